This design comes from an exercise in tuning for small area on the open sky130 flow, not from production work.
RTL that was checked went through simulation tests only; none was proved equivalent to the original.
The runs stand in the order in which they began. Some may have run side by side, so a run need not build on the results above it, and the first need not be the original design.
Not every run is shown, and edits may drop behaviour that the tests do not exercise.
For runs 3 to 5, only the layout was checked, not whether the RTL still works.
The clock cells of runs 8 to 17 come from the design's own scripts or RTL, not from TritonCTS.
The flow treats the clock pin as an ideal source. Dropping or thinning the clock tree relies on that and would not hold on a real chip.
Power is estimated from default activity; no workload was simulated.

==> design.v <==
module musec(input clk, input rb, output buzzer, output [7:0] segs, output [3:0] bits);
	parameter init = 0;
	parameter play = 1;
	reg state;
	reg [32:0] beat_cnt;
	reg [16:0] tone_cnt;
	reg [16:0] tone_value;
	reg buzz;
	reg [16:0] cur;
	reg silence, short, stop;
	reg [7:0] s;
	reg [3:0] b;
	reg [32:0] ctr;
	reg [1:0] st;
	assign buzzer = buzz;
	assign segs = s;
	assign bits = b;
	always @(posedge clk) begin
		ctr = ctr + 1;
		st = ctr[18:17];
		if (st == 2'b00) begin
			s = 8'b00000011;
			b = 4'b0111;
		end
		else if (st == 2'b01) begin
			s = 8'b11100011;
			b = 4'b1011;
		end
		else if (st == 2'b10) begin
			s = 8'b01100001;
			b = 4'b1101;
		end
		else if (st == 2'b11) begin
			s = 8'b01000011;
			b = 4'b1110;
		end
	end
	always @(posedge clk or posedge rb) begin
	if(rb) begin
		state = init;
		buzz=1;
		cur = 0;
		stop = 0;
		end
	else
		case(state)
			init : begin
				silence = 0;
				short = 0;
				beat_cnt = 0;
				tone_cnt = 0;
				buzz = 0;
				state = play;
				if(cur == 0) begin 
					tone_value = 8450;  
				end
				if(cur == 1) begin 
					tone_value = 7595; 
					short = 1;  
				end
				if(cur == 2) begin 
					silence = 1;  
				end
				if(cur == 3) begin 
					tone_value = 7595; 
					short = 1; 
				end
				if(cur == 4) begin 
					tone_value = 8450; 
				end
				if(cur == 5) begin 
					tone_value = 7595; 
					short = 1;  
				end
				if(cur == 6) begin 
					silence = 1;  
				end
				if(cur == 7) begin 
					tone_value = 7595; 
					short = 1; 
				end
				if(cur == 8) begin 
					tone_value = 8450;  
				end
				if(cur == 9) begin 
					tone_value = 7160; 
					short = 1;  
				end
				if(cur == 10) begin 
					silence = 1;  
				end
				if(cur == 11) begin 
					tone_value = 7160; 
					short = 1; 
				end
				if(cur == 12) begin 
					tone_value = 8450;  
				end
				if(cur == 13) begin 
					tone_value = 7160; 
					short = 1;  
				end
				if(cur == 14) begin 
					silence = 1;  
				end
				if(cur == 15) begin 
					tone_value = 7160; 
					short = 1; 
				end
				if(cur == 16) begin 
					tone_value = 8450;  
				end
				if(cur == 17) begin 
					tone_value = 6375; 
					short = 1;  
				end
				if(cur == 18) begin 
					silence = 1;  
				end
				if(cur == 19) begin 
					tone_value = 6375; 
					short = 1; 
				end
				if(cur == 20) begin 
					tone_value = 8450;  
				end
				if(cur == 21) begin 
					tone_value = 6375; 
					short = 1;  
				end
				if(cur == 22) begin 
					silence = 1;  
				end
				if(cur == 23) begin 
					tone_value = 6375; 
					short = 1; 
				end
				if(cur == 24) begin 
					tone_value = 5680; 
					short = 1;  
				end
				if(cur == 25) begin 
					silence = 1;  
				end
				if(cur == 26) begin 
					tone_value = 6375; 
					short = 1;  
				end
				if(cur == 27) begin 
					silence = 1;  
				end
				if(cur == 28) begin 
					tone_value = 7160; 
					short = 1;  
				end
				if(cur == 29) begin 
					silence = 1;  
				end
				if(cur == 30) begin 
					tone_value = 7595; 
					short = 1;  
				end
				if(cur == 31) begin 
					silence = 1; 
					if (!stop) begin 
						cur = 0; 
						stop = 1; 
					end
				end
				if(cur == 32) begin 
					tone_value = 8450;  
				end
				if(cur > 32) begin
					silence = 1;
				end
			end
			play : begin
				if (silence) begin
					beat_cnt = beat_cnt + 1;
					if(beat_cnt == 100000) begin 
						state = init; 
						if (cur <= 32) cur = cur + 1; 
					end
					buzz = 1;
				end
				else if (short) begin
					beat_cnt = beat_cnt + 1;
					if(beat_cnt == 100000) begin 
						state = init; 
						cur = cur + 1; 
					end
					tone_cnt = tone_cnt + 1;
					if(tone_cnt == tone_value) begin
						buzz = ~buzz;
						tone_cnt = 0;
					end
				end
				else begin
					beat_cnt = beat_cnt + 1;
					if (beat_cnt == 400000) begin 
						state = init; 
						cur = cur + 1; 
					end
					tone_cnt = tone_cnt + 1;
					if (tone_cnt == tone_value) begin
						buzz = ~buzz;
						tone_cnt = 0;
					end
				end	
			end
			default : state = init;
		endcase
	end
endmodule
==> run.sh <==
#!/bin/bash
# synth_recipe.tcl (not shown) runs the flow's synth.tcl, then flattens the netlist and writes it again
# the make line also repeats each setting of config.mk as NAME=value (left out here)
make -C /OpenROAD-flow-scripts/flow DESIGN_CONFIG=/design/flow/config.mk WORK_HOME=/design/flow/orfs CLKGATE_MAP_FILE= SYNTH_SCRIPT=/design/flow/synth_recipe.tcl finish
==> config.mk <==
export PLATFORM = sky130hd
export DESIGN_NAME = musec
export DESIGN_NICKNAME = musec
export VERILOG_FILES = /design/flow/design.v
export SDC_FILE = /design/flow/constraint.sdc
export NUM_CORES = 4
export LEC_CHECK = 0
export CAP_MARGIN = 20
export CORE_MARGIN = 2
export CORE_UTILIZATION = 40
export SLEW_MARGIN = 20
==> constraint.sdc <==
create_clock -name core_clock -period 10.0 [get_ports {clk}]
set_input_delay 2.0000 -clock core_clock [delete_from_list [all_inputs] [get_ports {clk}]]
set_output_delay 2.0000 -clock core_clock [all_outputs]
set_load 0.01 [all_outputs]
==> results.py, run 1 <==
metrics = {
    "placement": {
        "port-buffer-count": 10,
        "place_congestion": 0.876,
        "hpwl_um": 8670,
    },
    "sta": {
        "fin_crit_sh_pct": 37.1,
        "clock_skew_ns": 0.0141,
        "tns_ns": 0,
        "max_freq_mhz": 270,
        "finalHoldViolCount": 0,
        "worst_pin_slew_ns": 0.885,
        "relSlewSlack_pct": 40.4,
        "final-setup-viol-count": 0,
        "rsz0062_at_grt": "no",
        "slew_viol_final": 0,
        "final.min_clock_period_ns": 3.71,
    },
    "cells_and_area": {
        "finalCoreUtilization_pct": 44.5,
        "area_growth_pct": 8.58,
        "diodes": 0,
        "nNetsFinal": 650,
        "drive_gt1_share_pct": 6.72,
        "num-fill-cells": 1439,
    },
    "logic_synthesis": {
        "synthAdderAreaFrac_pct": 2.61,
        "synth_xor_area_share_pct": 12.1,
        "ys.flop_type": "edfxtp_1",
        "synth_cell_types": 67,
        "synth_simple_gate_area_share_pct": 25.9,
        "syn_area_um2": 6230,
        "async_flop_share_pct": 18.2,
        "ys_seq_area_share_pct": 47.1,
        "synth_compound_area_share_pct": 8.02,
        "synth_edf_count": 63,
        "synth_top_family_by_area": "simple AND/OR/NAND/NOR gates",
        "ys_warn_count": 1,
        "netlist_instances": 637,
        "avgSynthCellArea_um2": 9.78,
        "ys_ff_latch": 110,
        "synth_mux_area_share_pct": 0.804,
    },
    "routing": {
        "drtPass1Iterations": 5,
        "vias": 4566,
        "drt-initial-drc-count": 302,
        "vias_per_cell": 5.51,
        "drc_errors": 0,
        "wl_per_cell_um": 14.9,
        "totalWireLength_um": 12400,
        "ant_nets": 0,
    },
    "global_route": {
        "antenna_found_initial": 0,
        "grt_max_degree": 54,
        "overflow": 0,
        "grt_pass1_vias": 4225,
        "track_usage_pct": 15.4,
        "grt_pass1_wl_um": 20800,
    },
    "critical_path": {
        "slowest_stage": "or4_4",
        "worstPathMaxFanout": 11,
        "rr_startpoint": "beat_cnt[0]$_SDFFCE_PN0N_",
        "rrSetupSlack_ns": 6.29,
        "path_cells": "ha_1, nand4_2, or2_2, nor3_1, nand4b_1, a22o_1, or4_4, nor4_1, xor2_1",
        "max_stage_delay_ns": 0.66,
        "critPathKind": "flop to flop",
        "r2r_cells": 9,
        "reg2reg_to": "cur[15]$_DFFE_PP0P_",
        "crit_arrival_ns": 3.99,
        "cp-start-kind": "flop",
        "worst_setup_path_end_kind": "flop",
        "worstPathRequired_ns": 10.29,
    },
    "cts": {
        "cts_resized": 0,
        "postCtsSetupRepairBufs": 0,
        "holdBufCountCts": 0,
        "root_buffer": "clkbuf_16",
        "cts_max_level": 3,
        "cts_made_buffers": 9,
        "tritoncts": "done",
        "clock-sinks": 110,
        "worstSkewPairLatency_ns": 0.36,
        "clk_pin_slew_ns": 0.08,
        "clk_path_buf_depth": 2,
    },
    "die": {
        "die_area_um2": 16600,
        "io_pins": 15,
        "rows": 45,
        "start_util_pct": 41.0,
        "die_y_um": 129,
        "die_w_um": 129,
        "core-area_um2": 15200,
    },
    "power_and_ir_drop": {
        "seqPwrFrac_pct": 55.0,
        "clock_power_share_pct": 40.0,
        "p_leak_nw": 2.40,
        "p_per_area_nw_per_um2": 137,
        "p_int_mw": 0.692,
        "peakVddDrop_mv": 0.0803,
        "switchingPower_mw": 0.236,
        "swShare_pct": 25.5,
        "pwr-share-comb_pct": 4.9,
    },
    "run": {
        "cap_viol_max_count": 0,
    },
    "min_path": {
        "min_path_type": "flop to flop",
        "hold_start": "ctr[0]$_DFF_P_",
        "hold_path_end": "ctr[0]$_DFF_P_",
        "hold_depth": 1,
    },
    "run_status": {
        "status": "no timing/DRC/antenna violations",
    },
}
==> state kept, by name, indices dropped and copies added, names as in the netlist <==
name,cells
cur,17
state,1
silence,1
stop,1
buzz,1
b,4
ctr,19
tone_cnt,17
short,1
beat_cnt,33
s,4
tone_value,11
==> critical path: cells and delay by family (launching register included) <==
| kind | cells | cell delay (ns) |
|---|---|---|
| xor gates and xnor gates | 1 | 0.17 |
| AOI/OAI and AO/OA | 1 | 0.31 |
| and+or+nand+nor | 6 | 2.31 |
| adders and majority gates | 1 | 0.33 |
| DFF | 1 | 0.51 |
==> area by class of cell <==
cell class,count,area [µm²],share of cell area [%]
sequential,110,2930,43.4
timing repair buffer,13,123,1.81
clock buffer,9,225,3.33
inverter,19,72.6,1.07
multi-input combinational,482,3090,45.7
clock inverter,7,81.3,1.20
tap,188,235,3.48
==> how the worst max path moves through the flow <==
stage / startpoint / endpoint / slack [ns] / cells after the start
2_1_floorplan: rb / beat_cnt[0]$_SDFFCE_PN0N_ / 6.54 / 1
3_3_place_gp: rb / beat_cnt[2]$_SDFFCE_PN0N_ / 6.30 / 2
3_5_place_dp: rb / beat_cnt[4]$_SDFFCE_PN0N_ / 6.26 / 2
4_1_cts: beat_cnt[0]$_SDFFCE_PN0N_ / cur[15]$_DFFE_PP0P_ / 6.33 / 9
5_1_grt: beat_cnt[0]$_SDFFCE_PN0N_ / cur[15]$_DFFE_PP0P_ / 6.01 / 9
6_report: beat_cnt[0]$_SDFFCE_PN0N_ / cur[15]$_DFFE_PP0P_ / 6.29 / 9
==> power groups by stage <==
stage / Clock (mW) / Sequential, mW / Combinational (mW)
6_report: 0.371 / 0.511 / 0.0459
3_3_place_gp: 0 / 0.520 / 0.0449
3_5_place_dp: 0 / 0.520 / 0.0459
4_1_cts: 0.380 / 0.510 / 0.0462
2_1_floorplan: 0 / 0.512 / 0.0436
5_1_grt: 0.399 / 0.513 / 0.0520
==> cells in the final DEF (no fill, tap or decap), types with 3 or more instances in the layout <==
cell and n:
a31oi_1 3, clkbuf_16 9, o21a_1 3, and2_1 7, or2_2 6, ha_1 13
xor2_1 38, nor2_1 85, nand4b_1 4, a21oi_1 13, buf_4 3, nand4_1 19
o211ai_1 5, dfrtp_1 19, or4_1 6, o2111ai_1 3, xnor2_1 48, a21boi_0 3
and3_1 13, conb_1 4, o21ai_0 13, inv_1 18, edfxtp_1 63, nor4_2 3
or3_1 7, a2111oi_0 3, nand3_1 40, clkdlybuf4s50_1 10, nor2b_1 8, dfxtp_1 27
nor3_1 28, o31ai_1 3, nand2b_1 3, a211o_1 4, nor4_1 15, mux2i_1 5
nor3b_1 3, nand2_1 42
==> logic make-up (layout without fill, tap and decap cells) <==
family                     after synthesis  in the layout
muxes                                    5              5
and+or+nand+nor                        304            304
AOI/OAI and AO/OA                       70             70
xor gates and xnor gates                86             86
adders and majority gates               13             13
DFF                                    110            110
other                                    2              4
buffers and inverters                   47             48
==> per-layer routing <==
metal | vias to the layer above | track usage, % | share of wire (%) | routed length, µm
li1 | 2271 | - | - | -
met1 | 2208 | 21.1 | 48 | 5960
met2 | 73 | 24.6 | 47 | 5810
met3 | 14 | 3.16 | 3.2 | 398
met4 | 0 | 5.12 | 1.5 | 186
met5 | - | 0 | 0 | 0
==> Yosys cell counts (3+ instances only) <==
master	n	area [µm²]
nor2_1	85	319
edfxtp_1	63	1890
xnor2_1	48	420
nand2_1	42	158
nand3_1	40	200
xor2_1	38	333
nor3_1	28	140
dfxtp_1	27	541
dfrtp_1	19	475
inv_1	19	71.3
nand4_1	19	119
clkbuf_1	17	63.8
nor4_1	15	93.8
a21oi_1	13	65.1
and3_1	13	81.3
ha_1	13	163
o21ai_0	13	65.1
nor2b_1	8	50.1
and2_1	7	43.8
or3_1	7	43.8
buf_4	6	45.0
or2_2	6	37.5
or4_1	6	45.0
mux2i_1	5	50.1
o211ai_1	5	37.5
a211o_1	4	35.0
nand4b_1	4	35.0
a2111oi_0	3	26.3
a21boi_0	3	22.5
a31oi_1	3	18.8
nand2b_1	3	18.8
nor3b_1	3	22.5
nor4_2	3	37.5
o2111ai_1	3	26.3
o21a_1	3	22.5
o31ai_1	3	22.5
==> stage by stage <==
| stage | std cells | power [mW] | worst slack [ns] | area [µm²] | hold WS (ns) |
|---|---|---|---|---|---|
| 3_5_place_dp | 812 | 0.566 | 6.26 | 6450 | 0.396 |
| 2_1_floorplan | 639 | 0.556 | 6.54 | 6240 | 0.379 |
| 4_1_cts | 828 | 0.936 | 6.33 | 6760 | 0.417 |
| 5_1_grt | 828 | 0.964 | 6.01 | 6760 | 0.443 |
| 3_3_place_gp | 812 | 0.565 | 6.30 | 6450 | 0.388 |
| 6_report | 828 | 0.928 | 6.29 | 6760 | 0.411 |
==> run 2, diff against run 1 <==
==> design.v (replaced) <==
module musec(input clk, input rb, output buzzer, output [7:0] segs, output [3:0] bits);
	reg [16:0] dc;
	reg [1:0] lt;
	wire dz = dc[15:0] == 16'd0;
	wire dtick = dz & ~dc[16];
	always @(posedge clk) begin
		dc <= {dc[15:0], dc[16] ^ dc[13] ^ dz};
		lt <= lt ^ {lt[0] & dtick, dtick};
	end
	assign segs = {~lt[1] & lt[0], lt[1] | lt[0], lt[1] ^ lt[0], 3'b000, ~lt[1] | lt[0], 1'b1};
	assign bits = {lt[1] | lt[0], lt[1] | ~lt[0], ~lt[1] | lt[0], ~lt[1] | ~lt[0]};
	reg st;             
	reg buzz;
	reg [5:0] cur;
	reg stop;
	reg [13:0] tc;      
	reg [5:0] hc;       
	assign buzzer = buzz;
	wire c_lo = ~cur[5] & ~(cur[4] & cur[3]);          
	wire c_hi = ~cur[5] & cur[4] & cur[3];             
	wire c32 = cur[5] & ~cur[0];                       
	wire tlong = c32 | (c_lo & ~cur[1] & ~cur[0]);
	wire tone_lo = c_lo & cur[0];
	wire tone_hi = c_hi & ~cur[0];
	wire t1 = (tone_lo & ~cur[4] & ~cur[3]) | (tone_hi & cur[2] & cur[1]);
	wire t2 = (tone_lo & ~cur[4] & cur[3]) | (tone_hi & cur[2] & ~cur[1]);
	wire t3 = (tone_lo & cur[4] & ~cur[3]) | (tone_hi & ~cur[2] & cur[1]);
	wire t4 = tone_hi & ~cur[2] & ~cur[1];
	wire rest = ~(tlong | tone_lo | tone_hi);
	wire [13:0] ltv = ({14{tlong}} & 14'd7290) | ({14{t1}} & 14'd7088) | ({14{t2}} & 14'd14106) | ({14{t3}} & 14'd12583) | ({14{t4}} & 14'd6708) | ({14{rest}} & 14'd7088);
	wire [13:0] lrm = ({14{tlong}} & 14'd4520) | ({14{t1}} & 14'd3903) | ({14{t2}} & 14'd4997) | ({14{t3}} & 14'd10633) | ({14{t4}} & 14'd2510) | ({14{rest}} & 14'd3903);
	wire [5:0] lh = ({6{tlong}} & 6'd39) | ({6{t1}} & 6'd42) | ({6{t2}} & 6'd42) | ({6{t3}} & 6'd26) | ({6{t4}} & 6'd38) | ({6{rest}} & 6'd42);
	wire ev = tc == 14'd1;
	wire pre = hc == 6'd1;
	wire fin = hc == 6'd2;
	always @(posedge clk) begin
		if (st) begin
			tc <= ltv;
			hc <= lh;
		end else begin
			tc <= ev ? (pre ? lrm : ltv) : {tc[12:0], tc[13] ^ tc[12]};
			if (ev) hc <= {hc[4:0], hc[5] ^ hc[4]};
		end
	end
	always @(posedge clk or posedge rb) begin
		if (rb) begin
			st <= 1'b1;
			buzz <= 1'b1;
			cur <= 6'd0;
			stop <= 1'b0;
		end else if (st) begin
			st <= 1'b0;
			buzz <= 1'b0;
		end else begin
			if (rest) buzz <= 1'b1;
			else if (ev && !fin) buzz <= ~buzz;
			if (ev && fin) begin
				st <= 1'b1;
				if (~cur[5] & (&cur[4:0]) & ~stop) begin
					cur <= 6'd1;
					stop <= 1'b1;
				end else if (~(cur[5] & cur[0]))
					cur <= cur ^ {&cur[4:0], &cur[3:0], &cur[2:0], &cur[1:0], cur[0], 1'b1};
			end
		end
	end
endmodule
==> run 2 against run 1 <==
Effect of this change: still clean; register-to-register slack improved by 1.7 ns; cell area decreased by 64%; clock skew fell by 0.0040 ns; fmax grew 3.1%; via count decreased by 66%; critical endpoint is now segs[5].
==> results.py, run 2 <==
metrics = {
    "cts": {
        "tritoncts": "done",
        "cts_made_buffers": 5,
        "holdBufCountCts": 0,
        "clk_path_buf_depth": 2,
        "cts_max_level": 2,
        "cts_resized": 0,
        "worstSkewPairLatency_ns": 0.31,
        "postCtsSetupRepairBufs": 0,
        "root_buffer": "clkbuf_8",
        "clock-sinks": 48,
        "clk_pin_slew_ns": 0.10,
    },
    "cells_and_area": {
        "nNetsFinal": 243,
        "diodes": 0,
        "layout_common_cells": "dfxtp_1, inv_1, nor2_1",
        "largest_reg_flops": 17,
        "drive_gt1_share_pct": 9.91,
        "final_common_cell": "dfxtp_1",
        "area_growth_pct": 9.98,
        "finalCoreUtilization_pct": 45.1,
    },
    "placement": {
        "port-buffer-count": 10,
        "place_congestion": 0.806,
        "pre_cts_slack_ns": 6.75,
        "hpwl_um": 2870,
    },
    "logic_synthesis": {
        "synth.top_cells.by_count": "dfxtp_1, inv_1, nor2_1",
        "yosysTopAreaCellShare_pct": 29.4,
        "synth_edf_count": 6,
        "avgSynthCellArea_um2": 9.88,
        "ys_seq_area_share_pct": 47.6,
        "synth_cell_types": 59,
        "syn_area_um2": 2240,
        "netlist_instances": 227,
        "ys_warn_count": 1,
        "synth_top_cell_by_area": "dfxtp_1",
        "yosysMostFrequentCell": "dfxtp_1",
        "async_flop_share_pct": 18.8,
        "ys.flop_type": "dfxtp_1",
        "ys_ff_latch": 48,
        "yosys-top-cells-area": "dfxtp_1, edfxtp_1, dfrtp_1, ha_1, a21oi_1",
    },
    "sta": {
        "fin_ws_ns": 6.41,
        "finalHoldViolCount": 0,
        "slew_viol_final": 0,
        "rsz0062_at_grt": "no",
        "relSlewSlack_pct": 51.7,
        "tns_ns": 0,
        "final-setup-viol-count": 0,
        "fin_crit_sh_pct": 35.9,
        "worst_pin_slew_ns": 0.719,
        "max_freq_mhz": 278,
        "final.min_clock_period_ns": 3.59,
        "hold_ws_ns": 0.355,
        "clock_skew_ns": 0.0101,
    },
    "critical_path": {
        "slowest_stage": "clkdlybuf4s50_1",
        "cp-start-kind": "flop",
        "crit_family": "buffers and inverters",
        "critPathBufInv": 2,
        "rr_startpoint": "hc[4]$_DFFE_PP_",
        "worstPathRequired_ns": 8.00,
        "critPathKind": "flop to primary output",
        "path_cells": "inv_1, ha_1, clkdlybuf4s50_1",
        "rrSetupSlack_ns": 7.96,
        "reg2reg_to": "tc[12]$_DFF_P_",
        "critPathLaunch": "lt[1]$_DFF_P_",
        "worstPathMaxFanout": 4,
        "max_stage_delay_ns": 0.53,
        "worst_setup_path_end_kind": "primary output",
        "r2r_cells": 7,
        "crit_arrival_ns": 1.59,
    },
    "routing": {
        "drc_errors": 0,
        "vias": 1544,
        "ant_nets": 0,
        "drt-initial-drc-count": 118,
        "totalWireLength_um": 4140,
        "wl_per_cell_um": 13.6,
        "drtPass1Iterations": 4,
        "vias_per_cell": 5.08,
    },
    "global_route": {
        "grt_pass1_vias": 1415,
        "grt_max_degree": 31,
        "antenna_found_initial": 0,
        "grt_pass1_wl_um": 7070,
        "overflow": 0,
        "track_usage_pct": 14.5,
    },
    "die": {
        "die_y_um": 78.9,
        "core-area_um2": 5470,
        "start_util_pct": 41.0,
        "die_area_um2": 6220,
        "die_w_um": 78.9,
        "rows": 27,
        "io_pins": 15,
    },
    "min_path": {
        "hold_depth": 0,
        "hold_start": "dc[10]$_DFF_P_",
        "hold_path_end": "dc[11]$_DFF_P_",
        "min_path_type": "flop to flop",
    },
    "run_status": {
        "status": "no timing/DRC/antenna violations",
    },
    "run": {
        "cap_viol_max_count": 0,
    },
}
==> run 2: worst max-delay path by stage <==
stage | depth (start not counted) | end
detailed placement | 3 | segs[5]
global placement | 3 | segs[5]
CTS | 3 | segs[5]
finish | 3 | segs[5]
global route | 4 | segs[1]
floorplan | 4 | segs[1]
==> run 2: routing by layer <==
layer / GRT usage, % / vias to the layer above / share of wire, % / wire [µm]
met5: 0 / - / 0 / 0
met2: 20.8 / 19 / 43 / 1800
met3: 3.07 / 8 / 2.8 / 117
met1: 21.2 / 718 / 52 / 2150
met4: 5.69 / 0 / 1.7 / 70
li1: - / 799 / - / -
==> run 2: worst register-to-register path, delay by kind of cell, from the launching register on <==
kind | cells | cell delay [ns]
AND/OR/NAND/NOR | 4 | 1.21
flip-flops | 1 | 0.40
adder cells (fa/ha/maj) | 1 | 0.14
AO/OA/AOI/OAI | 1 | 0.12
buffers and inverters | 1 | 0.07
==> run 2: cell families after synthesis <==
family          after synthesis  share of synthesized area [%]
compound gates               54                           16.2
xor+xnor                      3                           1.17
fa+ha+maj                    10                           5.58
buf+inv                      32                           6.58
flops                        48                           47.6
mux                           6                           2.90
other cells                   2                          0.335
simple gates                 72                           19.6
==> run 2: layout make-up <==
cell class,instances,area [µm²]
fillers,538,3010
flip-flops and latches,48,1070
multi-input cells,149,1030
repair buffers,10,100
clock buffers,6,93.8
well taps,72,90.1
inverters,17,63.8
clock inverters,2,16.3
==> run 2: stage by stage <==
| stage | std cells | instance area [µm²] |
|---|---|---|
| finish | 304 | 2470 |
| global route | 304 | 2470 |
| CTS | 304 | 2470 |
| detailed placement | 296 | 2360 |
| global placement | 296 | 2360 |
| floorplan | 229 | 2250 |
Power of run 2 is not shown: the default activity estimate is doubtful for this run.
==> run 3, diff against run 2 <==
--- a/design.v
+++ b/design.v
@@ -14,7 +14,7 @@
 	reg [5:0] cur;
 	reg stop;
 	reg [13:0] tc;      
-	reg [5:0] hc;       
+	reg [4:0] hc;       
 	assign buzzer = buzz;
 	wire c_lo = ~cur[5] & ~(cur[4] & cur[3]);          
 	wire c_hi = ~cur[5] & cur[4] & cur[3];             
@@ -27,20 +27,16 @@
 	wire t3 = (tone_lo & cur[4] & ~cur[3]) | (tone_hi & ~cur[2] & cur[1]);
 	wire t4 = tone_hi & ~cur[2] & ~cur[1];
 	wire rest = ~(tlong | tone_lo | tone_hi);
-	wire [13:0] ltv = ({14{tlong}} & 14'd7290) | ({14{t1}} & 14'd7088) | ({14{t2}} & 14'd14106) | ({14{t3}} & 14'd12583) | ({14{t4}} & 14'd6708) | ({14{rest}} & 14'd7088);
-	wire [13:0] lrm = ({14{tlong}} & 14'd4520) | ({14{t1}} & 14'd3903) | ({14{t2}} & 14'd4997) | ({14{t3}} & 14'd10633) | ({14{t4}} & 14'd2510) | ({14{rest}} & 14'd3903);
-	wire [5:0] lh = ({6{tlong}} & 6'd39) | ({6{t1}} & 6'd42) | ({6{t2}} & 6'd42) | ({6{t3}} & 6'd26) | ({6{t4}} & 6'd38) | ({6{rest}} & 6'd42);
+	wire [13:0] ltv = ({14{tlong}} & 14'd7290) | ({14{(t1 | rest)}} & 14'd7088) | ({14{t2}} & 14'd14106) | ({14{t3}} & 14'd12583) | ({14{t4}} & 14'd6708);
+	wire [4:0] lh = ({5{tlong}} & 5'd12) | ({5{t1}} & 5'd26) | ({5{t2}} & 5'd26) | ({5{t3}} & 5'd29) | ({5{t4}} & 5'd14) | ({5{rest}} & 5'd3);
 	wire ev = tc == 14'd1;
-	wire pre = hc == 6'd1;
-	wire fin = hc == 6'd2;
+	wire fin = buzz & hc == 5'd1;
+	wire done = fin & ((tlong & tc == 14'd740) | ((t1 | rest) & tc == 14'd15162) | (t2 & tc == 14'd2225) | (t3 & tc == 14'd7755) | (t4 & tc == 14'd2588));
 	always @(posedge clk) begin
-		if (st) begin
-			tc <= ltv;
-			hc <= lh;
-		end else begin
-			tc <= ev ? (pre ? lrm : ltv) : {tc[12:0], tc[13] ^ tc[12]};
-			if (ev) hc <= {hc[4:0], hc[5] ^ hc[4]};
-		end
+		if (st | ev) tc <= ltv;
+		else tc <= {tc[12:0], tc[13] ^ tc[12]};
+		if (st) hc <= lh;
+		else if (ev & buzz) hc <= {hc[3:0], hc[4] ^ hc[2]};
 	end
 	always @(posedge clk or posedge rb) begin
 		if (rb) begin
@@ -53,8 +49,8 @@
 			buzz <= 1'b0;
 		end else begin
 			if (rest) buzz <= 1'b1;
-			else if (ev && !fin) buzz <= ~buzz;
-			if (ev && fin) begin
+			else if (ev) buzz <= ~buzz;
+			if (done) begin
 				st <= 1'b1;
 				if (~cur[5] & (&cur[4:0]) & ~stop) begin
 					cur <= 6'd1;
==> flow/run.sh (new file) <==
#!/bin/bash
# Standard synthesis, then an area-oriented re-mapping of its combinational logic
# (flip-flops untouched: same instances, names and cell types), then the standard flow's own
# standard layout steps from floorplan to finish.
set -euo pipefail
cd "$(dirname "$0")/.."
W=$PWD
R=$W/orfs/results/$FLOW_PLATFORM/musec/base
LIB=$FLOW_HOME/platforms/$FLOW_PLATFORM/lib/sky130_fd_sc_hd__tt_025C_1v80.lib

bash standard.sh synth > $W/1_standard_synth.log 2>&1

cp $R/1_2_yosys.v $W/1_2_yosys_standard.v
bash $W/flow/resyn.sh $W/1_2_yosys_standard.v $W/1_2_yosys_resyn.v $LIB > $W/2_resyn.log 2>&1
# keep the standard synthesis's registers: same instance names and cell types
grep -oE 'sky130_fd_sc_hd__(df|edf|sdf)[a-z]+_[0-9]+ +[^ ]+' $W/1_2_yosys_standard.v | awk '{sub(/_[0-9]+$/,"",$1); print $1, $2}' | sort > $W/regs_standard.txt
grep -oE 'sky130_fd_sc_hd__(df|edf|sdf)[a-z]+_[0-9]+ +[^ ]+' $W/1_2_yosys_resyn.v | awk '{sub(/_[0-9]+$/,"",$1); print $1, $2}' | sort > $W/regs_resyn.txt
if cmp -s $W/regs_standard.txt $W/regs_resyn.txt; then
  cp $W/1_2_yosys_resyn.v $R/1_2_yosys.v
  rm -f $R/1_synth.odb $R/1_synth.sdc
else
  echo "resyn changed the registers; keeping the standard netlist" >> $W/2_resyn.log
fi

bash standard.sh > $W/3_layout.log 2>&1
==> flow/resyn.sh (new file) <==
#!/bin/bash
# usage: resyn.sh in.v out.v liberty
# Re-maps the combinational logic of a mapped sky130hd netlist for area with ABC;
# flip-flop cells stay as they are (same instances, names and cell types).
set -euo pipefail
IN=$1; OUT=$2; LIB=$3
SCR="+strash;dc2;dch,-f;amap"
DU="-dont_use *probe* -dont_use *lpflow* -dont_use *clkbuf* -dont_use *dly* -dont_use *clkinv* -dont_use *_ha_* -dont_use *_fa_* -dont_use *_fah* -dont_use *conb* -dont_use *_df* -dont_use *_edf* -dont_use *_sdf* -dont_use *_dl* -dont_use *_sdl* -dont_use *ebuf* -dont_use *einv*"
yosys -p "
read_liberty -ignore_miss_func $LIB;
setattr -mod -unset blackbox;
setattr -mod -set blackbox 1 sky130_fd_sc_hd__df* sky130_fd_sc_hd__edf* sky130_fd_sc_hd__sdf* sky130_fd_sc_hd__conb_1;
read_verilog $IN;
hierarchy -top musec;
flatten;
opt -purge;
abc -liberty $LIB $DU -script $SCR;
opt_clean -purge;
hilomap -singleton -hicell sky130_fd_sc_hd__conb_1 HI -locell sky130_fd_sc_hd__conb_1 LO;
splitnets;
insbuf -buf sky130_fd_sc_hd__buf_4 A X;
opt_clean -purge;
stat -liberty $LIB;
write_verilog -noattr -nohex -nodec $OUT
"
==> standard.sh (new file) <==
#!/bin/bash
# synth_recipe.tcl (not shown) runs the flow's synth.tcl, then flattens the netlist and writes it again
# the make line also repeats each setting of config.mk as NAME=value (left out here)
make -C /OpenROAD-flow-scripts/flow DESIGN_CONFIG=/design/flow/config.mk WORK_HOME=/design/flow/orfs CLKGATE_MAP_FILE= SYNTH_SCRIPT=/design/flow/synth_recipe.tcl "${@:-finish}"
removed: run.sh
==> run 3 against run 2 <==
Effect of this change: still clean on timing, DRC and antenna; non-clock buffer count is the same; synthesized cell count shrank 5.3%; cell area shrank 14%; critical endpoint unchanged.
==> results.py, run 3 <==
metrics = {
    "critical_path": {
        "worstPathRequired_ns": 8.00,
        "cp-start-kind": "flop",
        "crit_arrival_ns": 1.52,
        "critPathKind": "flop to primary output",
        "max_stage_delay_ns": 0.52,
        "critPathLaunch": "lt[0]$_DFF_P_",
        "worst_path_most_repeated_cell": "inv_1",
        "worst_setup_path_end_kind": "primary output",
        "slowest_stage": "clkdlybuf4s50_1",
        "worstPathMaxFanout": 4,
        "rr_startpoint": "cur[3]$_DFFE_PP0P_",
        "path_cells": "inv_1, nor2_1, inv_1, nand2_1, clkdlybuf4s50_1",
    },
    "die": {
        "die_area_um2": 5340,
        "die_w_um": 73.1,
        "rows": 25,
        "core-area_um2": 4660,
        "die_y_um": 73.1,
        "io_pins": 15,
        "start_util_pct": 41.0,
    },
    "cells_and_area": {
        "nNetsFinal": 230,
        "largest_reg_flops": 17,
        "final_common_cell": "dfxtp_1",
        "diodes": 0,
        "stdcell_area_um2": 2130,
        "layout_common_cells": "dfxtp_1, inv_1, nor2_1",
        "drive_gt1_share_pct": 4.37,
        "area_growth_pct": 11.7,
    },
    "cts": {
        "clock-sinks": 47,
        "worstSkewPairLatency_ns": 0.31,
        "clk_path_buf_depth": 2,
        "cts_max_level": 2,
        "cts_made_buffers": 5,
        "root_buffer": "clkbuf_8",
        "clk_pin_slew_ns": 0.09,
        "cts_resized": 0,
        "tritoncts": "done",
        "holdBufCountCts": 0,
        "postCtsSetupRepairBufs": 0,
    },
    "sta": {
        "max_freq_mhz": 284,
        "worst_pin_slew_ns": 0.677,
        "clock_skew_ns": 0.00612,
        "final-setup-viol-count": 0,
        "tns_ns": 0,
        "finalHoldViolCount": 0,
        "final.min_clock_period_ns": 3.52,
        "slew_viol_final": 0,
        "fin_crit_sh_pct": 35.2,
        "rsz0062_at_grt": "no",
        "relSlewSlack_pct": 54.3,
    },
    "global_route": {
        "antenna_found_initial": 0,
        "overflow": 0,
        "grt_pass1_vias": 1389,
        "track_usage_pct": 15.7,
        "grt_pass1_wl_um": 6320,
        "grt_max_degree": 18,
    },
    "logic_synthesis": {
        "syn_area_um2": 1910,
        "ys_warn_count": 1,
        "netlist_instances": 215,
        "avgSynthCellArea_um2": 8.88,
    },
    "placement": {
        "placed_area_um2": 2040,
        "place_congestion": 0.930,
        "port-buffer-count": 10,
        "hpwl_um": 2820,
    },
    "min_path": {
        "min_path_type": "flop to flop",
        "hold_start": "dc[1]$_DFF_P_",
    },
    "routing": {
        "drtPass1Iterations": 4,
        "ant_nets": 0,
        "wl_per_cell_um": 13.3,
        "vias_per_cell": 5.28,
        "drc_errors": 0,
        "vias": 1494,
        "totalWireLength_um": 3780,
        "drt-initial-drc-count": 210,
    },
    "run_status": {
        "status": "no timing/DRC/antenna violations",
    },
    "run": {
        "cap_viol_max_count": 0,
    },
}
run 3: worst paths after layout:
check                                           to  slack (ns)  depth (start not counted)
max in group asynchronous             st$_DFF_PP1_        7.77                          2
min in group asynchronous       cur[4]$_DFFE_PP0P_        1.94                          2
worst max-delay path                       segs[5]        6.48                          5
worst min-delay path                 dc[2]$_DFF_P_        0.35                          0
worst min register to register       dc[2]$_DFF_P_        0.35                          0
worst max register to register  cur[0]$_DFFE_PP0P_        6.93                         12
run 3: per-stage QoR:
stage	util, %	hold WS [ns]	std cells	setup WS [ns]
finish	45.7	0.354	283	6.48
global route	45.7	0.363	283	6.35
CTS	45.7	0.353	283	6.46
detailed placement	43.8	0.341	275	6.81
global placement	43.8	0.336	275	6.84
floorplan	-	0.331	217	7.16
run 3: worst max-delay path: cells and delay by family, from the launching register on:
kind / cells / cell delay (ns)
buffers and inverters: 3 / 0.67
flip-flops: 1 / 0.38
AND/OR/NAND/NOR: 2 / 0.17
run 3: final cells by class:
type / count / area, µm²
repair buffers: 10 / 100
well taps: 54 / 67.6
multi-input cells: 135 / 724
inverters: 29 / 109
fillers: 454 / 2530
flip-flops and latches: 47 / 1040
clock inverters: 3 / 23.8
clock buffers: 5 / 68.8
run 3: metal layers:
layer  global-route usage [%]  share of wire [%]  wire, µm
met1                     20.9                 49      1850
met2                     22.0                 44      1670
met3                     5.94                5.1       194
met4                     8.23                1.6        61
met5                        0                  0         0
Power of run 3 is not shown: the default activity estimate is doubtful for this run.
==> run 4, diff against run 3 <==
--- a/flow/run.sh
+++ b/flow/run.sh
@@ -22,4 +22,6 @@
   echo "resyn changed the registers; keeping the standard netlist" >> $W/2_resyn.log
 fi
 
-bash standard.sh > $W/3_layout.log 2>&1
+# extra make settings for the layout steps, one per line
+mapfile -t KNOBS < <(grep -v '^#' $W/flow/knobs.txt | grep .)
+bash standard.sh "${KNOBS[@]}" finish > $W/3_layout.log 2>&1
==> flow/knobs.txt (new file) <==
# port buffers: the smallest buffer
BUFFER_PORTS_ARGS=-buffer_cell sky130_fd_sc_hd__buf_1
# one level of clock buffers, no dummy loads
CTS_ARGS=-sink_clustering_enable -repair_clock_nets -buf_list sky130_fd_sc_hd__clkbuf_16 -root_buf sky130_fd_sc_hd__clkbuf_16 -sink_clustering_size 50 -sink_clustering_max_diameter 500 -dont_use_dummy_load
==> run 4 against run 3 <==
Effect of this change: utilization down 0.64 points; count of clock-buffer cells in the layout unchanged; hold slack worse by 0.017 ns; first-iteration DRC count down 57%; sequential share of layout area up 0.70 points; fmax up 13%; clock skew up 0.0079 ns; global-route usage up 0.39 points; setup slack better by 0.41 ns; via count up 1.4%; flip-flop and latch count unchanged; critical endpoint unchanged; largest cell class unchanged.
==> results.py, run 4 <==
metrics = {
    "run_status": {
        "status": "no timing/DRC/antenna violations",
    },
    "die": {
        "die_y_um": 73.1,
        "io_pins": 15,
        "die_area_um2": 5340,
        "start_util_pct": 41.0,
        "die_w_um": 73.1,
        "rows": 25,
        "core-area_um2": 4660,
    },
    "global_route": {
        "antenna_found_initial": 0,
        "grt_pass1_wl_um": 6400,
        "track_usage_pct": 16.1,
        "overflow": 0,
        "grt_pass1_vias": 1433,
        "grt_max_degree": 18,
    },
    "sta": {
        "worst_pin_slew_ns": 0.771,
        "final-setup-viol-count": 0,
        "finalHoldViolCount": 0,
        "rsz0062_at_grt": "no",
        "final.min_clock_period_ns": 3.11,
        "fin_crit_sh_pct": 31.1,
        "relSlewSlack_pct": 48.0,
        "clock_skew_ns": 0.0140,
        "slew_viol_final": 0,
        "tns_ns": 0,
        "max_freq_mhz": 321,
    },
    "placement": {
        "hpwl_um": 2820,
        "place_inst": 275,
        "port-buffer-count": 10,
        "place_congestion": 0.970,
        "placed_area_um2": 1980,
    },
    "cts": {
        "cts_max_level": 2,
        "postCtsSetupRepairBufs": 0,
        "cts_resized": 0,
        "worstSkewPairLatency_ns": 0.29,
        "clock-sinks": 47,
        "root_buffer": "clkbuf_16",
        "clk_pin_slew_ns": 0.07,
        "tritoncts": "done",
        "cts_made_buffers": 5,
        "clk_path_buf_depth": 2,
        "holdBufCountCts": 0,
    },
    "critical_path": {
        "r2r_cells": 12,
        "cp-endpoint": "segs[5]",
        "worstPathMaxFanout": 4,
        "critPathLaunch": "lt[0]$_DFF_P_",
        "rrSetupSlack_ns": 7.10,
        "crit_arrival_ns": 1.11,
        "critPathKind": "flop to primary output",
        "worstPathRequired_ns": 8.00,
        "rr_startpoint": "cur[3]$_DFFE_PP0P_",
        "reg2reg_to": "cur[0]$_DFFE_PP0P_",
        "cp-start-kind": "flop",
        "worst_setup_path_end_kind": "primary output",
    },
    "cells_and_area": {
        "num-fill-cells": 432,
        "finalCoreUtilization_pct": 45.1,
        "largest_reg_flops": 17,
        "final_common_cell": "dfxtp_1",
        "instances_no_fill": 280,
        "seqCellArea_um2": 1040,
        "area_growth_pct": 10.1,
        "nNetsFinal": 230,
        "diodes": 0,
        "stdcell_area_um2": 2100,
        "multiInputGateArea_um2": 724,
        "layout_common_cells": "dfxtp_1, inv_1, nor2_1",
        "drive_gt1_share_pct": 3.10,
    },
    "routing": {
        "drt-initial-drc-count": 91,
        "vias_per_cell": 5.41,
        "drc_errors": 0,
        "wl_per_cell_um": 13.5,
        "drtPass1Iterations": 4,
        "vias": 1515,
        "ant_nets": 0,
        "totalWireLength_um": 3770,
    },
    "logic_synthesis": {
        "syn_area_um2": 1910,
        "avgSynthCellArea_um2": 8.88,
        "ys_warn_count": 1,
        "netlist_instances": 215,
    },
    "min_path": {
        "hold_depth": 0,
        "min_path_type": "flop to flop",
    },
    "run": {
        "cap_viol_max_count": 0,
    },
}
## run 4: area by class of cell
type / count / area share, %
tap: 54 / 3.21
sequential: 47 / 49.4
inverter: 29 / 5.18
multi-input combinational: 135 / 34.5
clock buffer: 5 / 5.95
timing repair buffer: 10 / 1.79
## run 4: how the worst min path moves through the flow
stage | start | end | slack [ns]
5_1_grt | dc[9]$_DFF_P_ | dc[10]$_DFF_P_ | 0.35
4_1_cts | dc[9]$_DFF_P_ | dc[10]$_DFF_P_ | 0.34
2_1_floorplan | dc[11]$_DFF_P_ | dc[12]$_DFF_P_ | 0.33
3_5_place_dp | dc[12]$_DFF_P_ | dc[13]$_DFF_P_ | 0.34
3_3_place_gp | dc[11]$_DFF_P_ | dc[12]$_DFF_P_ | 0.34
6_report | dc[9]$_DFF_P_ | dc[10]$_DFF_P_ | 0.34
## run 4: per-stage QoR
| step | worst slack [ns] | hold WS [ns] |
|---|---|---|
| after floorplan | 7.16 | 0.331 |
| after global placement | 7.22 | 0.338 |
| after detailed placement | 7.17 | 0.340 |
| after CTS | 6.88 | 0.339 |
| after global routing | 6.63 | 0.351 |
| final | 6.89 | 0.337 |
## run 4: worst max-delay path: stages (launching register included)
cell and delay, ns:
dfxtp_1 0.36, inv_1 0.08, nor2_1 0.12, inv_1 0.07, nand2_1 0.05, buf_1 0.14
## run 4: routing by layer
metal  vias up  global-route usage (%)  wire, µm
met5         -                       0         0
met4         0                    10.7       103
met3         7                    4.01       167
met2        41                    24.4      1770
met1       700                    20.2      1730
li1        767                       -         -
Power of run 4 is not shown: the default activity estimate is doubtful for this run.
==> run 5, diff against run 4 <==
==> flow/knobs.txt (replaced) <==
# port buffers: the smallest buffer
BUFFER_PORTS_ARGS=-buffer_cell sky130_fd_sc_hd__buf_1
# one level of clock buffers, no dummy loads
CTS_ARGS=-sink_clustering_enable -repair_clock_nets -buf_list sky130_fd_sc_hd__clkbuf_8 -root_buf sky130_fd_sc_hd__clkbuf_8 -sink_clustering_size 50 -sink_clustering_max_diameter 500 -dont_use_dummy_load
==> run 5 against run 4 <==
Effect of this change: non-clock buffer count stayed put; flip-flop and latch count did not move; critical path depth unchanged; sequential share of layout area grew 1.4 points; synthesized cell count stayed put; die area stayed put; fmax fell by 1.0%; count of clock-buffer cells in the layout unchanged; largest cell class unchanged; hold slack got worse by 0.0084 ns.
==> results.py, run 5 <==
metrics = {
    "routing": {
        "wl_met2_um": 1730,
        "vias_per_cell": 5.40,
        "top_layer": "met4",
        "ant_nets": 0,
        "drtPass1Iterations": 6,
        "drt-initial-drc-count": 120,
        "wl_per_cell_um": 13.5,
        "vias": 1511,
        "drc_errors": 0,
        "totalWireLength_um": 3770,
        "met1_length_um": 1730,
        "dr_wl_met3_um": 221,
    },
    "global_route": {
        "grt_pass1_vias": 1418,
        "antenna_found_initial": 0,
        "overflow": 0,
        "grt_max_degree": 18,
        "track_usage_pct": 15.8,
        "grt_pass1_wl_um": 6360,
    },
    "critical_path": {
        "critPathKind": "flop to primary output",
        "worstPathMaxFanout": 4,
        "worst_setup_path_end_kind": "primary output",
        "r2r_cells": 12,
        "rr_startpoint": "cur[3]$_DFFE_PP0P_",
        "crit_arrival_ns": 1.14,
        "reg2reg_to": "cur[0]$_DFFE_PP0P_",
        "worstPathRequired_ns": 8.00,
        "rrSetupSlack_ns": 7.08,
        "cp-start-kind": "flop",
    },
    "cells_and_area": {
        "layout_common_cells": "dfxtp_1, inv_1, nor2_1",
        "largest_reg_flops": 17,
        "diodes": 0,
        "num-fill-cells": 439,
        "finalCoreUtilization_pct": 43.9,
        "drive_gt1_share_pct": 3.10,
        "nNetsFinal": 230,
        "final_common_cell": "dfxtp_1",
        "area_growth_pct": 7.14,
    },
    "placement": {
        "hpwl_um": 2820,
        "place_congestion": 0.970,
        "port-buffer-count": 10,
        "pre_cts_slack_ns": 7.17,
    },
    "sta": {
        "max_freq_mhz": 318,
        "clock_skew_ns": 0.0265,
        "tns_ns": 0,
        "fin_ws_ns": 6.86,
        "slew_viol_final": 0,
        "relSlewSlack_pct": 47.1,
        "final.min_clock_period_ns": 3.14,
        "final-setup-viol-count": 0,
        "fin_crit_sh_pct": 31.4,
        "worst_pin_slew_ns": 0.783,
        "rsz0062_at_grt": "no",
        "finalHoldViolCount": 0,
    },
    "die": {
        "start_util_pct": 41.0,
        "die_w_um": 73.1,
        "die_y_um": 73.1,
        "io_pins": 15,
        "core-area_um2": 4660,
        "rows": 25,
        "die_area_um2": 5340,
    },
    "logic_synthesis": {
        "syn_area_um2": 1910,
        "avgSynthCellArea_um2": 8.88,
        "netlist_instances": 215,
        "ys_warn_count": 1,
    },
    "run": {
        "cap_viol_max_count": 0,
    },
    "min_path": {
        "min_path_type": "flop to flop",
        "hold_start": "dc[9]$_DFF_P_",
        "hold_path_end": "dc[10]$_DFF_P_",
        "hold_depth": 0,
    },
    "run_status": {
        "status": "no timing/DRC/antenna violations",
    },
    "cts": {
        "cts_max_level": 2,
        "cts_resized": 0,
        "clock-sinks": 47,
        "postCtsSetupRepairBufs": 0,
        "tritoncts": "done",
        "holdBufCountCts": 0,
        "worstSkewPairLatency_ns": 0.31,
        "cts_made_buffers": 5,
        "clk_pin_slew_ns": 0.10,
        "clk_path_buf_depth": 2,
        "root_buffer": "clkbuf_8",
    },
}
==> run 5: per-stage QoR <==
step	hold WS (ns)	std cells	cell area (µm²)
2_1_floorplan	0.331	217	1920
3_3_place_gp	0.338	275	1980
3_5_place_dp	0.340	275	1980
4_1_cts	0.334	280	2050
5_1_grt	0.345	280	2050
6_report	0.329	280	2050
==> run 5: area by class of cell <==
cell class,instances,area [µm²],share of cell area (%)
flip-flops and latches,47,1040,50.8
multi-input cells,135,724,35.4
inverters,29,109,5.32
clock buffers,5,68.8,3.36
well taps,54,67.6,3.30
repair buffers,10,37.5,1.83
==> run 5: worst max-delay path, cell delays in order, from the launching register on <==
cell and delay, ns:
dfxtp_1 0.37, inv_1 0.08, nor2_1 0.12, inv_1 0.07
nand2_1 0.05, buf_1 0.14
==> run 5: layer usage <==
layer | GRT usage [%] | vias up
met5 | 0 | -
met4 | 7.82 | 0
met3 | 4.28 | 9
met2 | 24.7 | 50
met1 | 20.1 | 682
li1 | - | 770
==> run 5: how the worst max path moves through the flow <==
stage                             startpoint                 end  slack [ns]  cells past startpoint
after CTS                      lt[0]$_DFF_P_             segs[5]        6.85                      5
after detailed placement  cur[3]$_DFFE_PP0P_  cur[0]$_DFFE_PP0P_        7.17                     12
after global routing      cur[3]$_DFFE_PP0P_  cur[0]$_DFFE_PP0P_        6.65                     12
after floorplan                lt[0]$_DFF_P_             segs[5]        7.16                      4
after global placement         lt[0]$_DFF_P_             segs[5]        7.22                      5
final                          lt[0]$_DFF_P_             segs[5]        6.86                      5
Power of run 5 is not shown: the default activity estimate is doubtful for this run.
==> run 6, diff against run 5 <==
--- a/design.v
+++ b/design.v
@@ -27,11 +27,11 @@
 	wire t3 = (tone_lo & cur[4] & ~cur[3]) | (tone_hi & ~cur[2] & cur[1]);
 	wire t4 = tone_hi & ~cur[2] & ~cur[1];
 	wire rest = ~(tlong | tone_lo | tone_hi);
-	wire [13:0] ltv = ({14{tlong}} & 14'd7290) | ({14{(t1 | rest)}} & 14'd7088) | ({14{t2}} & 14'd14106) | ({14{t3}} & 14'd12583) | ({14{t4}} & 14'd6708);
+	wire [13:0] ltv = ({14{tlong}} & 14'd9318) | ({14{(t1 | rest)}} & 14'd887) | ({14{t2}} & 14'd12669) | ({14{t3}} & 14'd9237) | ({14{t4}} & 14'd2874);
 	wire [4:0] lh = ({5{tlong}} & 5'd12) | ({5{t1}} & 5'd26) | ({5{t2}} & 5'd26) | ({5{t3}} & 5'd29) | ({5{t4}} & 5'd14) | ({5{rest}} & 5'd3);
-	wire ev = tc == 14'd1;
+	wire ev = tc == 14'd10676;
 	wire fin = buzz & hc == 5'd1;
-	wire done = fin & ((tlong & tc == 14'd740) | ((t1 | rest) & tc == 14'd15162) | (t2 & tc == 14'd2225) | (t3 & tc == 14'd7755) | (t4 & tc == 14'd2588));
+	wire done = fin & ((tlong & tc == 14'd3799) | ((t1 | rest) & tc == 14'd13078) | (t2 & tc == 14'd14665) | (t3 & tc == 14'd2519) | (t4 & tc == 14'd16055));
 	always @(posedge clk) begin
 		if (st | ev) tc <= ltv;
 		else tc <= {tc[12:0], tc[13] ^ tc[12]};
==> run 6 against run 5 <==
Effect of this change: critical endpoint unchanged; critical path depth stayed put; clock skew decreased by 0.0070 ns; global-route usage is 1.0 points lower; still clean on timing, DRC and antenna; register-to-register slack about the same; final cell count fell by 6.4%; utilization rose by 0.80 points; fmax about the same; cell area is 4.2% lower; first-iteration DRC count fell by 18%; flip-flop and latch count did not move.
==> results.py, run 6 <==
metrics = {
    "run_status": {
        "status": "no timing/DRC/antenna violations",
    },
    "cts": {
        "clk_pin_slew_ns": 0.09,
        "cts_resized": 0,
        "postCtsSetupRepairBufs": 0,
        "cts_max_level": 2,
        "cts_made_buffers": 5,
        "tritoncts": "done",
        "root_buffer": "clkbuf_8",
        "clk_path_buf_depth": 2,
        "worstSkewPairLatency_ns": 0.30,
        "holdBufCountCts": 0,
        "clock-sinks": 47,
    },
    "sta": {
        "final.min_clock_period_ns": 3.14,
        "slew_viol_final": 0,
        "max_freq_mhz": 318,
        "worst_pin_slew_ns": 0.537,
        "fin_crit_sh_pct": 31.4,
        "tns_ns": 0,
        "relSlewSlack_pct": 64.2,
        "final-setup-viol-count": 0,
        "clock_skew_ns": 0.0195,
        "finalHoldViolCount": 0,
        "rsz0062_at_grt": "no",
    },
    "die": {
        "io_pins": 15,
        "core-area_um2": 4380,
        "rows": 24,
        "die_y_um": 71.6,
        "die_w_um": 71.6,
        "die_area_um2": 5120,
        "start_util_pct": 41.6,
    },
    "global_route": {
        "track_usage_pct": 14.8,
        "grt_util_met2_pct": 22.5,
        "grt_util_met3_pct": 4.22,
        "grt.busiest_layer": "met2",
        "globalRouteMet1Util_pct": 19.9,
        "antenna_found_initial": 0,
        "grt_max_degree": 17,
        "grt_pass1_vias": 1307,
        "overflow": 0,
        "grt_pass1_wl_um": 5890,
    },
    "routing": {
        "drt-initial-drc-count": 98,
        "drtPass1Iterations": 4,
        "drc_errors": 0,
        "totalWireLength_um": 3430,
        "vias": 1368,
        "wl_per_cell_um": 13.1,
        "vias_per_cell": 5.22,
        "ant_nets": 0,
    },
    "critical_path": {
        "worstPathMaxFanout": 5,
        "rrSetupSlack_ns": 7.09,
        "r2r_cells": 16,
        "critPathBufInv": 3,
        "worst_setup_path_end_kind": "primary output",
        "cp-endpoint": "segs[5]",
        "reg2reg_to": "cur[4]$_DFFE_PP0P_",
        "crit_cells": 5,
        "rr_startpoint": "cur[3]$_DFFE_PP0P_",
        "worst_path_most_repeated_cell": "inv_1",
        "slowest_stage": "dfxtp_1",
        "max_stage_delay_ns": 0.33,
        "cp-start-kind": "flop",
        "worstPathRequired_ns": 8.00,
        "crit_arrival_ns": 1.14,
        "critPathLaunch": "lt[0]$_DFF_P_",
        "path_cells": "inv_1, nor2_1, inv_1, nand2_1, buf_1",
        "critPathKind": "flop to primary output",
        "crit_family": "flip-flops",
    },
    "cells_and_area": {
        "area_growth_pct": 7.33,
        "largest_reg_flops": 17,
        "multiInputGateArea_um2": 652,
        "diodes": 0,
        "final_common_cell": "dfxtp_1",
        "drive_gt1_share_pct": 3.33,
        "nNetsFinal": 214,
        "instances_no_fill": 262,
        "layout_common_cells": "dfxtp_1, inv_1, nor2_1",
        "num-fill-cells": 417,
        "seqCellArea_um2": 1040,
    },
    "logic_synthesis": {
        "avgSynthCellArea_um2": 9.17,
        "ys_warn_count": 1,
        "netlist_instances": 199,
        "syn_area_um2": 1830,
    },
    "min_path": {
        "min_path_type": "flop to flop",
    },
    "placement": {
        "place_inst": 257,
        "port-buffer-count": 10,
        "place_congestion": 0.917,
        "hpwl_um": 2590,
    },
    "run": {
        "cap_viol_max_count": 0,
    },
}
[run 6: changes by cell type in the layout (fill, tap and decap cells not counted), sizes merged, moves of 3 or more]
cell	previous run	this run
nor4	8	11
inv	29	26
a31oi	3	0
nor2b	1	4
nand2	21	15
nand4	8	5
nand3	4	9
nor3	7	2
[run 6: layout make-up]
| type | instances | area share [%] |
|---|---|---|
| Clock buffer | 5 | 3.51 |
| Sequential cell | 47 | 53.0 |
| Multi-Input combinational cell | 122 | 33.3 |
| Tap cell | 52 | 3.32 |
| Inverter | 26 | 4.98 |
| Timing Repair Buffer | 10 | 1.92 |
[run 6: worst min path at each step]
stage          slack, ns            from  depth (start not counted)             end
6_report            0.35   dc[8]$_DFF_P_                          0   dc[9]$_DFF_P_
3_3_place_gp        0.34  dc[14]$_DFF_P_                          0  dc[15]$_DFF_P_
3_5_place_dp        0.34  dc[14]$_DFF_P_                          0  dc[15]$_DFF_P_
5_1_grt             0.36   dc[8]$_DFF_P_                          0   dc[9]$_DFF_P_
2_1_floorplan       0.33  dc[15]$_DFF_P_                          0  dc[16]$_DFF_P_
4_1_cts             0.35   dc[8]$_DFF_P_                          0   dc[9]$_DFF_P_
[run 6: per-stage QoR]
step / area, µm² / hold slack (ns) / util (%) / setup slack, ns
6_report: 1960 / 0.352 / 44.7 / 6.86
5_1_grt: 1960 / 0.363 / 44.7 / 6.72
4_1_cts: 1960 / 0.352 / 44.7 / 6.84
3_5_place_dp: 1890 / 0.340 / 43.1 / 7.13
3_3_place_gp: 1890 / 0.338 / 43.1 / 7.20
2_1_floorplan: 1830 / 0.331 / - / 7.15
[run 6: metal layers]
| layer | vias up | share of wire [%] |
|---|---|---|
| met3 | 6 | 3.5 |
| met5 | - | 0 |
| li1 | 700 | - |
| met4 | 0 | 1.7 |
| met2 | 24 | 44 |
| met1 | 638 | 50 |
[run 6: worst reg2reg max path: stages, from the launching register on]
cell     delay, ns
dfrtp_1       0.39
inv_1         0.10
or3_1         0.37
or3_1         0.33
nor2_1        0.15
inv_1         0.11
nor4_1        0.18
o21ai_0       0.11
o21ai_0       0.09
o21ai_0       0.16
inv_1         0.11
nand3_1       0.12
nor2_1        0.20
nand2_1       0.12
nor2_1        0.13
nor2_1        0.05
a21oi_1       0.11
Power of run 6 is not shown: the default activity estimate is doubtful for this run.
==> run 7, diff against run 6 <==
--- a/flow/run.sh
+++ b/flow/run.sh
@@ -22,6 +22,22 @@
   echo "resyn changed the registers; keeping the standard netlist" >> $W/2_resyn.log
 fi
 
+# CTS: a single clock buffer between the clock port and all flip-flops, in place of
+# TritonCTS's tree (the design has under 50 flip-flops). The rest of ORFS's cts step
+# (placement legalisation, timing repair) is unchanged.
+CLKBUF=$(grep -v '^#' $W/flow/clkbuf.txt | head -1)
+rm -rf $W/scripts
+cp -r $FLOW_HOME/scripts $W/scripts
+python3 - $W/scripts/cts.tcl "$CLKBUF" <<'PY'
+import sys
+p, buf = sys.argv[1], sys.argv[2]
+s = open(p).read()
+old = 'log_cmd clock_tree_synthesis {*}$cts_args'
+assert old in s
+s = s.replace(old, f"""log_cmd insert_buffer -buffer_cell {buf} -net [get_full_name [get_nets -of_objects [get_ports clk]]] -buffer_name clkbuf_root -net_name clk_root
+set_propagated_clock [all_clocks]""")
+open(p, 'w').write(s)
+PY
 # extra make settings for the layout steps, one per line
 mapfile -t KNOBS < <(grep -v '^#' $W/flow/knobs.txt | grep .)
-bash standard.sh "${KNOBS[@]}" finish > $W/3_layout.log 2>&1
+bash standard.sh "${KNOBS[@]}" SCRIPTS_DIR=$W/scripts finish > $W/3_layout.log 2>&1
==> flow/clkbuf.txt (new file) <==
sky130_fd_sc_hd__clkbuf_16
==> flow/knobs.txt (replaced) <==
# port buffers: the smallest buffer
BUFFER_PORTS_ARGS=-buffer_cell sky130_fd_sc_hd__buf_1
# one level of clock buffers, no dummy loads
==> run 7 against run 6 <==
Effect of this change: the run now fails in clock tree synthesis; synthesized area is the same; synthesized cell count unchanged.
==> results.py, run 7 <==
metrics = {
    "run_status": {
        "lastStage": "clock tree synthesis",
        "error_line": "[ERROR STA-0100] unsupported object type Port.",
        "status": "did not finish",
    },
    "placement": {
        "place_congestion": 0.917,
        "placed_area_um2": 1890,
        "hpwl_um": 2590,
        "port-buffer-count": 10,
    },
    "logic_synthesis": {
        "syn_area_um2": 1830,
        "netlist_instances": 199,
        "ys_warn_count": 1,
        "avgSynthCellArea_um2": 9.17,
    },
    "die": {
        "rows": 24,
        "die_y_um": 71.6,
        "start_util_pct": 41.6,
        "die_w_um": 71.6,
        "io_pins": 15,
    },
}
[run 7: stage by stage]
step | instances | worst slack, ns | power [mW]
2_1_floorplan | 201 | 7.15 | 0.197
3_3_place_gp | 257 | 7.20 | 0.196
3_5_place_dp | 257 | 7.13 | 0.196
[run 7: power by group through the flow]
stage / Combinational, mW / Clock [mW] / Sequential [mW]
floorplan: 0.00237 / 0 / 0.195
global placement: 0.00153 / 0 / 0.195
detailed placement: 0.00154 / 0 / 0.195
[run 7: worst min path at each step]
stage	startpoint	end
floorplan	dc[15]$_DFF_P_	dc[16]$_DFF_P_
detailed placement	dc[14]$_DFF_P_	dc[15]$_DFF_P_
global placement	dc[14]$_DFF_P_	dc[15]$_DFF_P_
==> run 8, diff against run 7 <==
--- a/flow/run.sh
+++ b/flow/run.sh
@@ -22,20 +22,19 @@
   echo "resyn changed the registers; keeping the standard netlist" >> $W/2_resyn.log
 fi
 
-# CTS: a single clock buffer between the clock port and all flip-flops, in place of
-# TritonCTS's tree (the design has under 50 flip-flops). The rest of ORFS's cts step
-# (placement legalisation, timing repair) is unchanged.
-CLKBUF=$(grep -v '^#' $W/flow/clkbuf.txt | head -1)
+# CTS: the flip-flops (under 50) are split by position into a few groups, each driven
+# by one clock buffer from the clock port (flow/mycts.tcl), in place of TritonCTS's
+# tree. The rest of ORFS's cts step (legalisation, timing repair) is unchanged.
+read CLKBUF NGROUPS < <(grep -v '^#' $W/flow/clkbuf.txt | head -1)
 rm -rf $W/scripts
 cp -r $FLOW_HOME/scripts $W/scripts
-python3 - $W/scripts/cts.tcl "$CLKBUF" <<'PY'
+python3 - $W/scripts/cts.tcl "$W/flow/mycts.tcl" "$CLKBUF" "$NGROUPS" <<'PY'
 import sys
-p, buf = sys.argv[1], sys.argv[2]
+p, tcl, buf, n = sys.argv[1:5]
 s = open(p).read()
 old = 'log_cmd clock_tree_synthesis {*}$cts_args'
 assert old in s
-s = s.replace(old, f"""log_cmd insert_buffer -buffer_cell {buf} -net [get_full_name [get_nets -of_objects [get_ports clk]]] -buffer_name clkbuf_root -net_name clk_root
-set_propagated_clock [all_clocks]""")
+s = s.replace(old, f"source {tcl}\nlog_cmd my_small_cts {buf} {n}")
 open(p, 'w').write(s)
 PY
 # extra make settings for the layout steps, one per line
==> flow/clkbuf.txt (replaced) <==
sky130_fd_sc_hd__clkbuf_4 4
==> flow/cutff.py (new file) <==
#!/usr/bin/env python3
# usage: cutff.py in.v out.v
# Turns each flip-flop instance of a flat sky130hd netlist into ports, so two netlists with
# the same flip-flops can be compared as combinational logic: its Q (or Q_N) becomes an
# input port q_<n>, every other pin but CLK becomes an output port <pin>_<n>.
import re, sys
src = re.sub(r'\(\*.*?\*\)', '', open(sys.argv[1]).read(), flags=re.S)
m = re.search(r'module\s+(\w+)\s*\((.*?)\);', src, re.S)
ports = [p.strip() for p in m.group(2).split(',') if p.strip()]
newports, decls, assigns = [], [], []
idx = 0
def repl(mm):
    global idx
    typ, name, body = mm.group(1), mm.group(2), mm.group(3)
    if not re.match(r'sky130_fd_sc_hd__(df|edf|sdf)', typ):
        return mm.group(0)
    pins = re.findall(r'\.(\w+)\(([^()]*)\)', body)
    key = re.sub(r'\W', '_', name)
    for p, n in pins:
        n = n.strip()
        if p == 'CLK' or not n:
            continue
        pn = f'{p.lower()}_{key}'
        newports.append(pn)
        if p in ('Q', 'Q_N'):
            decls.append(f'  input {pn};')
            assigns.append(f'  assign {n} = {pn} ;')
        else:
            decls.append(f'  output {pn};')
            assigns.append(f'  assign {pn} = {n} ;')
    return ''
body = re.sub(r'\n\s*(sky130_fd_sc_hd__\w+)\s+(\S+)\s*\((.*?)\);', repl, src, flags=re.S)
body = body.replace(m.group(0), f'module {m.group(1)}({", ".join(ports + newports)});' + '\n' + '\n'.join(decls), 1)
body = body.replace('endmodule', '\n'.join(assigns) + '\nendmodule')
open(sys.argv[2], 'w').write(body)
==> flow/eqcheck.sh (new file) <==
#!/bin/bash
# usage: eqcheck.sh a.v b.v liberty  -> exit 0 if the combinational logic between the
# flip-flops (paired by instance name) is equivalent
set -euo pipefail
A=$1; B=$2; LIB=$3; T=$(mktemp -d)
D=$(dirname "$0")
python3 $D/cutff.py $A $T/a.v; python3 $D/cutff.py $B $T/b.v
sed -i 's/^module musec(/module gold(/' $T/a.v; sed -i 's/^module musec(/module gate(/' $T/b.v
yosys -q -p "
read_liberty -ignore_miss_func $LIB;
setattr -mod -unset blackbox;
read_verilog $T/a.v; read_verilog $T/b.v;
hierarchy; flatten; opt_clean; check -assert;
miter -equiv -flatten -make_outputs gold gate miter;
hierarchy -top miter;
sat -verify -prove trigger 0 -show-ports -set-def-inputs miter
" > $T/log 2>&1 && { rm -rf $T; exit 0; }
tail -30 $T/log; exit 1
==> flow/mycts.tcl (new file) <==
# Clock buffering in place of TritonCTS: the flip-flops are split into groups by
# position, and each group gets one clock buffer, placed at its centroid, driven
# straight from the clock port.
proc my_small_cts { buf ngroups } {
  set block [ord::get_db_block]
  set sinks {}
  foreach p [get_pins -of_objects [get_nets clk]] {
    if { [get_property $p direction] != "input" } { continue }
    set inst [sta::sta_to_db_inst [get_cells -of_objects $p]]
    set box [$inst getBBox]
    set x [expr { ([$box xMin] + [$box xMax]) / 2 }]
    set y [expr { ([$box yMin] + [$box yMax]) / 2 }]
    lappend sinks [list $x $y $p]
  }
  set n [llength $sinks]
  # split along the longer side of the sinks' bounding box, recursively
  set groups [list $sinks]
  while { [llength $groups] < $ngroups } {
    set big [lindex [lsort -command {apply {{a b} {expr {[llength $b] - [llength $a]}}}} $groups] 0]
    set i [lsearch -exact $groups $big]
    set xs {}; set ys {}
    foreach s $big { lappend xs [lindex $s 0]; lappend ys [lindex $s 1] }
    set xs [lsort -integer $xs]; set ys [lsort -integer $ys]
    set k [expr { ([lindex $xs end] - [lindex $xs 0]) >= ([lindex $ys end] - [lindex $ys 0]) ? 0 : 1 }]
    set sorted [lsort -integer -index $k $big]
    set h [expr { [llength $sorted] / 2 }]
    set groups [lreplace $groups $i $i [lrange $sorted 0 [expr {$h - 1}]] [lrange $sorted $h end]]
  }
  set dbu [$block getDbUnitsPerMicron]
  set g 0
  foreach grp $groups {
    set sx 0; set sy 0; set pins {}
    foreach s $grp { incr sx [lindex $s 0]; incr sy [lindex $s 1]; lappend pins [lindex $s 2] }
    set cx [expr { double($sx) / [llength $grp] / $dbu }]
    set cy [expr { double($sy) / [llength $grp] / $dbu }]
    puts "clock buffer $g: [llength $grp] sinks at ($cx, $cy)"
    insert_buffer -buffer_cell $buf -net [get_nets clk] -load_pins $pins \
      -location [list $cx $cy] -buffer_name clkbuf_$g -net_name clk_$g
    incr g
  }
  set_propagated_clock [all_clocks]
}
==> flow/resyn.sh (replaced) <==
#!/bin/bash
# usage: resyn.sh in.v out.v liberty
# Re-maps the combinational logic of the standard synthesis's sky130hd netlist for area with
# a few ABC scripts; flip-flop cells stay as they are (same instances, names and cell types).
# Each result is checked against the input (eqcheck.sh: the logic between the flip-flops,
# paired by instance name, must be equivalent); the smallest that passes is kept, or the
# input itself if none does.
set -uo pipefail
IN=$1; OUT=$2; LIB=$3
D=$(cd "$(dirname "$0")" && pwd)
T=$(dirname "$OUT")/resyn_tmp; rm -rf $T; mkdir -p $T
R="strash;dc2;dch,-f;amap"
SCRIPTS=(
  "+$R"
  "+$R;$R"
  "+$R;$R;$R"
  "+$R;$R;$R;$R"
  "+strash;dc2;dch,-f;map,-a;$R"
  "+strash;dch,-f;amap;$R"
  "+strash;&get,-n;&dch,-f;&nf,-a;&put;$R"
  "+$R;strash;&get,-n;&dch,-f;&nf,-a;&put"
  "+strash;dc2;dch,-f;map,-a"
  "+strash;&get,-n;&dch,-f;&nf,-a;&put"
)
DU="-dont_use *probe* -dont_use *lpflow* -dont_use *clkbuf* -dont_use *dly* -dont_use *clkinv* -dont_use *_ha_* -dont_use *_fa_* -dont_use *_fah* -dont_use *conb* -dont_use *_df* -dont_use *_edf* -dont_use *_sdf* -dont_use *_dl* -dont_use *_sdl* -dont_use *ebuf* -dont_use *einv*"
best=""; besta=""
i=0
for s in "${SCRIPTS[@]}"; do
  i=$((i+1))
  yosys -l $T/y$i.log -q -p "
read_liberty -ignore_miss_func $LIB;
setattr -mod -unset blackbox;
setattr -mod -set blackbox 1 sky130_fd_sc_hd__df* sky130_fd_sc_hd__edf* sky130_fd_sc_hd__sdf* sky130_fd_sc_hd__conb_1;
read_verilog $IN;
hierarchy -top musec;
flatten;
opt -purge;
abc -liberty $LIB $DU -script $s;
opt_clean -purge;
hilomap -singleton -hicell sky130_fd_sc_hd__conb_1 HI -locell sky130_fd_sc_hd__conb_1 LO;
splitnets;
insbuf -buf sky130_fd_sc_hd__buf_4 A X;
opt_clean -purge;
tee -o $T/s$i.txt stat -liberty $LIB;
write_verilog -noattr -nohex -nodec $T/o$i.v
" > /dev/null 2>&1 || { echo "script $i ($s): yosys failed"; continue; }
  a=$(grep "Chip area" $T/s$i.txt | awk '{print $NF}')
  if grep -q "assign" $T/o$i.v; then echo "script $i ($s): area $a, not fully mapped"; continue; fi
  if ! bash $D/eqcheck.sh $IN $T/o$i.v $LIB > $T/e$i.log 2>&1; then echo "script $i ($s): area $a, NOT equivalent"; continue; fi
  echo "script $i ($s): area $a, equivalent"
  if [[ -z "$besta" ]] || python3 -c "import sys; sys.exit(0 if $a < $besta else 1)"; then best=$T/o$i.v; besta=$a; fi
done
if [[ -n "$best" ]]; then
  echo "kept $best: area $besta"; cp $best $OUT
else
  echo "no script passed; keeping the input"; cp $IN $OUT
fi
==> run 8 against run 7 <==
Effect of this change: now clean on timing, DRC and antenna; synthesized cell count down 1.5%; synthesized area down 1.6%.
==> results.py, run 8 <==
metrics = {
    "run_status": {
        "status": "no timing/DRC/antenna violations",
    },
    "sta": {
        "final.min_clock_period_ns": 3.04,
        "fin_crit_sh_pct": 30.4,
        "clock_skew_ns": 0.0135,
        "finalHoldViolCount": 0,
        "slew_viol_final": 0,
        "max_freq_mhz": 329,
        "relSlewSlack_pct": 59.3,
        "tns_ns": 0,
        "rsz0062_at_grt": "no",
        "final-setup-viol-count": 0,
        "worst_pin_slew_ns": 0.608,
    },
    "cells_and_area": {
        "final_common_cell": "dfxtp_1",
        "largest_reg_flops": 17,
        "nNetsFinal": 210,
        "diodes": 0,
        "layout_common_cells": "dfxtp_1, nor2_1, inv_1",
        "drive_gt1_share_pct": 2.91,
        "area_growth_pct": 5.29,
    },
    "placement": {
        "place_congestion": 0.913,
        "port-buffer-count": 10,
        "hpwl_um": 2410,
    },
    "routing": {
        "vias": 1339,
        "vias_per_cell": 5.19,
        "wl_per_cell_um": 12.2,
        "drtPass1Iterations": 4,
        "drt-initial-drc-count": 78,
        "drc_errors": 0,
        "ant_nets": 0,
        "totalWireLength_um": 3160,
    },
    "die": {
        "rows": 24,
        "die_area_um2": 5040,
        "die_w_um": 71.0,
        "core-area_um2": 4350,
        "io_pins": 15,
        "die_y_um": 71.0,
        "start_util_pct": 41.3,
    },
    "critical_path": {
        "worstPathRequired_ns": 8.00,
        "crit_arrival_ns": 1.04,
        "cp-start-kind": "flop",
        "critPathKind": "flop to primary output",
        "worst_setup_path_end_kind": "primary output",
        "worstPathMaxFanout": 5,
    },
    "global_route": {
        "track_usage_pct": 13.0,
        "grt_pass1_wl_um": 5600,
        "antenna_found_initial": 0,
        "overflow": 0,
        "grt_pass1_vias": 1257,
        "grt_max_degree": 14,
    },
    "run": {
        "cap_viol_max_count": 0,
    },
    "logic_synthesis": {
        "syn_area_um2": 1800,
        "netlist_instances": 196,
        "ys_warn_count": 1,
        "avgSynthCellArea_um2": 9.17,
    },
    "cts": {
        "holdBufCountCts": 0,
        "clk_pin_slew_ns": 0.12,
        "worstSkewPairLatency_ns": 0.18,
        "postCtsSetupRepairBufs": 0,
        "cts_resized": 0,
    },
    "min_path": {
        "min_path_type": "flop to flop",
    },
}
[run 8: worst paths after layout]
| kind | start | endpoint | slack (ns) | cells after the start |
|---|---|---|---|---|
| max in group asynchronous | rb | st$_DFF_PP1_ | 7.99 | 2 |
| hold / removal | dc[4]$_DFF_P_ | dc[5]$_DFF_P_ | 0.35 | 0 |
| hold reg to reg | dc[4]$_DFF_P_ | dc[5]$_DFF_P_ | 0.35 | 0 |
| setup / recovery | lt[0]$_DFF_P_ | segs[5] | 6.96 | 5 |
| setup reg to reg | cur[4]$_DFFE_PP0P_ | cur[4]$_DFFE_PP0P_ | 6.98 | 17 |
| min in group asynchronous | rb | cur[0]$_DFFE_PP0P_ | 1.72 | 2 |
[run 8: layout make-up, without the clock buffers]
type,count,area (µm²)
fill,427,2460
multi-input combinational,121,631
sequential,47,1040
tap,52,65.1
timing repair buffer,10,37.5
inverter,24,90.1
[run 8: stage by stage]
stage | util, % | instances | instance area [µm²] | hold WS [ns] | setup WS (ns)
finish | 43.4 | 258 | 1890 | 0.354 | 6.96
global route | 43.4 | 258 | 1890 | 0.368 | 6.47
CTS | 43.4 | 258 | 1890 | 0.354 | 6.95
detailed placement | 42.8 | 254 | 1860 | 0.338 | 7.00
global placement | 42.8 | 254 | 1860 | 0.336 | 7.00
floorplan | - | 198 | 1800 | 0.331 | 7.15
[run 8: critical path, cell delays in order (launching register included)]
cell and delay (ns):
dfxtp_1 0.34, inv_1 0.08, nor2_1 0.14, inv_1 0.09, nand2_1 0.06, buf_1 0.15
[run 8: layer usage]
metal  GRT usage [%]  up-vias  wire length, µm
met2            21.4       29             1390
li1                -      694                -
met5               0        -                0
met1            19.3      608             1590
met3            1.42        8              126
met4            1.26        0               54
Power of run 8 is not shown: the default activity estimate is doubtful for this run.
==> run 9, diff against run 8 <==
--- a/config.mk
+++ b/config.mk
@@ -7,5 +7,5 @@
 export LEC_CHECK = 0
 export CAP_MARGIN = 20
 export CORE_MARGIN = 2
-export CORE_UTILIZATION = 40
+export CORE_UTILIZATION = 65
 export SLEW_MARGIN = 20
==> run 9 against run 8 <==
Effect of this change: via count grew 2.5%; synthesized cell count stayed put; sequential share of layout area grew 0.77 points; critical path depth rose by 12; hold slack better by 0.0035 ns; first-iteration DRC count fell by 3.8%; clock skew fell by 0.00086 ns; largest cell class unchanged; synthesized area unchanged; register-to-register slack worse by 0.05 ns; still clean; highest routed layer unchanged; utilization is 26 points higher; final cell count shrank 8.1%.
==> results.py, run 9 <==
metrics = {
    "run_status": {
        "status": "no timing/DRC/antenna violations",
    },
    "routing": {
        "drt-initial-drc-count": 75,
        "vias": 1373,
        "vias_per_cell": 5.79,
        "totalWireLength_um": 3280,
        "drc_errors": 0,
        "wl_per_cell_um": 13.8,
        "drtPass1Iterations": 4,
        "ant_nets": 0,
    },
    "placement": {
        "port-buffer-count": 10,
        "place_congestion": 0.925,
        "place_inst": 233,
        "hpwl_um": 2520,
    },
    "critical_path": {
        "worst_setup_path_end_kind": "flop",
        "cp-start-kind": "flop",
        "worstPathMaxFanout": 5,
        "worstPathRequired_ns": 10.09,
        "critPathKind": "flop to flop",
        "crit_arrival_ns": 3.16,
    },
    "global_route": {
        "track_usage_pct": 21.7,
        "antenna_found_initial": 0,
        "grt_pass1_wl_um": 5680,
        "grt_pass1_vias": 1317,
        "overflow": 0,
        "grt_max_degree": 14,
    },
    "cells_and_area": {
        "diodes": 0,
        "largest_reg_flops": 17,
        "instances_no_fill": 237,
        "nNetsFinal": 210,
        "final_common_cell": "dfxtp_1",
        "area_growth_pct": 3.83,
        "drive_gt1_share_pct": 2.91,
        "layout_common_cells": "dfxtp_1, nor2_1, inv_1",
    },
    "cts": {
        "holdBufCountCts": 0,
        "cts_resized": 0,
        "postCtsSetupRepairBufs": 0,
        "worstSkewPairLatency_ns": 0.18,
        "clk_pin_slew_ns": 0.11,
    },
    "sta": {
        "hold_ws_ns": 0.357,
        "final.min_clock_period_ns": 3.07,
        "max_freq_mhz": 326,
        "final-setup-viol-count": 0,
        "slew_viol_final": 0,
        "rsz0062_at_grt": "no",
        "relSlewSlack_pct": 60.5,
        "fin_crit_sh_pct": 30.7,
        "finalHoldViolCount": 0,
        "tns_ns": 0,
        "clock_skew_ns": 0.0127,
        "worst_pin_slew_ns": 0.590,
    },
    "logic_synthesis": {
        "syn_area_um2": 1800,
        "ys_warn_count": 1,
        "avgSynthCellArea_um2": 9.17,
        "netlist_instances": 196,
    },
    "die": {
        "start_util_pct": 66.9,
        "io_pins": 15,
        "rows": 19,
        "die_w_um": 56.6,
        "die_area_um2": 3200,
        "core-area_um2": 2690,
        "die_y_um": 56.6,
    },
    "run": {
        "cap_viol_max_count": 0,
    },
    "min_path": {
        "min_path_type": "flop to flop",
    },
}
==> run 9: routing by layer <==
| metal | vias up | wire length [µm] | GRT usage (%) |
|---|---|---|---|
| li1 | 689 | - | - |
| met1 | 635 | 1510 | 30.8 |
| met2 | 46 | 1530 | 37.0 |
| met3 | 3 | 213 | 1.38 |
| met4 | 0 | 29 | 4.42 |
| met5 | - | 0 | 0 |
==> run 9: critical path, cell delays in order (launching register included) <==
cell and delay [ns]:
dfrtp_1 0.42, inv_1 0.09, nor2_1 0.17, inv_1 0.12
nor3_1 0.31, nand3_1 0.18, inv_1 0.17, a21oi_1 0.08
nor4_1 0.17, o211a_1 0.20, o2111ai_1 0.16, inv_1 0.15
nand3_1 0.13, nor2_1 0.19, nand2_1 0.11, nor2_1 0.17
nor2_1 0.06, a21oi_1 0.13
==> run 9: path summary, 6_finish.rpt <==
check / start / end / slack, ns / cells past startpoint
worst max-delay path: cur[4]$_DFFE_PP0P_ / cur[4]$_DFFE_PP0P_ / 6.93 / 17
worst min-delay path: dc[6]$_DFF_P_ / dc[7]$_DFF_P_ / 0.36 / 0
worst max register to register: cur[4]$_DFFE_PP0P_ / cur[4]$_DFFE_PP0P_ / 6.93 / 17
worst min register to register: dc[6]$_DFF_P_ / dc[7]$_DFF_P_ / 0.36 / 0
max in group asynchronous: rb / st$_DFF_PP1_ / 7.97 / 2
min in group asynchronous: rb / cur[1]$_DFFE_PP0P_ / 1.74 / 2
==> run 9: final cells by class, without the clock buffers <==
type | count | area, µm²
flip-flops and latches | 47 | 1040
fillers | 231 | 821
multi-input cells | 121 | 631
inverters | 24 | 90.1
well taps | 31 | 38.8
repair buffers | 10 | 37.5
==> run 9: metrics by stage <==
stage	util [%]	setup slack [ns]	cell area (µm²)
after global placement	68.3	7.22	1840
after global routing	69.4	6.51	1870
after CTS	69.4	6.96	1870
final	69.4	6.93	1870
after detailed placement	68.3	7.00	1840
after floorplan	-	7.15	1800
Power of run 9 is not shown: the default activity estimate is doubtful for this run.
==> run 10, diff against run 9 <==
==> flow/clkbuf.txt (replaced) <==
sky130_fd_sc_hd__clkbuf_8 3
--- a/config.mk
+++ b/config.mk
@@ -7,5 +7,5 @@
 export LEC_CHECK = 0
 export CAP_MARGIN = 20
 export CORE_MARGIN = 2
-export CORE_UTILIZATION = 65
+export CORE_UTILIZATION = 40
 export SLEW_MARGIN = 20
==> run 10 against run 9 <==
Effect of this change: still clean on timing, DRC and antenna; fmax rose by 1.5%; critical path depth stayed put; register-to-register slack better by 0.04 ns; final cell count increased by 8.4%; cell area up 2.0%; first-iteration DRC count grew 8.0%.
==> results.py, run 10 <==
metrics = {
    "run_status": {
        "status": "no timing/DRC/antenna violations",
    },
    "placement": {
        "placed_area_um2": 1860,
        "port-buffer-count": 10,
        "place_congestion": 0.913,
        "hpwl_um": 2410,
    },
    "cts": {
        "holdBufCountCts": 0,
        "clk_pin_slew_ns": 0.12,
        "cts_resized": 0,
        "worstSkewPairLatency_ns": 0.17,
        "postCtsSetupRepairBufs": 0,
    },
    "global_route": {
        "antenna_found_initial": 0,
        "grt_pass1_wl_um": 5600,
        "track_usage_pct": 13.0,
        "grt_pass1_vias": 1244,
        "grt_max_degree": 24,
        "overflow": 0,
    },
    "logic_synthesis": {
        "ys_warn_count": 1,
        "avgSynthCellArea_um2": 9.17,
        "netlist_instances": 196,
        "syn_area_um2": 1800,
    },
    "sta": {
        "worst_pin_slew_ns": 0.602,
        "slew_viol_final": 0,
        "clock_skew_ns": 0.0367,
        "hold_ws_ns": 0.321,
        "tns_ns": 0,
        "final-setup-viol-count": 0,
        "finalHoldViolCount": 0,
        "fin_crit_sh_pct": 30.3,
        "rsz0062_at_grt": "no",
        "final.min_clock_period_ns": 3.03,
        "max_freq_mhz": 330,
        "relSlewSlack_pct": 59.7,
    },
    "routing": {
        "drt-initial-drc-count": 81,
        "wl_met2_um": 1390,
        "ant_nets": 0,
        "wl_per_cell_um": 12.3,
        "met1_length_um": 1560,
        "drtPass1Iterations": 4,
        "dr_wl_met3_um": 145,
        "vias_per_cell": 5.23,
        "totalWireLength_um": 3150,
        "drc_errors": 0,
        "top_layer": "met4",
        "vias": 1345,
    },
    "min_path": {
        "min_path_type": "flop to flop",
    },
    "critical_path": {
        "worstPathRequired_ns": 10.11,
        "worstPathMaxFanout": 5,
        "rrSetupSlack_ns": 6.97,
        "crit_arrival_ns": 3.14,
        "critPathKind": "flop to flop",
        "cp-start-kind": "flop",
        "worst_setup_path_end_kind": "flop",
    },
    "cells_and_area": {
        "stdcell_area_um2": 1900,
        "drive_gt1_share_pct": 2.44,
        "num-fill-cells": 428,
        "largest_reg_flops": 17,
        "layout_common_cells": "dfxtp_1, nor2_1, inv_1",
        "diodes": 0,
        "nNetsFinal": 209,
        "final_common_cell": "dfxtp_1",
        "area_growth_pct": 5.92,
    },
    "die": {
        "die_y_um": 71.0,
        "rows": 24,
        "core-area_um2": 4350,
        "die_w_um": 71.0,
        "io_pins": 15,
        "die_area_um2": 5040,
        "start_util_pct": 41.3,
    },
    "run": {
        "cap_viol_max_count": 0,
    },
}
## run 10: final cells by class, without the clock buffers
class	count	area, µm²	area share [%]
timing repair buffer	10	37.5	1.97
tap	52	65.1	3.42
inverter	24	90.1	4.73
sequential	47	1040	54.6
multi-input combinational	121	631	33.1
## run 10: routing by layer
metal / up-vias / GRT usage (%)
met3: 8 / 0.855
met4: 0 / 1.68
li1: 689 / -
met2: 39 / 21.4
met1: 609 / 19.5
met5: - / 0
## run 10: through the flow
stage,worst slack [ns],cells,util (%)
after global placement,7.00,254,42.8
after floorplan,7.15,198,-
after CTS,6.96,257,43.7
final,6.97,257,43.7
after detailed placement,7.00,254,42.8
after global routing,6.47,257,43.7
## run 10: final timing paths
check                                    from            endpoint  cells after the start
hold reg to reg                 dc[7]$_DFF_P_       dc[8]$_DFF_P_                      0
setup / recovery           cur[4]$_DFFE_PP0P_  cur[4]$_DFFE_PP0P_                     17
max in group asynchronous                  rb        st$_DFF_PP1_                      2
setup reg to reg           cur[4]$_DFFE_PP0P_  cur[4]$_DFFE_PP0P_                     17
min in group asynchronous                  rb  cur[5]$_DFFE_PP0P_                      2
hold / removal                  dc[7]$_DFF_P_       dc[8]$_DFF_P_                      0
## run 10: critical path, stage by stage, from the launching register on
cell and delay, ns:
dfrtp_1 0.43, inv_1 0.07, nor2_1 0.16, inv_1 0.11
nor3_1 0.32, nand3_1 0.20, inv_1 0.19, a21oi_1 0.09
nor4_1 0.17, o211a_1 0.20, o2111ai_1 0.15, inv_1 0.14
nand3_1 0.12, nor2_1 0.18, nand2_1 0.11, nor2_1 0.17
nor2_1 0.06, a21oi_1 0.10
Power of run 10 is not shown: the default activity estimate is doubtful for this run.
==> run 11, diff against run 10 <==
--- a/flow/run.sh
+++ b/flow/run.sh
@@ -11,7 +11,7 @@
 bash standard.sh synth > $W/1_standard_synth.log 2>&1
 
 cp $R/1_2_yosys.v $W/1_2_yosys_standard.v
-bash $W/flow/resyn.sh $W/1_2_yosys_standard.v $W/1_2_yosys_resyn.v $LIB > $W/2_resyn.log 2>&1
+bash $W/flow/resyn.sh $W/1_2_yosys_standard.v $W/1_2_yosys_resyn.v $LIB ${NUM_CORES:-4} > $W/2_resyn.log 2>&1
 # keep the standard synthesis's registers: same instance names and cell types
 grep -oE 'sky130_fd_sc_hd__(df|edf|sdf)[a-z]+_[0-9]+ +[^ ]+' $W/1_2_yosys_standard.v | awk '{sub(/_[0-9]+$/,"",$1); print $1, $2}' | sort > $W/regs_standard.txt
 grep -oE 'sky130_fd_sc_hd__(df|edf|sdf)[a-z]+_[0-9]+ +[^ ]+' $W/1_2_yosys_resyn.v | awk '{sub(/_[0-9]+$/,"",$1); print $1, $2}' | sort > $W/regs_resyn.txt
==> flow/clkbuf.txt (replaced) <==
sky130_fd_sc_hd__clkbuf_4 4
==> flow/resyn.sh (replaced) <==
#!/bin/bash
# usage: resyn.sh in.v out.v liberty [jobs]
# Re-maps the combinational logic of the standard synthesis's sky130hd netlist for area with
# several ABC scripts (some with ABC's randomised &deepsyn, each with a fixed seed); flip-flop
# cells stay as they are (same instances, names and cell types). Each result is checked
# against the input (eqcheck.sh: the logic between the flip-flops, paired by instance name,
# must be equivalent); the smallest that passes is kept, or the input itself if none does.
set -uo pipefail
IN=$1; OUT=$2; LIB=$3; JOBS=${4:-4}
D=$(cd "$(dirname "$0")" && pwd)
T=$(dirname "$OUT")/resyn_tmp; rm -rf $T; mkdir -p $T
R="strash;dc2;dch,-f;amap"
SCRIPTS=(
  "+$R"
  "+$R;$R"
  "+$R;$R;$R"
  "+strash;dc2;dch,-f;map,-a;$R"
  "+strash;&get,-n;&dch,-f;&nf,-a;&put;$R"
)
for seed in 1 2 3 4 5 6 7 8 9 10 11 12; do
  SCRIPTS+=("+strash;&get,-n;&deepsyn,-T,40,-S,$seed;&put;dch,-f;amap;$R")
done
DU="-dont_use *probe* -dont_use *lpflow* -dont_use *clkbuf* -dont_use *dly* -dont_use *clkinv* -dont_use *_ha_* -dont_use *_fa_* -dont_use *_fah* -dont_use *conb* -dont_use *_df* -dont_use *_edf* -dont_use *_sdf* -dont_use *_dl* -dont_use *_sdl* -dont_use *ebuf* -dont_use *einv*"
one() {
  local i=$1 s=$2
  yosys -l $T/y$i.log -q -p "
read_liberty -ignore_miss_func $LIB;
setattr -mod -unset blackbox;
setattr -mod -set blackbox 1 sky130_fd_sc_hd__df* sky130_fd_sc_hd__edf* sky130_fd_sc_hd__sdf* sky130_fd_sc_hd__conb_1;
read_verilog $IN;
hierarchy -top musec;
flatten;
opt -purge;
abc -liberty $LIB $DU -script $s;
opt_clean -purge;
hilomap -singleton -hicell sky130_fd_sc_hd__conb_1 HI -locell sky130_fd_sc_hd__conb_1 LO;
splitnets;
insbuf -buf sky130_fd_sc_hd__buf_4 A X;
opt_clean -purge;
tee -o $T/s$i.txt stat -liberty $LIB;
write_verilog -noattr -nohex -nodec $T/o$i.v
" > /dev/null 2>&1 || { echo "script $i ($s): yosys failed" > $T/r$i.txt; return; }
  local a=$(grep "Chip area" $T/s$i.txt | awk '{print $NF}')
  if grep -q "assign" $T/o$i.v; then echo "script $i ($s): area $a, not fully mapped" > $T/r$i.txt; return; fi
  if ! bash $D/eqcheck.sh $IN $T/o$i.v $LIB > $T/e$i.log 2>&1; then echo "script $i ($s): area $a, NOT equivalent" > $T/r$i.txt; return; fi
  echo "script $i ($s): area $a, equivalent" > $T/r$i.txt
  echo "$a $T/o$i.v" > $T/ok$i.txt
}
export -f one; export T IN LIB DU D
for i in "${!SCRIPTS[@]}"; do printf '%s\t%s\n' "$i" "${SCRIPTS[$i]}"; done | xargs -P $JOBS -d '\n' -I{} bash -c 'IFS=$'"'"'\t'"'"' read -r i s <<< "{}"; one "$i" "$s"'
cat $T/r*.txt
best=$(cat $T/ok*.txt 2>/dev/null | sort -g | head -1)
if [[ -n "$best" ]]; then
  echo "kept ${best#* }: area ${best%% *}"; cp ${best#* } $OUT
else
  echo "no script passed; keeping the input"; cp $IN $OUT
fi
--- a/config.mk
+++ b/config.mk
@@ -7,5 +7,5 @@
 export LEC_CHECK = 0
 export CAP_MARGIN = 20
 export CORE_MARGIN = 2
-export CORE_UTILIZATION = 40
+export CORE_UTILIZATION = 65
 export SLEW_MARGIN = 20
==> run 11 against run 10 <==
Effect of this change: hold slack better by 0.033 ns; die area decreased by 38%; clock skew down 0.026 ns; cell area is 4.1% lower; first-iteration DRC count fell by 43%; synthesized area is 2.2% lower; fmax fell by 3.8%; setup slack lost 0.12 ns; critical path depth is 2 lower; register-to-register slack worse by 0.12 ns; utilization up 29 points; critical path type unchanged; critical endpoint is now cur[5]$_DFFE_PP0P_.
==> results.py, run 11 <==
metrics = {
    "cts": {
        "clk_pin_slew_ns": 0.12,
        "worstSkewPairLatency_ns": 0.17,
        "postCtsSetupRepairBufs": 0,
        "cts_resized": 0,
        "holdBufCountCts": 0,
    },
    "critical_path": {
        "worstPathRequired_ns": 10.10,
        "cp-endpoint": "cur[5]$_DFFE_PP0P_",
        "worst_setup_path_end_kind": "flop",
        "worst_path_most_repeated_cell": "nor2_1",
        "path_cells": "nand2_1, a31oi_1, o21ai_0, inv_1, or2_0, nand2b_1, nor4_1, nor2_1, nor3_1, nand3_1, nor2_1, nand2_1, nor2_1, inv_1, o21ai_0",
        "reg2reg_to": "cur[5]$_DFFE_PP0P_",
        "crit_arrival_ns": 3.25,
        "rrSetupSlack_ns": 6.85,
        "worstPathMaxFanout": 5,
        "slowest_stage": "dfrtp_1",
        "cp-start-kind": "flop",
        "r2r_cells": 15,
        "max_stage_delay_ns": 0.43,
        "critPathLaunch": "cur[3]$_DFFE_PP0P_",
        "rr_startpoint": "cur[3]$_DFFE_PP0P_",
        "critPathKind": "flop to flop",
    },
    "cells_and_area": {
        "nNetsFinal": 204,
        "final_common_cell": "dfxtp_1",
        "largest_reg_flops": 17,
        "diodes": 0,
        "drive_gt1_share_pct": 3.00,
        "layout_common_cells": "dfxtp_1, inv_1, nor2_1",
        "area_growth_pct": 3.85,
    },
    "routing": {
        "totalWireLength_um": 3170,
        "ant_nets": 0,
        "vias": 1359,
        "drt-initial-drc-count": 46,
        "vias_per_cell": 5.91,
        "drc_errors": 0,
        "drtPass1Iterations": 4,
        "wl_per_cell_um": 13.8,
    },
    "sta": {
        "slew_viol_final": 0,
        "tns_ns": 0,
        "relSlewSlack_pct": 60.1,
        "final.min_clock_period_ns": 3.15,
        "rsz0062_at_grt": "no",
        "fin_crit_sh_pct": 31.5,
        "fin_ws_ns": 6.85,
        "finalHoldViolCount": 0,
        "final-setup-viol-count": 0,
        "worst_pin_slew_ns": 0.592,
        "hold_ws_ns": 0.354,
        "max_freq_mhz": 318,
        "clock_skew_ns": 0.0103,
    },
    "die": {
        "core-area_um2": 2520,
        "io_pins": 15,
        "die_y_um": 56.0,
        "die_area_um2": 3130,
        "start_util_pct": 69.6,
        "rows": 18,
        "die_w_um": 56.0,
    },
    "global_route": {
        "overflow": 0,
        "grt_max_degree": 14,
        "grt_pass1_vias": 1306,
        "antenna_found_initial": 0,
        "track_usage_pct": 22.2,
        "grt_pass1_wl_um": 5800,
    },
    "min_path": {
        "min_path_type": "flop to flop",
    },
    "logic_synthesis": {
        "syn_area_um2": 1760,
        "avgSynthCellArea_um2": 9.25,
        "netlist_instances": 190,
        "ys_warn_count": 1,
    },
    "run_status": {
        "status": "no timing/DRC/antenna violations",
    },
    "placement": {
        "port-buffer-count": 10,
        "hpwl_um": 2420,
        "pre_cts_slack_ns": 6.93,
        "place_congestion": 0.976,
    },
    "run": {
        "cap_viol_max_count": 0,
    },
}
==> run 11: cell types whose count changed in the layout (fill, tap and decap cells not counted), sizes merged, moves of 3 or more <==
cell | before | now
nor2 | 25 | 20
inv | 24 | 27
o22ai | 4 | 7
nand4 | 6 | 2
==> run 11: critical path: cells and delay by family (launching register included) <==
family          cells  cell delay (ns)
compound gates      3             0.47
simple gates       10             1.95
buf+inv             2             0.24
flops               1             0.43
==> run 11: area by class of cell, without the clock buffers <==
class / count / area (µm²)
Sequential cell: 47 / 1040
Multi-Input combinational cell: 112 / 579
Inverter: 27 / 101
Timing Repair Buffer: 10 / 37.5
Fill cell: 191 / 698
Tap cell: 30 / 37.5
==> run 11: routing by layer <==
| metal | global-route usage (%) | wire length (µm) | vias up | part of all wire [%] |
|---|---|---|---|---|
| met5 | 0 | 0 | - | 0 |
| met4 | 4.76 | 102 | 0 | 3.2 |
| met3 | 1.16 | 196 | 12 | 6.2 |
| met2 | 39.0 | 1520 | 72 | 48 |
| met1 | 30.6 | 1350 | 615 | 43 |
| li1 | - | - | 660 | - |
==> run 11: how the worst min path moves through the flow <==
stage	start	to	slack [ns]	cells after the start
6_report	dc[4]$_DFF_P_	dc[5]$_DFF_P_	0.35	0
5_1_grt	dc[4]$_DFF_P_	dc[5]$_DFF_P_	0.35	0
4_1_cts	dc[4]$_DFF_P_	dc[5]$_DFF_P_	0.35	0
3_5_place_dp	dc[3]$_DFF_P_	dc[4]$_DFF_P_	0.34	0
3_3_place_gp	dc[2]$_DFF_P_	dc[3]$_DFF_P_	0.34	0
2_1_floorplan	dc[15]$_DFF_P_	dc[16]$_DFF_P_	0.33	0
==> run 11: per-stage QoR <==
step / cell area, µm² / utilization (%) / std cells
floorplan: 1760 / - / 192
global placement: 1790 / 71.1 / 226
detailed placement: 1790 / 71.1 / 226
CTS: 1820 / 72.3 / 230
global route: 1820 / 72.3 / 230
finish: 1820 / 72.3 / 230
Power of run 11 is not shown: the default activity estimate is doubtful for this run.
==> run 12, diff against run 11 <==
--- a/design.v
+++ b/design.v
@@ -27,16 +27,15 @@
 	wire t3 = (tone_lo & cur[4] & ~cur[3]) | (tone_hi & ~cur[2] & cur[1]);
 	wire t4 = tone_hi & ~cur[2] & ~cur[1];
 	wire rest = ~(tlong | tone_lo | tone_hi);
-	wire [13:0] ltv = ({14{tlong}} & 14'd9318) | ({14{(t1 | rest)}} & 14'd887) | ({14{t2}} & 14'd12669) | ({14{t3}} & 14'd9237) | ({14{t4}} & 14'd2874);
+	wire [13:0] ltv = ({14{tlong}} & 14'd13793) | ({14{(t1 | rest)}} & 14'd5625) | ({14{t2}} & 14'd10223) | ({14{t3}} & 14'd13271) | ({14{t4}} & 14'd971);
 	wire [4:0] lh = ({5{tlong}} & 5'd12) | ({5{t1}} & 5'd26) | ({5{t2}} & 5'd26) | ({5{t3}} & 5'd29) | ({5{t4}} & 5'd14) | ({5{rest}} & 5'd3);
-	wire ev = tc == 14'd10676;
+	wire ev = tc == 14'd11713;
 	wire fin = buzz & hc == 5'd1;
-	wire done = fin & ((tlong & tc == 14'd3799) | ((t1 | rest) & tc == 14'd13078) | (t2 & tc == 14'd14665) | (t3 & tc == 14'd2519) | (t4 & tc == 14'd16055));
+	wire done = fin & ((tlong & tc == 14'd7188) | ((t1 | rest) & tc == 14'd5752) | (t2 & tc == 14'd10179) | (t3 & tc == 14'd16308) | (t4 & tc == 14'd2158));
 	always @(posedge clk) begin
 		if (st | ev) tc <= ltv;
 		else tc <= {tc[12:0], tc[13] ^ tc[12]};
-		if (st) hc <= lh;
-		else if (ev & buzz) hc <= {hc[3:0], hc[4] ^ hc[2]};
+		hc <= ({5{st}} & lh) | ({5{~st & ev & buzz}} & {hc[3:0], hc[4] ^ hc[2]}) | ({5{~st & ~(ev & buzz)}} & hc);
 	end
 	always @(posedge clk or posedge rb) begin
 		if (rb) begin
--- a/flow/run.sh
+++ b/flow/run.sh
@@ -11,7 +11,14 @@
 bash standard.sh synth > $W/1_standard_synth.log 2>&1
 
 cp $R/1_2_yosys.v $W/1_2_yosys_standard.v
-bash $W/flow/resyn.sh $W/1_2_yosys_standard.v $W/1_2_yosys_resyn.v $LIB ${NUM_CORES:-4} > $W/2_resyn.log 2>&1
+bash $W/flow/resyn.sh $W/1_2_yosys_standard.v $W/1_2_yosys_resyn0.v $LIB ${NUM_CORES:-4} > $W/2_resyn.log 2>&1
+# one tie cell for all constants
+python3 $W/flow/merge_conb.py $W/1_2_yosys_resyn0.v $W/1_2_yosys_resyn1.v
+if bash $W/flow/eqcheck.sh $W/1_2_yosys_standard.v $W/1_2_yosys_resyn1.v $LIB >> $W/2_resyn.log 2>&1; then
+  cp $W/1_2_yosys_resyn1.v $W/1_2_yosys_resyn.v
+else
+  cp $W/1_2_yosys_resyn0.v $W/1_2_yosys_resyn.v
+fi
 # keep the standard synthesis's registers: same instance names and cell types
 grep -oE 'sky130_fd_sc_hd__(df|edf|sdf)[a-z]+_[0-9]+ +[^ ]+' $W/1_2_yosys_standard.v | awk '{sub(/_[0-9]+$/,"",$1); print $1, $2}' | sort > $W/regs_standard.txt
 grep -oE 'sky130_fd_sc_hd__(df|edf|sdf)[a-z]+_[0-9]+ +[^ ]+' $W/1_2_yosys_resyn.v | awk '{sub(/_[0-9]+$/,"",$1); print $1, $2}' | sort > $W/regs_resyn.txt
==> flow/clkbuf.txt (replaced) <==
sky130_fd_sc_hd__clkbuf_8 3
==> flow/knobs.txt (replaced) <==
# port buffers: the smallest buffer
BUFFER_PORTS_ARGS=-buffer_cell sky130_fd_sc_hd__buf_1
# keep the single tie cell (constant outputs are not buffered either way)
SKIP_REPAIR_TIE_FANOUT=1
==> flow/merge_conb.py (new file) <==
#!/usr/bin/env python3
# usage: merge_conb.py in.v out.v
# Drives every constant of the netlist from a single sky130hd conb_1 cell (its HI and LO
# outputs), in place of one cell per constant.
import re, sys
v = open(sys.argv[1]).read()
cells = list(re.finditer(r'\n(\s*)sky130_fd_sc_hd__conb_1\s+(\S+)\s*\((.*?)\);', v, re.S))
hi, lo = [], []
for m in cells:
    for p, n in re.findall(r'\.(\w+)\(([^()]*)\)', m.group(3)):
        if n.strip():
            (hi if p == 'HI' else lo).append(n.strip())
if len(cells) > 1 and len(hi) <= 1 and len(lo) <= 1:
    first = cells[0]
    pins = []
    if hi: pins.append(f'.HI({hi[0]} )')
    if lo: pins.append(f'.LO({lo[0]} )')
    new = f'\n{first.group(1)}sky130_fd_sc_hd__conb_1 {first.group(2)} (' + ', '.join(pins) + ');'
    out = []
    last = 0
    for i, m in enumerate(cells):
        out.append(v[last:m.start()])
        if i == 0: out.append(new)
        last = m.end()
    out.append(v[last:])
    v = ''.join(out)
open(sys.argv[2], 'w').write(v)
--- a/flow/mycts.tcl
+++ b/flow/mycts.tcl
@@ -1,3 +1,16 @@
+proc my_split { sinks k } {
+  if { $k <= 1 } { return [list $sinks] }
+  set xs {}; set ys {}
+  foreach s $sinks { lappend xs [lindex $s 0]; lappend ys [lindex $s 1] }
+  set xs [lsort -integer $xs]; set ys [lsort -integer $ys]
+  set axis [expr { ([lindex $xs end] - [lindex $xs 0]) >= ([lindex $ys end] - [lindex $ys 0]) ? 0 : 1 }]
+  set sorted [lsort -integer -index $axis $sinks]
+  set k1 [expr { $k / 2 }]
+  set cut [expr { ([llength $sorted] * $k1 + $k / 2) / $k }]
+  return [concat [my_split [lrange $sorted 0 [expr {$cut - 1}]] $k1] \
+    [my_split [lrange $sorted $cut end] [expr {$k - $k1}]]]
+}
+
 # Clock buffering in place of TritonCTS: the flip-flops are split into groups by
 # position, and each group gets one clock buffer, placed at its centroid, driven
 # straight from the clock port.
@@ -13,19 +26,9 @@
     lappend sinks [list $x $y $p]
   }
   set n [llength $sinks]
-  # split along the longer side of the sinks' bounding box, recursively
-  set groups [list $sinks]
-  while { [llength $groups] < $ngroups } {
-    set big [lindex [lsort -command {apply {{a b} {expr {[llength $b] - [llength $a]}}}} $groups] 0]
-    set i [lsearch -exact $groups $big]
-    set xs {}; set ys {}
-    foreach s $big { lappend xs [lindex $s 0]; lappend ys [lindex $s 1] }
-    set xs [lsort -integer $xs]; set ys [lsort -integer $ys]
-    set k [expr { ([lindex $xs end] - [lindex $xs 0]) >= ([lindex $ys end] - [lindex $ys 0]) ? 0 : 1 }]
-    set sorted [lsort -integer -index $k $big]
-    set h [expr { [llength $sorted] / 2 }]
-    set groups [lreplace $groups $i $i [lrange $sorted 0 [expr {$h - 1}]] [lrange $sorted $h end]]
-  }
+  # recursive bisection along the longer side of each part's bounding box, into parts of
+  # near-equal size
+  set groups [my_split $sinks $ngroups]
   set dbu [$block getDbUnitsPerMicron]
   set g 0
   foreach grp $groups {
--- a/config.mk
+++ b/config.mk
@@ -7,5 +7,5 @@
 export LEC_CHECK = 0
 export CAP_MARGIN = 20
 export CORE_MARGIN = 2
-export CORE_UTILIZATION = 65
+export CORE_UTILIZATION = 40
 export SLEW_MARGIN = 20
==> run 12 against run 11 <==
Effect of this change: critical path type unchanged; utilization down 28 points; die area increased by 55%; still clean on timing, DRC and antenna; register-to-register slack better by 0.04 ns; hold slack is essentially flat; fmax is 1.3% higher; global-route usage down 8.4 points.
==> results.py, run 12 <==
metrics = {
    "run_status": {
        "status": "no timing/DRC/antenna violations",
    },
    "min_path": {
        "hold_depth": 0,
        "min_path_type": "flop to flop",
    },
    "cells_and_area": {
        "nNetsFinal": 203,
        "largest_reg_flops": 17,
        "layout_common_cells": "dfxtp_1, inv_1, nor2_1",
        "num-fill-cells": 406,
        "seqCellArea_um2": 988,
        "final_common_cell": "dfxtp_1",
        "multiInputGateArea_um2": 587,
        "diodes": 0,
        "drive_gt1_share_pct": 2.53,
        "area_growth_pct": 5.60,
    },
    "global_route": {
        "grt_max_degree": 17,
        "antenna_found_initial": 0,
        "grt_pass1_wl_um": 5890,
        "overflow": 0,
        "grt_pass1_vias": 1372,
        "track_usage_pct": 13.8,
    },
    "placement": {
        "hpwl_um": 2500,
        "place_congestion": 0.826,
        "port-buffer-count": 10,
    },
    "die": {
        "rows": 23,
        "io_pins": 15,
        "die_y_um": 69.6,
        "core-area_um2": 4060,
        "die_area_um2": 4840,
        "start_util_pct": 42.4,
        "die_w_um": 69.6,
    },
    "cts": {
        "cts_resized": 0,
        "holdBufCountCts": 0,
        "postCtsSetupRepairBufs": 0,
        "clk_pin_slew_ns": 0.10,
        "worstSkewPairLatency_ns": 0.16,
    },
    "sta": {
        "fin_crit_sh_pct": 31.1,
        "finalHoldViolCount": 0,
        "rsz0062_at_grt": "no",
        "final.min_clock_period_ns": 3.11,
        "clock_skew_ns": 0.0120,
        "max_freq_mhz": 322,
        "slew_viol_final": 0,
        "relSlewSlack_pct": 56.6,
        "tns_ns": 0,
        "final-setup-viol-count": 0,
        "worst_pin_slew_ns": 0.642,
    },
    "critical_path": {
        "worst_setup_path_end_kind": "flop",
        "max_stage_delay_ns": 0.41,
        "slowest_stage": "dfrtp_1",
        "worst_path_most_repeated_cell": "nor2_1",
        "critPathKind": "flop to flop",
        "worstPathMaxFanout": 4,
        "cp-start-kind": "flop",
        "worstPathRequired_ns": 10.10,
        "r2r_cells": 17,
        "path_cells": "nand2_1, nor2_1, nand2_1, o22ai_1, nor2_1, a32oi_1, or3_1, a21oi_1, a31oi_1, nor4_1, nand3_1, nor2_1, nand2_1, nor2_1, inv_1, nor2_1, o22a_1",
        "crit_arrival_ns": 3.21,
    },
    "run": {
        "cap_viol_max_count": 0,
    },
    "routing": {
        "totalWireLength_um": 3230,
        "drc_errors": 0,
        "wl_per_cell_um": 13.0,
        "vias_per_cell": 5.23,
        "drtPass1Iterations": 4,
        "ant_nets": 0,
        "drt-initial-drc-count": 70,
        "vias": 1298,
    },
    "logic_synthesis": {
        "ys_warn_count": 1,
        "avgSynthCellArea_um2": 9.01,
        "syn_area_um2": 1720,
        "netlist_instances": 191,
    },
}
## run 12: final timing paths
path / slack, ns / to / start
setup reg to reg: 6.89 / cur[0]$_DFFE_PP0P_ / cur[4]$_DFFE_PP0P_
setup / recovery: 6.89 / cur[0]$_DFFE_PP0P_ / cur[4]$_DFFE_PP0P_
max in group asynchronous: 7.94 / buzz$_DFFE_PP1P_ / rb
min in group asynchronous: 1.76 / cur[0]$_DFFE_PP0P_ / rb
hold / removal: 0.35 / dc[13]$_DFF_P_ / dc[12]$_DFF_P_
hold reg to reg: 0.35 / dc[13]$_DFF_P_ / dc[12]$_DFF_P_
## run 12: cell type report, without the clock buffers
type	instances	area share (%)
sequential	47	54.4
multi-input combinational	111	32.3
inverter	27	5.57
tap	50	3.44
timing repair buffer	10	2.06
## run 12: routing by layer
metal | vias to the layer above | routed length (µm) | track usage (%)
met1 | 599 | 1460 | 17.9
li1 | 659 | - | -
met4 | 0 | 60 | 3.49
met5 | - | 0 | 0
met2 | 34 | 1580 | 24.9
met3 | 6 | 137 | 1.02
## run 12: critical path, delay by kind of cell, from the launching register on
family	cells	cell delay (ns)
buffers and inverters	1	0.09
and+or+nand+nor	11	1.94
AOI/OAI and AO/OA	5	0.61
DFF	1	0.41
## run 12: per-stage QoR
| stage | hold WS (ns) | setup WS [ns] | instances | area (µm²) | utilization (%) |
|---|---|---|---|---|---|
| global placement | 0.337 | 7.07 | 245 | 1780 | 43.8 |
| global route | 0.366 | 6.52 | 248 | 1820 | 44.8 |
| detailed placement | 0.340 | 6.97 | 245 | 1780 | 43.8 |
| floorplan | 0.331 | 7.14 | 191 | 1720 | - |
| CTS | 0.357 | 6.95 | 248 | 1820 | 44.8 |
| finish | 0.353 | 6.89 | 248 | 1820 | 44.8 |
Power of run 12 is not shown: the default activity estimate is doubtful for this run.
==> run 13, diff against run 12 <==
--- a/flow/run.sh
+++ b/flow/run.sh
@@ -11,7 +11,7 @@
 bash standard.sh synth > $W/1_standard_synth.log 2>&1
 
 cp $R/1_2_yosys.v $W/1_2_yosys_standard.v
-bash $W/flow/resyn.sh $W/1_2_yosys_standard.v $W/1_2_yosys_resyn0.v $LIB ${NUM_CORES:-4} > $W/2_resyn.log 2>&1
+bash $W/flow/resyn_iter.sh $W/1_2_yosys_standard.v $W/1_2_yosys_resyn0.v $LIB ${NUM_CORES:-4} > $W/2_resyn.log 2>&1
 # one tie cell for all constants
 python3 $W/flow/merge_conb.py $W/1_2_yosys_resyn0.v $W/1_2_yosys_resyn1.v
 if bash $W/flow/eqcheck.sh $W/1_2_yosys_standard.v $W/1_2_yosys_resyn1.v $LIB >> $W/2_resyn.log 2>&1; then
--- a/flow/resyn.sh
+++ b/flow/resyn.sh
@@ -1,14 +1,15 @@
 #!/bin/bash
-# usage: resyn.sh in.v out.v liberty [jobs]
+# usage: resyn.sh in.v out.v liberty [jobs] [ref.v]
 # Re-maps the combinational logic of the standard synthesis's sky130hd netlist for area with
 # several ABC scripts (some with ABC's randomised &deepsyn, each with a fixed seed); flip-flop
 # cells stay as they are (same instances, names and cell types). Each result is checked
 # against the input (eqcheck.sh: the logic between the flip-flops, paired by instance name,
-# must be equivalent); the smallest that passes is kept, or the input itself if none does.
+# must be equivalent to ref.v, by default the input); the smallest that passes is kept, or the
+# input itself if none does.
 set -uo pipefail
-IN=$1; OUT=$2; LIB=$3; JOBS=${4:-4}
+IN=$1; OUT=$2; LIB=$3; JOBS=${4:-4}; REF=${5:-$1}
 D=$(cd "$(dirname "$0")" && pwd)
-T=$(dirname "$OUT")/resyn_tmp; rm -rf $T; mkdir -p $T
+T=${OUT%.v}_tmp; rm -rf $T; mkdir -p $T
 R="strash;dc2;dch,-f;amap"
 SCRIPTS=(
   "+$R"
@@ -42,11 +43,11 @@
 " > /dev/null 2>&1 || { echo "script $i ($s): yosys failed" > $T/r$i.txt; return; }
   local a=$(grep "Chip area" $T/s$i.txt | awk '{print $NF}')
   if grep -q "assign" $T/o$i.v; then echo "script $i ($s): area $a, not fully mapped" > $T/r$i.txt; return; fi
-  if ! bash $D/eqcheck.sh $IN $T/o$i.v $LIB > $T/e$i.log 2>&1; then echo "script $i ($s): area $a, NOT equivalent" > $T/r$i.txt; return; fi
+  if ! bash $D/eqcheck.sh $REF $T/o$i.v $LIB > $T/e$i.log 2>&1; then echo "script $i ($s): area $a, NOT equivalent" > $T/r$i.txt; return; fi
   echo "script $i ($s): area $a, equivalent" > $T/r$i.txt
   echo "$a $T/o$i.v" > $T/ok$i.txt
 }
-export -f one; export T IN LIB DU D
+export -f one; export T IN LIB DU D REF
 for i in "${!SCRIPTS[@]}"; do printf '%s\t%s\n' "$i" "${SCRIPTS[$i]}"; done | xargs -P $JOBS -d '\n' -I{} bash -c 'IFS=$'"'"'\t'"'"' read -r i s <<< "{}"; one "$i" "$s"'
 cat $T/r*.txt
 best=$(cat $T/ok*.txt 2>/dev/null | sort -g | head -1)
==> flow/resyn_iter.sh (new file) <==
#!/bin/bash
set -uo pipefail
IN=$1; OUT=$2; LIB=$3; JOBS=${4:-4}
D=$(cd "$(dirname "$0")" && pwd)
W=$(dirname "$OUT")
cur=$IN; cura=1e9
for r in 1 2 3 4; do
  bash $D/resyn.sh $cur $W/resyn_round$r.v $LIB $JOBS $IN > $W/resyn_round$r.log 2>&1
  a=$(grep "^kept" $W/resyn_round$r.log | awk '{print $NF}')
  echo "round $r: ${a:-none}"
  [[ -z "$a" ]] && break
  if python3 -c "import sys; sys.exit(0 if $a < $cura - 1 else 1)"; then cur=$W/resyn_round$r.v; cura=$a; else break; fi
done
echo "kept $cur: area $cura"
cp $cur $OUT
==> run 13 against run 12 <==
Effect of this change: utilization decreased by 0.34 points; critical endpoint is now segs[5]; cell area decreased by 0.76%; critical path depth decreased by 12; global-route usage decreased by 1.4 points; flip-flop and latch count unchanged.
==> results.py, run 13 <==
metrics = {
    "cells_and_area": {
        "drive_gt1_share_pct": 2.54,
        "nNetsFinal": 202,
        "layout_common_cells": "dfxtp_1, inv_1, nor2_1",
        "final_common_cell": "dfxtp_1",
        "area_growth_pct": 5.64,
        "diodes": 0,
        "largest_reg_flops": 17,
    },
    "routing": {
        "vias": 1294,
        "totalWireLength_um": 3130,
        "ant_nets": 0,
        "wl_per_cell_um": 12.7,
        "drc_errors": 0,
        "drtPass1Iterations": 5,
        "vias_per_cell": 5.24,
        "drt-initial-drc-count": 64,
    },
    "sta": {
        "relSlewSlack_pct": 67.0,
        "clock_skew_ns": 0.0150,
        "finalHoldViolCount": 0,
        "rsz0062_at_grt": "no",
        "final.min_clock_period_ns": 2.99,
        "final-setup-viol-count": 0,
        "fin_crit_sh_pct": 29.9,
        "tns_ns": 0,
        "max_freq_mhz": 334,
        "worst_pin_slew_ns": 0.491,
        "slew_viol_final": 0,
    },
    "cts": {
        "postCtsSetupRepairBufs": 0,
        "worstSkewPairLatency_ns": 0.16,
        "holdBufCountCts": 0,
        "cts_resized": 0,
        "clk_pin_slew_ns": 0.09,
    },
    "critical_path": {
        "worstPathMaxFanout": 4,
        "critPathBufInv": 3,
        "rr_startpoint": "cur[5]$_DFFE_PP0P_",
        "worst_setup_path_end_kind": "primary output",
        "critPathKind": "flop to primary output",
        "rrSetupSlack_ns": 7.03,
        "cp-start-kind": "flop",
        "path_cells": "inv_1, nand2_1, nand2_1, inv_1, buf_1",
        "worstPathRequired_ns": 8.00,
        "critPathLaunch": "lt[1]$_DFF_P_",
        "max_stage_delay_ns": 0.39,
        "slowest_stage": "dfxtp_1",
        "crit_family": "flip-flops",
        "crit_arrival_ns": 0.99,
    },
    "global_route": {
        "grt_max_degree": 17,
        "grt_pass1_wl_um": 5180,
        "overflow": 0,
        "antenna_found_initial": 0,
        "track_usage_pct": 12.5,
        "grt_pass1_vias": 1167,
    },
    "die": {
        "rows": 23,
        "die_w_um": 69.3,
        "io_pins": 15,
        "start_util_pct": 42.1,
        "core-area_um2": 4060,
        "die_area_um2": 4810,
        "die_y_um": 69.3,
    },
    "run_status": {
        "status": "no timing/DRC/antenna violations",
    },
    "min_path": {
        "hold_start": "dc[10]$_DFF_P_",
        "min_path_type": "flop to flop",
    },
    "placement": {
        "port-buffer-count": 10,
        "hpwl_um": 2380,
        "place_congestion": 0.850,
    },
    "logic_synthesis": {
        "avgSynthCellArea_um2": 8.99,
        "ys_warn_count": 1,
        "syn_area_um2": 1710,
        "netlist_instances": 190,
    },
    "run": {
        "cap_viol_max_count": 0,
    },
}
run 13: per-stage QoR:
stage | hold slack (ns) | setup slack [ns] | utilization (%) | instances | instance area [µm²]
2_1_floorplan | 0.331 | 7.28 | - | 190 | 1710
3_3_place_gp | 0.335 | 7.14 | 43.4 | 244 | 1760
3_5_place_dp | 0.339 | 7.14 | 43.4 | 244 | 1760
4_1_cts | 0.357 | 7.01 | 44.5 | 247 | 1800
5_1_grt | 0.360 | 6.68 | 44.5 | 247 | 1800
6_report | 0.354 | 7.01 | 44.5 | 247 | 1800
run 13: area by class of cell, without the clock buffers:
class / count / area (µm²)
Sequential cell: 47 / 988
Inverter: 27 / 101
Timing Repair Buffer: 10 / 37.5
Fill cell: 391 / 2250
Multi-Input combinational cell: 110 / 573
Tap cell: 50 / 62.6
run 13: path summary, 6_finish.rpt:
kind | end | cells past startpoint
worst min register to register | dc[11]$_DFF_P_ | 0
min in group asynchronous | cur[5]$_DFFE_PP0P_ | 2
worst min-delay path | dc[11]$_DFF_P_ | 0
worst max register to register | cur[0]$_DFFE_PP0P_ | 13
worst max-delay path | segs[5] | 5
max in group asynchronous | buzz$_DFFE_PP1P_ | 2
run 13: worst reg2reg max path, cell delays in order (launching register included):
cell	delay (ns)
dfrtp_1	0.35
inv_1	0.08
a21oi_1	0.34
nor2_1	0.13
nor4_1	0.48
nand3_1	0.12
o21ai_0	0.09
a21oi_1	0.08
nor3_1	0.34
nand3_1	0.19
nor2_1	0.19
nand2_1	0.14
nor3_1	0.22
o22a_1	0.16
run 13: layer usage:
layer / wire length (µm) / global-route usage (%) / vias up
li1: - / - / 659
met1: 1530 / 18.0 / 591
met2: 1420 / 20.9 / 40
met3: 140 / 0.727 / 4
met4: 38 / 1.96 / 0
met5: 0 / 0 / -
Power of run 13 is not shown: the default activity estimate is doubtful for this run.
==> run 14, diff against run 13 <==
--- a/flow/resyn.sh
+++ b/flow/resyn.sh
@@ -11,6 +11,7 @@
 D=$(cd "$(dirname "$0")" && pwd)
 T=${OUT%.v}_tmp; rm -rf $T; mkdir -p $T
 R="strash;dc2;dch,-f;amap"
+SEEDS=${SEEDS:-"1 2 3 4 5 6 7 8 9 10 11 12"}
 SCRIPTS=(
   "+$R"
   "+$R;$R"
@@ -18,7 +19,7 @@
   "+strash;dc2;dch,-f;map,-a;$R"
   "+strash;&get,-n;&dch,-f;&nf,-a;&put;$R"
 )
-for seed in 1 2 3 4 5 6 7 8 9 10 11 12; do
+for seed in $SEEDS; do
   SCRIPTS+=("+strash;&get,-n;&deepsyn,-T,40,-S,$seed;&put;dch,-f;amap;$R")
 done
 DU="-dont_use *probe* -dont_use *lpflow* -dont_use *clkbuf* -dont_use *dly* -dont_use *clkinv* -dont_use *_ha_* -dont_use *_fa_* -dont_use *_fah* -dont_use *conb* -dont_use *_df* -dont_use *_edf* -dont_use *_sdf* -dont_use *_dl* -dont_use *_sdl* -dont_use *ebuf* -dont_use *einv*"
==> flow/resyn_iter.sh (replaced) <==
#!/bin/bash
set -uo pipefail
IN=$1; OUT=$2; LIB=$3; JOBS=${4:-4}
D=$(cd "$(dirname "$0")" && pwd)
W=$(dirname "$OUT")
cur=$IN; cura=1e9
for r in 1 2 3 4 5; do
  SEEDS="$(seq -s ' ' $((r * 100 + 1)) $((r * 100 + 16)))" bash $D/resyn.sh $cur $W/resyn_round$r.v $LIB $JOBS $IN > $W/resyn_round$r.log 2>&1
  a=$(grep "^kept" $W/resyn_round$r.log | awk '{print $NF}')
  echo "round $r: ${a:-none}"
  [[ -z "$a" ]] && break
  if python3 -c "import sys; sys.exit(0 if $a < $cura - 0.5 else 1)"; then cur=$W/resyn_round$r.v; cura=$a; fi
done
echo "kept $cur: area $cura"
cp $cur $OUT
==> run 14 against run 13 <==
Effect of this change: utilization rose by 0.15 points; synthesized area rose by 0.37%; synthesized cell count rose by 1.6%; routed wire length fell by 1.8%; global-route usage did not move; register-to-register slack got worse by 0.14 ns; clock skew barely moved; die area rose by 0.33%; critical endpoint is now cur[0]$_DFFE_PP0P_; highest routed layer unchanged.
==> results.py, run 14 <==
metrics = {
    "routing": {
        "totalWireLength_um": 3070,
        "ant_nets": 0,
        "drtPass1Iterations": 4,
        "drt-initial-drc-count": 160,
        "wl_met2_um": 1370,
        "vias": 1303,
        "wl_per_cell_um": 12.3,
        "dr_wl_met3_um": 122,
        "drc_errors": 0,
        "top_layer": "met4",
        "met1_length_um": 1500,
        "vias_per_cell": 5.21,
    },
    "sta": {
        "slew_viol_final": 0,
        "finalHoldViolCount": 0,
        "clock_skew_ns": 0.0154,
        "final-setup-viol-count": 0,
        "rsz0062_at_grt": "no",
        "relSlewSlack_pct": 60.1,
        "worst_pin_slew_ns": 0.593,
        "tns_ns": 0,
        "final.min_clock_period_ns": 3.11,
        "hold_ws_ns": 0.355,
        "fin_crit_sh_pct": 31.1,
        "max_freq_mhz": 322,
    },
    "critical_path": {
        "cp-start-kind": "flop",
        "worst_setup_path_end_kind": "flop",
        "worst_path_most_repeated_cell": "nand3_1",
        "critPathBufInv": 2,
        "crit_arrival_ns": 3.21,
        "max_stage_delay_ns": 0.47,
        "slowest_stage": "a311oi_1",
        "worstPathRequired_ns": 10.10,
        "worstPathMaxFanout": 5,
        "crit_family": "simple AND/OR/NAND/NOR gates",
        "path_cells": "inv_1, nand3_1, o21ai_0, nand3_1, nor2_1, a21oi_1, or4_1, a311oi_1, nand3_1, nor3_1, nand2_1, inv_1, a21oi_1, nor2_1",
        "critPathKind": "flop to flop",
    },
    "cells_and_area": {
        "drive_gt1_share_pct": 2.50,
        "area_growth_pct": 5.62,
        "diodes": 0,
        "nNetsFinal": 205,
        "stdcell_area_um2": 1810,
        "layout_common_cells": "dfxtp_1, inv_1, nor2_1",
        "final_common_cell": "dfxtp_1",
        "largest_reg_flops": 17,
    },
    "logic_synthesis": {
        "syn_area_um2": 1710,
        "netlist_instances": 193,
        "ys_warn_count": 1,
        "avgSynthCellArea_um2": 8.88,
    },
    "cts": {
        "worstSkewPairLatency_ns": 0.16,
        "postCtsSetupRepairBufs": 0,
        "clk_pin_slew_ns": 0.10,
        "holdBufCountCts": 0,
        "cts_resized": 0,
    },
    "global_route": {
        "antenna_found_initial": 0,
        "grt_max_degree": 17,
        "grt_pass1_vias": 1217,
        "track_usage_pct": 12.5,
        "overflow": 0,
        "grt_pass1_wl_um": 5200,
    },
    "min_path": {
        "min_path_type": "flop to flop",
    },
    "placement": {
        "place_congestion": 0.907,
        "hpwl_um": 2330,
        "placed_area_um2": 1770,
        "port-buffer-count": 10,
    },
    "die": {
        "io_pins": 15,
        "die_w_um": 69.5,
        "die_y_um": 69.5,
        "die_area_um2": 4820,
        "core-area_um2": 4060,
        "start_util_pct": 42.2,
        "rows": 23,
    },
    "run": {
        "cap_viol_max_count": 0,
    },
    "run_status": {
        "status": "no timing/DRC/antenna violations",
    },
}
[run 14: routing by layer]
layer | up-vias | global-route usage, %
met3 | 11 | 0.872
met2 | 32 | 21.6
li1 | 661 | -
met5 | - | 0
met1 | 599 | 16.8
met4 | 0 | 3.27
[run 14: area by class of cell, without the clock buffers]
type | count | area, µm²
multi-input combinational | 112 | 576
tap | 50 | 62.6
timing repair buffer | 10 | 37.5
sequential | 47 | 988
inverter | 28 | 105
fill | 389 | 2250
[run 14: final timing paths]
| path | from | slack [ns] | depth (start not counted) | to |
|---|---|---|---|---|
| hold / removal | dc[9]$_DFF_P_ | 0.35 | 0 | dc[10]$_DFF_P_ |
| setup / recovery | cur[5]$_DFFE_PP0P_ | 6.89 | 14 | cur[0]$_DFFE_PP0P_ |
| min in group asynchronous | rb | 1.74 | 2 | cur[0]$_DFFE_PP0P_ |
| hold reg to reg | dc[9]$_DFF_P_ | 0.35 | 0 | dc[10]$_DFF_P_ |
| setup reg to reg | cur[5]$_DFFE_PP0P_ | 6.89 | 14 | cur[0]$_DFFE_PP0P_ |
| max in group asynchronous | rb | 7.96 | 2 | st$_DFF_PP1_ |
[run 14: per-stage QoR]
step | cells | util [%] | setup WS [ns]
final | 250 | 44.6 | 6.89
after global routing | 250 | 44.6 | 6.54
after CTS | 250 | 44.6 | 6.89
after detailed placement | 247 | 43.6 | 6.94
after global placement | 247 | 43.6 | 7.03
after floorplan | 193 | - | 7.25
Power of run 14 is not shown: the default activity estimate is doubtful for this run.
==> run 15, diff against run 14 <==
--- a/design.v
+++ b/design.v
@@ -28,14 +28,13 @@
 	wire t4 = tone_hi & ~cur[2] & ~cur[1];
 	wire rest = ~(tlong | tone_lo | tone_hi);
 	wire [13:0] ltv = ({14{tlong}} & 14'd13793) | ({14{(t1 | rest)}} & 14'd5625) | ({14{t2}} & 14'd10223) | ({14{t3}} & 14'd13271) | ({14{t4}} & 14'd971);
-	wire [4:0] lh = ({5{tlong}} & 5'd12) | ({5{t1}} & 5'd26) | ({5{t2}} & 5'd26) | ({5{t3}} & 5'd29) | ({5{t4}} & 5'd14) | ({5{rest}} & 5'd3);
 	wire ev = tc == 14'd11713;
-	wire fin = buzz & hc == 5'd1;
+	wire fin = buzz & ((tlong & hc == 5'd14) | (t1 & hc == 5'd11) | (t2 & hc == 5'd11) | (t3 & hc == 5'd22) | (t4 & hc == 5'd12) | (rest & hc == 5'd31));
 	wire done = fin & ((tlong & tc == 14'd7188) | ((t1 | rest) & tc == 14'd5752) | (t2 & tc == 14'd10179) | (t3 & tc == 14'd16308) | (t4 & tc == 14'd2158));
 	always @(posedge clk) begin
 		if (st | ev) tc <= ltv;
 		else tc <= {tc[12:0], tc[13] ^ tc[12]};
-		hc <= ({5{st}} & lh) | ({5{~st & ev & buzz}} & {hc[3:0], hc[4] ^ hc[2]}) | ({5{~st & ~(ev & buzz)}} & hc);
+		hc <= ({5{st}} & 5'd1) | ({5{~st & ev & buzz}} & {hc[3:0], hc[4] ^ hc[2]}) | ({5{~st & ~(ev & buzz)}} & hc);
 	end
 	always @(posedge clk or posedge rb) begin
 		if (rb) begin
==> run 15 against run 14 <==
Effect of this change: clock skew shrank 0.0085 ns; highest routed layer unchanged; flip-flop and latch count is the same; register-to-register slack gained 0.14 ns; routed wire length shrank 2.8%; synthesized area shrank 1.5%.
==> results.py, run 15 <==
metrics = {
    "placement": {
        "port-buffer-count": 10,
        "hpwl_um": 2330,
        "place_congestion": 0.863,
    },
    "cells_and_area": {
        "diodes": 0,
        "seqCellArea_um2": 988,
        "drive_gt1_share_pct": 2.63,
        "area_growth_pct": 5.71,
        "layout_common_cells": "dfxtp_1, inv_1, nor2_1",
        "final_common_cell": "dfxtp_1",
        "multiInputGateArea_um2": 549,
        "largest_reg_flops": 17,
        "num-fill-cells": 394,
        "nNetsFinal": 195,
        "finalCoreUtilization_pct": 44.3,
    },
    "cts": {
        "cts_resized": 0,
        "clk_pin_slew_ns": 0.09,
        "postCtsSetupRepairBufs": 0,
        "holdBufCountCts": 0,
        "worstSkewPairLatency_ns": 0.16,
    },
    "global_route": {
        "grt_pass1_vias": 1167,
        "overflow": 0,
        "grt_pass1_wl_um": 5180,
        "antenna_found_initial": 0,
        "grt_max_degree": 17,
        "track_usage_pct": 13.9,
    },
    "logic_synthesis": {
        "ys_warn_count": 1,
        "avgSynthCellArea_um2": 9.22,
        "syn_area_um2": 1690,
        "netlist_instances": 183,
    },
    "routing": {
        "drt-initial-drc-count": 60,
        "ant_nets": 0,
        "vias": 1247,
        "drc_errors": 0,
        "wl_per_cell_um": 12.4,
        "drtPass1Iterations": 4,
        "vias_per_cell": 5.20,
        "totalWireLength_um": 2990,
    },
    "run_status": {
        "status": "no timing/DRC/antenna violations",
    },
    "sta": {
        "max_freq_mhz": 325,
        "final.min_clock_period_ns": 3.07,
        "slew_viol_final": 0,
        "tns_ns": 0,
        "relSlewSlack_pct": 52.5,
        "fin_crit_sh_pct": 30.7,
        "worst_pin_slew_ns": 0.705,
        "finalHoldViolCount": 0,
        "clock_skew_ns": 0.00684,
        "rsz0062_at_grt": "no",
        "final-setup-viol-count": 0,
    },
    "min_path": {
        "hold_path_end": "dc[7]$_DFF_P_",
        "hold_depth": 0,
        "hold_start": "dc[6]$_DFF_P_",
        "min_path_type": "flop to flop",
    },
    "die": {
        "rows": 23,
        "io_pins": 15,
        "core-area_um2": 4030,
        "die_y_um": 69.0,
        "die_w_um": 69.0,
        "die_area_um2": 4760,
        "start_util_pct": 41.9,
    },
    "critical_path": {
        "r2r_cells": 12,
        "reg2reg_to": "cur[5]$_DFFE_PP0P_",
        "crit_arrival_ns": 1.07,
        "critPathKind": "flop to primary output",
        "critPathBufInv": 3,
        "slowest_stage": "dfxtp_1",
        "crit_family": "flip-flops",
        "path_cells": "inv_1, nor2_1, inv_1, nand2_1, buf_1",
        "rr_startpoint": "cur[4]$_DFFE_PP0P_",
        "max_stage_delay_ns": 0.39,
        "cp-start-kind": "flop",
        "worstPathMaxFanout": 4,
        "worst_path_most_repeated_cell": "inv_1",
        "worstPathRequired_ns": 8.00,
        "worst_setup_path_end_kind": "primary output",
        "rrSetupSlack_ns": 7.03,
    },
    "run": {
        "cap_viol_max_count": 0,
    },
}
[run 15: layer usage]
layer	wire, µm	GRT usage [%]
met5	0	0
met1	1490	19.2
met3	105	0.974
met2	1360	24.6
met4	29	1.47
[run 15: worst max path at each step]
stage                       startpoint            endpoint  slack, ns  cells past startpoint
CTS                      lt[0]$_DFF_P_             segs[5]       6.92                      5
global placement         lt[0]$_DFF_P_             segs[5]       7.20                      5
detailed placement  cur[4]$_DFFE_PP0P_  cur[5]$_DFFE_PP0P_       7.11                     12
floorplan                lt[0]$_DFF_P_             segs[5]       7.15                      4
finish                   lt[0]$_DFF_P_             segs[5]       6.93                      5
global route        cur[4]$_DFFE_PP0P_  cur[5]$_DFFE_PP0P_       6.64                     12
[run 15: area by class of cell, without the clock buffers]
class,count,share of cell area [%]
Timing Repair Buffer,10,2.10
Tap cell,50,3.51
Sequential cell,47,55.4
Inverter,28,5.89
Multi-Input combinational cell,102,30.8
[run 15: worst reg2reg max path, delay by kind of cell (launching register included)]
kind	cells	cell delay [ns]
AO/OA/AOI/OAI	3	0.82
AND/OR/NAND/NOR	8	1.58
flip-flops	1	0.43
buffers and inverters	1	0.08
[run 15: through the flow]
step	instances	instance area, µm²	hold slack (ns)	setup WS [ns]
final	240	1780	0.353	6.93
after global routing	240	1780	0.362	6.64
after CTS	240	1780	0.354	6.92
after detailed placement	237	1740	0.336	7.11
after global placement	237	1740	0.338	7.20
after floorplan	183	1690	0.331	7.15
Power of run 15 is not shown: the default activity estimate is doubtful for this run.
==> run 16, diff against run 15 <==
--- a/design.v
+++ b/design.v
@@ -12,14 +12,13 @@
 	reg st;             
 	reg buzz;
 	reg [5:0] cur;
-	reg stop;
+	reg stop;           
 	reg [13:0] tc;      
 	reg [4:0] hc;       
 	assign buzzer = buzz;
-	wire c_lo = ~cur[5] & ~(cur[4] & cur[3]);          
-	wire c_hi = ~cur[5] & cur[4] & cur[3];             
-	wire c32 = cur[5] & ~cur[0];                       
-	wire tlong = c32 | (c_lo & ~cur[1] & ~cur[0]);
+	wire c_lo = ~stop & ~(cur[4] & cur[3]);            
+	wire c_hi = ~stop & cur[4] & cur[3];               
+	wire tlong = c_lo & ~cur[1] & ~cur[0];
 	wire tone_lo = c_lo & cur[0];
 	wire tone_hi = c_hi & ~cur[0];
 	wire t1 = (tone_lo & ~cur[4] & ~cur[3]) | (tone_hi & cur[2] & cur[1]);
@@ -50,11 +49,8 @@
 			else if (ev) buzz <= ~buzz;
 			if (done) begin
 				st <= 1'b1;
-				if (~cur[5] & (&cur[4:0]) & ~stop) begin
-					cur <= 6'd1;
-					stop <= 1'b1;
-				end else if (~(cur[5] & cur[0]))
-					cur <= cur ^ {&cur[4:0], &cur[3:0], &cur[2:0], &cur[1:0], cur[0], 1'b1};
+				if (cur[5] & ~(|cur[4:0])) stop <= 1'b1;
+				cur <= {cur[5] | (&cur[4:0]), cur[4:1] ^ {&cur[3:0], &cur[2:0], &cur[1:0], cur[0]}, ~cur[0] | ((&cur[4:0]) & ~cur[5])};
 			end
 		end
 	end
--- a/flow/resyn_iter.sh
+++ b/flow/resyn_iter.sh
@@ -4,7 +4,7 @@
 D=$(cd "$(dirname "$0")" && pwd)
 W=$(dirname "$OUT")
 cur=$IN; cura=1e9
-for r in 1 2 3 4 5; do
+for r in 1 2 3 4 5 6 7; do
   SEEDS="$(seq -s ' ' $((r * 100 + 1)) $((r * 100 + 16)))" bash $D/resyn.sh $cur $W/resyn_round$r.v $LIB $JOBS $IN > $W/resyn_round$r.log 2>&1
   a=$(grep "^kept" $W/resyn_round$r.log | awk '{print $NF}')
   echo "round $r: ${a:-none}"
==> run 16 against run 15 <==
Effect of this change: synthesized area increased by 0.44%; largest cell class unchanged; final cell count unchanged; global-route usage down 0.93 points; hold slack got worse by 0.0034 ns; clock skew is 0.0031 ns higher; still clean; critical path type is now flop to flop.
==> results.py, run 16 <==
metrics = {
    "sta": {
        "max_freq_mhz": 264,
        "worst_pin_slew_ns": 1.09,
        "clock_skew_ns": 0.00997,
        "rsz0062_at_grt": "no",
        "relSlewSlack_pct": 25.6,
        "tns_ns": 0,
        "slew_viol_final": 0,
        "final.min_clock_period_ns": 3.79,
        "final-setup-viol-count": 0,
        "finalHoldViolCount": 0,
        "fin_crit_sh_pct": 37.9,
        "fin_ws_ns": 6.21,
    },
    "placement": {
        "pre_cts_slack_ns": 6.22,
        "hpwl_um": 2360,
        "place_inst": 237,
        "port-buffer-count": 10,
        "place_congestion": 0.879,
    },
    "cells_and_area": {
        "nNetsFinal": 195,
        "final_common_cell": "dfxtp_1",
        "diodes": 0,
        "instances_no_fill": 240,
        "seqCellArea_um2": 988,
        "largest_reg_flops": 17,
        "num-fill-cells": 397,
        "layout_common_cells": "dfxtp_1, inv_1, nor2_1",
        "area_growth_pct": 5.68,
        "finalCoreUtilization_pct": 44.5,
        "drive_gt1_share_pct": 2.63,
        "multiInputGateArea_um2": 576,
    },
    "global_route": {
        "grt_pass1_vias": 1228,
        "overflow": 0,
        "track_usage_pct": 13.0,
        "grt_max_degree": 17,
        "antenna_found_initial": 0,
        "grt_pass1_wl_um": 5440,
    },
    "run_status": {
        "status": "no timing/DRC/antenna violations",
    },
    "logic_synthesis": {
        "netlist_instances": 183,
        "avgSynthCellArea_um2": 9.26,
        "syn_area_um2": 1700,
        "ys_warn_count": 1,
    },
    "critical_path": {
        "cp-start-kind": "flop",
        "worstPathMaxFanout": 7,
        "critPathKind": "flop to flop",
        "worst_setup_path_end_kind": "flop",
        "worstPathRequired_ns": 10.08,
        "crit_arrival_ns": 3.87,
        "r2r_cells": 13,
    },
    "routing": {
        "ant_nets": 0,
        "wl_per_cell_um": 13.1,
        "totalWireLength_um": 3150,
        "drtPass1Iterations": 5,
        "drc_errors": 0,
        "vias": 1270,
        "vias_per_cell": 5.29,
        "drt-initial-drc-count": 81,
    },
    "cts": {
        "holdBufCountCts": 0,
        "clk_pin_slew_ns": 0.10,
        "worstSkewPairLatency_ns": 0.15,
        "cts_resized": 0,
        "postCtsSetupRepairBufs": 0,
    },
    "min_path": {
        "min_path_type": "flop to flop",
        "hold_depth": 0,
    },
    "die": {
        "rows": 23,
        "io_pins": 15,
        "core-area_um2": 4030,
        "start_util_pct": 42.1,
        "die_area_um2": 4780,
        "die_y_um": 69.1,
        "die_w_um": 69.1,
    },
    "run": {
        "cap_viol_max_count": 0,
    },
}
## run 16: changes by cell type in the layout (fill, tap and decap cells not counted), sizes merged, moves of 3 or more
cell    delta
a21o       +3
a21oi      -4
inv        -5
nand2      +7
nor3       +3
o211ai     -3
o21ai      -3
## run 16: final cells by class, without the clock buffers
type	instances	share of cell area, %
repair buffers	10	2.09
well taps	50	3.49
inverters	23	4.82
multi-input cells	107	32.1
flip-flops and latches	47	55.2
## run 16: routing by layer
metal / wire [µm] / track usage, % / vias to the layer above / part of all wire, %
met5: 0 / 0 / - / 0
met4: 60 / 3.05 / 0 / 1.9
met3: 114 / 0.877 / 7 / 3.6
met2: 1500 / 22.0 / 30 / 47
met1: 1480 / 18.1 / 592 / 47
li1: - / - / 641 / -
## run 16: critical path, cell delays in order, from the launching register on
cell       delay (ns)
dfrtp_1          0.44
nor2b_1          0.16
a21o_1           0.19
nor3_1           0.64
o21ai_0          0.21
nor3_1           0.20
a41oi_1          0.06
a2111oi_0        0.85
nand2_1          0.17
inv_1            0.11
nand2_1          0.09
nor2_1           0.29
nand2_1          0.11
o21ai_0          0.18
## run 16: worst paths after layout
kind,startpoint,to,slack (ns)
min in group asynchronous,rb,cur[4]$_DFFE_PP0P_,1.74
setup reg to reg,cur[0]$_DFFE_PP0P_,cur[0]$_DFFE_PP0P_,6.21
hold reg to reg,dc[12]$_DFF_P_,dc[13]$_DFF_P_,0.35
hold / removal,dc[12]$_DFF_P_,dc[13]$_DFF_P_,0.35
max in group asynchronous,rb,st$_DFF_PP1_,7.98
setup / recovery,cur[0]$_DFFE_PP0P_,cur[0]$_DFFE_PP0P_,6.21
## run 16: through the flow
| stage | cell area (µm²) | hold WS, ns |
|---|---|---|
| after detailed placement | 1750 | 0.338 |
| final | 1790 | 0.350 |
| after CTS | 1790 | 0.357 |
| after global placement | 1750 | 0.338 |
| after floorplan | 1700 | 0.331 |
| after global routing | 1790 | 0.366 |
Power of run 16 is not shown: the default activity estimate is doubtful for this run.
==> run 17, diff against run 16 <==
--- a/design.v
+++ b/design.v
@@ -12,13 +12,14 @@
 	reg st;             
 	reg buzz;
 	reg [5:0] cur;
-	reg stop;           
+	reg stop;
 	reg [13:0] tc;      
 	reg [4:0] hc;       
 	assign buzzer = buzz;
-	wire c_lo = ~stop & ~(cur[4] & cur[3]);            
-	wire c_hi = ~stop & cur[4] & cur[3];               
-	wire tlong = c_lo & ~cur[1] & ~cur[0];
+	wire c_lo = ~cur[5] & ~(cur[4] & cur[3]);          
+	wire c_hi = ~cur[5] & cur[4] & cur[3];             
+	wire c32 = cur[5] & ~cur[0];                       
+	wire tlong = c32 | (c_lo & ~cur[1] & ~cur[0]);
 	wire tone_lo = c_lo & cur[0];
 	wire tone_hi = c_hi & ~cur[0];
 	wire t1 = (tone_lo & ~cur[4] & ~cur[3]) | (tone_hi & cur[2] & cur[1]);
@@ -49,8 +50,11 @@
 			else if (ev) buzz <= ~buzz;
 			if (done) begin
 				st <= 1'b1;
-				if (cur[5] & ~(|cur[4:0])) stop <= 1'b1;
-				cur <= {cur[5] | (&cur[4:0]), cur[4:1] ^ {&cur[3:0], &cur[2:0], &cur[1:0], cur[0]}, ~cur[0] | ((&cur[4:0]) & ~cur[5])};
+				if (~cur[5] & (&cur[4:0]) & ~stop) begin
+					cur <= 6'd1;
+					stop <= 1'b1;
+				end else if (~(cur[5] & cur[0]))
+					cur <= cur ^ {&cur[4:0], &cur[3:0], &cur[2:0], &cur[1:0], cur[0], 1'b1};
 			end
 		end
 	end
==> run 17 against run 16 <==
Effect of this change: critical path depth shrank 8; via count shrank 1.8%; synthesized area shrank 0.44%; first-iteration DRC count shrank 26%; setup slack gained 0.71 ns; cell area shrank 0.42%; clock skew shrank 0.0031 ns; synthesized cell count is the same; largest cell class unchanged; highest routed layer unchanged.
==> results.py, run 17 <==
metrics = {
    "critical_path": {
        "worst_setup_path_end_kind": "primary output",
        "crit_arrival_ns": 1.07,
        "worstPathRequired_ns": 8.00,
        "cp-start-kind": "flop",
        "worstPathMaxFanout": 4,
        "rrSetupSlack_ns": 7.03,
        "critPathKind": "flop to primary output",
    },
    "sta": {
        "max_freq_mhz": 325,
        "tns_ns": 0,
        "fin_crit_sh_pct": 30.7,
        "finalHoldViolCount": 0,
        "slew_viol_final": 0,
        "worst_pin_slew_ns": 0.705,
        "clock_skew_ns": 0.00684,
        "relSlewSlack_pct": 52.5,
        "final.min_clock_period_ns": 3.07,
        "rsz0062_at_grt": "no",
        "final-setup-viol-count": 0,
        "fin_ws_ns": 6.93,
    },
    "cells_and_area": {
        "drive_gt1_share_pct": 2.63,
        "final_common_cell": "dfxtp_1",
        "layout_common_cells": "dfxtp_1, inv_1, nor2_1",
        "finalCoreUtilization_pct": 44.3,
        "nNetsFinal": 195,
        "area_growth_pct": 5.71,
        "largest_reg_flops": 17,
        "diodes": 0,
    },
    "die": {
        "rows": 23,
        "die_w_um": 69.0,
        "io_pins": 15,
        "die_y_um": 69.0,
        "start_util_pct": 41.9,
        "core-area_um2": 4030,
        "die_area_um2": 4760,
    },
    "cts": {
        "cts_resized": 0,
        "holdBufCountCts": 0,
        "clk_pin_slew_ns": 0.09,
        "worstSkewPairLatency_ns": 0.16,
        "postCtsSetupRepairBufs": 0,
    },
    "min_path": {
        "min_path_type": "flop to flop",
    },
    "routing": {
        "wl_per_cell_um": 12.4,
        "drt-initial-drc-count": 60,
        "totalWireLength_um": 2990,
        "drtPass1Iterations": 4,
        "vias": 1247,
        "ant_nets": 0,
        "vias_per_cell": 5.20,
        "drc_errors": 0,
    },
    "placement": {
        "port-buffer-count": 10,
        "hpwl_um": 2330,
        "place_congestion": 0.863,
        "pre_cts_slack_ns": 7.11,
    },
    "global_route": {
        "overflow": 0,
        "antenna_found_initial": 0,
        "grt_pass1_wl_um": 5180,
        "grt_pass1_vias": 1167,
        "track_usage_pct": 13.9,
        "grt_max_degree": 17,
    },
    "logic_synthesis": {
        "ys_warn_count": 1,
        "netlist_instances": 183,
        "avgSynthCellArea_um2": 9.22,
        "syn_area_um2": 1690,
    },
    "run_status": {
        "status": "no timing/DRC/antenna violations",
    },
    "run": {
        "cap_viol_max_count": 0,
    },
}
==> run 17: cell count changes in the layout (fill, tap and decap cells not counted), moves of 3 or more <==
cell / previous run / this run
o21ai_0: 8 / 11
nor3_1: 9 / 6
o211ai_1: 0 / 3
inv_1: 23 / 28
a21o_1: 3 / 0
a21oi_1: 8 / 12
nand2_1: 16 / 9
==> run 17: critical path, stage by stage, from the launching register on <==
cell and delay [ns]:
dfxtp_1 0.39, inv_1 0.09, nor2_1 0.13, inv_1 0.08
nand2_1 0.08, buf_1 0.16
==> run 17: cell type report, without the clock buffers <==
class / count / area [µm²]
fillers: 394 / 2240
flip-flops and latches: 47 / 988
multi-input cells: 102 / 549
inverters: 28 / 105
well taps: 50 / 62.6
repair buffers: 10 / 37.5
==> run 17: metrics by stage <==
stage               instances  hold slack [ns]  cell area, µm²
floorplan                 183            0.331            1690
global placement          237            0.338            1740
detailed placement        237            0.336            1740
CTS                       240            0.354            1780
global route              240            0.362            1780
finish                    240            0.353            1780
==> run 17: worst paths after layout <==
kind	start	endpoint	depth (start not counted)
min in group asynchronous	rb	cur[1]$_DFFE_PP0P_	2
min	dc[6]$_DFF_P_	dc[7]$_DFF_P_	0
min reg2reg	dc[6]$_DFF_P_	dc[7]$_DFF_P_	0
max in group asynchronous	rb	buzz$_DFFE_PP1P_	2
max reg2reg	cur[4]$_DFFE_PP0P_	cur[5]$_DFFE_PP0P_	12
max	lt[0]$_DFF_P_	segs[5]	5
==> run 17: per-layer routing <==
layer	GRT usage [%]	share of wire, %	wire length (µm)	up-vias
li1	-	-	-	632
met1	19.2	50	1490	591
met2	24.6	46	1360	20
met3	0.974	3.5	105	4
met4	1.47	0.97	29	0
met5	0	0	0	-
Power of run 17 is not shown: the default activity estimate is doubtful for this run.

-- what the ideal ports hide --
How much do the figures lean on ideal ports? The routed layouts below were timed once more, with nothing changed but the port constraints. Step 1 sets driving cells, clkbuf_16 on the clock port and buf_2 on the other inputs (assumed; they add their load-dependent delay and slew). Step 2, shift: input delay + t, output delay - t, t = (earliest + latest rising clock arrival at the registers) / 2. This alone moves slack from input paths to output paths. Slacks: ideal / step 1 / step 2; pairs: ideal / step 1.
run	shift t [ns]	slack for setup (ns)	hold WS [ns]
run 1	0.396	6.295 / 6.295 / 6.186	0.411 / 0.411 / 0.411
run 2	0.329	6.407 / 6.379 / 6.708	0.355 / 0.355 / 0.355
run 3	0.334	6.477 / 6.450 / 6.784	0.354 / 0.354 / 0.354
run 4	0.318	6.889 / 6.856 / 7.099	0.337 / 0.337 / 0.337
run 5	0.327	6.857 / 6.831 / 7.076	0.329 / 0.329 / 0.329
run 6	0.315	6.858 / 6.831 / 7.092	0.352 / 0.352 / 0.352
run 8	0.213	6.963 / 6.921 / 6.977	0.354 / 0.354 / 0.354
run 9	0.213	6.929 / 6.923 / 6.929	0.357 / 0.357 / 0.357
run 10	0.201	6.974 / 6.966 / 6.974	0.321 / 0.321 / 0.321
run 11	0.209	6.853 / 6.853 / 6.853	0.354 / 0.354 / 0.354
run 12	0.197	6.892 / 6.892 / 6.892	0.353 / 0.353 / 0.353
run 13	0.197	7.008 / 6.963 / 7.033	0.354 / 0.354 / 0.354
run 14	0.198	6.893 / 6.893 / 6.893	0.355 / 0.355 / 0.355
run 15	0.195	6.926 / 6.883 / 7.026	0.353 / 0.353 / 0.353
run 16	0.195	6.211 / 6.211 / 6.211	0.350 / 0.350 / 0.350
run 17	0.195	6.926 / 6.883 / 7.026	0.353 / 0.353 / 0.353
After both steps every run listed still meets setup and hold. The setup slack of run 1, which loses most, moves by 0.000 ns with the drivers and by -0.109 ns with both steps.
